Source: an optimization exercise on an open RTL-to-GDS flow (aim: small area). Production flows keep margins and buffers that such runs may drop.
Where RTL was checked, it was by simulation tests only, not by an equivalence proof against the original.
Runs are listed by start time; runs that overlapped did not see each other's results, and the first one shown may already differ from the original design.
Not every run is shown, and edits may drop behaviour that the tests do not exercise.
For runs 7 and 8, only the layout was checked, not whether the RTL still works.
No driver is modelled on the clock port, so clocking that relies on it looks cheaper here than on a real chip.

**design/flow/design.v**
```verilog
module segmento_a (A, B, C, D, seg_a, seg_a_n);
	input A, B, C, D;
	output seg_a, seg_a_n;
	wire [15:0] tabela = 16'b1111111111101101;
	assign seg_a = tabela[{D, C, B, A}];
	assign seg_a_n = ~seg_a;
endmodule
module segmento_b (A, B, C, D, seg_b, seg_b_n);
	input A, B, C, D;
	output seg_b, seg_b_n;
	wire [15:0] tabela = 16'b0010011110011111;
	assign seg_b = tabela[{D, C, B, A}];
	assign seg_b_n = ~seg_b;
endmodule
module segmento_c (A, B, C, D, segmento_c, segmento_c_barra);
	input A, B, C, D;
	output segmento_c, segmento_c_barra;
	wire [15:0] tabela = 16'b0010111111111011;
	assign segmento_c = tabela[{D, C, B, A}];
	assign segmento_c_barra = ~segmento_c;
endmodule
module segmento_d (A, B, C, D, seg_d, seg_d_n);
	input A, B, C, D;
	output seg_d, seg_d_n;
	wire [15:0] tabela = 16'b0111101101101101;
	assign seg_d = tabela[{D, C, B, A}];
	assign seg_d_n = ~seg_d;
endmodule
module segmento_e (A, B, C, D, seg_e, seg_e_n);
	input A, B, C, D;
	output seg_e, seg_e_n;
	wire [15:0] tabela = 16'b0000000101000101;
	assign seg_e = tabela[{D, C, B, A}];
	assign seg_e_n = ~seg_e;
endmodule
module segmento_f (A, B, C, D, seg_f, seg_f_n);
	input A, B, C, D;
	output seg_f, seg_f_n;
	wire [15:0] tabela = 16'b1111111101110001;
	assign seg_f = tabela[{D, C, B, A}];
	assign seg_f_n = ~seg_f;
endmodule
module segmento_g (A, B, C, D, seg_g, seg_g_n);
	input A, B, C, D;
	output seg_g, seg_g_n;
	wire [15:0] tabela = 16'b1110111101111100;
	assign seg_g = tabela[{D, C, B, A}];
	assign seg_g_n = ~seg_g;
endmodule
module decoder(
	E_D,
	E_C,
	E_B,
	E_A,
	SEG_A,
	SEG_A_N,
	SEG_B,
	SEG_B_N,
	SEG_C,
	SEG_C_N,
	SEG_D,
	SEG_D_N,
	SEG_E,
	SEG_E_N,
	SEG_F,
	SEG_F_N,
	SEG_G,
	SEG_G_N
);
input wire	E_D;
input wire	E_C;
input wire	E_B;
input wire	E_A;
output wire	SEG_A;
output wire	SEG_A_N;
output wire	SEG_B;
output wire	SEG_B_N;
output wire	SEG_C;
output wire	SEG_C_N;
output wire	SEG_D;
output wire	SEG_D_N;
output wire	SEG_E;
output wire	SEG_E_N;
output wire	SEG_F;
output wire	SEG_F_N;
output wire	SEG_G;
output wire	SEG_G_N;
segmento_a	b2v_inst(
	.A(E_A),
	.C(E_C),
	.B(E_B),
	.D(E_D),
	.seg_a(SEG_A),
	.seg_a_n(SEG_A_N));
segmento_c	b2v_inst1(
	.A(E_A),
	.B(E_B),
	.C(E_C),
	.D(E_D),
	.segmento_c(SEG_C),
	.segmento_c_barra(SEG_C_N));
segmento_d	b2v_inst2(
	.A(E_A),
	.B(E_B),
	.C(E_C),
	.D(E_D),
	.seg_d(SEG_D),
	.seg_d_n(SEG_D_N));
segmento_e	b2v_inst3(
	.D(E_D),
	.C(E_C),
	.B(E_B),
	.A(E_A),
	.seg_e(SEG_E),
	.seg_e_n(SEG_E_N));
segmento_f	b2v_inst5(
	.A(E_A),
	.B(E_B),
	.C(E_C),
	.D(E_D),
	.seg_f(SEG_F),
	.seg_f_n(SEG_F_N));
segmento_g	b2v_inst6(
	.A(E_A),
	.B(E_B),
	.C(E_C),
	.D(E_D),
	.seg_g(SEG_G),
	.seg_g_n(SEG_G_N));
segmento_b	b2v_inst7(
	.A(E_A),
	.B(E_B),
	.C(E_C),
	.D(E_D),
	.seg_b(SEG_B),
	.seg_b_n(SEG_B_N));
endmodule
module encapsula_decoder (entra, sai);
	parameter TIPO = "AC";	 
	input [3:0] entra;
	output reg [7:0] sai;
	wire [7:0] sai_ac, sai_cc;
	decoder decoder_inst
	(
		.E_D(entra[3]) ,			 
		.E_C(entra[2]) ,			 
		.E_B(entra[1]) ,			 
		.E_A(entra[0]) ,			 
		.SEG_A  (sai_cc[0]) ,	 
		.SEG_A_N(sai_ac[0]) ,	 
		.SEG_B  (sai_cc[1]) ,	 
		.SEG_B_N(sai_ac[1]) ,	 
		.SEG_C  (sai_cc[2]) ,	 
		.SEG_C_N(sai_ac[2]) ,	 
		.SEG_D  (sai_cc[3]) ,	 
		.SEG_D_N(sai_ac[3]) ,	 
		.SEG_E  (sai_cc[4]) ,	 
		.SEG_E_N(sai_ac[4]) ,	 
		.SEG_F  (sai_cc[5]) ,	 
		.SEG_F_N(sai_ac[5]) ,	 
		.SEG_G  (sai_cc[6]) ,	 
		.SEG_G_N(sai_ac[6]) 		 
	);
	always @ (*)
	begin
		if (TIPO == "AC")
			sai <= sai_ac;
		else if (TIPO == "CC")
			sai <= sai_cc;
		else
			sai <= 0;	 
	end
	assign sai_cc[7] = 0;
	assign sai_ac[7] = 1;
endmodule
module contador (clk, rst, clr, clk_in, clk_out, count);
	parameter modulo   = 10;
	parameter largura  = 4;
	input clk, rst, clr, clk_in;
	output clk_out;
	output reg [largura-1:0] count;
	assign clk_out = clk_in & (count == (modulo-1));
	always @(posedge clk or negedge rst)
	begin
		if(rst == 0)
		begin
			count <= 0;
		end
		else if(clr)
		begin
			count <= 0;
		end
		else if(clk_in)
		begin
			if(count == (modulo-1))
				count <= 0;
			else
				count <= count + 1;
		end
	end
endmodule
module prescaler (clk_in, rst, 
						clk_1kHz, clk_100Hz, clk_10Hz, clk_1Hz, clk_c);
	parameter main_clock   = 50_000_000;
	parameter custom_clock = 60;
	input clk_in, rst;
	output reg clk_1kHz, clk_100Hz, clk_10Hz, clk_1Hz, clk_c;
	reg [31:0] count_1kHz, count_100Hz, count_10Hz, count_1Hz, count_c;
	always @(posedge clk_in or negedge rst)
	begin
		if(rst == 0)
		begin
			count_1kHz <= 0;
			clk_1kHz <= 0;			
		end
		else if(count_1kHz == (main_clock/1000/2))
		begin
			count_1kHz <= 0;
			clk_1kHz <= ~clk_1kHz;
		end
		else
		begin
			count_1kHz <= count_1kHz + 1;
		end
	end
	always @(posedge clk_in or negedge rst)
	begin
		if(rst == 0)
		begin
			count_100Hz <= 0;
			clk_100Hz <= 0;			
		end
		else if(count_100Hz == (main_clock/100/2))
		begin
			count_100Hz <= 0;
			clk_100Hz <= ~clk_100Hz;
		end
		else
		begin
			count_100Hz <= count_100Hz + 1;
		end
	end
	always @(posedge clk_in or negedge rst)
	begin
		if(rst == 0)
		begin
			count_10Hz <= 0;
			clk_10Hz <= 0;			
		end
		else if(count_10Hz == (main_clock/10/2))
		begin
			count_10Hz <= 0;
			clk_10Hz <= ~clk_10Hz;
		end
		else
		begin
			count_10Hz <= count_10Hz + 1;
		end
	end
	always @(posedge clk_in or negedge rst)
	begin
		if(rst == 0)
		begin
			count_1Hz <= 0;
			clk_1Hz <= 0;			
		end
		else if(count_1Hz == (main_clock/1/2))
		begin
			count_1Hz <= 0;
			clk_1Hz <= ~clk_1Hz;
		end
		else
		begin
			count_1Hz <= count_1Hz + 1;
		end
	end
	always @(posedge clk_in or negedge rst)
	begin
		if(rst == 0)
		begin
			count_c <= 0;
			clk_c <= 0;			
		end
		else if(count_c == (main_clock/custom_clock/2))
		begin
			count_c <= 0;
			clk_c <= ~clk_c;
		end
		else
		begin
			count_c <= count_c + 1;
		end
	end
endmodule
module SE13_Relogio_Aula (clk, rst, speed, dh, uh, dm, um, ds, us);
	parameter main_clock = 32_768;
	input clk, rst, speed;
	output [7:0] dh, uh, dm, um, ds, us;
	wire clk_1, clk_c;
	wire clk_out [5:0];
	wire [3:0] count [5:0];
	wire [7:0] disp [5:0];
	wire clr_24h;
	reg  clk_base;
	reg  clk_base_ant;	 
	wire pulso_base;	 
	prescaler #(.main_clock(main_clock), .custom_clock(500)) 
				 prescaler_inst(.clk_in(clk), 	.rst(rst), 
									 .clk_1Hz(clk_1), .clk_c(clk_c));
	contador #(.modulo(10), .largura(4))
				us_inst(.clk(clk), .rst(rst), .clr(1'b0), .clk_in (pulso_base),
						  .clk_out(clk_out[0]), .count(count[0]));
	contador #(.modulo( 6), .largura(4))
				ds_inst(.clk(clk), .rst(rst), .clr(1'b0), .clk_in (clk_out[0]),
					     .clk_out(clk_out[1]), .count(count[1]));
	contador #(.modulo(10), .largura(4))
				um_inst(.clk(clk), .rst(rst), .clr(1'b0), .clk_in (clk_out[1]),
				        .clk_out(clk_out[2]), .count(count[2]));
	contador #(.modulo( 6), .largura(4))
				dm_inst(.clk(clk), .rst(rst), .clr(1'b0), .clk_in (clk_out[2]),
						  .clk_out(clk_out[3]), .count(count[3]));
	contador #(.modulo(10), .largura(4))
				uh_inst(.clk(clk), .rst(rst), .clr(clr_24h), .clk_in (clk_out[3]),
						  .clk_out(clk_out[4]), .count(count[4]));
	contador #(.modulo( 3), .largura(4))
				dh_inst(.clk(clk), .rst(rst), .clr(clr_24h), .clk_in (clk_out[4]),
						  .clk_out(clk_out[5]), .count(count[5]));
	generate	 
	genvar i;
	for (i = 0; i < 6; i=i+1) 
	begin: criador_de_decoders	 
		encapsula_decoder #(.TIPO("AC")) decoder_inst 
		(
			.entra(count[i]),
			.sai(disp[i])
		);
	end
	endgenerate
	assign dh = disp[5];
	assign uh[6:0] = disp[4][6:0];
	assign uh[7] = clk_1;	 
	assign dm = disp[3];
	assign um[6:0] = disp[2][6:0];
	assign um[7] = clk_1;	 
	assign ds = disp[1];
	assign us = disp[0];
	assign clr_24h = clk_out[3] & count[5][1] & (count[4] == 3);
	always @(*)
	begin
		if(speed == 1)	 
			clk_base <= clk_1;			
		else					 
			clk_base <= clk_c;	
	end
	always @(posedge clk or negedge rst)
	begin
		if(rst == 0)
			clk_base_ant <= 0;
		else
			clk_base_ant <= clk_base;
	end
	assign pulso_base = clk_base & ~clk_base_ant;
endmodule
```
**design/flow/run.sh**
```bash
#!/bin/bash
# synth_recipe.tcl (not shown) runs the flow's synth.tcl, then flattens the netlist and writes it again
# the make line also repeats each setting of config.mk as NAME=value (left out here)
make -C /OpenROAD-flow-scripts/flow DESIGN_CONFIG=/design/flow/config.mk WORK_HOME=/design/flow/orfs CLKGATE_MAP_FILE= SYNTH_SCRIPT=/design/flow/synth_recipe.tcl finish
```
**design/flow/config.mk**
```make
export PLATFORM = sky130hd
export DESIGN_NAME = SE13_Relogio_Aula
export DESIGN_NICKNAME = SE13_Relogio_Aula
export VERILOG_FILES = /design/flow/design.v
export SDC_FILE = /design/flow/constraint.sdc
export NUM_CORES = 4
export LEC_CHECK = 0
export CAP_MARGIN = 20
export CORE_MARGIN = 2
export CORE_UTILIZATION = 40
export SLEW_MARGIN = 20
```
**design/flow/constraint.sdc**
```tcl
create_clock -name core_clock -period 10.0 [get_ports {clk}]
set_input_delay 2.0000 -clock core_clock [delete_from_list [all_inputs] [get_ports {clk}]]
set_output_delay 2.0000 -clock core_clock [all_outputs]
set_load 0.01 [all_outputs]
```
==> results.toml, run 1 <==
[outcome]
status = "finished clean"

[clock_tree]
cts.repair.resized = 0
numCtsBuffers = 9
cts_sinks = 91
hold_buffers = 0
cts_tree = "built"
cts_post_setup_buffers_inserted = 0
clk_pin_slew_ns = 0.06
insertion_delay_ns = 0.34
clockRootBuffer = "clkbuf_16"
clock_path_buffers = 2
h-tree-depth = 3

[timing]
fin_setup_tns_ns = 0
finalCritPeriodShare_pct = 43.0
maxClockFrequency_mhz = 232
hold_viol_final = 0
maxSlewViolCount = 0
setup_viol = 0
grt_setup_unrepaired = "no"
period_needed_ns = 4.30
worst_pin_slew_ns = 0.719
finalClockSkew_ns = 0.00535
relSlewSlack_pct = 52.0

[detailed_routing]
wire_per_inst_um = 14.4
drtAntennaViolNets = 0
wirelength_um = 11700
drt_iter0_drc = 219
viasPerCell = 5.21
vias = 4250
drc = 0
first_pass_iters = 6

[setup_path]
path_class = "reg -> out"
crit_fanout = 6
crit_chain = "inv_1 > ha_1 > inv_1 > mux4_2 > clkdlybuf4s50_1"
path_common_cell = "inv_1"
slowest_delay_ns = 0.50
arrival_ns = 2.30
critPathSlowestCell = "clkdlybuf4s50_1"
start_kind = "flip-flop"
crit_required_ns = 8.00
endpoint_kind = "primary output"

[cells_and_area]
stdcell_count = 815
layout_commonest_cell = "dfrtp_1"
syn2layout_area_growth_pct = 9.30
antennaDiodeCount = 0
layout.nets = 669
nFillCells = 1399
drive_above_1_share_pct = 4.28
mostFrequentLayoutCells = "91 x dfrtp_1, 47 x xnor2_1, 45 x clkdlybuf4s50_1"

[yosys]
synth_compound_area_share_pct = 8.07
synth_cells = 631
synth_area_mm2 = 0.00589
netlist.area_leader.share_pct = 38.6
synth_flop_cell = "dfrtp_1"
synthDistinctLibCells = 56
ys_warn_count = 6
synth-edff-count = 0
synth_seq_cells = 91
synthSimpleGateAreaFrac_pct = 22.6
synth_seq_area_share_pct = 38.6
synth_fa_ha_area_share_pct = 8.28
synth_top_family_by_area = "simple AND/OR/NAND/NOR gates"
synth.avg_cell_area_um2 = 9.34
muxShareOfSynthArea_pct = 3.74
synth_xor_area_share_pct = 9.22
synth_area_leader_cell = "dfrtp_1"
async_flop_share_pct = 100
synthTopCellsByArea = "dfrtp_1 39%, ha_1 8.3%, xnor2_1 7.0%, buf_4 6.1%, nand3_1 3.7%"

[global_routing]
antenna_found_initial = 0
first_global_vias = 4214
grt_max_degree = 60
grt_usage_pct = 15.5
grt_pass1_wl_um = 20500
overflow = 0

[place]
hpwl_um = 8300
gp_congestion = 0.816
dp_cells = 800
port-buffer-count = 46

[floorplanning]
dieArea_mm2 = 0.0157
io_pins = 51
initial_core_util_pct = 40.7
die_y_um = 125
num_rows = 44
die_w_um = 125
core-area_mm2 = 0.0145

[min_path]
hold_path.class = "reg -> reg"

[job]
maxCapViolCount = 0
## per-stage QoR
| step | instance area (um2) | utilization (%) | hold WS [ns] | setup slack [ns] |
|---|---|---|---|---|
| after global placement | 6170 | 42.6 | 0.460 | 5.98 |
| final | 6440 | 44.5 | 0.481 | 5.70 |
| after CTS | 6430 | 44.4 | 0.481 | 5.69 |
| after floorplan | 5900 | - | 0.441 | 6.55 |
| after global routing | 6440 | 44.5 | 0.510 | 5.57 |
| after detailed placement | 6170 | 42.6 | 0.469 | 5.94 |
## synthesized netlist by cell type (all sizes together) (2+ instances only)
cell type	number
nor2b	11
mux2i	13
inv	30
clkbuf	14
o31ai	10
o2bb2ai	2
buf	52
o21bai	2
nor4	17
mux2	4
and2	5
dfrtp	91
nor3	13
o211ai	4
nor3b	4
mux4	2
a21oi	19
nand2	42
nand3	43
xor2	15
and3	13
a31o	2
xnor2	47
nand4	24
nor4b	4
or3	2
o21ai	34
ha	39
and4	8
and3b	2
nand3b	3
or4	2
nand2b	3
nor2	43
## state kept, by name, summed over array words and instances (netlist names)
register                  flops
prescaler_inst.count_1Hz     32
prescaler_inst.count_c       32
dh_inst.count                 4
dm_inst.count                 4
ds_inst.count                 4
uh_inst.count                 4
um_inst.count                 4
us_inst.count                 4
clk_base_ant                  1
prescaler_inst.clk_1Hz        1
prescaler_inst.clk_c          1
## final cells by class
class | instances | area [um2] | area share [%]
Clock buffer | 13 | 250 | 3.89
Clock inverter | 2 | 12.5 | 0.194
Inverter | 30 | 113 | 1.75
Multi-Input combinational cell | 447 | 3080 | 47.9
Sequential cell | 91 | 2280 | 35.4
Tap cell | 184 | 230 | 3.57
Timing Repair Buffer | 48 | 473 | 7.34
## metal layers
metal  part of all wire [%]  routed length (um)  vias to the layer above  global-route usage (%)
met5                      0                   0                        -                       0
met4                    1.1                 131                        0                    4.25
met3                    2.3                 272                       13                    2.52
met2                     47                5520                       48                    25.0
met1                     49                5810                     2044                    21.7
li1                       -                   -                     2145                       -
## final timing paths
| kind | startpoint | end | slack (ns) | cells after the start |
|---|---|---|---|---|
| setup / recovery | dm_inst.count[1] | dm[3] | 5.70 | 5 |
| hold / removal | prescaler_inst.count_1Hz[31] | prescaler_inst.count_1Hz[31] | 0.48 | 1 |
| setup reg to reg | ds_inst.count[1] | dh_inst.count[2] | 7.54 | 6 |
| hold reg to reg | prescaler_inst.count_1Hz[31] | prescaler_inst.count_1Hz[31] | 0.48 | 1 |
| max in group asynchronous | rst | prescaler_inst.count_1Hz[30] | 7.33 | 2 |
| min in group asynchronous | rst | prescaler_inst.count_c[22] | 1.60 | 1 |
## cell families (layout without fill, tap and decap cells)
kind of cell / count (synthesis) / count (layout)
AOI/OAI and AO/OA: 80 / 80
and+or+nand+nor: 243 / 243
muxes: 19 / 19
DFF: 91 / 91
buffers and inverters: 96 / 93
adders and majority gates: 39 / 39
xor gates and xnor gates: 62 / 62
other: 1 / 4
## worst max-delay path: cells and delay by family (launching register included)
kind                       cells  cell delay, ns
muxes                          1            0.48
adders and majority gates      1            0.35
buffers and inverters          3            0.69
DFF                            1            0.45
Power of run 1 is not shown: the default activity estimate is doubtful for this run.
==> inputs of run 2 (changes only) <==
==> design/flow/design.v (replaced) <==
module SE13_Relogio_Aula (clk, rst, speed, dh, uh, dm, um, ds, us);
	input clk, rst, speed;
	output [7:0] dh, uh, dm, um, ds, us;
	reg [14:0] c1;
	reg [5:0]  cc;
	reg clk_1, clk_c, base_ant;
	always @(posedge clk or negedge rst)
		if (!rst) begin
			c1 <= 0; cc <= 0; clk_1 <= 0; clk_c <= 0; base_ant <= 0;
		end else begin
			c1 <= c1[14] ? 15'd0 : c1 + 15'd1;
			clk_1 <= clk_1 ^ c1[14];
			cc <= cc[5] ? 6'd0 : cc + 6'd1;
			clk_c <= clk_c ^ cc[5];
			base_ant <= base;
		end
	wire base = speed ? clk_1 : clk_c;
	wire p = base & ~base_ant;
	reg [3:0] s0, m0, h0;
	reg [2:0] s1, m1;
	reg [1:0] h1;
	wire c0 = p & s0[3] & s0[0];
	wire c1s = c0 & s1[2] & s1[0];
	wire c2 = c1s & m0[3] & m0[0];
	wire c3 = c2 & m1[2] & m1[0];
	wire c4 = c3 & h0[3] & h0[0];
	wire wrap = c3 & h1[1] & h0[1] & h0[0];
	always @(posedge clk or negedge rst)
		if (!rst) begin
			s0 <= 0; s1 <= 0; m0 <= 0; m1 <= 0; h0 <= 0; h1 <= 0;
		end else begin
			if (p)  s0 <= c0 ? 4'd0 : s0 + 4'd1;
			if (c0) s1 <= c1s ? 3'd0 : s1 + 3'd1;
			if (c1s) m0 <= c2 ? 4'd0 : m0 + 4'd1;
			if (c2) m1 <= c3 ? 3'd0 : m1 + 3'd1;
			if (wrap) begin h0 <= 0; h1 <= 0; end
			else if (c3) begin
				h0 <= c4 ? 4'd0 : h0 + 4'd1;
				if (c4) h1 <= h1 + 2'd1;
			end
		end
	function [6:0] dec10;
		input [3:0] q;
		reg D, C, B, A;
		begin
			{D, C, B, A} = q;
			dec10[0] = (C & ~B & ~A) | (~D & ~C & ~B & A);
			dec10[1] = C & (B ^ A);
			dec10[2] = ~C & B & ~A;
			dec10[3] = (C & ~(B ^ A)) | (~D & ~C & ~B & A);
			dec10[4] = A | (C & ~B);
			dec10[5] = (B & A) | (~C & B) | (~C & ~D & A);
			dec10[6] = (~D & ~C & ~B) | (C & B & A);
		end
	endfunction
	function [6:0] dec6;
		input [2:0] q;
		reg C, B, A;
		begin
			{C, B, A} = q;
			dec6[0] = ~B & (C ^ A);
			dec6[1] = C & A;
			dec6[2] = B & ~A;
			dec6[3] = ~B & (C ^ A);
			dec6[4] = A | C;
			dec6[5] = ~C & (A | B);
			dec6[6] = ~C & ~B;
		end
	endfunction
	assign us = {1'b1, dec10(s0)};
	assign ds = {1'b1, dec6(s1)};
	assign um = {clk_1, dec10(m0)};
	assign dm = {1'b1, dec6(m1)};
	assign uh = {clk_1, dec10(h0)};
	assign dh = {1'b1, ~h1[1], h1[1] | h1[0], h1[0], h1[0], h1[1], 1'b0, h1[0]};
endmodule
==> run 2 against run 1 <==
Compared with the run above:
- still clean
- setup slack gained 0.36 ns
- hold slack lost 0.023 ns
- clock skew about the same
- count of clock-buffer cells in the layout shrank 6
- sequential share of layout area grew 0.38 points
- via count is 56% lower
- first-iteration DRC count decreased by 47%
- sequential cell count down 47
- critical endpoint is now um[3]
- largest cell class unchanged
==> results.toml, run 2 <==
[setup_path]
endpoint_kind = "primary output"
arrival_ns = 1.95
crit_fanout = 10
crit_required_ns = 8.00
start_kind = "flip-flop"
r2r_slack_ns = 8.20
path_class = "reg -> out"

[yosys]
synth_seq_cells = 44
netlist.area_leader.share_pct = 43.3
ys_warn_count = 1
synth_most_common_cell = "dfrtp_1"
synthTopCellsByCount = "44 x dfrtp_1, 28 x nor2_1, 20 x inv_1"
synthDistinctLibCells = 41
synth_flop_cell = "dfrtp_1"
async_flop_share_pct = 100
synth_seq_area_share_pct = 43.3
synthTopCellsByArea = "dfrtp_1 43%, ha_1 7.9%, nor2_1 4.1%, xor2_1 4.1%, nand3_1 3.7%"
synth_cells = 267
synth_area_mm2 = 0.00254
synth_area_leader_cell = "dfrtp_1"
synth-edff-count = 0
synth.avg_cell_area_um2 = 9.52

[clock_tree]
clk_pin_slew_ns = 0.08
cts_tree = "built"
numCtsBuffers = 5
h-tree-depth = 2
cts_sinks = 44
insertion_delay_ns = 0.29
clock_path_buffers = 2
cts_post_setup_buffers_inserted = 0
cts.repair.resized = 0
clockRootBuffer = "clkbuf_8"
hold_buffers = 0

[detailed_routing]
wirelength_um = 4420
vias = 1853
wire_per_inst_um = 11.7
first_pass_iters = 4
viasPerCell = 4.90
drtAntennaViolNets = 0
drt_iter0_drc = 115
drc = 0

[outcome]
status = "finished clean"

[global_routing]
grt_pass1_wl_um = 7620
first_global_vias = 1720
overflow = 0
grt_max_degree = 45
grt_usage_pct = 13.1
antenna_found_initial = 0

[cells_and_area]
layout.nets = 319
drive_above_1_share_pct = 6.64
syn2layout_area_growth_pct = 21.2
antennaDiodeCount = 0
mostFrequentLayoutCells = "44 x dfrtp_1, 44 x clkdlybuf4s50_1, 28 x nor2_1"
largest_reg_flops = 15
reg.largest.list = "c1: 15 flops, cc: 6 flops"
largest_register = "c1"
finalInstanceArea_mm2 = 0.00308

[min_path]
hold_path.class = "reg -> reg"

[timing]
finalClockSkew_ns = 0.00555
relSlewSlack_pct = 50.2
fin_setup_tns_ns = 0
worst_pin_slew_ns = 0.740
period_needed_ns = 3.95
setup_viol = 0
maxClockFrequency_mhz = 253
setup_slack_ns = 6.05
maxSlewViolCount = 0
finalCritPeriodShare_pct = 39.5
hold_viol_final = 0
grt_setup_unrepaired = "no"

[floorplanning]
die_w_um = 83.7
num_rows = 29
die_y_um = 83.7
io_pins = 51
dieArea_mm2 = 0.00701
core-area_mm2 = 0.00624
initial_core_util_pct = 40.7

[place]
hpwl_um = 3250
port-buffer-count = 45
post_dp_cell_area_mm2 = 0.00295
place_ws_ns = 6.25
gp_congestion = 0.748

[job]
maxCapViolCount = 0
run 2: cell type report:
cell class                 instances  area, um2
fill                             591       3160
tap                               77       96.3
sequential                        44       1100
clock buffer                       7       96.3
multi-input combinational        184       1230
inverter                          20       75.1
timing repair buffer              45        448
clock inverter                     1       30.0
run 2: path summary, 6_finish.rpt:
kind,from,cells past startpoint,to
setup / recovery,m0[0],4,um[3]
hold / removal,c1[0],1,c1[0]
setup reg to reg,s0[0],4,m1[2]
hold reg to reg,c1[0],1,c1[0]
max in group asynchronous,rst,1,h0[0]
min in group asynchronous,rst,1,c1[13]
run 2: kinds of logic after synthesis:
group	synth area share [%]
compound gates	8.47
xor+xnor	6.89
fa+ha+maj	7.88
buf+inv	8.57
flops	43.3
mux	4.19
other cells	0.296
simple gates	20.4
run 2: through the flow:
stage,util (%),cells,hold slack [ns]
after CTS,49.3,378,0.467
after global routing,49.4,378,0.496
after global placement,47.3,370,0.445
after floorplan,-,270,0.425
final,49.4,378,0.457
after detailed placement,47.3,370,0.455
run 2: routing by layer:
layer  GRT usage [%]  routed length [um]  up-vias
met5               0                   0        -
met4            3.52                  37        0
met3            2.87                 160        5
met2            22.2                2170       30
met1            17.0                2050      874
li1                -                   -      944
run 2: worst max-delay path, stage by stage, from the launching register on:
cell	delay, ns
dfrtp_1	0.50
ha_1	0.37
nand2b_1	0.15
o31ai_1	0.07
clkdlybuf4s50_1	0.57
Power of run 2 is not shown: the default activity estimate is doubtful for this run.
==> inputs of run 3 (changes only) <==
--- a/design/flow/design.v
+++ b/design/flow/design.v
@@ -6,14 +6,18 @@
 	reg clk_1, clk_c, base_ant;
 	always @(posedge clk or negedge rst)
 		if (!rst) begin
-			c1 <= 0; cc <= 0; clk_1 <= 0; clk_c <= 0; base_ant <= 0;
+			c1 <= 15'd23328; cc <= 6'd50; clk_1 <= 0; clk_c <= 0; base_ant <= 0;
 		end else begin
-			c1 <= c1[14] ? 15'd0 : c1 + 15'd1;
-			clk_1 <= clk_1 ^ c1[14];
-			cc <= cc[5] ? 6'd0 : cc + 6'd1;
-			clk_c <= clk_c ^ cc[5];
+			c1 <= {c1[13:0], ~(c1[14] ^ c1[7]) ^ d1};
+			clk_1 <= clk_1 ^ d1;
+			cc <= {cc[4:0], (cc[5] ^ cc[0]) ^ dc};
+			clk_c <= clk_c ^ dc;
 			base_ant <= base;
 		end
+	localparam [14:0] S1 = 15'd28048, M1 = 15'b111011111101110;
+	localparam [5:0]  SC = 6'd25,     MC = 6'b001111;
+	wire d1 = (c1 & M1) == (S1 & M1);
+	wire dc = (cc & MC) == (SC & MC);
 	wire base = speed ? clk_1 : clk_c;
 	wire p = base & ~base_ant;
 	reg [3:0] s0, m0, h0;
@@ -25,19 +29,26 @@
 	wire c3 = c2 & m1[2] & m1[0];
 	wire c4 = c3 & h0[3] & h0[0];
 	wire wrap = c3 & h1[1] & h0[1] & h0[0];
+	function [3:0] inc10;	 
+		input e;
+		input [3:0] q;
+		inc10 = q ^ {e & q[0] & (q[3] | q[2] & q[1]), e & q[0] & q[1], e & q[0] & ~q[3], e};
+	endfunction
+	function [2:0] inc6;	 
+		input e;
+		input [2:0] q;
+		inc6 = q ^ {e & q[0] & (q[2] | q[1]), e & q[0] & ~q[2], e};
+	endfunction
 	always @(posedge clk or negedge rst)
 		if (!rst) begin
 			s0 <= 0; s1 <= 0; m0 <= 0; m1 <= 0; h0 <= 0; h1 <= 0;
 		end else begin
-			if (p)  s0 <= c0 ? 4'd0 : s0 + 4'd1;
-			if (c0) s1 <= c1s ? 3'd0 : s1 + 3'd1;
-			if (c1s) m0 <= c2 ? 4'd0 : m0 + 4'd1;
-			if (c2) m1 <= c3 ? 3'd0 : m1 + 3'd1;
-			if (wrap) begin h0 <= 0; h1 <= 0; end
-			else if (c3) begin
-				h0 <= c4 ? 4'd0 : h0 + 4'd1;
-				if (c4) h1 <= h1 + 2'd1;
-			end
+			s0 <= inc10(p, s0);
+			s1 <= inc6(c0, s1);
+			m0 <= inc10(c1s, m0);
+			m1 <= inc6(c2, m1);
+			h0 <= inc10(c3, h0) & {1'b1, ~wrap, 2'b11};
+			h1 <= {(h1[1] & ~wrap) | (c4 & h1[0]), h1[0] ^ c4};
 		end
 	function [6:0] dec10;
 		input [3:0] q;
==> run 3 against run 2 <==
Compared with the run above:
- still clean
- via count down 25%
- clock skew is 0.0057 ns higher
- synthesized area shrank 18%
- hold slack got worse by 0.10 ns
- critical endpoint is now dm[0]
- largest cell class is now sequential cells
==> results.toml, run 3 <==
[yosys]
synth.avg_cell_area_um2 = 10.8
synth_flop_cell = "dfrtp_1"
synthTopCellsByCount = "35 x dfrtp_1, 17 x nor2_1, 15 x inv_1"
synthTopCellsByArea = "dfrtp_1 42%, dfstp_2 11%, ha_1 7.8%, buf_4 3.9%, xnor2_1 3.8%"
synth_area_leader_cell = "dfrtp_1"
synth_most_common_cell = "dfrtp_1"
synth_cells = 193
ys_warn_count = 1
synthDistinctLibCells = 36
async_flop_share_pct = 100
synth_seq_area_share_pct = 53.2
synth_area_mm2 = 0.00209
synth_seq_cells = 44
synth-edff-count = 0
netlist.area_leader.share_pct = 41.9

[clock_tree]
insertion_delay_ns = 0.30
cts_tree = "built"
cts.repair.resized = 0
h-tree-depth = 2
clk_pin_slew_ns = 0.09
numCtsBuffers = 5
cts_post_setup_buffers_inserted = 0
clockRootBuffer = "clkbuf_8"
hold_buffers = 0
clock_path_buffers = 2
cts_sinks = 44

[cells_and_area]
largest_register = "c1"
layout_commonest_cell = "clkdlybuf4s50_1"
reg.largest.list = "c1: 15 flops, cc: 6 flops"
layout.nets = 247
antennaDiodeCount = 0
drive_above_1_share_pct = 9.48
nFillCells = 487
mostFrequentLayoutCells = "44 x clkdlybuf4s50_1, 35 x dfrtp_1, 17 x nor2_1"
syn2layout_area_growth_pct = 25.1
largest_reg_flops = 15
finalInstanceArea_mm2 = 0.00262

[outcome]
status = "finished clean"

[global_routing]
grt_pass1_wl_um = 5840
antenna_found_initial = 0
grt.met2_usage_pct = 18.7
first_global_vias = 1217
use_met3_pct = 3.67
grt_usage_pct = 12.6
grt_max_degree = 45
use_met1_pct = 17.7
top_usage_layer = "met2"
overflow = 0

[timing]
setup_viol = 0
finalCritPeriodShare_pct = 39.6
maxClockFrequency_mhz = 253
fin_setup_tns_ns = 0
finalClockSkew_ns = 0.0113
period_needed_ns = 3.96
relSlewSlack_pct = 63.0
maxSlewViolCount = 0
setup_slack_ns = 6.04
hold_viol_final = 0
grt_setup_unrepaired = "no"
worst_pin_slew_ns = 0.540

[setup_path]
path_class = "reg -> out"
start_kind = "flip-flop"
critPathBufInv = 2
endpoint_kind = "primary output"
crit_required_ns = 8.00
critPathSlowestCell = "clkdlybuf4s50_1"
slowest_delay_ns = 0.56
cp_top_family = "buffers and inverters"
crit_fanout = 6
crit_chain = "inv_1 > ha_1 > nor2b_1 > clkdlybuf4s50_1"
arrival_ns = 1.96

[detailed_routing]
wire_per_inst_um = 12.0
wirelength_um = 3620
vias = 1391
first_pass_iters = 4
drt_iter0_drc = 43
drtAntennaViolNets = 0
viasPerCell = 4.61
drc = 0

[place]
place_ws_ns = 5.95
hpwl_um = 2640
post_dp_cell_area_mm2 = 0.00253
gp_congestion = 0.769
port-buffer-count = 45

[floorplanning]
dieArea_mm2 = 0.00582
io_pins = 51
core-area_mm2 = 0.00507
die_y_um = 76.3
die_w_um = 76.3
initial_core_util_pct = 41.2
num_rows = 26

[min_path]
hold_path.class = "reg -> reg"

[job]
maxCapViolCount = 0
[run 3: layer usage]
metal / up-vias / wire [um]
met4: 0 / 49
met3: 6 / 153
met1: 649 / 1820
li1: 703 / -
met2: 33 / 1600
met5: - / 0
[run 3: cell families after synthesis]
kind of cell	after synthesis	synth area share (%)
AO/OA/AOI/OAI	21	6.70
XOR/XNOR	11	4.61
adder cells (fa/ha/maj)	13	7.78
buffers and inverters	32	7.78
flip-flops	44	53.2
multiplexers	6	2.93
other	2	0.359
AND/OR/NAND/NOR	64	16.6
[run 3: worst paths after layout]
check                           startpoint    end  slack, ns  cells past startpoint
worst max-delay path                 m1[2]  dm[0]       6.04                      4
worst min-delay path                 c1[4]  c1[5]       0.35                      0
worst max register to register       s0[0]  h0[2]       7.99                      7
worst min register to register       c1[4]  c1[5]       0.35                      0
max in group asynchronous              rst  cc[4]       7.93                      1
min in group asynchronous              rst  h1[0]       1.68                      1
[run 3: cell type report]
type | count | area, um2 | area share, %
well taps | 70 | 87.6 | 3.35
repair buffers | 45 | 448 | 17.1
flip-flops and latches | 44 | 1110 | 42.5
clock buffers | 6 | 72.6 | 2.77
inverters | 15 | 56.3 | 2.15
clock inverters | 2 | 12.5 | 0.478
multi-input cells | 120 | 827 | 31.6
[run 3: worst reg2reg max path, stage by stage, from the launching register on]
cell,delay [ns]
dfrtp_1,0.51
nand3b_1,0.19
or4_4,0.49
nor4_4,0.14
ha_1,0.22
nand2_1,0.09
xor2_1,0.16
a31oi_1,0.14
[run 3: metrics by stage]
stage / util [%] / cells / hold WS, ns
after floorplan: - / 196 / 0.331
after global placement: 49.8 / 294 / 0.333
after detailed placement: 49.8 / 294 / 0.340
after CTS: 51.5 / 302 / 0.354
after global routing: 51.6 / 302 / 0.355
final: 51.6 / 302 / 0.353
Power of run 3 is not shown: the default activity estimate is doubtful for this run.
==> inputs of run 4 (changes only) <==
==> design/flow/flow/run.sh (new file) <==
#!/bin/bash
# Standard ORFS layout with two changes: ports are buffered with the
# smallest buffer, and the clock tree uses no dummy loads.
set -euo pipefail
export BUFFER_PORTS_ARGS="-buffer_cell sky130_fd_sc_hd__buf_1"
export CTS_ARGS="-sink_clustering_enable -repair_clock_nets -dont_use_dummy_load"
bash standard.sh finish > standard.log 2>&1
==> design/flow/standard.sh (new file) <==
#!/bin/bash
# synth_recipe.tcl (not shown) runs the flow's synth.tcl, then flattens the netlist and writes it again
# the make line also repeats each setting of config.mk as NAME=value (left out here)
make -C /OpenROAD-flow-scripts/flow DESIGN_CONFIG=/design/flow/config.mk WORK_HOME=/design/flow/orfs CLKGATE_MAP_FILE= SYNTH_SCRIPT=/design/flow/synth_recipe.tcl "${@:-finish}"
removed: design/flow/run.sh
==> run 4 against run 3 <==
Compared with the run above:
- final area down 11%
- count of clock-buffer cells in the layout shrank 1
- routed wire length down 3.0%
- fmax grew 12%
- global-route usage increased by 0.23 points
- synthesized area did not move
- via count shrank 0.79%
- utilization fell by 5.7 points
- final cell count shrank 0.99%
- first-iteration DRC count up 67%
- critical endpoint is now dm[3]
==> results.toml, run 4 <==
[cells_and_area]
final-seq-area_mm2 = 0.00111
largest_register = "c1"
mostFrequentLayoutCells = "44 x buf_1, 35 x dfrtp_1, 17 x nor2_1"
nFillCells = 506
multi_input_area_um2 = 827
drive_above_1_share_pct = 8.73
reg.largest.list = "c1: 15 flops, cc: 6 flops"
largest_reg_flops = 15
layout_commonest_cell = "buf_1"
layout.nets = 247
antennaDiodeCount = 0
syn2layout_area_growth_pct = 11.2

[outcome]
status = "finished clean"

[setup_path]
critPathSlowestCell = "dfrtp_1"
arrival_ns = 1.54
cp.depth = 4
cp_top_family = "flip-flops"
path_class = "reg -> out"
r2r_cells = 7
crit_required_ns = 8.00
endpoint_kind = "primary output"
crit_chain = "inv_1 > ha_1 > nor2b_1 > buf_1"
critPathBufInv = 2
crit_fanout = 6
start_kind = "flip-flop"
slowest_delay_ns = 0.45

[timing]
finalClockSkew_ns = 0.00783
maxClockFrequency_mhz = 282
fin_setup_tns_ns = 0
setup_viol = 0
worst_pin_slew_ns = 0.517
maxSlewViolCount = 0
period_needed_ns = 3.54
finalCritPeriodShare_pct = 35.4
hold_viol_final = 0
relSlewSlack_pct = 64.5
grt_setup_unrepaired = "no"

[floorplanning]
core-area_mm2 = 0.00507
io_pins = 51
num_rows = 26
dieArea_mm2 = 0.00582
die_w_um = 76.3
initial_core_util_pct = 41.2
die_y_um = 76.3

[yosys]
synth_seq_area_share_pct = 53.2
synthDistinctLibCells = 36
synth_cells = 193
synth_seq_cells = 44
netlist.area_leader.share_pct = 41.9
synth_area_leader_cell = "dfrtp_1"
synth-edff-count = 0
synth_flop_cell = "dfrtp_1"
synth_most_common_cell = "dfrtp_1"
synthTopCellsByCount = "35 x dfrtp_1, 17 x nor2_1, 15 x inv_1"
synth.avg_cell_area_um2 = 10.8
ys_warn_count = 1
synth_area_mm2 = 0.00209
synthTopCellsByArea = "dfrtp_1 42%, dfstp_2 11%, ha_1 7.8%, buf_4 3.9%, xnor2_1 3.8%"
async_flop_share_pct = 100

[clock_tree]
hold_buffers = 0
cts_sinks = 44
h-tree-depth = 2
clk_pin_slew_ns = 0.08
cts_post_setup_buffers_inserted = 0
cts_tree = "built"
cts.repair.resized = 0
numCtsBuffers = 5
clock_path_buffers = 2
insertion_delay_ns = 0.29
clockRootBuffer = "clkbuf_8"

[detailed_routing]
drc = 0
drtAntennaViolNets = 0
wire_per_inst_um = 11.7
drt_iter0_drc = 72
wirelength_um = 3510
first_pass_iters = 4
vias = 1380
viasPerCell = 4.62

[global_routing]
grt_usage_pct = 12.8
grt_pass1_wl_um = 5940
grt_max_degree = 45
antenna_found_initial = 0
first_global_vias = 1308
overflow = 0

[min_path]
hold_path.class = "reg -> reg"
whs_path_depth = 0

[place]
hpwl_um = 2570
gp_congestion = 0.742
port-buffer-count = 45

[job]
maxCapViolCount = 0
run 4: cell count changes in the layout (fill, tap and decap cells not counted), sizes merged:
cell and change:
clkbuf -1, clkdlybuf4s50 -44, buf +44, clkinvlp -1, clkinv -1
run 4: kinds of logic (layout without fill, tap and decap cells):
kind of cell	count (synthesis)	in the layout	share of synthesized area [%]
mux	6	6	2.93
compound gates	21	21	6.70
other cells	2	5	0.359
xor+xnor	11	11	4.61
simple gates	64	64	16.6
flops	44	44	53.2
fa+ha+maj	13	13	7.78
buf+inv	32	65	7.78
run 4: final timing paths:
path | start | to | slack (ns)
worst max-delay path | m1[2] | dm[3] | 6.46
worst min-delay path | c1[0] | c1[1] | 0.35
worst max register to register | s0[0] | h0[2] | 7.97
worst min register to register | c1[0] | c1[1] | 0.35
max in group asynchronous | rst | cc[5] | 7.93
min in group asynchronous | rst | c1[13] | 1.69
run 4: worst register-to-register path, cell delays in order (launching register included):
cell and delay, ns:
dfrtp_1 0.52, nand3b_1 0.20, or4_4 0.49, nor4_4 0.15, ha_1 0.21, nand2_1 0.09
xor2_1 0.16, a31oi_1 0.16
run 4: layout make-up:
cell class,count,share of cell area (%)
flip-flops and latches,44,47.8
well taps,70,3.77
inverters,15,2.42
repair buffers,45,7.43
clock buffers,5,2.96
multi-input cells,120,35.6
run 4: through the flow:
| stage | cell area (um2) | std cells | setup WS, ns | hold slack [ns] | util [%] |
|---|---|---|---|---|---|
| 2_1_floorplan | 2100 | 196 | 6.54 | 0.331 | - |
| 3_3_place_gp | 2250 | 294 | 6.34 | 0.333 | 44.4 |
| 3_5_place_dp | 2250 | 294 | 6.28 | 0.338 | 44.4 |
| 4_1_cts | 2320 | 299 | 6.43 | 0.353 | 45.8 |
| 5_1_grt | 2320 | 299 | 6.34 | 0.363 | 45.8 |
| 6_report | 2320 | 299 | 6.46 | 0.354 | 45.8 |
run 4: layer usage:
layer	global-route usage (%)	part of all wire, %
met5	0	0
met4	5.45	1.5
met3	4.38	4.9
met2	19.0	43
met1	17.2	51
Power of run 4 is not shown: the default activity estimate is doubtful for this run.
==> inputs of run 5 (changes only) <==
==> design/flow/design.v (replaced) <==
module SE13_Relogio_Aula (clk, rst, speed, dh, uh, dm, um, ds, us);
	input clk, rst, speed;
	output [7:0] dh, uh, dm, um, ds, us;
	reg [14:0] c1;
	reg [5:0]  cc;
	reg clk_1, clk_c, base_ant;
	localparam [14:0] S1 = 15'd28048, M1 = 15'b111011111101110;
	localparam [5:0]  SC = 6'd25,     MC = 6'b001111;
	wire d1 = (c1 & M1) == (S1 & M1);
	wire dc = (cc & MC) == (SC & MC);
	wire base = speed ? clk_1 : clk_c;
	wire p = base & ~base_ant;	 
	always @(posedge clk or negedge rst)
		if (!rst) begin
			c1 <= 15'd23328; cc <= 6'd50; clk_1 <= 0; clk_c <= 0; base_ant <= 0;
		end else begin
			c1 <= {c1[13:0], ~(c1[14] ^ c1[7]) ^ d1};
			clk_1 <= clk_1 ^ d1;
			cc <= {cc[4:0], (cc[5] ^ cc[0]) ^ dc};
			clk_c <= clk_c ^ dc;
			base_ant <= base;
		end
	function [3:0] nx_d10;	 
		input e;
		input [3:0] q;
		nx_d10 = q ^ ({4{e}} & {(1'b1), (q[1]), (~q[0]) | (q[2] & ~q[3]), (q[3]) | (q[1])});
	endfunction
	function last_d10;
		input [3:0] q;
		last_d10 = (~q[1] & ~q[2] & q[3]);
	endfunction
	function [6:0] seg_d10;	 
		input [3:0] q;
		seg_d10 = {(~q[0] & q[3]) | (~q[0] & ~q[1] & ~q[2]),
			(q[1] & q[3]) | (q[0] & q[2] & ~q[3]),
			(q[3]) | (q[1]),
			(~q[0] & q[1]),
			(q[0] & q[2] & ~q[3]),
			~((~q[2]) | (q[1]) | (q[0] & ~q[3])),
			(q[1] & ~q[2])};
	endfunction
	function [2:0] nx_d6;	 
		input e;
		input [2:0] q;
		nx_d6 = q ^ ({3{e}} & {(~q[1]), (q[1]) | (q[2]), (q[1])});
	endfunction
	function last_d6;
		input [2:0] q;
		last_d6 = (q[0] & q[1]);
	endfunction
	function [6:0] seg_d6;	 
		input [2:0] q;
		seg_d6 = {(~q[0] & ~q[1]),
			(~q[0] & q[1]) | (~q[0] & q[2]) | (q[0] & ~q[1] & ~q[2]),
			(q[0]) | (q[2]),
			(q[2]),
			(~q[0] & q[1]),
			(q[0] & q[1]),
			(q[2])};
	endfunction
	reg [3:0] s0, m0, h0;
	reg [2:0] s1, m1;
	reg [1:0] h1;	 
	wire c0 = p & last_d10(s0);
	wire c1s = c0 & last_d6(s1);
	wire c2 = c1s & last_d10(m0);
	wire c3 = c2 & last_d6(m1);
	wire c4 = c3 & last_d10(h0);
	wire wrap = c3 & h1[1] & ((h0[0] & h0[3]));	 
	always @(posedge clk or negedge rst)
		if (!rst) begin
			s0 <= 4'd0; s1 <= 3'd0; m0 <= 4'd0; m1 <= 3'd0; h0 <= 4'd0; h1 <= 0;
		end else begin
			s0 <= nx_d10(p, s0);
			s1 <= nx_d6(c0, s1);
			m0 <= nx_d10(c1s, m0);
			m1 <= nx_d6(c2, m1);
			h0 <= (nx_d10(c3, h0) & ~({4{wrap}} & 4'd2));
			h1 <= {(h1[1] & ~wrap) | (c4 & h1[0]), h1[0] ^ c4};
		end
	assign us = {1'b1, seg_d10(s0)};
	assign ds = {1'b1, seg_d6(s1)};
	assign um = {clk_1, seg_d10(m0)};
	assign dm = {1'b1, seg_d6(m1)};
	assign uh = {clk_1, seg_d10(h0)};
	assign dh = {1'b1, ~h1[1], h1[1] | h1[0], h1[0], h1[0], h1[1], 1'b0, h1[0]};
endmodule
==> design/flow/flow/run.sh (replaced) <==
#!/bin/bash
# Layout flow: the standard ORFS flow (standard.sh) with these changes:
#  1. after the standard synthesis, the combinational cells are mapped again
#     for area (flow/reopt.tcl, flow/abc_area_deep.script); registers are kept
#     exactly as the standard synthesis made them;
#  2. ports are buffered with the smallest buffer (buf_1);
#  3. the clock tree is built from one cluster, without dummy loads.
# Each tool's output goes to a log file of its own in this folder.
set -euo pipefail
HERE=$PWD
R=$HERE/orfs/results/$FLOW_PLATFORM/SE13_Relogio_Aula/base
PLAT=$FLOW_HOME/platforms/$FLOW_PLATFORM
LIB=$PLAT/lib/sky130_fd_sc_hd__tt_025C_1v80.lib
YOSYS=$(command -v yosys || echo $FLOW_HOME/../tools/install/yosys/bin/yosys)

bash standard.sh $R/1_2_yosys.v > synth_standard.log 2>&1
cp $R/1_2_yosys.v $HERE/standard_synth.v

DU=$(sed -n '/DONT_USE_CELLS/,/^$/p' $PLAT/config.mk | grep -o 'sky130_fd_sc_hd__[a-z0-9_]*' | sed 's/^/-dont_use /' | tr '\n' ' ')
REOPT_LIB=$LIB REOPT_IN=$HERE/standard_synth.v REOPT_TOP=$FLOW_TOP \
REOPT_SCRIPT=$HERE/flow/abc_area_deep.script REOPT_DONT_USE="$DU" REOPT_OUT=$HERE/reopt.v \
  $YOSYS -c $HERE/flow/reopt.tcl > reopt.log 2>&1
cp $HERE/reopt.v $R/1_2_yosys.v
touch $R/1_2_yosys.v

export BUFFER_PORTS_ARGS="-buffer_cell sky130_fd_sc_hd__buf_1"
export CTS_ARGS="-sink_clustering_enable -repair_clock_nets -dont_use_dummy_load -root_buf sky130_fd_sc_hd__clkbuf_8 -buf_list sky130_fd_sc_hd__clkbuf_8"
bash standard.sh finish > standard.log 2>&1
==> design/flow/flow/abc_area_deep.script (new file) <==
strash
&get -n
&deepsyn -J 100 -T 300
&put
dch -f
map -a
topo
==> design/flow/flow/reopt.tcl (new file) <==
# Re-map the combinational cells of a mapped netlist for area; registers stay as they are.
yosys -import
set lib $::env(REOPT_LIB)
read_liberty -ignore_miss_func $lib
read_verilog -defer $::env(REOPT_IN)
hierarchy -top $::env(REOPT_TOP)
set seq {}
foreach c [split [exec grep -o {sky130_fd_sc_hd__[a-z0-9_]*} $::env(REOPT_IN) | sort -u] "\n"] {
  if {[regexp {__(df|sdf|edf|dl|sdl|sedf)} $c]} { lappend seq $c }
}
foreach c $seq { setattr -mod -set keep_hierarchy 1 $c }
flatten
opt_clean -purge
setundef -zero
abc -script $::env(REOPT_SCRIPT) -liberty $lib {*}$::env(REOPT_DONT_USE)
opt_clean -purge
splitnets
opt_clean -purge
hilomap -singleton -hicell sky130_fd_sc_hd__conb_1 HI -locell sky130_fd_sc_hd__conb_1 LO
insbuf -buf sky130_fd_sc_hd__buf_1 A X
foreach c $seq { setattr -mod -unset keep_hierarchy $c }
blackbox sky130_fd_sc_hd__*
select -clear
tee -o $::env(REOPT_OUT).stat stat -liberty $lib
write_verilog -noattr -nohex -nodec $::env(REOPT_OUT)
==> run 5 against run 4 <==
Compared with the run above:
- die area fell by 12%
- critical path type is now in -> reg
- count of clock-buffer cells in the layout did not move
- global-route usage is 0.14 points higher
- still clean
==> results.toml, run 5 <==
[outcome]
status = "finished clean"

[global_routing]
overflow = 0
first_global_vias = 1156
grt_pass1_wl_um = 5080
antenna_found_initial = 0
grt_max_degree = 45
grt_usage_pct = 13.0

[detailed_routing]
vias = 1282
wirelength_met1_um = 1380
met2RoutedLength_um = 1210
viasPerCell = 4.50
drc = 0
route.met3.wl_um = 214
wire_per_inst_um = 10.1
wirelength_um = 2880
first_pass_iters = 4
top_layer_used = "met4"
drt_iter0_drc = 48
drtAntennaViolNets = 0

[cells_and_area]
layout_commonest_cell = "buf_1"
antennaDiodeCount = 0
multi_input_area_um2 = 554
syn2layout_area_growth_pct = 14.2
drive_above_1_share_pct = 6.87
mostFrequentLayoutCells = "44 x buf_1, 35 x dfrtp_1, 34 x nor2_1"
largest_register = "c1"
reg.largest.list = "c1: 15 flops, cc: 6 flops"
final-seq-area_mm2 = 0.00111
largest_reg_flops = 15
nFillCells = 450
layout.nets = 238

[clock_tree]
cts.repair.resized = 0
clk_pin_slew_ns = 0.07
insertion_delay_ns = 0.29
cts_sinks = 44
cts_post_setup_buffers_inserted = 0
numCtsBuffers = 5
cts_tree = "built"
h-tree-depth = 2
hold_buffers = 0
clockRootBuffer = "clkbuf_8"
clock_path_buffers = 2

[setup_path]
r2r_slack_ns = 7.86
timing.rr.end = "h1[0]"
crit_required_ns = 10.18
reg2reg_from = "clk_1"
endpoint_kind = "flip-flop"
r2r_cells = 14
path_class = "in -> reg"
crit_fanout = 5
arrival_ns = 3.66
start_kind = "primary input"

[yosys]
synth.avg_cell_area_um2 = 9.34
synth_cells = 195
ys_warn_count = 1
synth_area_mm2 = 0.00182

[floorplanning]
core-area_mm2 = 0.00438
num_rows = 24
die_w_um = 71.5
initial_core_util_pct = 41.5
dieArea_mm2 = 0.00511
die_y_um = 71.5
io_pins = 51

[min_path]
min_from = "c1[4]"
hold_end = "c1[5]"
whs_path_depth = 0
hold_path.class = "reg -> reg"

[timing]
maxClockFrequency_mhz = 287
finalCritPeriodShare_pct = 34.8
grt_setup_unrepaired = "no"
worst_pin_slew_ns = 0.919
fin_setup_tns_ns = 0
relSlewSlack_pct = 38.7
setup_viol = 0
maxSlewViolCount = 0
period_needed_ns = 3.48
hold_viol_final = 0
finalClockSkew_ns = 0.0115

[place]
gp_congestion = 0.764
hpwl_um = 2110
port-buffer-count = 45

[job]
maxCapViolCount = 0
run 5: critical path, stage by stage:
cell and delay [ns]:
buf_1 0.09, nor2_1 0.04, a21oi_1 0.15, nand2_1 0.13, nor2_1 0.15, nand2_1 0.11, clkinv_1 0.08, nand2_1 0.09
nor2_1 0.14, nand2_1 0.10, clkinv_1 0.07, nand2_1 0.12, clkinv_1 0.10, nand4_1 0.12, xor2_1 0.16
run 5: cell type report:
cell class	count	area share [%]
Inverter	29	5.23
Sequential cell	44	53.5
Tap cell	52	3.13
Clock buffer	5	3.31
Multi-Input combinational cell	110	26.7
Timing Repair Buffer	45	8.18
run 5: worst max path at each step:
stage          cells past startpoint  slack, ns  endpoint   from
2_1_floorplan                     14       6.55     h1[0]  speed
3_3_place_gp                      15       6.26     h1[0]  speed
3_5_place_dp                      15       6.20     h1[0]  speed
4_1_cts                           15       6.51     h1[0]  speed
5_1_grt                           15       6.28     h1[0]  speed
6_report                          15       6.52     h1[0]  speed
run 5: layer usage:
metal  vias up  track usage [%]
met5         -                0
met4         0             6.92
met3         8             4.78
met2        42             18.1
met1       566             17.6
li1        666                -
run 5: through the flow:
step	hold WS [ns]	worst slack (ns)	area (um2)	std cells	util, %
6_report	0.342	6.52	2080	285	47.4
5_1_grt	0.346	6.28	2080	285	47.4
4_1_cts	0.350	6.51	2080	285	47.4
3_5_place_dp	0.342	6.20	2010	280	45.9
3_3_place_gp	0.337	6.26	2010	280	45.9
2_1_floorplan	0.331	6.55	1830	198	-
Power of run 5 is not shown: the default activity estimate is doubtful for this run.
==> inputs of run 6 (changes only) <==
--- a/design/flow/flow/run.sh
+++ b/design/flow/flow/run.sh
@@ -24,5 +24,5 @@
 touch $R/1_2_yosys.v
 
 export BUFFER_PORTS_ARGS="-buffer_cell sky130_fd_sc_hd__buf_1"
-export CTS_ARGS="-sink_clustering_enable -repair_clock_nets -dont_use_dummy_load -root_buf sky130_fd_sc_hd__clkbuf_8 -buf_list sky130_fd_sc_hd__clkbuf_8"
+export CTS_ARGS="-sink_clustering_enable -repair_clock_nets -dont_use_dummy_load -root_buf sky130_fd_sc_hd__clkbuf_4 -buf_list sky130_fd_sc_hd__clkbuf_4"
 bash standard.sh finish > standard.log 2>&1
==> run 6 against run 5 <==
Compared with the run above:
- sequential share of layout area up 0.82 points
- first-iteration DRC count up 4.2%
- final cell count unchanged
- register-to-register slack about the same
- clock skew up 0.0057 ns
- synthesized cell count unchanged
- global-route usage down 0.12 points
==> results.toml, run 6 <==
[setup_path]
path_class = "reg -> out"
arrival_ns = 1.50
critPathSlowestCell = "dfrtp_1"
endpoint_kind = "primary output"
reg2reg_from = "clk_1"
slowest_delay_ns = 0.40
start_kind = "flip-flop"
crit_required_ns = 8.00
cp-startpoint = "h0[2]"
crit_fanout = 4
crit_chain = "clkinv_1 > nor3_1 > o21bai_1 > buf_1"

[detailed_routing]
wirelength_met1_um = 1370
vias = 1286
wire_per_inst_um = 10.0
met2RoutedLength_um = 1240
route.met3.wl_um = 200
drt_iter0_drc = 50
viasPerCell = 4.51
first_pass_iters = 4
drc = 0
wirelength_um = 2850
top_layer_used = "met4"
drtAntennaViolNets = 0

[cells_and_area]
antennaDiodeCount = 0
reg.largest.list = "c1: 15 flops, cc: 6 flops"
finalInstanceArea_mm2 = 0.00205
mostFrequentLayoutCells = "44 x buf_1, 35 x dfrtp_1, 34 x nor2_1"
largest_register = "c1"
layout_commonest_cell = "buf_1"
syn2layout_area_growth_pct = 12.5
layout.nets = 238
drive_above_1_share_pct = 6.87
largest_reg_flops = 15
stdcell_count = 285

[yosys]
synth.avg_cell_area_um2 = 9.34
ys_warn_count = 1
synth_cells = 195
synth_area_mm2 = 0.00182

[clock_tree]
cts_sinks = 44
cts.repair.resized = 0
clock_path_buffers = 2
insertion_delay_ns = 0.35
h-tree-depth = 2
cts_post_setup_buffers_inserted = 0
clk_pin_slew_ns = 0.11
cts_tree = "built"
hold_buffers = 0
clockRootBuffer = "clkbuf_4"
numCtsBuffers = 5

[timing]
fin_setup_tns_ns = 0
worst_pin_slew_ns = 0.916
finalCritPeriodShare_pct = 35.0
setup_viol = 0
hold_viol_final = 0
relSlewSlack_pct = 38.9
period_needed_ns = 3.50
maxClockFrequency_mhz = 286
maxSlewViolCount = 0
finalClockSkew_ns = 0.0173
setup_slack_ns = 6.50
grt_setup_unrepaired = "no"

[floorplanning]
num_rows = 24
core-area_mm2 = 0.00438
dieArea_mm2 = 0.00511
io_pins = 51
die_w_um = 71.5
die_y_um = 71.5
initial_core_util_pct = 41.5

[global_routing]
overflow = 0
first_global_vias = 1163
grt_pass1_wl_um = 5060
grt_usage_pct = 12.9
antenna_found_initial = 0
grt_max_degree = 45

[place]
post_dp_cell_area_mm2 = 0.00201
dp_cells = 280
port-buffer-count = 45
place_ws_ns = 6.20
gp_congestion = 0.764
hpwl_um = 2110

[min_path]
min_from = "c1[4]"
hold_path.class = "reg -> reg"

[outcome]
status = "finished clean"

[job]
maxCapViolCount = 0
run 6: final timing paths:
check / end / slack, ns / depth (start not counted)
worst min register to register: c1[5] / 0.34 / 0
worst min-delay path: c1[5] / 0.34 / 0
worst max-delay path: uh[5] / 6.50 / 4
worst max register to register: h1[0] / 7.86 / 14
max in group asynchronous: m0[0] / 7.64 / 1
min in group asynchronous: c1[13] / 1.77 / 1
run 6: metal layers:
layer | GRT usage [%] | vias up
li1 | - | 669
met1 | 17.6 | 570
met2 | 18.0 | 41
met3 | 3.09 | 6
met4 | 8.81 | 0
met5 | 0 | -
run 6: worst max-delay path, delay by kind of cell (launching register included):
kind,cells,cell delay (ns)
buffers and inverters,2,0.29
AO/OA/AOI/OAI,1,0.16
AND/OR/NAND/NOR,1,0.32
flip-flops,1,0.40
run 6: final cells by class:
type / count / area (um2)
sequential: 44 / 1110
fill: 455 / 2340
clock buffer: 5 / 37.5
multi-input combinational: 110 / 554
inverter: 29 / 109
timing repair buffer: 45 / 170
tap: 52 / 65.1
run 6: per-stage QoR:
step           util [%]  hold WS [ns]
2_1_floorplan         -         0.331
3_3_place_gp       45.9         0.337
3_5_place_dp       45.9         0.342
4_1_cts            46.7         0.350
5_1_grt            46.7         0.348
6_report           46.7         0.343
Power of run 6 is not shown: the default activity estimate is doubtful for this run.
==> inputs of run 7 (changes only) <==
--- a/design/flow/design.v
+++ b/design/flow/design.v
@@ -23,21 +23,21 @@
 	function [3:0] nx_d10;	 
 		input e;
 		input [3:0] q;
-		nx_d10 = q ^ ({4{e}} & {(1'b1), (q[1]), (~q[0]) | (q[2] & ~q[3]), (q[3]) | (q[1])});
+		nx_d10 = q ^ ({4{e}} & {(q[0] & ~q[2]), (q[1]) | (~q[2]), (q[0] & q[2] & ~q[3]), (q[2])});
 	endfunction
 	function last_d10;
 		input [3:0] q;
-		last_d10 = (~q[1] & ~q[2] & q[3]);
+		last_d10 = (~q[0] & q[2] & q[3]);
 	endfunction
 	function [6:0] seg_d10;	 
 		input [3:0] q;
-		seg_d10 = {(~q[0] & q[3]) | (~q[0] & ~q[1] & ~q[2]),
-			(q[1] & q[3]) | (q[0] & q[2] & ~q[3]),
-			(q[3]) | (q[1]),
-			(~q[0] & q[1]),
-			(q[0] & q[2] & ~q[3]),
-			~((~q[2]) | (q[1]) | (q[0] & ~q[3])),
-			(q[1] & ~q[2])};
+		seg_d10 = {~((~q[0]) | (~q[1]) | (~q[2] & ~q[3])),
+			(~q[0] & ~q[1]) | (q[0] & q[1] & q[2]),
+			(q[2]),
+			(q[0] & q[2]),
+			(~q[1] & ~q[2]),
+			~((q[3]) | (~q[1]) | (q[0] & q[2])),
+			(q[0] & q[2] & ~q[3])};
 	endfunction
 	function [2:0] nx_d6;	 
 		input e;
@@ -66,16 +66,16 @@
 	wire c2 = c1s & last_d10(m0);
 	wire c3 = c2 & last_d6(m1);
 	wire c4 = c3 & last_d10(h0);
-	wire wrap = c3 & h1[1] & ((h0[0] & h0[3]));	 
+	wire wrap = c3 & h1[1] & ((~h0[0] & h0[2]));	 
 	always @(posedge clk or negedge rst)
 		if (!rst) begin
-			s0 <= 4'd0; s1 <= 3'd0; m0 <= 4'd0; m1 <= 3'd0; h0 <= 4'd0; h1 <= 0;
+			s0 <= 4'd11; s1 <= 3'd0; m0 <= 4'd11; m1 <= 3'd0; h0 <= 4'd11; h1 <= 0;
 		end else begin
 			s0 <= nx_d10(p, s0);
 			s1 <= nx_d6(c0, s1);
 			m0 <= nx_d10(c1s, m0);
 			m1 <= nx_d6(c2, m1);
-			h0 <= (nx_d10(c3, h0) & ~({4{wrap}} & 4'd2));
+			h0 <= ((nx_d10(c3, h0) & ~({4{wrap}} & 4'd4)) | ({4{wrap}} & 4'd10));
 			h1 <= {(h1[1] & ~wrap) | (c4 & h1[0]), h1[0] ^ c4};
 		end
 	assign us = {1'b1, seg_d10(s0)};
==> run 7 against run 6 <==
Compared with the run above:
- clock skew is 0.0052 ns lower
- critical endpoint is now h0[2]
- critical path type is now in -> reg
- highest routed layer unchanged
- critical path depth rose by 16
- sequential cell count stayed put
- global-route usage barely moved
- count of clock-buffer cells in the layout stayed put
==> results.toml, run 7 <==
[outcome]
status = "finished clean"

[global_routing]
overflow = 0
grt_pass1_wl_um = 5180
first_global_vias = 1211
grt_usage_pct = 12.9
grt_max_degree = 45
antenna_found_initial = 0

[cells_and_area]
drive_above_1_share_pct = 11.2
layout.nets = 237
multi_input_area_um2 = 533
reg.largest.list = "c1: 15 flops, cc: 6 flops"
nFillCells = 434
largest_register = "c1"
largest_reg_flops = 15
syn2layout_area_growth_pct = 11.9
layout_commonest_cell = "buf_1"
finalInstanceArea_mm2 = 0.00203
mostFrequentLayoutCells = "44 x buf_1, 35 x nor2_1, 27 x clkinv_1"
final-seq-area_mm2 = 0.00112
antennaDiodeCount = 0
stdcell_count = 284

[detailed_routing]
wirelength_um = 2860
first_pass_iters = 4
wire_per_inst_um = 10.1
vias = 1281
drc = 0
drtAntennaViolNets = 0
viasPerCell = 4.51
drt_iter0_drc = 16

[floorplanning]
die_y_um = 71.3
io_pins = 51
core-area_mm2 = 0.00435
die_w_um = 71.3
initial_core_util_pct = 41.7
num_rows = 24
dieArea_mm2 = 0.00509

[place]
dp_cells = 279
port-buffer-count = 45
hpwl_um = 2110
gp_congestion = 0.705
post_dp_cell_area_mm2 = 0.00199

[clock_tree]
insertion_delay_ns = 0.34
clk_pin_slew_ns = 0.11
numCtsBuffers = 5
cts_post_setup_buffers_inserted = 0
h-tree-depth = 2
clock_path_buffers = 2
clockRootBuffer = "clkbuf_4"
cts.repair.resized = 0
hold_buffers = 0
cts_tree = "built"
cts_sinks = 44

[timing]
worst_pin_slew_ns = 0.899
maxClockFrequency_mhz = 234
hold_viol_final = 0
finalClockSkew_ns = 0.0121
setup_viol = 0
fin_setup_tns_ns = 0
finalCritPeriodShare_pct = 42.7
period_needed_ns = 4.27
grt_setup_unrepaired = "no"
maxSlewViolCount = 0
relSlewSlack_pct = 40.0

[setup_path]
start_kind = "primary input"
crit_fanout = 6
path_class = "in -> reg"
slowest_delay_ns = 0.27
crit_required_ns = 10.23
cp_top_family = "simple AND/OR/NAND/NOR gates"
critPathBufInv = 3
arrival_ns = 4.50
path_common_cell = "nor2_1"
endpoint_kind = "flip-flop"
crit_chain = "buf_1 > nor2_1 > a21oi_1 > nand2_1 > nor2_1 > nand2_1 > nor2_1 > nand2_1 > nor2_1 > nand2_1 > nor2_1 > nand2_1 > nor2_1 > clkinv_1 > nor2_1 > clkinv_1 > nor2_1 > nor2_1 > nor2_1 > a21oi_1"
r2r_cells = 19
cp.depth = 20
critPathSlowestCell = "nor2_1"

[yosys]
synth_area_mm2 = 0.00181
synth_cells = 197
ys_warn_count = 1
synth.avg_cell_area_um2 = 9.21

[min_path]
hold_path.class = "reg -> reg"
whs_path_depth = 0

[job]
maxCapViolCount = 0
run 7: metrics by stage:
stage | util (%) | setup slack (ns) | hold slack, ns
floorplan | - | 5.85 | 0.331
global placement | 45.8 | 5.45 | 0.335
detailed placement | 45.8 | 5.36 | 0.340
CTS | 46.6 | 5.72 | 0.365
global route | 46.6 | 5.22 | 0.371
finish | 46.6 | 5.73 | 0.363
run 7: cell type report:
cell class,count,share of cell area [%]
Timing Repair Buffer,45,8.38
Tap cell,52,3.20
Sequential cell,44,55.3
Inverter,27,4.99
Clock buffer,5,1.85
Multi-Input combinational cell,111,26.2
run 7: final timing paths:
path,startpoint,slack [ns],to
max in group asynchronous,rst,7.65,s0[2]
setup / recovery,speed,5.73,h0[2]
hold reg to reg,c1[11],0.36,c1[12]
hold / removal,c1[11],0.36,c1[12]
setup reg to reg,clk_1,7.01,h0[2]
min in group asynchronous,rst,1.77,cc[2]
run 7: metal layers:
layer  routed length, um  share of wire [%]  vias up  global-route usage, %
met4                  71                2.5        0                   6.92
met5                   0                  0        -                      0
met2                1310                 46       28                   20.0
li1                    -                  -      668                      -
met1                1370                 48      577                   16.9
met3                 110                3.9        8                   2.95
Power of run 7 is not shown: the default activity estimate is doubtful for this run.
==> inputs of run 8 (changes only) <==
--- a/design/flow/flow/run.sh
+++ b/design/flow/flow/run.sh
@@ -4,7 +4,9 @@
 #     for area (flow/reopt.tcl, flow/abc_area_deep.script); registers are kept
 #     exactly as the standard synthesis made them;
 #  2. ports are buffered with the smallest buffer (buf_1);
-#  3. the clock tree is built from one cluster, without dummy loads.
+#  3. the clock tree is built without dummy loads; after CTS all clock sinks
+#     are driven from the root clock buffer alone (flow/post_cts.tcl), which
+#     also drives all constant outputs from a single tie cell.
 # Each tool's output goes to a log file of its own in this folder.
 set -euo pipefail
 HERE=$PWD
@@ -25,4 +27,6 @@
 
 export BUFFER_PORTS_ARGS="-buffer_cell sky130_fd_sc_hd__buf_1"
 export CTS_ARGS="-sink_clustering_enable -repair_clock_nets -dont_use_dummy_load -root_buf sky130_fd_sc_hd__clkbuf_4 -buf_list sky130_fd_sc_hd__clkbuf_4"
+bash standard.sh $R/4_cts.odb > standard_to_cts.log 2>&1
+R=$R CLK_ROOT_CELL=sky130_fd_sc_hd__clkbuf_8 COLLAPSE_CLK=0 MERGE_TIES=1 openroad -no_init -exit $HERE/flow/post_cts.tcl > post_cts.log 2>&1
 bash standard.sh finish > standard.log 2>&1
==> design/flow/flow/post_cts.tcl (new file) <==
# After CTS: drive all clock sinks from the root clock buffer alone, and drive
# all constant outputs from a single tie cell.
read_db $::env(R)/4_cts.odb
set db [ord::get_db]
set block [ord::get_db_block]

set root [$block findInst clkbuf_0_clk]
if {$root != "NULL" && $::env(COLLAPSE_CLK)} {
  set rnet [[$root findITerm X] getNet]
  foreach inst [$block getInsts] {
    set n [$inst getName]
    if {$inst == $root} continue
    if {![string match "sky130_fd_sc_hd__clkbuf_*" [[$inst getMaster] getName]]} continue
    set ait [$inst findITerm A]
    if {[$ait getNet] != $rnet} continue
    set onet [[$inst findITerm X] getNet]
    foreach it [$onet getITerms] {
      if {[$it getInst] == $inst} continue
      $it disconnect
      $it connect $rnet
    }
    $ait disconnect
    odb::dbInst_destroy $inst
    odb::dbNet_destroy $onet
  }
  $root swapMaster [$db findMaster $::env(CLK_ROOT_CELL)]
}

set ties {}
foreach inst [$block getInsts] {
  if {[[$inst getMaster] getName] == "sky130_fd_sc_hd__conb_1"} { lappend ties $inst }
}
if {[llength $ties] > 1 && $::env(MERGE_TIES)} {
  set keep [lindex $ties 0]
  foreach pin {HI LO} {
    set knet [[$keep findITerm $pin] getNet]
    foreach t [lrange $ties 1 end] {
      set net [[$t findITerm $pin] getNet]
      if {$net == "NULL"} continue
      if {$knet == "NULL"} {
        [$t findITerm $pin] disconnect
        [$keep findITerm $pin] connect $net
        set knet $net
        continue
      }
      foreach it [$net getITerms] {
        if {[$it getInst] == $t} continue
        $it disconnect
        $it connect $knet
      }
      foreach bt [$net getBTerms] {
        $bt disconnect
        $bt connect $knet
      }
      [$t findITerm $pin] disconnect
      odb::dbNet_destroy $net
    }
  }
  foreach t [lrange $ties 1 end] { odb::dbInst_destroy $t }
}

detailed_placement
check_placement -verbose
write_db $::env(R)/4_cts.odb
==> run 8 against run 7 <==
Compared with the run above:
- synthesized cell count unchanged
- die area unchanged
- highest routed layer unchanged
- critical path depth did not move
- via count shrank 0.47%
- first-iteration DRC count rose by 6.3%
- fmax barely moved
==> results.toml, run 8 <==
[outcome]
status = "finished clean"

[global_routing]
first_global_vias = 1219
grt_pass1_wl_um = 5350
antenna_found_initial = 0
grt_max_degree = 45
grt_usage_pct = 13.6
overflow = 0

[timing]
worst_pin_slew_ns = 0.902
period_needed_ns = 4.27
hold_slack_ns = 0.363
finalCritPeriodShare_pct = 42.7
relSlewSlack_pct = 39.9
maxSlewViolCount = 0
setup_viol = 0
fin_setup_tns_ns = 0
maxClockFrequency_mhz = 234
hold_viol_final = 0
finalClockSkew_ns = 0.0127
grt_setup_unrepaired = "no"

[cells_and_area]
layout_commonest_cell = "buf_1"
drive_above_1_share_pct = 11.4
largest_register = "c1"
antennaDiodeCount = 0
layout.nets = 234
final-seq-area_mm2 = 0.00112
nFillCells = 436
reg.largest.list = "c1: 15 flops, cc: 6 flops"
mostFrequentLayoutCells = "44 x buf_1, 35 x nor2_1, 27 x clkinv_1"
largest_reg_flops = 15
syn2layout_area_growth_pct = 11.1
multi_input_area_um2 = 518

[detailed_routing]
met2RoutedLength_um = 1380
drt_iter0_drc = 17
wirelength_um = 3020
first_pass_iters = 4
route.met3.wl_um = 181
top_layer_used = "met4"
viasPerCell = 4.55
vias = 1275
drc = 0
wire_per_inst_um = 10.8
drtAntennaViolNets = 0
wirelength_met1_um = 1380

[yosys]
synth_area_mm2 = 0.00181
synth_cells = 197
ys_warn_count = 1
synth.avg_cell_area_um2 = 9.21

[floorplanning]
die_w_um = 71.3
dieArea_mm2 = 0.00509
die_y_um = 71.3
io_pins = 51
initial_core_util_pct = 41.7
num_rows = 24
core-area_mm2 = 0.00435

[place]
port-buffer-count = 45
gp_congestion = 0.705
hpwl_um = 2110

[job]
maxCapViolCount = 0

[clock_tree]
hold_buffers = 0
numCtsBuffers = 5
clock_path_buffers = 2
h-tree-depth = 2
cts_post_setup_buffers_inserted = 0
cts.repair.resized = 0
insertion_delay_ns = 0.34
clk_pin_slew_ns = 0.11
cts_tree = "built"
clockRootBuffer = "clkbuf_4"
cts_sinks = 44

[setup_path]
crit_required_ns = 10.23
start_kind = "primary input"
path_class = "in -> reg"
crit_fanout = 6
arrival_ns = 4.50
endpoint_kind = "flip-flop"

[min_path]
hold_path.class = "reg -> reg"
## run 8: metal layers
layer	vias to the layer above	track usage, %
met4	0	6.92
met2	28	21.5
li1	665	-
met5	-	0
met1	574	16.9
met3	8	4.22
## run 8: worst paths after layout
kind,startpoint,to,slack [ns],cells after the start
setup / recovery,speed,h0[2],5.73,20
hold / removal,c1[11],c1[12],0.36,0
setup reg to reg,clk_1,h0[2],7.01,19
hold reg to reg,c1[11],c1[12],0.36,0
max in group asynchronous,rst,c1[7],7.65,1
min in group asynchronous,rst,cc[2],1.78,1
## run 8: worst max-delay path: stages
cell,delay [ns]
buf_1,0.09
nor2_1,0.04
a21oi_1,0.16
nand2_1,0.13
nor2_1,0.14
nand2_1,0.08
nor2_1,0.23
nand2_1,0.15
nor2_1,0.15
nand2_1,0.09
nor2_1,0.27
nand2_1,0.18
nor2_1,0.13
clkinv_1,0.10
nor2_1,0.13
clkinv_1,0.11
nor2_1,0.14
nor2_1,0.07
nor2_1,0.08
a21oi_1,0.05
## run 8: through the flow
stage	instances	setup slack [ns]	utilization, %	instance area [um2]
after floorplan	200	5.85	-	1830
after global placement	279	5.45	45.8	1990
after detailed placement	279	5.36	45.8	1990
after CTS	284	5.72	46.6	2030
after global routing	280	5.22	46.3	2020
final	280	5.73	46.3	2020
## run 8: final cells by class
class                   count  area share [%]
repair buffers             45            8.44
multi-input cells         107            25.7
inverters                  27            5.03
flip-flops and latches     44            55.7
clock buffers               5            1.86
well taps                  52            3.23
Power of run 8 is not shown: the default activity estimate is doubtful for this run.
==> inputs of run 9 (changes only) <==
==> design/flow/design.v (replaced) <==
module SE13_Relogio_Aula (clk, rst, speed, dh, uh, dm, um, ds, us);
	input clk, rst, speed;
	output [7:0] dh, uh, dm, um, ds, us;
	reg [14:0] c1;
	reg [5:0]  cc;
	reg clk_1, clk_c, base_ant;
	localparam [14:0] S1 = 15'd28048, M1 = 15'b111011111101110;
	localparam [5:0]  SC = 6'd38,     MC = 6'b001111;
	wire d1 = (c1 & M1) == (S1 & M1);
	wire dc = (cc & MC) == (SC & MC);
	wire base = speed ? clk_1 : clk_c;
	wire p = base & ~base_ant;	 
	always @(posedge clk or negedge rst)
		if (!rst) begin
			c1 <= 15'd23328; cc <= 6'd13; clk_1 <= 0; clk_c <= 0; base_ant <= 0;
		end else begin
			c1 <= {c1[13:0], ~(c1[14] ^ c1[7]) ^ d1};
			clk_1 <= clk_1 ^ d1;
			cc <= {cc[4:0], ~(cc[5] ^ cc[0]) ^ dc};
			clk_c <= clk_c ^ dc;
			base_ant <= base;
		end
	function [3:0] nx_d10;	 
		input e;
		input [3:0] q;
		nx_d10 = q ^ ({4{e}} & {(~q[0] & q[1] & ~q[2]), ~((q[0]) | (~q[1]) | (~q[2] & ~q[3])), (~q[3]) | (~q[1]), (q[1])});
	endfunction
	function last_d10;
		input [3:0] q;
		last_d10 = (q[0] & q[1] & ~q[2] & ~q[3]);
	endfunction
	function [6:0] seg_d10;	 
		input [3:0] q;
		seg_d10 = {~((q[0]) | (q[3]) | (~q[1] & q[2])),
			(q[0] & q[3]) | (~q[0] & q[1] & ~q[3]),
			(q[1]),
			(~q[0] & q[1]),
			(~q[1] & q[3]),
			~((~q[2]) | (~q[0] & q[1])),
			(~q[0] & q[1] & ~q[2])};
	endfunction
	function [2:0] nx_d6;	 
		input e;
		input [2:0] q;
		nx_d6 = q ^ ({3{e}} & {~((q[1]) | (~q[0] & ~q[2])), (~q[2]) | (~q[0] & q[1]), (~q[0] & ~q[2]) | (q[0] & q[2])});
	endfunction
	function last_d6;
		input [2:0] q;
		last_d6 = (~q[1] & q[2]);
	endfunction
	function [6:0] seg_d6;	 
		input [2:0] q;
		seg_d6 = {~((q[2]) | (q[0] & ~q[1])),
			(q[0]),
			(q[1]) | (q[2]),
			~((~q[1]) | (q[0] & q[2])),
			(q[0] & ~q[1]),
			(~q[1] & q[2]),
			~((~q[1]) | (q[0] & q[2]))};
	endfunction
	reg [3:0] s0, m0, h0;
	reg [2:0] s1, m1;
	reg [1:0] h1;	 
	wire c0 = p & last_d10(s0);
	wire c1s = c0 & last_d6(s1);
	wire c2 = c1s & last_d10(m0);
	wire c3 = c2 & last_d6(m1);
	wire c4 = c3 & last_d10(h0);
	wire wrap = c3 & h1[1] & ((h0[1] & h0[3]));	 
	always @(posedge clk or negedge rst)
		if (!rst) begin
			s0 <= 4'd0; s1 <= 3'd0; m0 <= 4'd0; m1 <= 3'd0; h0 <= 4'd0; h1 <= 0;
		end else begin
			s0 <= nx_d10(p, s0);
			s1 <= nx_d6(c0, s1);
			m0 <= nx_d10(c1s, m0);
			m1 <= nx_d6(c2, m1);
			h0 <= (nx_d10(c3, h0) & ~({4{wrap}} & 4'd10));
			h1 <= {(h1[1] & ~wrap) | (c4 & h1[0]), h1[0] ^ c4};
		end
	assign us = {1'b1, seg_d10(s0)};
	assign ds = {1'b1, seg_d6(s1)};
	assign um = {clk_1, seg_d10(m0)};
	assign dm = {1'b1, seg_d6(m1)};
	assign uh = {clk_1, seg_d10(h0)};
	assign dh = {1'b1, ~h1[1], h1[1] | h1[0], h1[0], h1[0], h1[1], 1'b0, h1[0]};
endmodule
--- a/design/flow/flow/run.sh
+++ b/design/flow/flow/run.sh
@@ -4,9 +4,9 @@
 #     for area (flow/reopt.tcl, flow/abc_area_deep.script); registers are kept
 #     exactly as the standard synthesis made them;
 #  2. ports are buffered with the smallest buffer (buf_1);
-#  3. the clock tree is built without dummy loads; after CTS all clock sinks
-#     are driven from the root clock buffer alone (flow/post_cts.tcl), which
-#     also drives all constant outputs from a single tie cell.
+#  3. the clock tree uses clkbuf_4 and no dummy loads; after CTS
+#     (flow/post_cts_hook.tcl) a clock buffer with many sinks becomes clkbuf_8
+#     and all constant outputs are driven from a single tie cell.
 # Each tool's output goes to a log file of its own in this folder.
 set -euo pipefail
 HERE=$PWD
@@ -27,6 +27,7 @@
 
 export BUFFER_PORTS_ARGS="-buffer_cell sky130_fd_sc_hd__buf_1"
 export CTS_ARGS="-sink_clustering_enable -repair_clock_nets -dont_use_dummy_load -root_buf sky130_fd_sc_hd__clkbuf_4 -buf_list sky130_fd_sc_hd__clkbuf_4"
-bash standard.sh $R/4_cts.odb > standard_to_cts.log 2>&1
-R=$R CLK_ROOT_CELL=sky130_fd_sc_hd__clkbuf_8 COLLAPSE_CLK=0 MERGE_TIES=1 openroad -no_init -exit $HERE/flow/post_cts.tcl > post_cts.log 2>&1
+export POST_CTS_TCL=$HERE/flow/post_cts_hook.tcl
+export CLK_BIG_CELL=sky130_fd_sc_hd__clkbuf_8
+export CLK_BIG_FANOUT=12
 bash standard.sh finish > standard.log 2>&1
==> design/flow/flow/post_cts_hook.tcl (new file) <==
# Sourced by ORFS's CTS step (POST_CTS_TCL), before it writes its result.
# 2. All constant outputs are driven from a single tie cell.
set db [ord::get_db]
set block [ord::get_db_block]

set big [$db findMaster $::env(CLK_BIG_CELL)]
foreach inst [$block getInsts] {
  if {![string match "sky130_fd_sc_hd__clkbuf_*" [[$inst getMaster] getName]]} continue
  set onet [[$inst findITerm X] getNet]
  if {$onet == "NULL" || [$onet getSigType] != "CLOCK"} continue
  set n 0
  foreach it [$onet getITerms] { if {[$it isInputSignal] || [$it getSigType] == "CLOCK"} { incr n } }
  if {$n >= $::env(CLK_BIG_FANOUT)} {
    puts "post_cts_hook: [$inst getName] drives $n pins, now [$big getName]"
    $inst swapMaster $big
  }
}

set ties {}
foreach inst [$block getInsts] {
  if {[[$inst getMaster] getName] == "sky130_fd_sc_hd__conb_1"} { lappend ties $inst }
}
if {[llength $ties] > 1} {
  set keep [lindex $ties 0]
  foreach pin {HI LO} {
    set knet [[$keep findITerm $pin] getNet]
    foreach t [lrange $ties 1 end] {
      set net [[$t findITerm $pin] getNet]
      if {$net == "NULL"} continue
      if {$knet == "NULL"} {
        [$t findITerm $pin] disconnect
        [$keep findITerm $pin] connect $net
        set knet $net
        continue
      }
      foreach it [$net getITerms] {
        if {[$it getInst] == $t} continue
        $it disconnect
        $it connect $knet
      }
      foreach bt [$net getBTerms] {
        $bt disconnect
        $bt connect $knet
      }
      [$t findITerm $pin] disconnect
      odb::dbNet_destroy $net
    }
  }
  puts "post_cts_hook: [llength $ties] tie cells merged into [$keep getName]"
  foreach t [lrange $ties 1 end] { odb::dbInst_destroy $t }
}

detailed_placement
check_placement -verbose
removed: design/flow/flow/post_cts.tcl
==> run 9 against run 8 <==
Compared with the run above:
- setup slack improved by 0.13 ns
- fmax up 3.1%
- still clean
- utilization about the same
- sequential cell count did not move
- final area decreased by 1.4%
- sequential share of layout area increased by 0.24 points
- synthesized cell count decreased by 4.1%
==> results.toml, run 9 <==
[outcome]
status = "finished clean"

[floorplanning]
initial_core_util_pct = 41.1
core-area_mm2 = 0.00429
die_w_um = 70.4
io_pins = 51
num_rows = 24
dieArea_mm2 = 0.00496
die_y_um = 70.4

[timing]
finalCritPeriodShare_pct = 41.4
hold_viol_final = 0
period_needed_ns = 4.14
worst_pin_slew_ns = 0.530
fin_setup_tns_ns = 0
hold_slack_ns = 0.352
maxClockFrequency_mhz = 241
maxSlewViolCount = 0
setup_viol = 0
grt_setup_unrepaired = "no"
finalClockSkew_ns = 0.0253
relSlewSlack_pct = 64.7

[setup_path]
start_kind = "primary input"
path_class = "in -> reg"
cp-startpoint = "speed"
slowest_delay_ns = 0.19
critPathSlowestCell = "nor2_1"
path_common_cell = "nor2_1"
reg2reg_from = "clk_1"
crit_chain = "buf_1 > nor2_1 > a21oi_1 > nand2_1 > nor2_1 > clkinv_1 > nor2_1 > nand3_1 > clkinv_1 > nand2_1 > nor2_1 > clkinv_1 > nor2_1 > nand3_1 > clkinv_1 > nand2_1 > nor2_1 > nand4_1 > xor2_1"
crit_fanout = 6
endpoint_kind = "flip-flop"
arrival_ns = 4.36
crit_required_ns = 10.22

[yosys]
synth_area_mm2 = 0.00177
synth_cells = 189
synth.avg_cell_area_um2 = 9.34
ys_warn_count = 1

[cells_and_area]
mostFrequentLayoutCells = "44 x buf_1, 35 x dfrtp_1, 27 x clkinv_1, 27 x nor2_1, 24 x nand2_1"
largest_reg_flops = 15
largest_register = "c1"
layout_commonest_cell = "buf_1"
drive_above_1_share_pct = 7.69
antennaDiodeCount = 0
nFillCells = 423
reg.largest.list = "c1: 15 flops, cc: 6 flops"
layout.nets = 227
syn2layout_area_growth_pct = 12.5

[detailed_routing]
first_pass_iters = 4
viasPerCell = 4.61
drt_iter0_drc = 70
wire_per_inst_um = 11.3
vias = 1258
wirelength_um = 3090
drtAntennaViolNets = 0
drc = 0

[global_routing]
antenna_found_initial = 0
first_global_vias = 1133
grt_max_degree = 45
grt_usage_pct = 14.1
overflow = 0
grt_pass1_wl_um = 5330

[place]
hpwl_um = 2210
port-buffer-count = 45
gp_congestion = 0.871

[clock_tree]
cts_sinks = 44
cts_tree = "built"
insertion_delay_ns = 0.35
clk_pin_slew_ns = 0.08

[min_path]
min_from = "c1[0]"
hold_path.class = "reg -> reg"

[job]
maxCapViolCount = 0
run 9: worst max-delay path: cells and delay by family:
| family | cells | cell delay (ns) |
|---|---|---|
| compound gates | 1 | 0.17 |
| xor+xnor | 1 | 0.17 |
| buf+inv | 5 | 0.53 |
| simple gates | 12 | 1.50 |
run 9: path summary, 6_finish.rpt:
path / to / slack [ns] / cells after the start
max: h1[0] / 5.86 / 19
max in group asynchronous: cc[2] / 7.89 / 2
max reg2reg: h1[0] / 7.18 / 18
min reg2reg: c1[1] / 0.35 / 0
min: c1[1] / 0.35 / 0
min in group asynchronous: s1[2] / 1.72 / 2
run 9: metrics by stage:
step	cell area (um2)	util (%)	worst slack, ns	instances
6_report	1990	46.3	5.86	273
3_5_place_dp	1950	45.5	5.50	272
2_1_floorplan	1780	-	6.00	192
3_3_place_gp	1950	45.5	5.64	272
5_1_grt	1990	46.3	5.50	273
run 9: area by class of cell:
type                    count  area, um2  share of cell area (%)
repair buffers             46        178                    8.94
well taps                  52       65.1                    3.27
clock buffers               5       50.0                    2.52
flip-flops and latches     44       1110                    56.0
inverters                  27        101                    5.10
multi-input cells          99        480                    24.2
run 9: routing by layer:
| metal | track usage, % | part of all wire, % | vias up |
|---|---|---|---|
| met5 | 0 | 0 | - |
| met4 | 6.41 | 2.1 | 0 |
| met3 | 5.19 | 5.9 | 5 |
| met2 | 20.2 | 44 | 32 |
| met1 | 18.9 | 48 | 571 |
| li1 | - | - | 650 |
Power of run 9 is not shown: the default activity estimate is doubtful for this run.
==> inputs of run 10 (changes only) <==
--- a/design/flow/design.v
+++ b/design/flow/design.v
@@ -58,6 +58,25 @@
 			(~q[1] & q[2]),
 			~((~q[1]) | (q[0] & q[2]))};
 	endfunction
+	function [3:0] nx_h10;	 
+		input e;
+		input [3:0] q;
+		nx_h10 = q ^ ({4{e}} & {(q[0]), (q[2]) | (q[1]), (q[0]) | (q[1]), ~((q[2]) | (~q[0] & q[1] & ~q[3]))});
+	endfunction
+	function last_h10;
+		input [3:0] q;
+		last_h10 = (q[2] & ~q[3]);
+	endfunction
+	function [6:0] seg_h10;	 
+		input [3:0] q;
+		seg_h10 = {~((q[2]) | (q[1]) | (~q[0] & q[3])),
+			(q[0] & ~q[1]) | (q[1] & q[3]),
+			(q[0]) | (q[2]),
+			(q[0] & ~q[2]),
+			(q[1] & q[3]),
+			(~q[0] & ~q[1] & q[3]),
+			(q[0] & ~q[3])};
+	endfunction
 	reg [3:0] s0, m0, h0;
 	reg [2:0] s1, m1;
 	reg [1:0] h1;	 
@@ -65,8 +84,8 @@
 	wire c1s = c0 & last_d6(s1);
 	wire c2 = c1s & last_d10(m0);
 	wire c3 = c2 & last_d6(m1);
-	wire c4 = c3 & last_d10(h0);
-	wire wrap = c3 & h1[1] & ((h0[1] & h0[3]));	 
+	wire c4 = c3 & last_h10(h0);
+	wire wrap = c3 & h1[1] & ((h0[2]));	 
 	always @(posedge clk or negedge rst)
 		if (!rst) begin
 			s0 <= 4'd0; s1 <= 3'd0; m0 <= 4'd0; m1 <= 3'd0; h0 <= 4'd0; h1 <= 0;
@@ -75,13 +94,13 @@
 			s1 <= nx_d6(c0, s1);
 			m0 <= nx_d10(c1s, m0);
 			m1 <= nx_d6(c2, m1);
-			h0 <= (nx_d10(c3, h0) & ~({4{wrap}} & 4'd10));
+			h0 <= (nx_h10(c3, h0) & ~({4{wrap}} & 4'd3));
 			h1 <= {(h1[1] & ~wrap) | (c4 & h1[0]), h1[0] ^ c4};
 		end
 	assign us = {1'b1, seg_d10(s0)};
 	assign ds = {1'b1, seg_d6(s1)};
 	assign um = {clk_1, seg_d10(m0)};
 	assign dm = {1'b1, seg_d6(m1)};
-	assign uh = {clk_1, seg_d10(h0)};
+	assign uh = {clk_1, seg_h10(h0)};
 	assign dh = {1'b1, ~h1[1], h1[1] | h1[0], h1[0], h1[0], h1[1], 1'b0, h1[0]};
 endmodule
--- a/design/flow/config.mk
+++ b/design/flow/config.mk
@@ -5,7 +5,7 @@
 export SDC_FILE = /design/flow/constraint.sdc
 export NUM_CORES = 4
 export LEC_CHECK = 0
-export CAP_MARGIN = 20
+export CAP_MARGIN = 0
 export CORE_MARGIN = 2
 export CORE_UTILIZATION = 40
-export SLEW_MARGIN = 20
+export SLEW_MARGIN = 0
==> run 10 against run 9 <==
Compared with the run above:
- sequential share of layout area is 0.82 points higher
- count of clock-buffer cells in the layout did not move
- via count decreased by 1.3%
- critical path type unchanged
- clock skew decreased by 0.0023 ns
- routed wire length shrank 2.9%
- still clean
==> results.toml, run 10 <==
[timing]
maxSlewViolCount = 0
period_needed_ns = 3.94
fin_setup_tns_ns = 0
worst_pin_slew_ns = 1.04
relSlewSlack_pct = 30.8
setup_slack_ns = 6.06
maxClockFrequency_mhz = 254
finalCritPeriodShare_pct = 39.4
hold_viol_final = 0
hold_slack_ns = 0.336
setup_viol = 0
grt_setup_unrepaired = "no"
finalClockSkew_ns = 0.0230

[setup_path]
arrival_ns = 4.18
start_kind = "primary input"
crit_fanout = 7
path_class = "in -> reg"
endpoint_kind = "flip-flop"
r2r_slack_ns = 7.37
crit_required_ns = 10.24

[min_path]
hold_path.class = "reg -> reg"

[detailed_routing]
first_pass_iters = 4
wire_per_inst_um = 11.1
viasPerCell = 4.62
drtAntennaViolNets = 0
drt_iter0_drc = 58
vias = 1242
wirelength_um = 3000
drc = 0

[cells_and_area]
drive_above_1_share_pct = 7.37
antennaDiodeCount = 0
syn2layout_area_growth_pct = 12.1
largest_reg_flops = 15
largest_register = "c1"
reg.largest.list = "c1: 15 flops, cc: 6 flops"
mostFrequentLayoutCells = "44 x buf_1, 35 x dfrtp_1, 29 x nor2_1"
layout_commonest_cell = "buf_1"
layout.nets = 223

[global_routing]
first_global_vias = 1222
grt_usage_pct = 14.5
grt_pass1_wl_um = 5570
antenna_found_initial = 0
grt_max_degree = 45
overflow = 0

[place]
hpwl_um = 2120
place_ws_ns = 5.63
port-buffer-count = 45
gp_congestion = 0.780

[floorplanning]
die_y_um = 70.1
core-area_mm2 = 0.00429
num_rows = 24
initial_core_util_pct = 40.7
dieArea_mm2 = 0.00491
die_w_um = 70.1
io_pins = 51

[yosys]
ys_warn_count = 1
synth_area_mm2 = 0.00175
synth_cells = 185
synth.avg_cell_area_um2 = 9.44

[clock_tree]
clk_pin_slew_ns = 0.11
cts_tree = "built"
insertion_delay_ns = 0.34
cts_sinks = 44

[outcome]
status = "finished clean"

[job]
maxCapViolCount = 0
## run 10: critical path, stage by stage
cell      delay, ns
buf_1          0.09
nor2_1         0.04
a21oi_1        0.17
nand2_1        0.09
nor2_1         0.16
clkinv_1       0.10
nor2_1         0.13
nand3_1        0.11
clkinv_1       0.10
nand2_1        0.10
clkinv_1       0.09
nand2_1        0.06
nor2_1         0.13
nand3_1        0.09
clkinv_1       0.12
nand2_1        0.13
nor2_1         0.20
nand2_1        0.11
xor2_1         0.15
## run 10: path summary, 6_finish.rpt
path,start,end,cells after the start
hold / removal,c1[11],c1[12],0
hold reg to reg,c1[11],c1[12],0
setup / recovery,speed,h1[0],19
setup reg to reg,clk_1,h1[0],18
max in group asynchronous,rst,s1[2],1
min in group asynchronous,rst,c1[3],1
## run 10: metal layers
metal	share of wire (%)	global-route usage, %	vias to the layer above
li1	-	-	637
met1	51	20.4	569
met2	43	21.1	31
met3	5.5	5.34	5
met4	1.3	4.70	0
met5	0	0	-
## run 10: final cells by class
class                           instances  area (um2)
Sequential cell                        44        1110
Inverter                               25        93.8
Multi-Input combinational cell         98         473
Fill cell                             437        2340
Timing Repair Buffer                   45         170
Tap cell                               52        65.1
Clock buffer                            5        43.8
## run 10: stage by stage
step	utilization, %	instances	instance area (um2)
floorplan	-	188	1760
detailed placement	44.9	268	1930
global route	45.6	269	1960
global placement	44.9	268	1930
finish	45.6	269	1960
Power of run 10 is not shown: the default activity estimate is doubtful for this run.
==> inputs of run 11 (changes only) <==
--- a/design/flow/flow/run.sh
+++ b/design/flow/flow/run.sh
@@ -5,7 +5,9 @@
 #     exactly as the standard synthesis made them;
 #  2. ports are buffered with the smallest buffer (buf_1);
 #  3. the clock tree uses clkbuf_4 and no dummy loads; after CTS
-#     (flow/post_cts_hook.tcl) a clock buffer with many sinks becomes clkbuf_8
+#     (flow/post_cts_hook.tcl) flip-flops are moved between clock leaf buffers
+#     so that none drives more than 11, a clock buffer with 12 or more sinks
+#     becomes clkbuf_8
 #     and all constant outputs are driven from a single tie cell.
 # Each tool's output goes to a log file of its own in this folder.
 set -euo pipefail
@@ -30,4 +32,5 @@
 export POST_CTS_TCL=$HERE/flow/post_cts_hook.tcl
 export CLK_BIG_CELL=sky130_fd_sc_hd__clkbuf_8
 export CLK_BIG_FANOUT=12
+export CLK_MAX_SINKS=11
 bash standard.sh finish > standard.log 2>&1
--- a/design/flow/flow/post_cts_hook.tcl
+++ b/design/flow/flow/post_cts_hook.tcl
@@ -2,6 +2,112 @@
 # 2. All constant outputs are driven from a single tie cell.
 set db [ord::get_db]
 set block [ord::get_db_block]
+
+
+# Optionally merge CLK_MERGE_LEAVES times the two closest clock leaf buffers,
+# so that fewer, larger buffers drive the flip-flops.
+if {[info exists ::env(CLK_MERGE_LEAVES)] && $::env(CLK_MERGE_LEAVES)} {
+  set root [$block findInst clkbuf_0_clk]
+  set rnet [[$root findITerm X] getNet]
+  set leaves {}
+  foreach it [$rnet getITerms] {
+    set inst [$it getInst]
+    if {$inst == $root} continue
+    if {[string match "sky130_fd_sc_hd__clkbuf_*" [[$inst getMaster] getName]]} { lappend leaves $inst }
+  }
+  set merges 0
+  while {[llength $leaves] >= 2 && $merges < $::env(CLK_MERGE_LEAVES)} {
+    incr merges
+    set best {}
+    set bd 1e30
+    for {set i 0} {$i < [llength $leaves]} {incr i} {
+      for {set j [expr {$i + 1}]} {$j < [llength $leaves]} {incr j} {
+        set a [lindex $leaves $i]; set b [lindex $leaves $j]
+        set d [expr {abs([lindex [$a getLocation] 0] - [lindex [$b getLocation] 0]) + abs([lindex [$a getLocation] 1] - [lindex [$b getLocation] 1])}]
+        if {$d < $bd} { set bd $d; set best [list $i $j] }
+      }
+    }
+    set a [lindex $leaves [lindex $best 0]]; set b [lindex $leaves [lindex $best 1]]
+    set anet [[$a findITerm X] getNet]
+    set bnet [[$b findITerm X] getNet]
+    foreach it [$bnet getITerms] {
+      if {[$it getInst] == $b} continue
+      $it disconnect
+      $it connect $anet
+    }
+    [$b findITerm A] disconnect
+    odb::dbInst_destroy $b
+    odb::dbNet_destroy $bnet
+    # place the kept buffer at the centre of its sinks
+    set sx 0; set sy 0; set n 0
+    foreach it [$anet getITerms] {
+      if {[$it getInst] == $a} continue
+      set loc [[$it getInst] getLocation]
+      incr sx [lindex $loc 0]; incr sy [lindex $loc 1]; incr n
+    }
+    if {$n > 0} { $a setLocation [expr {$sx / $n}] [expr {$sy / $n}] }
+    puts "post_cts_hook: merged [$b getName] into [$a getName] ($n sinks)"
+    set leaves [lreplace $leaves [lindex $best 1] [lindex $best 1]]
+    set leaves [lreplace $leaves [lindex $best 0] [lindex $best 0]]
+  }
+}
+
+# Optionally move flip-flops from a clock leaf buffer with more than
+# CLK_MAX_SINKS sinks to the nearest leaf buffer with room, so that all leaf
+# buffers can stay small.
+if {[info exists ::env(CLK_MAX_SINKS)]} {
+  set root [$block findInst clkbuf_0_clk]
+  set rnet [[$root findITerm X] getNet]
+  set leaves {}
+  foreach it [$rnet getITerms] {
+    set inst [$it getInst]
+    if {$inst == $root} continue
+    if {[string match "sky130_fd_sc_hd__clkbuf_*" [[$inst getMaster] getName]]} { lappend leaves $inst }
+  }
+  proc leaf_sinks {leaf} {
+    set r {}
+    foreach it [[[$leaf findITerm X] getNet] getITerms] {
+      if {[$it getInst] != $leaf} { lappend r $it }
+    }
+    return $r
+  }
+  set max $::env(CLK_MAX_SINKS)
+  for {set guard 0} {$guard < 200} {incr guard} {
+    set full {}
+    foreach l $leaves { if {[llength [leaf_sinks $l]] > $max} { lappend full $l } }
+    if {[llength $full] == 0} break
+    set from [lindex $full 0]
+    set best {}; set bd 1e30
+    foreach it [leaf_sinks $from] {
+      set p [[$it getInst] getLocation]
+      foreach l $leaves {
+        if {$l == $from || [llength [leaf_sinks $l]] >= $max} continue
+        set q [$l getLocation]
+        set d [expr {abs([lindex $p 0] - [lindex $q 0]) + abs([lindex $p 1] - [lindex $q 1])}]
+        if {$d < $bd} { set bd $d; set best [list $it $l] }
+      }
+    }
+    if {$best == {}} break
+    set it [lindex $best 0]
+    $it disconnect
+    $it connect [[[lindex $best 1] findITerm X] getNet]
+    puts "post_cts_hook: moved [[$it getInst] getName] from [$from getName] to [[lindex $best 1] getName]"
+  }
+  # put each leaf buffer at the centre of its sinks
+  foreach l $leaves {
+    set sx 0; set sy 0; set n 0
+    foreach it [leaf_sinks $l] {
+      set loc [[$it getInst] getLocation]
+      incr sx [lindex $loc 0]; incr sy [lindex $loc 1]; incr n
+    }
+    if {$n > 0} { $l setLocation [expr {$sx / $n}] [expr {$sy / $n}] }
+  }
+}
+
+if {[info exists ::env(CLK_ROOT_CELL)]} {
+  set root [$block findInst clkbuf_0_clk]
+  if {$root != "NULL"} { $root swapMaster [$db findMaster $::env(CLK_ROOT_CELL)] }
+}
 
 set big [$db findMaster $::env(CLK_BIG_CELL)]
 foreach inst [$block getInsts] {
==> run 11 against run 10 <==
Compared with the run above:
- via count barely moved
- non-clock buffer count did not move
- register-to-register slack got worse by 0.02 ns
- setup slack got worse by 0.0019 ns
- die area did not move
- critical endpoint unchanged
- clock skew fell by 0.0080 ns
- final area fell by 0.32%
==> results.toml, run 11 <==
[timing]
fin_setup_tns_ns = 0
worst_pin_slew_ns = 1.03
grt_setup_unrepaired = "no"
relSlewSlack_pct = 31.0
setup_viol = 0
finalCritPeriodShare_pct = 39.5
maxClockFrequency_mhz = 253
maxSlewViolCount = 0
finalClockSkew_ns = 0.0150
hold_viol_final = 0
setup_slack_ns = 6.05
period_needed_ns = 3.95

[clock_tree]
insertion_delay_ns = 0.35
cts_sinks = 44
cts_tree = "built"
clk_pin_slew_ns = 0.12

[setup_path]
critPathBufInv = 5
crit_chain = "buf_1 > nor2_1 > a21oi_1 > nand2_1 > nor2_1 > clkinv_1 > nor2_1 > nand3_1 > clkinv_1 > nand2_1 > clkinv_1 > nand2_1 > nor2_1 > nand3_1 > clkinv_1 > nand2_1 > nor2_1 > nand2_1 > xor2_1"
path_class = "in -> reg"
cp_top_family = "simple AND/OR/NAND/NOR gates"
crit_required_ns = 10.24
endpoint_kind = "flip-flop"
start_kind = "primary input"
crit_fanout = 7
critPathSlowestCell = "nor2_1"
arrival_ns = 4.18
slowest_delay_ns = 0.20

[global_routing]
grt_pass1_wl_um = 5560
overflow = 0
antenna_found_initial = 0
grt_max_degree = 45
grt_usage_pct = 14.5
first_global_vias = 1222

[place]
dp_cells = 268
place_ws_ns = 5.63
hpwl_um = 2120
port-buffer-count = 45
gp_congestion = 0.780

[detailed_routing]
route.met3.wl_um = 163
met2RoutedLength_um = 1340
drt_iter0_drc = 23
drtAntennaViolNets = 0
first_pass_iters = 4
vias = 1243
wirelength_met1_um = 1490
drc = 0
top_layer_used = "met4"
wirelength_um = 3040
wire_per_inst_um = 11.3
viasPerCell = 4.62

[job]
maxCapViolCount = 0

[cells_and_area]
largest_reg_flops = 15
antennaDiodeCount = 0
layout.nets = 223
largest_register = "c1"
layout_commonest_cell = "buf_1"
reg.largest.list = "c1: 15 flops, cc: 6 flops"
fin_util_pct = 45.5
syn2layout_area_growth_pct = 11.7
stdcell_count = 269
drive_above_1_share_pct = 7.37
mostFrequentLayoutCells = "44 x buf_1, 35 x dfrtp_1, 29 x nor2_1"

[floorplanning]
num_rows = 24
die_w_um = 70.1
die_y_um = 70.1
initial_core_util_pct = 40.7
dieArea_mm2 = 0.00491
io_pins = 51
core-area_mm2 = 0.00429

[min_path]
hold_path.class = "reg -> reg"

[outcome]
status = "finished clean"

[yosys]
synth_area_mm2 = 0.00175
synth.avg_cell_area_um2 = 9.44
ys_warn_count = 1
synth_cells = 185
==> run 11: worst paths after layout <==
kind                       startpoint  cells after the start  endpoint  slack, ns
setup / recovery                speed                     19     h1[0]       6.05
hold / removal                 c1[11]                      0    c1[12]       0.35
setup reg to reg                clk_1                     18     h1[0]       7.35
hold reg to reg                c1[11]                      0    c1[12]       0.35
max in group asynchronous         rst                      1     c1[6]       7.55
min in group asynchronous         rst                      1     c1[2]       1.81
==> run 11: layer usage <==
| layer | vias to the layer above | track usage (%) |
|---|---|---|
| li1 | 640 | - |
| met1 | 567 | 20.4 |
| met2 | 31 | 21.4 |
| met3 | 5 | 4.91 |
| met4 | 0 | 4.70 |
| met5 | - | 0 |
==> run 11: layout make-up <==
cell class | instances | area, um2
clock buffers | 5 | 37.5
inverters | 25 | 93.8
repair buffers | 45 | 170
fillers | 437 | 2340
multi-input cells | 98 | 473
flip-flops and latches | 44 | 1110
well taps | 52 | 65.1
==> run 11: worst register-to-register path, cell delays in order, from the launching register on <==
cell and delay (ns):
dfrtp_1 0.38, clkinv_1 0.10, a21oi_1 0.19, nand2_1 0.09
nor2_1 0.16, clkinv_1 0.10, nor2_1 0.13, nand3_1 0.11
clkinv_1 0.10, nand2_1 0.10, clkinv_1 0.09, nand2_1 0.06
nor2_1 0.13, nand3_1 0.09, clkinv_1 0.12, nand2_1 0.13
nor2_1 0.20, nand2_1 0.11, xor2_1 0.15
==> run 11: through the flow <==
step           instance area, um2  hold slack (ns)
2_1_floorplan                1760            0.331
3_3_place_gp                 1930            0.335
3_5_place_dp                 1930            0.338
5_1_grt                      1950            0.364
6_report                     1950            0.351
Power of run 11 is not shown: the default activity estimate is doubtful for this run.
==> inputs of run 12 (changes only) <==
--- a/design/flow/flow/run.sh
+++ b/design/flow/flow/run.sh
@@ -5,9 +5,7 @@
 #     exactly as the standard synthesis made them;
 #  2. ports are buffered with the smallest buffer (buf_1);
 #  3. the clock tree uses clkbuf_4 and no dummy loads; after CTS
-#     (flow/post_cts_hook.tcl) flip-flops are moved between clock leaf buffers
-#     so that none drives more than 11, a clock buffer with 12 or more sinks
-#     becomes clkbuf_8
+#     (flow/post_cts_hook.tcl) a clock buffer with many sinks becomes clkbuf_8
 #     and all constant outputs are driven from a single tie cell.
 # Each tool's output goes to a log file of its own in this folder.
 set -euo pipefail
@@ -32,5 +30,4 @@
 export POST_CTS_TCL=$HERE/flow/post_cts_hook.tcl
 export CLK_BIG_CELL=sky130_fd_sc_hd__clkbuf_8
 export CLK_BIG_FANOUT=12
-export CLK_MAX_SINKS=11
 bash standard.sh finish > standard.log 2>&1
==> design/flow/flow/post_cts_hook.tcl (replaced) <==
# Sourced by ORFS's CTS step (POST_CTS_TCL), before it writes its result.
# 2. All constant outputs are driven from a single tie cell.
set db [ord::get_db]
set block [ord::get_db_block]

set big [$db findMaster $::env(CLK_BIG_CELL)]
foreach inst [$block getInsts] {
  if {![string match "sky130_fd_sc_hd__clkbuf_*" [[$inst getMaster] getName]]} continue
  set onet [[$inst findITerm X] getNet]
  if {$onet == "NULL" || [$onet getSigType] != "CLOCK"} continue
  set n 0
  foreach it [$onet getITerms] { if {[$it isInputSignal] || [$it getSigType] == "CLOCK"} { incr n } }
  if {$n >= $::env(CLK_BIG_FANOUT)} {
    puts "post_cts_hook: [$inst getName] drives $n pins, now [$big getName]"
    $inst swapMaster $big
  }
}

set ties {}
foreach inst [$block getInsts] {
  if {[[$inst getMaster] getName] == "sky130_fd_sc_hd__conb_1"} { lappend ties $inst }
}
if {[llength $ties] > 1} {
  set keep [lindex $ties 0]
  foreach pin {HI LO} {
    set knet [[$keep findITerm $pin] getNet]
    foreach t [lrange $ties 1 end] {
      set net [[$t findITerm $pin] getNet]
      if {$net == "NULL"} continue
      if {$knet == "NULL"} {
        [$t findITerm $pin] disconnect
        [$keep findITerm $pin] connect $net
        set knet $net
        continue
      }
      foreach it [$net getITerms] {
        if {[$it getInst] == $t} continue
        $it disconnect
        $it connect $knet
      }
      foreach bt [$net getBTerms] {
        $bt disconnect
        $bt connect $knet
      }
      [$t findITerm $pin] disconnect
      odb::dbNet_destroy $net
    }
  }
  puts "post_cts_hook: [llength $ties] tie cells merged into [$keep getName]"
  foreach t [lrange $ties 1 end] { odb::dbInst_destroy $t }
}

detailed_placement
check_placement -verbose
--- a/design/flow/config.mk
+++ b/design/flow/config.mk
@@ -7,5 +7,5 @@
 export LEC_CHECK = 0
 export CAP_MARGIN = 0
 export CORE_MARGIN = 2
-export CORE_UTILIZATION = 40
+export CORE_UTILIZATION = 25
 export SLEW_MARGIN = 0
==> run 12 against run 11 <==
Compared with the run above:
- still clean on timing, DRC and antenna
- register-to-register slack got worse by 0.04 ns
- routed wire length increased by 12%
- sequential share of layout area decreased by 1.9 points
- via count increased by 1.4%
- sequential cell count unchanged
- clock skew increased by 0.020 ns
- count of clock-buffer cells in the layout unchanged
- global-route usage decreased by 4.8 points
- critical endpoint unchanged
==> results.toml, run 12 <==
[yosys]
ys_warn_count = 1
synth_cells = 185
synth.avg_cell_area_um2 = 9.44
synth_area_mm2 = 0.00175

[clock_tree]
cts_sinks = 44
cts_tree = "built"
clk_pin_slew_ns = 0.11
insertion_delay_ns = 0.33

[floorplanning]
core-area_mm2 = 0.00679
io_pins = 51
die_w_um = 87.6
die_y_um = 87.6
num_rows = 30
dieArea_mm2 = 0.00767
initial_core_util_pct = 25.7

[setup_path]
crit_required_ns = 10.20
critPathCapture = "h1[0]"
endpoint_kind = "flip-flop"
crit_chain = "buf_1 > nor2_1 > a21oi_1 > nand2_1 > nor2_1 > clkinv_1 > nor2_1 > nand3_1 > clkinv_1 > nand2_1 > clkinv_1 > nand2_1 > nor2_1 > nand3_1 > clkinv_1 > nand2_1 > nor2_1 > nand2_1 > xor2_1"
r2r_slack_ns = 7.31
slowest_delay_ns = 0.19
reg2reg_from = "clk_1"
timing.rr.end = "h1[0]"
cp-startpoint = "speed"
start_kind = "primary input"
critPathSlowestCell = "nor2_1"
crit_fanout = 7
path_class = "in -> reg"
r2r_cells = 18
arrival_ns = 4.21

[cells_and_area]
antennaDiodeCount = 0
multi_input_area_um2 = 473
final-seq-area_mm2 = 0.00111
syn2layout_area_growth_pct = 15.6
mostFrequentLayoutCells = "44 x buf_1, 35 x dfrtp_1, 29 x nor2_1"
largest_register = "c1"
reg.largest.list = "c1: 15 flops, cc: 6 flops"
largest_reg_flops = 15
finalInstanceArea_mm2 = 0.00202
nFillCells = 724
layout.nets = 223
layout_commonest_cell = "buf_1"
drive_above_1_share_pct = 7.37

[timing]
period_needed_ns = 4.01
worst_pin_slew_ns = 1.05
finalClockSkew_ns = 0.0352
hold_viol_final = 0
relSlewSlack_pct = 30.2
setup_viol = 0
finalCritPeriodShare_pct = 40.1
maxSlewViolCount = 0
fin_setup_tns_ns = 0
grt_setup_unrepaired = "no"
maxClockFrequency_mhz = 249

[detailed_routing]
drc = 0
vias = 1260
wire_per_inst_um = 10.8
wirelength_um = 3400
drt_iter0_drc = 63
viasPerCell = 4.03
first_pass_iters = 4
drtAntennaViolNets = 0

[place]
port-buffer-count = 45
gp_congestion = 0.762
post_dp_cell_area_mm2 = 0.00198
hpwl_um = 2390

[outcome]
status = "finished clean"

[global_routing]
antenna_found_initial = 0
overflow = 0
grt_pass1_wl_um = 5730
grt_usage_pct = 9.77
first_global_vias = 1244
grt_max_degree = 45

[min_path]
hold_path.class = "reg -> reg"

[job]
maxCapViolCount = 0
run 12: cell type report:
class / count / area share, %
sequential: 44 / 55.1
inverter: 25 / 4.65
clock buffer: 5 / 2.48
timing repair buffer: 45 / 8.43
multi-input combinational: 98 / 23.4
tap: 96 / 5.95
run 12: layer usage:
metal	wire length, um	up-vias	GRT usage, %	share of wire (%)
li1	-	637	-	-
met1	1680	584	13.6	49
met2	1490	37	14.4	44
met3	217	2	3.49	6.4
met4	16	0	2.94	0.47
met5	0	-	0	0
run 12: through the flow:
step	hold slack (ns)	util, %	setup WS (ns)	cells
3_5_place_dp	0.337	29.2	5.68	312
2_1_floorplan	0.331	-	6.11	188
5_1_grt	0.354	29.7	5.62	313
6_report	0.338	29.7	5.99	313
3_3_place_gp	0.334	29.2	5.75	312
run 12: worst min path at each step:
stage	from	end	slack (ns)	cells past startpoint
floorplan	c1[0]	c1[1]	0.33	0
global placement	cc[4]	cc[5]	0.33	0
detailed placement	cc[4]	cc[5]	0.34	0
global route	c1[1]	c1[2]	0.35	0
finish	c1[1]	c1[2]	0.34	0
run 12: critical path, delay by kind of cell:
family	cells	cell delay (ns)
compound gates	1	0.16
xor+xnor	1	0.16
buf+inv	5	0.52
simple gates	12	1.37
Power of run 12 is not shown: the default activity estimate is doubtful for this run.
==> inputs of run 13 (changes only) <==
--- a/design/flow/config.mk
+++ b/design/flow/config.mk
@@ -7,5 +7,5 @@
 export LEC_CHECK = 0
 export CAP_MARGIN = 0
 export CORE_MARGIN = 2
-export CORE_UTILIZATION = 25
+export CORE_UTILIZATION = 60
 export SLEW_MARGIN = 0
==> run 13 against run 12 <==
Compared with the run above:
- first-iteration DRC count down 33%
- utilization up 41 points
- critical path depth unchanged
- synthesized cell count unchanged
- register-to-register slack better by 0.05 ns
- fmax up 2.4%
==> results.toml, run 13 <==
[outcome]
status = "finished clean"

[global_routing]
grt_usage_pct = 20.8
first_global_vias = 1165
grt_pass1_wl_um = 5140
use_met3_pct = 7.59
grt_max_degree = 45
antenna_found_initial = 0
grt.met2_usage_pct = 32.6
top_usage_layer = "met2"
use_met1_pct = 27.5
overflow = 0

[yosys]
synth_cells = 185
synth_area_mm2 = 0.00175
synth.avg_cell_area_um2 = 9.44
ys_warn_count = 1

[clock_tree]
insertion_delay_ns = 0.34
cts_sinks = 44
cts_tree = "built"
clk_pin_slew_ns = 0.09

[timing]
fin_setup_tns_ns = 0
finalCritPeriodShare_pct = 39.2
worst_pin_slew_ns = 1.02
maxSlewViolCount = 0
maxClockFrequency_mhz = 255
grt_setup_unrepaired = "no"
hold_viol_final = 0
setup_slack_ns = 6.08
finalClockSkew_ns = 0.0346
period_needed_ns = 3.92
relSlewSlack_pct = 31.7
setup_viol = 0

[cells_and_area]
layout_commonest_cell = "buf_1"
drive_above_1_share_pct = 7.37
mostFrequentLayoutCells = "44 x buf_1, 35 x dfrtp_1, 29 x nor2_1"
largest_reg_flops = 15
nFillCells = 236
largest_register = "c1"
reg.largest.list = "c1: 15 flops, cc: 6 flops"
syn2layout_area_growth_pct = 11.0
layout.nets = 223
antennaDiodeCount = 0

[place]
hpwl_um = 2140
port-buffer-count = 45
gp_congestion = 0.788
place_ws_ns = 5.71

[detailed_routing]
drtAntennaViolNets = 0
viasPerCell = 5.12
wire_per_inst_um = 12.0
drc = 0
vias = 1269
first_pass_iters = 4
wirelength_um = 2980
drt_iter0_drc = 42

[setup_path]
slowest_delay_ns = 0.19
start_kind = "primary input"
arrival_ns = 4.15
crit_required_ns = 10.23
cp_top_family = "simple AND/OR/NAND/NOR gates"
path_class = "in -> reg"
r2r_slack_ns = 7.36
critPathBufInv = 5
reg2reg_from = "clk_1"
crit_fanout = 7
timing.rr.end = "h1[0]"
endpoint_kind = "flip-flop"
crit_chain = "buf_1 > nor2_1 > a21oi_1 > nand2_1 > nor2_1 > clkinv_1 > nor2_1 > nand3_1 > clkinv_1 > nand2_1 > clkinv_1 > nand2_1 > nor2_1 > nand3_1 > clkinv_1 > nand2_1 > nor2_1 > nand2_1 > xor2_1"
critPathSlowestCell = "nor2_1"
r2r_cells = 18

[floorplanning]
core-area_mm2 = 0.00276
initial_core_util_pct = 63.3
die_y_um = 58.0
io_pins = 51
dieArea_mm2 = 0.00336
die_w_um = 58.0
num_rows = 19

[job]
maxCapViolCount = 0

[min_path]
min_from = "c1[4]"
hold_path.class = "reg -> reg"
whs_path_depth = 0
hold_end = "c1[5]"
==> run 13: cell type report <==
cell class              instances  area, um2  share of cell area (%)
inverters                      25       93.8                    4.84
multi-input cells              98        473                    24.4
flip-flops and latches         44       1110                    57.4
clock buffers                   5       50.0                    2.58
well taps                      31       38.8                    2.00
repair buffers                 45        170                    8.78
==> run 13: worst max path at each step <==
stage	startpoint	cells after the start	to	slack, ns
after floorplan	speed	18	h1[0]	6.11
after global placement	speed	19	h1[0]	5.79
after detailed placement	speed	19	h1[0]	5.71
after global routing	speed	19	h1[0]	5.65
final	speed	19	h1[0]	6.08
==> run 13: stage by stage <==
step / area [um2] / std cells / hold WS, ns / utilization, %
floorplan: 1760 / 188 / 0.331 / -
global placement: 1900 / 247 / 0.334 / 69.0
detailed placement: 1900 / 247 / 0.337 / 69.0
global route: 1940 / 248 / 0.359 / 70.3
finish: 1940 / 248 / 0.355 / 70.3
==> run 13: layer usage <==
metal / wire, um / vias to the layer above / share of wire (%)
met2: 1340 / 40 / 45
met4: 34 / 0 / 1.1
li1: - / 636 / -
met5: 0 / - / 0
met3: 235 / 5 / 7.9
met1: 1370 / 588 / 46
Power of run 13 is not shown: the default activity estimate is doubtful for this run.
==> inputs of run 14 (changes only) <==
--- a/design/flow/flow/run.sh
+++ b/design/flow/flow/run.sh
@@ -30,4 +30,5 @@
 export POST_CTS_TCL=$HERE/flow/post_cts_hook.tcl
 export CLK_BIG_CELL=sky130_fd_sc_hd__clkbuf_8
 export CLK_BIG_FANOUT=12
+export CLK_ROOT_CELL=sky130_fd_sc_hd__clkbuf_2
 bash standard.sh finish > standard.log 2>&1
--- a/design/flow/flow/post_cts_hook.tcl
+++ b/design/flow/flow/post_cts_hook.tcl
@@ -2,6 +2,132 @@
 # 2. All constant outputs are driven from a single tie cell.
 set db [ord::get_db]
 set block [ord::get_db_block]
+
+
+# Optionally merge CLK_MERGE_LEAVES times the two closest clock leaf buffers,
+# so that fewer, larger buffers drive the flip-flops.
+if {[info exists ::env(CLK_MERGE_LEAVES)] && $::env(CLK_MERGE_LEAVES)} {
+  set root [$block findInst clkbuf_0_clk]
+  set rnet [[$root findITerm X] getNet]
+  set leaves {}
+  foreach it [$rnet getITerms] {
+    set inst [$it getInst]
+    if {$inst == $root} continue
+    if {[string match "sky130_fd_sc_hd__clkbuf_*" [[$inst getMaster] getName]]} { lappend leaves $inst }
+  }
+  set merges 0
+  while {[llength $leaves] >= 2 && $merges < $::env(CLK_MERGE_LEAVES)} {
+    incr merges
+    set best {}
+    set bd 1e30
+    for {set i 0} {$i < [llength $leaves]} {incr i} {
+      for {set j [expr {$i + 1}]} {$j < [llength $leaves]} {incr j} {
+        set a [lindex $leaves $i]; set b [lindex $leaves $j]
+        set d [expr {abs([lindex [$a getLocation] 0] - [lindex [$b getLocation] 0]) + abs([lindex [$a getLocation] 1] - [lindex [$b getLocation] 1])}]
+        if {$d < $bd} { set bd $d; set best [list $i $j] }
+      }
+    }
+    set a [lindex $leaves [lindex $best 0]]; set b [lindex $leaves [lindex $best 1]]
+    set anet [[$a findITerm X] getNet]
+    set bnet [[$b findITerm X] getNet]
+    foreach it [$bnet getITerms] {
+      if {[$it getInst] == $b} continue
+      $it disconnect
+      $it connect $anet
+    }
+    [$b findITerm A] disconnect
+    odb::dbInst_destroy $b
+    odb::dbNet_destroy $bnet
+    # place the kept buffer at the centre of its sinks
+    set sx 0; set sy 0; set n 0
+    foreach it [$anet getITerms] {
+      if {[$it getInst] == $a} continue
+      set loc [[$it getInst] getLocation]
+      incr sx [lindex $loc 0]; incr sy [lindex $loc 1]; incr n
+    }
+    if {$n > 0} { $a setLocation [expr {$sx / $n}] [expr {$sy / $n}] }
+    puts "post_cts_hook: merged [$b getName] into [$a getName] ($n sinks)"
+    set leaves [lreplace $leaves [lindex $best 1] [lindex $best 1]]
+    set leaves [lreplace $leaves [lindex $best 0] [lindex $best 0]]
+  }
+}
+
+# Optionally regroup the flip-flops among the clock leaf buffers into compact
+# groups of at most CLK_MAX_SINKS (a capacitated k-means on their locations),
+# with each leaf buffer at the centre of its group, so that all leaf buffers
+# can stay small.
+if {[info exists ::env(CLK_MAX_SINKS)]} {
+  set root [$block findInst clkbuf_0_clk]
+  set rnet [[$root findITerm X] getNet]
+  set leaves {}
+  foreach it [$rnet getITerms] {
+    set inst [$it getInst]
+    if {$inst == $root} continue
+    if {[string match "sky130_fd_sc_hd__clkbuf_*" [[$inst getMaster] getName]]} { lappend leaves $inst }
+  }
+  set sinks {}
+  foreach l $leaves {
+    foreach it [[[$l findITerm X] getNet] getITerms] {
+      if {[$it getInst] != $l} { lappend sinks $it }
+    }
+  }
+  set max $::env(CLK_MAX_SINKS)
+  set k [llength $leaves]
+  if {$k * $max >= [llength $sinks]} {
+    set cx {}; set cy {}
+    foreach l $leaves { set p [$l getLocation]; lappend cx [lindex $p 0]; lappend cy [lindex $p 1] }
+    for {set iter 0} {$iter < 20} {incr iter} {
+      set pairs {}
+      set si 0
+      foreach it $sinks {
+        set p [[$it getInst] getLocation]
+        for {set j 0} {$j < $k} {incr j} {
+          lappend pairs [list [expr {abs([lindex $p 0] - [lindex $cx $j]) + abs([lindex $p 1] - [lindex $cy $j])}] $si $j]
+        }
+        incr si
+      }
+      set pairs [lsort -real -index 0 $pairs]
+      set assign [lrepeat [llength $sinks] -1]
+      set cnt [lrepeat $k 0]
+      foreach pr $pairs {
+        lassign $pr d si j
+        if {[lindex $assign $si] >= 0 || [lindex $cnt $j] >= $max} continue
+        lset assign $si $j
+        lset cnt $j [expr {[lindex $cnt $j] + 1}]
+      }
+      set sx [lrepeat $k 0]; set sy [lrepeat $k 0]
+      set si 0
+      foreach it $sinks {
+        set p [[$it getInst] getLocation]; set j [lindex $assign $si]
+        lset sx $j [expr {[lindex $sx $j] + [lindex $p 0]}]
+        lset sy $j [expr {[lindex $sy $j] + [lindex $p 1]}]
+        incr si
+      }
+      for {set j 0} {$j < $k} {incr j} {
+        if {[lindex $cnt $j] > 0} {
+          lset cx $j [expr {[lindex $sx $j] / [lindex $cnt $j]}]
+          lset cy $j [expr {[lindex $sy $j] / [lindex $cnt $j]}]
+        }
+      }
+    }
+    set si 0
+    foreach it $sinks {
+      set l [lindex $leaves [lindex $assign $si]]
+      set net [[$l findITerm X] getNet]
+      if {[$it getNet] != $net} { $it disconnect; $it connect $net }
+      incr si
+    }
+    for {set j 0} {$j < $k} {incr j} {
+      [lindex $leaves $j] setLocation [expr {int([lindex $cx $j])}] [expr {int([lindex $cy $j])}]
+      puts "post_cts_hook: [[lindex $leaves $j] getName] drives [lindex $cnt $j] flip-flops"
+    }
+  }
+}
+
+if {[info exists ::env(CLK_ROOT_CELL)]} {
+  set root [$block findInst clkbuf_0_clk]
+  if {$root != "NULL"} { $root swapMaster [$db findMaster $::env(CLK_ROOT_CELL)] }
+}
 
 set big [$db findMaster $::env(CLK_BIG_CELL)]
 foreach inst [$block getInsts] {
--- a/design/flow/config.mk
+++ b/design/flow/config.mk
@@ -7,5 +7,5 @@
 export LEC_CHECK = 0
 export CAP_MARGIN = 0
 export CORE_MARGIN = 2
-export CORE_UTILIZATION = 60
+export CORE_UTILIZATION = 40
 export SLEW_MARGIN = 0
==> run 14 against run 13 <==
Compared with the run above:
- setup slack got worse by 0.0042 ns
- register-to-register slack is essentially flat
- final area grew 0.90%
- non-clock buffer count did not move
- clock skew shrank 0.011 ns
- synthesized cell count unchanged
- first-iteration DRC count rose by 38%
- global-route usage fell by 6.2 points
==> results.toml, run 14 <==
[timing]
setup_slack_ns = 6.08
relSlewSlack_pct = 30.8
grt_setup_unrepaired = "no"
finalClockSkew_ns = 0.0234
hold_viol_final = 0
finalCritPeriodShare_pct = 39.2
worst_pin_slew_ns = 1.04
fin_setup_tns_ns = 0
maxSlewViolCount = 0
period_needed_ns = 3.92
setup_viol = 0
maxClockFrequency_mhz = 255

[detailed_routing]
wire_per_inst_um = 11.1
wirelength_um = 3000
vias = 1244
drtAntennaViolNets = 0
drt_iter0_drc = 58
first_pass_iters = 4
viasPerCell = 4.62
drc = 0

[cells_and_area]
largest_reg_flops = 15
mostFrequentLayoutCells = "44 x buf_1, 35 x dfrtp_1, 29 x nor2_1"
layout.nets = 223
syn2layout_area_growth_pct = 12.0
drive_above_1_share_pct = 7.37
layout_commonest_cell = "buf_1"
fin_util_pct = 45.5
stdcell_count = 269
reg.largest.list = "c1: 15 flops, cc: 6 flops"
largest_register = "c1"
antennaDiodeCount = 0

[yosys]
synth_area_mm2 = 0.00175
synth.avg_cell_area_um2 = 9.44
synth_cells = 185
ys_warn_count = 1

[global_routing]
overflow = 0
grt_pass1_wl_um = 5570
grt_usage_pct = 14.5
antenna_found_initial = 0
first_global_vias = 1222
grt_max_degree = 45

[setup_path]
endpoint_kind = "flip-flop"
critPathSlowestCell = "nor2_1"
slowest_delay_ns = 0.20
crit_chain = "buf_1 > nor2_1 > a21oi_1 > nand2_1 > nor2_1 > clkinv_1 > nor2_1 > nand3_1 > clkinv_1 > nand2_1 > clkinv_1 > nand2_1 > nor2_1 > nand3_1 > clkinv_1 > nand2_1 > nor2_1 > nand2_1 > xor2_1"
cp_top_family = "simple AND/OR/NAND/NOR gates"
critPathBufInv = 5
crit_fanout = 7
start_kind = "primary input"
crit_required_ns = 10.26
arrival_ns = 4.18
path_class = "in -> reg"

[floorplanning]
core-area_mm2 = 0.00429
die_y_um = 70.1
num_rows = 24
dieArea_mm2 = 0.00491
io_pins = 51
initial_core_util_pct = 40.7
die_w_um = 70.1

[clock_tree]
cts_sinks = 44
cts_tree = "built"
clk_pin_slew_ns = 0.11
insertion_delay_ns = 0.36

[place]
place_ws_ns = 5.63
dp_cells = 268
port-buffer-count = 45
gp_congestion = 0.780
hpwl_um = 2120

[outcome]
status = "finished clean"

[min_path]
hold_path.class = "reg -> reg"

[job]
maxCapViolCount = 0
[run 14: cell count changes in the layout (fill, tap and decap cells not counted)]
cell / change
clkbuf_2: +1
clkbuf_8: -1
[run 14: layout make-up]
cell class / count / area, um2
inverters: 25 / 93.8
well taps: 52 / 65.1
repair buffers: 45 / 170
multi-input cells: 98 / 473
clock buffers: 5 / 41.3
fillers: 437 / 2340
flip-flops and latches: 44 / 1110
[run 14: layer usage]
metal,routed length (um),vias up,GRT usage (%)
met5,0,-,0
met4,38,0,4.70
met3,166,5,5.34
met2,1280,31,21.1
met1,1520,571,20.4
li1,-,637,-
[run 14: through the flow]
| stage | instance area (um2) | hold WS (ns) |
|---|---|---|
| 2_1_floorplan | 1760 | 0.331 |
| 3_3_place_gp | 1930 | 0.335 |
| 3_5_place_dp | 1930 | 0.338 |
| 5_1_grt | 1960 | 0.348 |
| 6_report | 1960 | 0.336 |
[run 14: final timing paths]
check	from	slack [ns]	cells past startpoint	endpoint
min in group asynchronous	rst	1.81	1	c1[3]
max in group asynchronous	rst	7.54	1	s1[2]
worst min-delay path	c1[11]	0.34	0	c1[12]
worst min register to register	c1[11]	0.34	0	c1[12]
worst max-delay path	speed	6.08	19	h1[0]
worst max register to register	clk_1	7.37	18	h1[0]
Power of run 14 is not shown: the default activity estimate is doubtful for this run.
==> inputs of run 15 (changes only) <==
--- a/design/flow/flow/run.sh
+++ b/design/flow/flow/run.sh
@@ -26,9 +26,8 @@
 touch $R/1_2_yosys.v
 
 export BUFFER_PORTS_ARGS="-buffer_cell sky130_fd_sc_hd__buf_1"
-export CTS_ARGS="-sink_clustering_enable -repair_clock_nets -dont_use_dummy_load -root_buf sky130_fd_sc_hd__clkbuf_4 -buf_list sky130_fd_sc_hd__clkbuf_4"
+export CTS_ARGS="-sink_clustering_enable -repair_clock_nets -dont_use_dummy_load -sink_clustering_size 11 -root_buf sky130_fd_sc_hd__clkbuf_4 -buf_list sky130_fd_sc_hd__clkbuf_4"
 export POST_CTS_TCL=$HERE/flow/post_cts_hook.tcl
 export CLK_BIG_CELL=sky130_fd_sc_hd__clkbuf_8
 export CLK_BIG_FANOUT=12
-export CLK_ROOT_CELL=sky130_fd_sc_hd__clkbuf_2
 bash standard.sh finish > standard.log 2>&1
==> run 15 against run 14 <==
Compared with the run above:
- critical endpoint unchanged
- critical path depth stayed put
- die area stayed put
- hold slack hardly changed
- synthesized area stayed put
- clock skew hardly changed
- count of clock-buffer cells in the layout stayed put
- sequential share of layout area is 0.073 points lower
==> results.toml, run 15 <==
[yosys]
synth_area_mm2 = 0.00175
synth_cells = 185
ys_warn_count = 1
synth.avg_cell_area_um2 = 9.44

[cells_and_area]
reg.largest.list = "c1: 15 flops, cc: 6 flops"
multi_input_area_um2 = 473
final-seq-area_mm2 = 0.00111
largest_reg_flops = 15
layout_commonest_cell = "buf_1"
layout.nets = 223
largest_register = "c1"
drive_above_1_share_pct = 7.37
nFillCells = 437
syn2layout_area_growth_pct = 12.1
stdcell_count = 269
antennaDiodeCount = 0
mostFrequentLayoutCells = "44 x buf_1, 35 x dfrtp_1, 29 x nor2_1"

[global_routing]
grt_max_degree = 45
first_global_vias = 1222
antenna_found_initial = 0
grt_pass1_wl_um = 5570
overflow = 0
grt_usage_pct = 14.5

[setup_path]
start_kind = "primary input"
path_class = "in -> reg"
endpoint_kind = "flip-flop"
r2r_slack_ns = 7.37
reg2reg_from = "clk_1"
timing.rr.end = "h1[0]"
arrival_ns = 4.18
critPathBufInv = 5
r2r_cells = 18
slowest_delay_ns = 0.20
crit_fanout = 7
critPathSlowestCell = "nor2_1"
crit_required_ns = 10.24
cp_top_family = "simple AND/OR/NAND/NOR gates"
crit_chain = "buf_1 > nor2_1 > a21oi_1 > nand2_1 > nor2_1 > clkinv_1 > nor2_1 > nand3_1 > clkinv_1 > nand2_1 > clkinv_1 > nand2_1 > nor2_1 > nand3_1 > clkinv_1 > nand2_1 > nor2_1 > nand2_1 > xor2_1"

[timing]
finalClockSkew_ns = 0.0230
hold_viol_final = 0
maxClockFrequency_mhz = 254
grt_setup_unrepaired = "no"
fin_setup_tns_ns = 0
hold_slack_ns = 0.336
relSlewSlack_pct = 30.8
worst_pin_slew_ns = 1.04
finalCritPeriodShare_pct = 39.4
period_needed_ns = 3.94
setup_slack_ns = 6.06
maxSlewViolCount = 0
setup_viol = 0

[clock_tree]
insertion_delay_ns = 0.34
cts_tree = "built"
clk_pin_slew_ns = 0.11
cts_sinks = 44

[min_path]
whs_path_depth = 0
hold_path.class = "reg -> reg"
hold_end = "c1[12]"
min_from = "c1[11]"

[detailed_routing]
drc = 0
first_pass_iters = 4
wirelength_um = 3000
vias = 1242
drt_iter0_drc = 58
viasPerCell = 4.62
wire_per_inst_um = 11.1
drtAntennaViolNets = 0

[floorplanning]
die_y_um = 70.1
num_rows = 24
dieArea_mm2 = 0.00491
die_w_um = 70.1
initial_core_util_pct = 40.7
io_pins = 51
core-area_mm2 = 0.00429

[place]
hpwl_um = 2120
gp_congestion = 0.780
place_ws_ns = 5.63
port-buffer-count = 45
dp_cells = 268

[outcome]
status = "finished clean"

[job]
maxCapViolCount = 0
## run 15: final cells by class
cell class,count,share of cell area (%)
Clock buffer,5,2.24
Tap cell,52,3.32
Sequential cell,44,56.8
Timing Repair Buffer,45,8.69
Inverter,25,4.79
Multi-Input combinational cell,98,24.2
## run 15: worst max path at each step
stage               startpoint  endpoint  cells after the start  slack [ns]
floorplan                speed     h1[0]                     18        6.11
global placement         speed     h1[0]                     19        5.74
detailed placement       speed     h1[0]                     19        5.63
global route             speed     h1[0]                     19        5.57
finish                   speed     h1[0]                     19        6.06
## run 15: worst register-to-register path: stages (launching register included)
cell      delay (ns)
dfrtp_1         0.37
clkinv_1        0.10
a21oi_1         0.19
nand2_1         0.09
nor2_1          0.16
clkinv_1        0.10
nor2_1          0.13
nand3_1         0.11
clkinv_1        0.10
nand2_1         0.10
clkinv_1        0.09
nand2_1         0.06
nor2_1          0.13
nand3_1         0.09
clkinv_1        0.12
nand2_1         0.13
nor2_1          0.20
nand2_1         0.11
xor2_1          0.15
## run 15: through the flow
| step | utilization, % | cell area (um2) |
|---|---|---|
| after global routing | 45.6 | 1960 |
| after floorplan | - | 1760 |
| after global placement | 44.9 | 1930 |
| after detailed placement | 44.9 | 1930 |
| final | 45.6 | 1960 |
## run 15: layer usage
layer | global-route usage (%) | wire (um)
met5 | 0 | 0
met3 | 5.34 | 164
met2 | 21.1 | 1280
met4 | 4.70 | 39
met1 | 20.4 | 1520
Power of run 15 is not shown: the default activity estimate is doubtful for this run.
==> inputs of run 16 (changes only) <==
--- a/design/flow/flow/run.sh
+++ b/design/flow/flow/run.sh
@@ -5,8 +5,10 @@
 #     exactly as the standard synthesis made them;
 #  2. ports are buffered with the smallest buffer (buf_1);
 #  3. the clock tree uses clkbuf_4 and no dummy loads; after CTS
-#     (flow/post_cts_hook.tcl) a clock buffer with many sinks becomes clkbuf_8
-#     and all constant outputs are driven from a single tie cell.
+#     (flow/post_cts_hook.tcl) the root clock buffer, which drives only the
+#     leaf clock buffers, becomes clkbuf_2, a leaf clock buffer with 12 or
+#     more flip-flops becomes clkbuf_8, and all constant outputs are driven
+#     from a single tie cell.
 # Each tool's output goes to a log file of its own in this folder.
 set -euo pipefail
 HERE=$PWD
@@ -26,8 +28,9 @@
 touch $R/1_2_yosys.v
 
 export BUFFER_PORTS_ARGS="-buffer_cell sky130_fd_sc_hd__buf_1"
-export CTS_ARGS="-sink_clustering_enable -repair_clock_nets -dont_use_dummy_load -sink_clustering_size 11 -root_buf sky130_fd_sc_hd__clkbuf_4 -buf_list sky130_fd_sc_hd__clkbuf_4"
+export CTS_ARGS="-sink_clustering_enable -repair_clock_nets -dont_use_dummy_load -root_buf sky130_fd_sc_hd__clkbuf_4 -buf_list sky130_fd_sc_hd__clkbuf_4"
 export POST_CTS_TCL=$HERE/flow/post_cts_hook.tcl
 export CLK_BIG_CELL=sky130_fd_sc_hd__clkbuf_8
 export CLK_BIG_FANOUT=12
+export CLK_ROOT_CELL=sky130_fd_sc_hd__clkbuf_2
 bash standard.sh finish > standard.log 2>&1
==> run 16 against run 15 <==
Compared with the run above:
- global-route usage is the same
- still clean on timing, DRC and antenna
- first-iteration DRC count unchanged
- highest routed layer unchanged
- critical endpoint unchanged
- final cell count is the same
- utilization decreased by 0.058 points
- final area shrank 0.13%
- sequential share of layout area increased by 0.073 points
- critical path depth unchanged
==> results.toml, run 16 <==
[timing]
hold_slack_ns = 0.336
finalCritPeriodShare_pct = 39.2
maxClockFrequency_mhz = 255
setup_viol = 0
grt_setup_unrepaired = "no"
hold_viol_final = 0
maxSlewViolCount = 0
fin_setup_tns_ns = 0
period_needed_ns = 3.92
worst_pin_slew_ns = 1.04
relSlewSlack_pct = 30.8
finalClockSkew_ns = 0.0234

[detailed_routing]
viasPerCell = 4.62
first_pass_iters = 4
drt_iter0_drc = 58
wirelength_um = 3000
vias = 1244
drtAntennaViolNets = 0
drc = 0
wire_per_inst_um = 11.1

[cells_and_area]
layout_commonest_cell = "buf_1"
antennaDiodeCount = 0
largest_reg_flops = 15
largest_register = "c1"
mostFrequentLayoutCells = "44 x buf_1, 35 x dfrtp_1, 29 x nor2_1"
syn2layout_area_growth_pct = 12.0
layout.nets = 223
reg.largest.list = "c1: 15 flops, cc: 6 flops"
drive_above_1_share_pct = 7.37

[global_routing]
first_global_vias = 1222
grt_pass1_wl_um = 5570
grt_usage_pct = 14.5
grt_max_degree = 45
overflow = 0
antenna_found_initial = 0

[place]
hpwl_um = 2120
gp_congestion = 0.780
port-buffer-count = 45

[setup_path]
r2r_cells = 18
start_kind = "primary input"
endpoint_kind = "flip-flop"
crit_fanout = 7
timing.rr.end = "h1[0]"
r2r_slack_ns = 7.37
crit_chain = "buf_1 > nor2_1 > a21oi_1 > nand2_1 > nor2_1 > clkinv_1 > nor2_1 > nand3_1 > clkinv_1 > nand2_1 > clkinv_1 > nand2_1 > nor2_1 > nand3_1 > clkinv_1 > nand2_1 > nor2_1 > nand2_1 > xor2_1"
path_class = "in -> reg"
slowest_delay_ns = 0.20
critPathSlowestCell = "nor2_1"
arrival_ns = 4.18
reg2reg_from = "clk_1"
crit_required_ns = 10.26

[clock_tree]
clk_pin_slew_ns = 0.11
insertion_delay_ns = 0.36
cts_sinks = 44
cts_tree = "built"

[floorplanning]
dieArea_mm2 = 0.00491
die_y_um = 70.1
io_pins = 51
die_w_um = 70.1
core-area_mm2 = 0.00429
initial_core_util_pct = 40.7
num_rows = 24

[yosys]
synth.avg_cell_area_um2 = 9.44
synth_area_mm2 = 0.00175
synth_cells = 185
ys_warn_count = 1

[min_path]
whs_path_depth = 0
hold_path.class = "reg -> reg"
min_from = "c1[11]"
hold_end = "c1[12]"

[job]
maxCapViolCount = 0

[outcome]
status = "finished clean"
==> run 16: cell types whose count changed in the layout (fill, tap and decap cells not counted) <==
cell      change
clkbuf_4      -1
clkbuf_2      +1
==> run 16: routing by layer <==
metal | vias up | part of all wire, % | global-route usage, %
met5 | - | 0 | 0
met4 | 0 | 1.3 | 4.70
li1 | 637 | - | -
met2 | 31 | 43 | 21.1
met1 | 571 | 51 | 20.4
met3 | 5 | 5.5 | 5.34
==> run 16: worst max-delay path by stage <==
stage,startpoint,end,cells after the start
3_5_place_dp,speed,h1[0],19
6_report,speed,h1[0],19
5_1_grt,speed,h1[0],19
2_1_floorplan,speed,h1[0],18
3_3_place_gp,speed,h1[0],19
==> run 16: cell type report <==
cell class,count,area (um2)
multi-input cells,98,473
fillers,437,2340
repair buffers,45,170
flip-flops and latches,44,1110
inverters,25,93.8
clock buffers,5,41.3
well taps,52,65.1
==> run 16: critical path, delay by kind of cell <==
kind	cells	cell delay [ns]
compound gates	1	0.17
xor+xnor	1	0.15
buf+inv	5	0.50
simple gates	12	1.35
==> run 16: metrics by stage <==
stage | cell area, um2 | util (%) | setup WS, ns | instances
after global placement | 1930 | 44.9 | 5.74 | 268
after floorplan | 1760 | - | 6.11 | 188
final | 1960 | 45.5 | 6.08 | 269
after global routing | 1960 | 45.5 | 5.60 | 269
after detailed placement | 1930 | 44.9 | 5.63 | 268
Power of run 16 is not shown: the default activity estimate is doubtful for this run.
==> inputs of run 17 (changes only) <==
--- a/design/flow/design.v
+++ b/design/flow/design.v
@@ -58,49 +58,27 @@
 			(~q[1] & q[2]),
 			~((~q[1]) | (q[0] & q[2]))};
 	endfunction
-	function [3:0] nx_h10;	 
-		input e;
-		input [3:0] q;
-		nx_h10 = q ^ ({4{e}} & {(q[0]), (q[2]) | (q[1]), (q[0]) | (q[1]), ~((q[2]) | (~q[0] & q[1] & ~q[3]))});
-	endfunction
-	function last_h10;
-		input [3:0] q;
-		last_h10 = (q[2] & ~q[3]);
-	endfunction
-	function [6:0] seg_h10;	 
-		input [3:0] q;
-		seg_h10 = {~((q[2]) | (q[1]) | (~q[0] & q[3])),
-			(q[0] & ~q[1]) | (q[1] & q[3]),
-			(q[0]) | (q[2]),
-			(q[0] & ~q[2]),
-			(q[1] & q[3]),
-			(~q[0] & ~q[1] & q[3]),
-			(q[0] & ~q[3])};
-	endfunction
-	reg [3:0] s0, m0, h0;
+	reg [3:0] s0, m0;
+	reg [4:0] hr;	 
 	reg [2:0] s1, m1;
-	reg [1:0] h1;	 
 	wire c0 = p & last_d10(s0);
 	wire c1s = c0 & last_d6(s1);
 	wire c2 = c1s & last_d10(m0);
 	wire c3 = c2 & last_d6(m1);
-	wire c4 = c3 & last_h10(h0);
-	wire wrap = c3 & h1[1] & ((h0[2]));	 
 	always @(posedge clk or negedge rst)
 		if (!rst) begin
-			s0 <= 4'd0; s1 <= 3'd0; m0 <= 4'd0; m1 <= 3'd0; h0 <= 4'd0; h1 <= 0;
+			s0 <= 4'd0; s1 <= 3'd0; m0 <= 4'd0; m1 <= 3'd0; hr <= 5'd8;
 		end else begin
 			s0 <= nx_d10(p, s0);
 			s1 <= nx_d6(c0, s1);
 			m0 <= nx_d10(c1s, m0);
 			m1 <= nx_d6(c2, m1);
-			h0 <= (nx_h10(c3, h0) & ~({4{wrap}} & 4'd3));
-			h1 <= {(h1[1] & ~wrap) | (c4 & h1[0]), h1[0] ^ c4};
+			hr <= hr ^ ({5{c3}} & {(hr[0] & hr[1] & ~hr[2] & ~hr[3]) | (hr[0] & ~hr[1] & hr[2] & ~hr[3] & ~hr[4]), ~((~hr[0] & hr[1] & hr[2] & ~hr[3]) | (hr[0] & ~hr[1] & ~hr[2] & ~hr[3])), (hr[0] & ~hr[1] & ~hr[3]), (hr[0] & ~hr[2] & ~hr[3]) | (hr[1] & hr[2] & hr[3]) | (hr[0] & ~hr[1] & ~hr[3] & hr[4]), (~hr[3])});
 		end
 	assign us = {1'b1, seg_d10(s0)};
 	assign ds = {1'b1, seg_d6(s1)};
 	assign um = {clk_1, seg_d10(m0)};
 	assign dm = {1'b1, seg_d6(m1)};
-	assign uh = {clk_1, seg_h10(h0)};
-	assign dh = {1'b1, ~h1[1], h1[1] | h1[0], h1[0], h1[0], h1[1], 1'b0, h1[0]};
+	assign uh = {clk_1, ~((hr[0]) | (hr[1] & hr[2])), ~((hr[0] & hr[2]) | (hr[1] & hr[2]) | (~hr[0] & hr[3])), (~hr[3]), (~hr[0] & ~hr[3]), (hr[0] & ~hr[2] & hr[3]), ~((~hr[1]) | (~hr[2]) | (~hr[0] & ~hr[3])), ~((hr[0]) | (hr[3]) | (~hr[1] & hr[2]))};
+	assign dh = {1'b1, (~hr[1]) | (hr[2]), (hr[4]), ~((~hr[4]) | (hr[1] & ~hr[2])), ~((~hr[4]) | (hr[1] & ~hr[2])), (hr[1] & ~hr[2]), 1'b0, ~((~hr[4]) | (hr[1] & ~hr[2]))};
 endmodule
==> run 17 against run 16 <==
Compared with the run above:
- critical path type unchanged
- still clean on timing, DRC and antenna
- final cell count rose by 0.74%
- critical path depth rose by 2
- die area fell by 0.74%
- global-route usage fell by 0.29 points
- final area fell by 0.64%
- via count rose by 1.8%
- non-clock buffer count did not move
- synthesized cell count rose by 1.6%
- largest cell class unchanged
==> results.toml, run 17 <==
[timing]
finalClockSkew_ns = 0.0263
fin_setup_tns_ns = 0
finalCritPeriodShare_pct = 40.0
maxClockFrequency_mhz = 250
relSlewSlack_pct = 32.8
period_needed_ns = 4.00
grt_setup_unrepaired = "no"
worst_pin_slew_ns = 1.01
setup_viol = 0
maxSlewViolCount = 0
hold_viol_final = 0

[floorplanning]
num_rows = 23
core-area_mm2 = 0.00409
die_w_um = 69.8
die_y_um = 69.8
dieArea_mm2 = 0.00487
io_pins = 51
initial_core_util_pct = 42.4

[clock_tree]
cts_sinks = 43
clk_pin_slew_ns = 0.10
insertion_delay_ns = 0.36
cts_tree = "built"

[cells_and_area]
mostFrequentLayoutCells = "44 x buf_1, 33 x dfrtp_1, 30 x nor2_1"
largest_register = "c1"
drive_above_1_share_pct = 7.69
syn2layout_area_growth_pct = 12.1
layout_commonest_cell = "buf_1"
antennaDiodeCount = 0
nFillCells = 410
reg.largest.list = "c1: 15 flops, cc: 6 flops, hr: 5 flops"
largest_reg_flops = 15
layout.nets = 227

[detailed_routing]
viasPerCell = 4.68
drt_iter0_drc = 36
drtAntennaViolNets = 0
wire_per_inst_um = 10.9
vias = 1267
drc = 0
first_pass_iters = 4
wirelength_um = 2970

[setup_path]
endpoint_kind = "flip-flop"
crit_required_ns = 10.28
crit_chain = "buf_1 > nor2_1 > a21oi_1 > nand2_1 > nor2_1 > clkinv_1 > nor2_1 > nand3_1 > clkinv_1 > nand2_1 > clkinv_1 > nand2_1 > nor2_1 > nand3_1 > clkinv_1 > nand2_1 > nor2_1 > nand2_1 > nor3_1 > nand2_1 > o21ai_0"
cp-startpoint = "speed"
critPathSlowestCell = "nor3_1"
path_class = "in -> reg"
crit_fanout = 5
arrival_ns = 4.28
slowest_delay_ns = 0.24
start_kind = "primary input"
reg2reg_from = "clk_1"
path_common_cell = "nand2_1"

[job]
maxCapViolCount = 0

[global_routing]
use_met1_pct = 19.6
top_usage_layer = "met2"
use_met3_pct = 6.10
overflow = 0
antenna_found_initial = 0
grt_usage_pct = 14.2
grt_max_degree = 44
grt_pass1_wl_um = 5410
first_global_vias = 1172
grt.met2_usage_pct = 20.0

[yosys]
ys_warn_count = 1
synth_cells = 188
synth_area_mm2 = 0.00173
synth.avg_cell_area_um2 = 9.22

[outcome]
status = "finished clean"

[min_path]
hold_path.class = "reg -> reg"
min_from = "c1[8]"

[place]
hpwl_um = 2090
port-buffer-count = 45
gp_congestion = 0.772
[run 17: critical path, delay by kind of cell]
kind / cells / cell delay [ns]
AO/OA/AOI/OAI: 2 / 0.22
buffers and inverters: 5 / 0.43
AND/OR/NAND/NOR: 14 / 1.62
[run 17: path summary, 6_finish.rpt]
kind	to	slack, ns	cells past startpoint
worst max-delay path	hr[4]	6.00	21
max in group asynchronous	c1[7]	7.56	1
worst min register to register	c1[9]	0.34	0
min in group asynchronous	s0[2]	1.79	1
worst min-delay path	c1[9]	0.34	0
worst max register to register	hr[4]	7.32	20
[run 17: metrics by stage]
stage,utilization (%),cell area [um2],instances,hold slack (ns),setup WS [ns]
2_1_floorplan,-,1740,191,0.331,6.09
3_3_place_gp,46.9,1920,270,0.332,5.70
3_5_place_dp,46.9,1920,270,0.335,5.62
5_1_grt,47.6,1940,271,0.339,5.55
6_report,47.6,1940,271,0.344,6.00
[run 17: cell type report]
type	count	area [um2]	area share (%)
multi-input cells	101	479	24.7
repair buffers	45	170	8.76
well taps	50	62.6	3.22
inverters	27	101	5.22
flip-flops and latches	43	1090	56.0
clock buffers	5	41.3	2.12
[run 17: metal layers]
layer	routed length (um)	part of all wire, %
met1	1460	49
met2	1240	42
met3	225	7.6
met4	40	1.3
met5	0	0
Power of run 17 is not shown: the default activity estimate is doubtful for this run.

[separate check: timing with driven ports]
The flow's constraints put no driver on any port. The routed layouts listed below were extracted and timed again, unchanged, in two steps.
Step 1 (the two cells are an assumption about what drives the block):
set clk [get_ports {clk}]
set_driving_cell -lib_cell sky130_fd_sc_hd__clkbuf_16 $clk
set_driving_cell -lib_cell sky130_fd_sc_hd__buf_2 [delete_from_list [all_inputs] $clk]
Step 2 moves the port delays by t, midway between the first and last clock arrival at a register: inputs arrive t later, outputs are due t later. That takes back most of the time a late clock gives input paths.
a / b / c = no drivers / after step 1 / after step 2; a / b = the first two.
run	t, ns	setup slack, ns	worst setup path at the end
run 1	0.373	5.698 / 5.664 / 5.925	input to register
run 2	0.315	6.054 / 6.028 / 6.262	input to register
run 3	0.317	6.043 / 6.019 / 5.917	input to register
run 4	0.309	6.457 / 6.430 / 6.278	input to register
run 5	0.309	6.521 / 6.523 / 6.214	input to register
run 6	0.362	6.498 / 6.475 / 6.224	input to register
run 7	0.351	5.730 / 5.727 / 5.376	input to register
run 8	0.351	5.730 / 5.727 / 5.376	input to register
run 9	0.356	5.858 / 5.854 / 5.498	input to register
run 10	0.352	6.056 / 6.057 / 5.705	input to register
run 11	0.364	6.054 / 6.053 / 5.689	input to register
run 12	0.339	5.986 / 5.973 / 5.635	input to register
run 13	0.348	6.081 / 6.074 / 5.726	input to register
run 14	0.371	6.076 / 6.077 / 5.705	input to register
run 15	0.352	6.056 / 6.057 / 5.705	input to register
run 16	0.371	6.076 / 6.077 / 5.705	input to register
run 17	0.366	6.004 / 6.002 / 5.636	input to register
After both steps every run listed still meets setup and hold.
